This is an optimization exercise on Yosys and OpenROAD, whose aim is small area and a short achievable clock period, not a production implementation.
At most, simulation tests tie the RTL to the original design; equivalence was not proved.
The runs stand in the order in which they began. Some may have run side by side, so a run need not build on the results above it, and the first need not be the original design.
The series may have gaps, and a smaller design here may also do less where the tests do not look.
The RTL of run 5 was laid out without a check of its function.
Power figures rest on the tool's default switching activity, not on a simulated workload.

[flow/run.sh]
#!/bin/bash
# synth_recipe.tcl (not shown) runs the flow's synth.tcl, then flattens the netlist and writes it again
# the make line also repeats each setting of config.mk as NAME=value (left out here)
make -C /OpenROAD-flow-scripts/flow DESIGN_CONFIG=/design/flow/config.mk WORK_HOME=/design/flow/orfs CLKGATE_MAP_FILE= SYNTH_SCRIPT=/design/flow/synth_recipe.tcl finish
[flow/config.mk]
export PLATFORM = sky130hd
export DESIGN_NAME = CPU
export DESIGN_NICKNAME = CPU
export VERILOG_FILES = /design/flow/design.v
export SDC_FILE = /design/flow/constraint.sdc
export NUM_CORES = 4
export LEC_CHECK = 0
export CAP_MARGIN = 20
export CORE_MARGIN = 2
export CORE_UTILIZATION = 40
export SLEW_MARGIN = 20
[flow/constraint.sdc]
create_clock -name core_clock -period 36.0 [get_ports {clk}]
set_input_delay 7.2000 -clock core_clock [delete_from_list [all_inputs] [get_ports {clk}]]
set_output_delay 7.2000 -clock core_clock [all_outputs]
set_load 0.01 [all_outputs]
[flow/design.v]
module ArithmeticLU(
  input [18:0] r1,
  input [18:0] r2,
  input [4:0] Opcode,
  output reg [18:0] r3
);
  wire sub = Opcode == 5'b00010;
  wire inc = Opcode == 5'b00101;
  wire dec = Opcode == 5'b00110;
  wire [18:0] y = (inc | dec) ? {19{dec}} : (sub ? ~r2 : r2);
  wire [18:0] sum = r1 + y + {18'b0, sub | inc};
  always @(*)
    case (Opcode)
      5'b00001, 5'b00010, 5'b00101, 5'b00110: r3 = sum;
      5'b00011: r3 = r1 * r2;
      5'b00111: r3 = r1 & r2;
      5'b01000: r3 = r1 | r2;
      5'b01001: r3 = r1 ^ r2;
      5'b01010: r3 = ~r1;
      default:  r3 = r1;
    endcase
endmodule
module DivStep #(parameter S = 0) (
  input [18:0] P,
  input a,
  input [18:0] B,
  output [18:0] Po,
  output q
);
  localparam W = S + 1;
  wire [W-1:0] X;
  wire hz;
  generate
    if (S == 0) begin : g0
      assign X = a;
    end else begin : gn
      assign X = {P[S-1:0], a};
    end
    if (S == 18) begin : h18
      assign hz = 1'b1;
    end else begin : hn
      assign hz = ~|B[18:S+1];
    end
  endgenerate
  wire [W:0] diff = {1'b0, X} - {1'b0, B[S:0]};
  assign q = hz & ~diff[W];
  wire [W-1:0] r = q ? diff[W-1:0] : X;
  generate
    if (S == 18) begin : o18
      assign Po = r;
    end else begin : on
      assign Po = {{(18-S){1'b0}}, r};
    end
  endgenerate
endmodule
module DivSteps #(parameter FIRST = 0, parameter LAST = 19) (
  input [18:0] P,
  input [18:0] AQ,
  input [18:0] B,
  output [18:0] Po,
  output [18:0] AQo
);
  wire [18:0] p [FIRST:LAST];
  wire [18:0] aq [FIRST:LAST];
  assign p[FIRST] = P;
  assign aq[FIRST] = AQ;
  genvar s;
  generate
    for (s = FIRST; s < LAST; s = s + 1) begin : st
      wire q;
      DivStep #(.S(s)) step(.P(p[s]), .a(aq[s][18]), .B(B), .Po(p[s+1]), .q(q));
      assign aq[s+1] = {aq[s][17:0], q};
    end
  endgenerate
  assign Po = p[LAST];
  assign AQo = aq[LAST];
endmodule
module ControlUnit(
  input [4:0] Opcode,
  output register_write,
  output is_div,
  output is_load,
  output is_store,
  output sel_res,      
  output branch,
  output jump,         
  output call,
  output ret
);
  assign is_div   = Opcode == 5'b00100;
  assign is_load  = Opcode == 5'b10000;
  assign is_store = Opcode == 5'b10001;
  assign branch   = Opcode == 5'b01011 || Opcode == 5'b01100;
  assign jump     = Opcode == 5'b01101 || Opcode == 5'b01110;
  assign call     = Opcode == 5'b01110;
  assign ret      = Opcode == 5'b01111;
  assign sel_res  = (Opcode >= 5'b00001 && Opcode <= 5'b01101 && !is_div) || is_store;
  assign register_write = (Opcode >= 5'b00001 && Opcode <= 5'b01010) || is_load ||
                          Opcode == 5'b10010 || Opcode == 5'b10011 || Opcode == 5'b10100;
endmodule
module MemoryInterface(
  input clk,
  input reset,
  input [3:0] address,
  input [18:0] write_data,
  input memory_write,
  output [18:0] read_data
);
  reg [18:0] memory [0:15];
  reg [15:0] valid;
  assign read_data = valid[address] ? memory[address] : 19'b0;
  always @(posedge clk)
    if (memory_write)
      memory[address] <= write_data;
  integer i;
  always @(posedge clk or posedge reset)
    if (reset)
      valid <= 16'b0;
    else
      for (i = 0; i < 16; i = i + 1)
        if (memory_write && address == i)
          valid[i] <= 1'b1;
endmodule
module RegisterFile(
  input clk,
  input reset,
  input [2:0] r1, r2, r3,
  input [18:0] write_data,
  input register_write,
  output [18:0] read_data1,
  output [18:0] read_data2
);
  reg [18:0] registers [0:7];
  reg [7:0] valid;
  assign read_data1 = valid[r1] ? registers[r1] : 19'b0;
  assign read_data2 = valid[r2] ? registers[r2] : 19'b0;
  always @(posedge clk)
    if (register_write)
      registers[r3] <= write_data;
  integer i;
  always @(posedge clk or posedge reset)
    if (reset)
      valid <= 8'b0;
    else
      for (i = 0; i < 8; i = i + 1)
        if (register_write && r3 == i)
          valid[i] <= 1'b1;
endmodule
module CPU(
  input clk,
  input reset,
  input [18:0] instruction,
  output reg [18:0] r3,
  output [14:0] Pc
);
  localparam T1 = 8;
  localparam T2 = 14;
  reg [14:0] Pc_register;
  reg [14:0] Link_register;
  assign Pc = Pc_register;
  wire [14:0] Pc_next = Pc_register + 15'd1;
  reg [18:6] If_Id_instruction;
  reg [14:0] If_Id_Pc1;
  always @(posedge clk) begin
    If_Id_instruction <= instruction[18:6];
    If_Id_Pc1 <= Pc_next;
  end
  wire [4:0] id_op = If_Id_instruction[18:14];
  reg [2:0] Memory_Wb_rd;
  reg Memory_Wb_write;
  wire [18:0] A, B;
  RegisterFile register_file(
    .clk(clk),
    .reset(reset),
    .r1(If_Id_instruction[14:12]),
    .r2(If_Id_instruction[11:9]),
    .r3(Memory_Wb_rd),
    .write_data(r3),
    .register_write(Memory_Wb_write),
    .read_data1(A),
    .read_data2(B)
  );
  wire id_register_write, id_div, id_load, id_store, id_sel_res, id_branch, id_jump, id_call, id_ret;
  ControlUnit control(
    .Opcode(id_op),
    .register_write(id_register_write),
    .is_div(id_div),
    .is_load(id_load),
    .is_store(id_store),
    .sel_res(id_sel_res),
    .branch(id_branch),
    .jump(id_jump),
    .call(id_call),
    .ret(id_ret)
  );
  wire [18:0] id_res;
  ArithmeticLU alu(.r1(A), .r2(B), .Opcode(id_op), .r3(id_res));
  wire [18:0] id_P, id_AQ;
  DivSteps #(.FIRST(0), .LAST(T1)) div1(.P(19'b0), .AQ(A), .B(B), .Po(id_P), .AQo(id_AQ));
  reg [18:0] Id_Ex_res, Id_Ex_B, Id_Ex_P, Id_Ex_AQ;
  reg [14:0] Id_Ex_Pc1;
  reg [2:0] Id_Ex_rd;
  reg Id_Ex_register_write, Id_Ex_div, Id_Ex_load, Id_Ex_store, Id_Ex_sel_res;
  reg Id_Ex_take, Id_Ex_call, Id_Ex_ret;
  always @(posedge clk) begin
    Id_Ex_res <= id_res;
    Id_Ex_B <= B;
    Id_Ex_P <= id_P;
    Id_Ex_AQ <= id_AQ;
    Id_Ex_Pc1 <= If_Id_Pc1;
    Id_Ex_rd <= If_Id_instruction[8:6];
    Id_Ex_register_write <= id_register_write;
    Id_Ex_div <= id_div;
    Id_Ex_load <= id_load;
    Id_Ex_store <= id_store;
    Id_Ex_sel_res <= id_sel_res;
    Id_Ex_take <= id_jump | (id_branch && A == B);
    Id_Ex_call <= id_call;
    Id_Ex_ret <= id_ret;
  end
  always @(posedge clk or posedge reset)
    if (reset) begin
      Pc_register <= 15'b0;
      Link_register <= 15'b0;
    end else begin
      if (Id_Ex_ret)
        Pc_register <= Link_register;
      else if (Id_Ex_take)
        Pc_register <= Id_Ex_res[14:0];
      else
        Pc_register <= Pc_next;
      if (Id_Ex_call)
        Link_register <= Id_Ex_Pc1;
    end
  wire [18:0] ex_P, ex_AQ;
  DivSteps #(.FIRST(T1), .LAST(T2)) div2(.P(Id_Ex_P), .AQ(Id_Ex_AQ), .B(Id_Ex_B), .Po(ex_P), .AQo(ex_AQ));
  reg [18:0] Ex_Memory_res, Ex_Memory_B, Ex_Memory_P, Ex_Memory_AQ;
  reg [2:0] Ex_Memory_rd;
  reg Ex_Memory_register_write, Ex_Memory_div, Ex_Memory_load, Ex_Memory_store, Ex_Memory_sel_res;
  always @(posedge clk) begin
    Ex_Memory_res <= Id_Ex_res;
    Ex_Memory_B <= Id_Ex_B;
    Ex_Memory_P <= ex_P;
    Ex_Memory_AQ <= ex_AQ;
    Ex_Memory_rd <= Id_Ex_rd;
    Ex_Memory_register_write <= Id_Ex_register_write;
    Ex_Memory_div <= Id_Ex_div;
    Ex_Memory_load <= Id_Ex_load;
    Ex_Memory_store <= Id_Ex_store;
    Ex_Memory_sel_res <= Id_Ex_sel_res;
  end
  wire [18:0] memory_data;
  MemoryInterface memory_interface(
    .clk(clk),
    .reset(reset),
    .address(Ex_Memory_res[3:0]),
    .write_data(Ex_Memory_B),
    .memory_write(Ex_Memory_store),
    .read_data(memory_data)
  );
  wire [18:0] mem_P, quotient;
  DivSteps #(.FIRST(T2), .LAST(19)) div3(.P(Ex_Memory_P), .AQ(Ex_Memory_AQ), .B(Ex_Memory_B), .Po(mem_P), .AQo(quotient));
  wire sel_div = Ex_Memory_div && Ex_Memory_B != 19'b0;    
  always @(posedge clk) begin
    r3 <= ({19{sel_div}} & quotient) |
          ({19{Ex_Memory_load}} & memory_data) |
          ({19{Ex_Memory_sel_res}} & Ex_Memory_res);
    Memory_Wb_rd <= Ex_Memory_rd;
    Memory_Wb_write <= Ex_Memory_register_write;
  end
endmodule
==> results of run 1 <==
-- per-layer routing --
metal | track usage, % | wire length, um | up-vias
met5 | 0 | 0 | -
met2 | 34.0 | 53800 | 1123
met4 | 7.23 | 3730 | 0
met3 | 2.95 | 9000 | 177
li1 | - | - | 13129
met1 | 31.0 | 52900 | 14539
-- per-stage QoR --
stage	instances	worst slack (ns)	total power, mW	util [%]	hold slack, ns
5_1_grt	5140	17.99	4.74	45.0	0.332
4_1_cts	5140	19.72	4.41	45.0	0.326
3_5_place_dp	4995	19.80	3.58	42.6	0.312
3_3_place_gp	4995	19.78	3.55	42.6	0.310
2_1_floorplan	3610	21.45	2.86	-	0.310
6_report	5141	19.76	4.40	45.0	0.321
-- cell usage after synthesis (19+ instances only) --
master	instances	share of area, %
o21a_1	36	0.63
nor3_1	57	0.66
a31oi_1	19	0.27
ha_1	315	9.1
clkbuf_1	96	0.83
or3_1	25	0.36
nand3_1	31	0.36
dfrtp_1	54	3.1
a22oi_1	20	0.35
o211ai_1	20	0.35
fa_1	142	6.6
buf_1	21	0.18
edfxtp_1	456	32
nand2b_1	48	0.69
mux2_2	125	3.3
mux2i_1	78	1.8
nor2b_1	45	0.65
dfxtp_1	221	10
or2_2	34	0.49
inv_1	326	2.8
mux4_2	169	8.8
xnor2_1	118	2.4
o22ai_1	32	0.46
nor2_1	213	1.8
xor2_1	55	1.1
a21o_1	55	0.96
o21ai_0	127	1.5
a211oi_1	22	0.38
nand2_1	314	2.7
a21oi_1	113	1.3
-- cell families (layout without fill, tap and decap cells) --
| family | Yosys count | after routing | share of synthesized area, % |
|---|---|---|---|
| muxes | 380 | 380 | 14.1 |
| adders and majority gates | 457 | 457 | 15.7 |
| and+or+nand+nor | 836 | 836 | 8.96 |
| DFF | 731 | 731 | 45.0 |
| xor gates and xnor gates | 174 | 174 | 3.56 |
| other | 0 | 1 | 0 |
| buffers and inverters | 470 | 597 | 4.21 |
| AOI/OAI and AO/OA | 562 | 562 | 8.46 |
-- worst reg2reg max path, delay by kind of cell (launching register included) --
family,cells,cell delay (ns)
muxes,3,1.24
buffers and inverters,6,1.29
and+or+nand+nor,8,1.43
DFF,1,0.60
adders and majority gates,6,2.22
AOI/OAI and AO/OA,42,9.35
-- layout make-up --
type,count,area (um^2)
sequential,731,19500
clock inverter,39,404
tap,1403,1760
inverter,335,1260
antenna,1,2.50
multi-input combinational,2409,22100
timing repair buffer,117,998
fill,9645,58800
clock buffer,106,2200
-- worst max path at each step --
stage          startpoint         endpoint  slack (ns)  depth (start not counted)
2_1_floorplan  Id_Ex_B[1]  Ex_Memory_P[11]       21.45                         68
3_3_place_gp   Id_Ex_B[1]   Ex_Memory_P[8]       19.78                         65
3_5_place_dp   Id_Ex_B[1]   Ex_Memory_P[9]       19.80                         65
4_1_cts        Id_Ex_B[1]   Ex_Memory_P[9]       19.72                         65
5_1_grt        Id_Ex_B[1]   Ex_Memory_P[6]       17.99                         65
6_report       Id_Ex_B[1]   Ex_Memory_P[8]       19.76                         65
-- sequential cells by signal (all words and copies together) (netlist names), 16 cells and up --
signal	cells
register_file.registers	152
Ex_Memory_res	19
Ex_Memory_B	19
r3	19
Id_Ex_B	19
memory_interface.memory	304
Id_Ex_res	19
Ex_Memory_AQ	19
memory_interface.valid	16
Id_Ex_AQ	19
-- report_power, final --
part | internal (mW) | leakage, nW | switching [mW]
Clock | 0.459 | 1.26 | 0.350
Combinational | 1.07 | 11.3 | 1.43
Sequential | 0.998 | 6.68 | 0.0900
==> results.ini, run 1 <==
[run_status]
status = timing/DRC/antenna clean

[floorplan]
io_pins = 55
coreArea_mm2 = 0.107
die_w_um = 333
rows = 120
dieArea_mm2 = 0.111
die_h_um = 333
initial_utilization_pct = 40.4

[cells_and_area]
area_delta_synth_final_pct = 11.5
mostFrequentLayoutCell = edfxtp_1
finalInstanceArea_mm2 = 0.0482
drive_above_1_share_pct = 15.4
nNetsFinal = 4151
layout_common_cells = 456 x edfxtp_1, 325 x inv_1, 315 x ha_1

[setup_path]
crit_top_cell = o21ai_0
crit_path_end_kind = flip-flop
path_class = flip-flop to flip-flop
rr_worst_depth = 65
startpoint_type = flip-flop
slowest_stage = o21ai_1
cp_top_family = compound AO/OA/AOI/OAI gates
r2r-end = Ex_Memory_P[8]
critPathMaxFanout = 19
worstPathRequired_ns = 36.53
critPathArrivalTime_ns = 16.76
reg2reg_from = Id_Ex_B[1]
path_buf_inv = 6
reg2reg_slack_ns = 19.76
critical-path-max-stage-delay_ns = 0.71

[synthesis]
synth_cells = 3610
avgSynthCellArea_um2 = 12.0
syn_nets = 4088
synth_enable_flop_cells = 456
seq_area_frac_synth_pct = 45.0
ys_ff_latch = 731
synth_cell_types = 81
async_flop_share_pct = 7.39
yosysWarnings = 7
synth_top_flop_cell = edfxtp_1
syn_area_mm2 = 0.0432

[sta]
rsz0062_at_grt = false
fin_crit_ns = 16.24
hold_violations = 0
clock_skew_ns = 0.0440
fmax_mhz = 61.6
max_slew_margin_pct = 28.1
period_share_pct = 45.1
tns_ns = 0
worst_pin_slew_ns = 1.07
finalSetupViolations = 0
slew_violations = 0

[global_routing]
grt_usage_pct = 21.7
first_global_vias = 28755
gr-total-overflow = 0
grt_antenna_before_repair = 2
grt_pass1_wl_mm = 181
grt_max_degree = 55

[placed_design]
gp_congestion = 0.874
placedInstanceArea_mm2 = 0.0456
portBuffers = 48
place_hpwl_mm = 84.6

[clock_network]
htreeDepth = 3
cts_tree = done
hold_buffers = 0
cts_root_buf = clkbuf_16
cts.sinks = 731
clockBufferDepth = 3
clk_pin_slew_worst_paths_ns = 0.06
clk_latency_ns = 0.65
post-cts-setup-buffers = 0
cts_buffers = 79
cts_resized = 0

[route]
vias = 28968
routed_via_density = 5.63
drt-initial-drc-count = 2643
totalWireLength_mm = 119
drc = 0
post_drt_wl_per_cell_um = 23.2
dr.pass1.iters = 6
ant_nets = 0

[power]
power_density_mw_per_mm2 = 91.4
leakage_nw = 19.2
ir_worst_vdd_uv = 110

[hold_path]
hp-class = flip-flop to flip-flop
holdPathEnd = Ex_Memory_load
hold_start = Id_Ex_load
hold-path-cell-count = 0

[flow_run]
max_cap_viol_count = 0

==> run 2: changes to the inputs <==
--- a/flow/design.v
+++ b/flow/design.v
@@ -20,6 +20,37 @@
       default:  r3 = r1;
     endcase
 endmodule
+module SubGe #(parameter W = 1) (
+  input [W-1:0] Y,
+  input [W-1:0] K,
+  output ge,
+  output [W-1:0] d
+);
+  wire [W-1:0] g [0:5];
+  wire [W-1:0] p [0:5];
+  assign g[0] = ~Y & K;
+  assign p[0] = ~Y | K;
+  genvar l, i;
+  generate
+    for (l = 0; l < 5; l = l + 1) begin : lv
+      for (i = 0; i < W; i = i + 1) begin : b
+        if (i >= (1 << l)) begin : c
+          assign g[l+1][i] = g[l][i] | (p[l][i] & g[l][i - (1 << l)]);
+          assign p[l+1][i] = p[l][i] & p[l][i - (1 << l)];
+        end else begin : n
+          assign g[l+1][i] = g[l][i];
+          assign p[l+1][i] = p[l][i];
+        end
+      end
+    end
+    if (W == 1) begin : w1
+      assign d = K;
+    end else begin : wn
+      assign d = K ^ {g[5][W-2:0], 1'b0};
+    end
+  endgenerate
+  assign ge = ~g[5][W-1];
+endmodule
 module DivStep #(parameter S = 0) (
   input [18:0] P,
   input a,
@@ -42,9 +73,11 @@
       assign hz = ~|B[18:S+1];
     end
   endgenerate
-  wire [W:0] diff = {1'b0, X} - {1'b0, B[S:0]};
-  assign q = hz & ~diff[W];
-  wire [W-1:0] r = q ? diff[W-1:0] : X;
+  wire ge;
+  wire [W-1:0] d;
+  SubGe #(.W(W)) sub(.Y(X), .K(B[S:0]), .ge(ge), .d(d));
+  assign q = hz & ge;
+  wire [W-1:0] r = X ^ ({W{q}} & d);
   generate
     if (S == 18) begin : o18
       assign Po = r;
@@ -53,13 +86,56 @@
     end
   endgenerate
 endmodule
-module DivSteps #(parameter FIRST = 0, parameter LAST = 19) (
+module DivStep2 #(parameter S = 0) (
+  input [18:0] P,
+  input a1,
+  input a2,
+  input [18:0] B,
+  input [20:0] B3,
+  output [18:0] Po,
+  output q1,
+  output q2
+);
+  localparam W = S + 2;
+  wire [W-1:0] Y;
+  generate
+    if (S == 0) begin : g0
+      assign Y = {a1, a2};
+    end else begin : gn
+      assign Y = {P[S-1:0], a1, a2};
+    end
+  endgenerate
+  wire [21:0] K1 = {3'b0, B};
+  wire [21:0] K2 = {2'b0, B, 1'b0};
+  wire [21:0] K3 = {1'b0, B3};
+  wire g1, g2, g3;
+  wire [W-1:0] d1, d2, d3;
+  SubGe #(.W(W)) s1(.Y(Y), .K(K1[W-1:0]), .ge(g1), .d(d1));
+  SubGe #(.W(W)) s2(.Y(Y), .K(K2[W-1:0]), .ge(g2), .d(d2));
+  SubGe #(.W(W)) s3(.Y(Y), .K(K3[W-1:0]), .ge(g3), .d(d3));
+  wire ge1 = ~|K1[21:W] & g1;
+  wire ge2 = ~|K2[21:W] & g2;
+  wire ge3 = ~|K3[21:W] & g3;
+  assign q1 = ge2;
+  assign q2 = ge2 ? ge3 : ge1;
+  wire [W-1:0] r = Y ^ (ge3 ? d3 : ge2 ? d2 : ge1 ? d1 : {W{1'b0}});
+  generate
+    if (W == 19) begin : o19
+      assign Po = r;
+    end else begin : on
+      assign Po = {{(19-W){1'b0}}, r};
+    end
+  endgenerate
+endmodule
+module DivSteps #(parameter FIRST = 0, parameter LAST = 19, parameter R2 = 0) (
   input [18:0] P,
   input [18:0] AQ,
   input [18:0] B,
+  input [20:0] B3,
   output [18:0] Po,
   output [18:0] AQo
 );
+  localparam PS = (FIRST > R2) ? FIRST : R2;    
   wire [18:0] p [FIRST:LAST];
   wire [18:0] aq [FIRST:LAST];
   assign p[FIRST] = P;
@@ -67,9 +143,16 @@
   genvar s;
   generate
     for (s = FIRST; s < LAST; s = s + 1) begin : st
-      wire q;
-      DivStep #(.S(s)) step(.P(p[s]), .a(aq[s][18]), .B(B), .Po(p[s+1]), .q(q));
-      assign aq[s+1] = {aq[s][17:0], q};
+      if (s < PS || ((s - PS) % 2 == 0 && s + 1 == LAST)) begin : one
+        wire q;
+        DivStep #(.S(s)) step(.P(p[s]), .a(aq[s][18]), .B(B), .Po(p[s+1]), .q(q));
+        assign aq[s+1] = {aq[s][17:0], q};
+      end else if ((s - PS) % 2 == 0) begin : two
+        wire q1, q2;
+        DivStep2 #(.S(s)) step(.P(p[s]), .a1(aq[s][18]), .a2(aq[s][17]), .B(B), .B3(B3),
+                               .Po(p[s+2]), .q1(q1), .q2(q2));
+        assign aq[s+2] = {aq[s][16:0], q1, q2};
+      end
     end
   endgenerate
   assign Po = p[LAST];
@@ -124,7 +207,8 @@
 module RegisterFile(
   input clk,
   input reset,
-  input [2:0] r1, r2, r3,
+  input [7:0] r1, r2,
+  input [2:0] r3,
   input [18:0] write_data,
   input register_write,
   output [18:0] read_data1,
@@ -132,12 +216,23 @@
 );
   reg [18:0] registers [0:7];
   reg [7:0] valid;
-  assign read_data1 = valid[r1] ? registers[r1] : 19'b0;
-  assign read_data2 = valid[r2] ? registers[r2] : 19'b0;
+  wire [18:0] d1 [0:8];
+  wire [18:0] d2 [0:8];
+  assign d1[0] = 19'b0;
+  assign d2[0] = 19'b0;
+  genvar g;
+  generate
+    for (g = 0; g < 8; g = g + 1) begin : rd
+      assign d1[g+1] = d1[g] | (registers[g] & {19{r1[g] & valid[g]}});
+      assign d2[g+1] = d2[g] | (registers[g] & {19{r2[g] & valid[g]}});
+    end
+  endgenerate
+  assign read_data1 = d1[8];
+  assign read_data2 = d2[8];
+  integer i;
   always @(posedge clk)
     if (register_write)
       registers[r3] <= write_data;
-  integer i;
   always @(posedge clk or posedge reset)
     if (reset)
       valid <= 8'b0;
@@ -153,27 +248,33 @@
   output reg [18:0] r3,
   output [14:0] Pc
 );
-  localparam T1 = 8;
-  localparam T2 = 14;
+  localparam T1 = 6;
+  localparam T2 = 13;
+  localparam R2 = 4;
   reg [14:0] Pc_register;
   reg [14:0] Link_register;
   assign Pc = Pc_register;
   wire [14:0] Pc_next = Pc_register + 15'd1;
-  reg [18:6] If_Id_instruction;
+  reg [4:0] If_Id_Opcode;
+  reg [7:0] If_Id_rs1, If_Id_rs2;
+  reg [2:0] If_Id_rd;
   reg [14:0] If_Id_Pc1;
   always @(posedge clk) begin
-    If_Id_instruction <= instruction[18:6];
+    If_Id_Opcode <= instruction[18:14];
+    If_Id_rs1 <= 8'b1 << instruction[14:12];
+    If_Id_rs2 <= 8'b1 << instruction[11:9];
+    If_Id_rd <= instruction[8:6];
     If_Id_Pc1 <= Pc_next;
   end
-  wire [4:0] id_op = If_Id_instruction[18:14];
+  wire [4:0] id_op = If_Id_Opcode;
   reg [2:0] Memory_Wb_rd;
   reg Memory_Wb_write;
   wire [18:0] A, B;
   RegisterFile register_file(
     .clk(clk),
     .reset(reset),
-    .r1(If_Id_instruction[14:12]),
-    .r2(If_Id_instruction[11:9]),
+    .r1(If_Id_rs1),
+    .r2(If_Id_rs2),
     .r3(Memory_Wb_rd),
     .write_data(r3),
     .register_write(Memory_Wb_write),
@@ -196,19 +297,20 @@
   wire [18:0] id_res;
   ArithmeticLU alu(.r1(A), .r2(B), .Opcode(id_op), .r3(id_res));
   wire [18:0] id_P, id_AQ;
-  DivSteps #(.FIRST(0), .LAST(T1)) div1(.P(19'b0), .AQ(A), .B(B), .Po(id_P), .AQo(id_AQ));
+  wire [20:0] B3 = {2'b0, B} + {1'b0, B, 1'b0};
+  DivSteps #(.FIRST(0), .LAST(T1), .R2(R2)) div1(.P(19'b0), .AQ(A), .B(B), .B3(B3), .Po(id_P), .AQo(id_AQ));
   reg [18:0] Id_Ex_res, Id_Ex_B, Id_Ex_P, Id_Ex_AQ;
-  reg [14:0] Id_Ex_Pc1;
+  reg [20:0] Id_Ex_B3;
   reg [2:0] Id_Ex_rd;
   reg Id_Ex_register_write, Id_Ex_div, Id_Ex_load, Id_Ex_store, Id_Ex_sel_res;
   reg Id_Ex_take, Id_Ex_call, Id_Ex_ret;
   always @(posedge clk) begin
     Id_Ex_res <= id_res;
     Id_Ex_B <= B;
+    Id_Ex_B3 <= B3;
     Id_Ex_P <= id_P;
     Id_Ex_AQ <= id_AQ;
-    Id_Ex_Pc1 <= If_Id_Pc1;
-    Id_Ex_rd <= If_Id_instruction[8:6];
+    Id_Ex_rd <= If_Id_rd;
     Id_Ex_register_write <= id_register_write;
     Id_Ex_div <= id_div;
     Id_Ex_load <= id_load;
@@ -219,27 +321,37 @@
     Id_Ex_ret <= id_ret;
   end
   always @(posedge clk or posedge reset)
-    if (reset) begin
+    if (reset)
       Pc_register <= 15'b0;
+    else if (Id_Ex_ret)
+      Pc_register <= Link_register;
+    else if (Id_Ex_take)
+      Pc_register <= Id_Ex_res[14:0];
+    else
+      Pc_register <= Pc_next;
+  reg reset_seen;    
+  always @(posedge clk or posedge reset)
+    if (reset)
+      reset_seen <= 1'b1;
+    else
+      reset_seen <= 1'b0;
+  always @(posedge clk or posedge reset)
+    if (reset)
       Link_register <= 15'b0;
-    end else begin
-      if (Id_Ex_ret)
-        Pc_register <= Link_register;
-      else if (Id_Ex_take)
-        Pc_register <= Id_Ex_res[14:0];
-      else
-        Pc_register <= Pc_next;
-      if (Id_Ex_call)
-        Link_register <= Id_Ex_Pc1;
-    end
+    else if (id_call)
+      Link_register <= If_Id_Pc1;
+    else if (reset_seen && Id_Ex_call)
+      Link_register <= 15'd1;
   wire [18:0] ex_P, ex_AQ;
-  DivSteps #(.FIRST(T1), .LAST(T2)) div2(.P(Id_Ex_P), .AQ(Id_Ex_AQ), .B(Id_Ex_B), .Po(ex_P), .AQo(ex_AQ));
+  DivSteps #(.FIRST(T1), .LAST(T2), .R2(R2)) div2(.P(Id_Ex_P), .AQ(Id_Ex_AQ), .B(Id_Ex_B), .B3(Id_Ex_B3), .Po(ex_P), .AQo(ex_AQ));
   reg [18:0] Ex_Memory_res, Ex_Memory_B, Ex_Memory_P, Ex_Memory_AQ;
+  reg [20:0] Ex_Memory_B3;
   reg [2:0] Ex_Memory_rd;
   reg Ex_Memory_register_write, Ex_Memory_div, Ex_Memory_load, Ex_Memory_store, Ex_Memory_sel_res;
   always @(posedge clk) begin
     Ex_Memory_res <= Id_Ex_res;
     Ex_Memory_B <= Id_Ex_B;
+    Ex_Memory_B3 <= Id_Ex_B3;
     Ex_Memory_P <= ex_P;
     Ex_Memory_AQ <= ex_AQ;
     Ex_Memory_rd <= Id_Ex_rd;
@@ -259,7 +371,7 @@
     .read_data(memory_data)
   );
   wire [18:0] mem_P, quotient;
-  DivSteps #(.FIRST(T2), .LAST(19)) div3(.P(Ex_Memory_P), .AQ(Ex_Memory_AQ), .B(Ex_Memory_B), .Po(mem_P), .AQo(quotient));
+  DivSteps #(.FIRST(T2), .LAST(19), .R2(R2)) div3(.P(Ex_Memory_P), .AQ(Ex_Memory_AQ), .B(Ex_Memory_B), .B3(Ex_Memory_B3), .Po(mem_P), .AQo(quotient));
   wire sel_div = Ex_Memory_div && Ex_Memory_B != 19'b0;    
   always @(posedge clk) begin
     r3 <= ({19{sel_div}} & quotient) |
==> run 2 against run 1 <==
Against the previous run:
- non-clock buffer count is 61 higher
- highest routed layer unchanged
- fmax increased by 34%
- global-route usage rose by 2.6 points
- sequential cell count rose by 34
- register-to-register slack improved by 4.1 ns
- sequential power is 7% higher
- cell count up 14%
- count of clock-buffer cells in the layout is 7 lower
- synthesized cell count up 18%
- setup slack better by 4.1 ns
- combinational power shrank 12%
- final area is 6.3% higher
- still clean on timing, DRC and antenna
==> results.ini, run 2 <==
[run_status]
status = timing/DRC/antenna clean  ; unchanged

[clock_network]
hold_buffers = 0  ; unchanged
post-cts-setup-buffers = 0  ; unchanged
cts.sinks = 765  ; was 731
clk_pin_slew_worst_paths_ns = 0.08  ; was 0.06 ns
cts_root_buf = clkbuf_16  ; unchanged
clockBufferDepth = 3  ; unchanged
clk_latency_ns = 0.68  ; was 0.65 ns
htreeDepth = 3  ; unchanged
cts_resized = 0  ; unchanged
cts_tree = done  ; unchanged
cts_buffers = 80  ; was 79

[global_routing]
grt_usage_pct = 24.3  ; was 21.7%
grt_antenna_before_repair = 2  ; unchanged
grt_pass1_wl_mm = 216  ; was 181 mm
grt_max_degree = 56  ; was 55
gr-total-overflow = 0  ; unchanged
first_global_vias = 33961  ; was 28,755

[setup_path]
worstPathRequired_ns = 36.35  ; was 36.53 ns
reg2reg_from = Ex_Memory_B[2]  ; was Id_Ex_B[1]
crit_path_end_kind = flip-flop  ; unchanged
path_class = flip-flop to flip-flop  ; unchanged
critPathArrivalTime_ns = 12.49  ; was 16.76 ns
crit_top_cell = maj3_1  ; was o21ai_0
slowest_stage = dfxtp_1  ; was o21ai_1
critical-path-max-stage-delay_ns = 1.07  ; was 0.71 ns
startpoint_type = flip-flop  ; unchanged
startpoint = Ex_Memory_B[2]  ; was Id_Ex_B[1]
critPathMaxFanout = 26  ; was 19

[sta]
rsz0062_at_grt = false  ; unchanged
clock_skew_ns = 0.0447  ; was 0.0440 ns
fmax_mhz = 82.4  ; was 61.6 MHz
fin_crit_ns = 12.14  ; was 16.24 ns
tns_ns = 0  ; unchanged
finalSetupViolations = 0  ; unchanged
hold_violations = 0  ; unchanged
max_slew_margin_pct = 22.2  ; was 28.1%
slew_violations = 0  ; unchanged
period_share_pct = 33.7  ; was 45.1%
whs_ns = 0.324  ; was 0.321 ns
worst_pin_slew_ns = 1.17  ; was 1.07 ns

[flow_run]
max_cap_viol_count = 0  ; unchanged

[synthesis]
synth_enable_flop_cells = 456  ; unchanged
seq_area_frac_synth_pct = 43.8  ; was 45.0%
syn_nets = 4569  ; was 4,088
yosysTopAreaCell = edfxtp_1  ; unchanged
synth_top_area_share_pct = 29.7  ; was 31.7%
synth_cells = 4267  ; was 3,610
yosysWarnings = 19  ; was 7
synth_cell_types = 114  ; was 81
synth_top_flop_cell = edfxtp_1  ; unchanged
yosysMostFrequentCell = edfxtp_1  ; unchanged
synthTopCellsByCount = 456 x edfxtp_1, 317 x nand2_1, 286 x inv_1  ; was 456 x edfxtp_1, 326 x inv_1, 315 x ha_1
async_flop_share_pct = 7.19  ; was 7.39%
syn_area_mm2 = 0.0460  ; was 0.0432 mm^2
ys_top_cells_by_area = edfxtp_1 30%, dfxtp_1 11%, fa_1 5.5%  ; was edfxtp_1 32%, dfxtp_1 10%, ha_1 9.1%
ys_ff_latch = 765  ; was 731
avgSynthCellArea_um2 = 10.8  ; was 12.0 um^2

[placed_design]
portBuffers = 48  ; unchanged
place_inst = 5695  ; was 4,995
gp_congestion = 0.947  ; was 0.874
place_hpwl_mm = 98.6  ; was 84.6 mm

[cells_and_area]
area_delta_synth_final_pct = 11.3  ; was 11.5%
fill_cells = 10542  ; was 9,645
mostFrequentLayoutCell = edfxtp_1  ; unchanged
instances_no_fill = 5844  ; was 5,141
largest_register = memory_interface.memory  ; unchanged
largest_register_ffs = 304  ; unchanged
final_core_util_pct = 44.9  ; was 45.0%
largestRegisters = memory_interface.memory x304, register_file.registers x152  ; unchanged
layout_common_cells = 456 x edfxtp_1, 317 x nand2_1, 285 x inv_1  ; was 456 x edfxtp_1, 325 x inv_1, 315 x ha_1
nNetsFinal = 4567  ; was 4,151
drive_above_1_share_pct = 11.8  ; was 15.4%

[route]
post_drt_wl_per_cell_um = 24.8  ; was 23.2 um
drc = 0  ; unchanged
routed_via_density = 5.95  ; was 5.63
drt-initial-drc-count = 3376  ; was 2,643
dr.pass1.iters = 6  ; unchanged
vias = 34775  ; was 28,968
totalWireLength_mm = 145  ; was 119 mm
ant_nets = 0  ; unchanged

[power]
seqPwrFrac_pct = 27.6  ; was 24.7%
ir_worst_vdd_uv = 56.0  ; was 110 uV
switchingPower_mw = 1.82  ; was 1.87 mW
leakage_nw = 18.9  ; was 19.2 nW
p_total_mw = 4.24  ; was 4.40 mW
pwr-share-comb_pct = 52.1  ; was 56.9%
p_int_mw = 2.43  ; was 2.53 mW
clkPwrFrac_pct = 20.3  ; was 18.4%
power_density_mw_per_mm2 = 82.8  ; was 91.4 mW/mm^2
p_sw_share_pct = 42.8  ; was 42.5%

[floorplan]
dieArea_mm2 = 0.118  ; was 0.111 mm^2
initial_utilization_pct = 40.3  ; was 40.4%
rows = 124  ; was 120
die_w_um = 343  ; was 333 um
coreArea_mm2 = 0.114  ; was 0.107 mm^2
io_pins = 55  ; unchanged
die_h_um = 343  ; was 333 um

[hold_path]
hold_start = Id_Ex_sel_res  ; was Id_Ex_load
hp-class = flip-flop to flip-flop  ; unchanged

run 2: worst paths after layout:
kind	endpoint	slack, ns	depth (start not counted)
max	r3[0]	23.86	28
min	Ex_Memory_sel_res	0.32	0
max reg2reg	r3[0]	23.86	28
min reg2reg	Ex_Memory_sel_res	0.32	0
max in group asynchronous	memory_interface.valid[9]	28.30	3
min in group asynchronous	Link_register[4]	7.09	3
run 2: area by class of cell:
class	count	area, um^2	area share [%]
Antenna cell	2	5.00	0.00976
Clock buffer	99	2140	4.18
Clock inverter	48	633	1.23
Inverter	305	1140	2.23
Multi-Input combinational cell	2935	23800	46.5
Sequential cell	765	20200	39.3
Tap cell	1512	1890	3.69
Timing Repair Buffer	178	1460	2.84
run 2: per-stage QoR:
stage | worst slack [ns] | instance area, um^2
4_1_cts | 24.06 | 51200
6_report | 23.86 | 51300
3_5_place_dp | 24.08 | 48500
2_1_floorplan | 27.46 | 46000
5_1_grt | 23.57 | 51300
3_3_place_gp | 24.24 | 48500
run 2: logic make-up (layout without fill, tap and decap cells):
| kind of cell | Yosys count | after routing | synth area share (%) |
|---|---|---|---|
| muxes | 133 | 133 | 5.61 |
| buffers and inverters | 567 | 630 | 4.76 |
| other | 1 | 3 | 0.00814 |
| xor gates and xnor gates | 334 | 334 | 6.37 |
| adders and majority gates | 402 | 402 | 12.4 |
| AOI/OAI and AO/OA | 984 | 984 | 15.5 |
| and+or+nand+nor | 1081 | 1081 | 11.6 |
| DFF | 765 | 765 | 43.8 |
run 2: power groups by stage:
stage	combinational [mW]	clock (mW)	sequential, mW
final	2.21	0.861	1.17
after global routing	2.40	0.908	1.18
after CTS	2.18	0.875	1.17
after detailed placement	2.16	0	1.19
after global placement	2.14	0	1.19
after floorplan	1.64	0	1.10
run 2: worst max-delay path, delay by kind of cell (launching register included):
kind | cells | cell delay (ns)
simple gates | 8 | 3.27
fa+ha+maj | 7 | 2.81
compound gates | 10 | 3.46
flops | 1 | 1.07
xor+xnor | 1 | 0.78
buf+inv | 1 | 0.32
mux | 1 | 0.11
run 2: metal layers:
layer | vias to the layer above | part of all wire, % | global-route usage [%]
met2 | 1455 | 46 | 39.0
met4 | 0 | 4.2 | 9.84
met1 | 17416 | 43 | 33.4
met5 | - | 0 | 0
met3 | 274 | 7.3 | 3.05
li1 | 15630 | - | -
==> run 3: changes to the inputs <==
==> flow/flow/run.sh (new file) <==
#!/bin/bash
# Standard ORFS layout (standard.sh, standard synthesis unchanged), with
# two changes to how the layout is made:
#  - port buffers are buf_2 cells instead of the resizer's default delay cells;
#  - timing repair aims for the slack the design can reach at its real speed
#    (a setup margin), so it upsizes the slowest paths.
# The clock period, I/O delays and loads are the design's (constraint.sdc).
set -euo pipefail
export BUFFER_PORTS_ARGS="-buffer_cell sky130_fd_sc_hd__buf_2"
export SETUP_SLACK_MARGIN=27.5
bash standard.sh > standard.log 2>&1
==> flow/standard.sh (new file) <==
#!/bin/bash
# synth_recipe.tcl (not shown) runs the flow's synth.tcl, then flattens the netlist and writes it again
# the make line also repeats each setting of config.mk as NAME=value (left out here)
make -C /OpenROAD-flow-scripts/flow DESIGN_CONFIG=/design/flow/config.mk WORK_HOME=/design/flow/orfs CLKGATE_MAP_FILE= SYNTH_SCRIPT=/design/flow/synth_recipe.tcl "${@:-finish}"
removed: flow/run.sh
==> run 3 against run 2 <==
Against the previous run:
- hold slack got worse by 0.021 ns
- fmax rose by 37%
- critical path depth rose by 4
- highest routed layer unchanged
- register-to-register slack improved by 3.3 ns
- critical endpoint is now Ex_Memory_P[0]
==> results.ini, run 3 <==
[placed_design]
place_inst = 5690  ; was 5,695
portBuffers = 48  ; unchanged
gp_congestion = 0.956  ; was 0.947
place_hpwl_mm = 98.8  ; was 98.6 mm

[power]
power_density_mw_per_mm2 = 85.2  ; was 82.8 mW/mm^2
p_total_mw = 4.70  ; was 4.24 mW
leakage_nw = 20.7  ; was 18.9 nW
ir_worst_vdd_uv = 59.9  ; was 56.0 uV

[floorplan]
die_w_um = 343  ; unchanged
coreArea_mm2 = 0.114  ; unchanged
io_pins = 55  ; unchanged
rows = 124  ; unchanged
dieArea_mm2 = 0.118  ; unchanged
die_h_um = 343  ; unchanged
initial_utilization_pct = 40.3  ; unchanged

[synthesis]
syn_nets = 4569  ; unchanged
synth_top_area_share_pct = 29.7  ; unchanged
avgSynthCellArea_um2 = 10.8  ; unchanged
ys_top_cells_by_area = edfxtp_1 30%, dfxtp_1 11%, fa_1 5.5%  ; unchanged
yosysTopAreaCell = edfxtp_1  ; unchanged
yosysWarnings = 19  ; unchanged
ys_ff_latch = 765  ; unchanged
synthTopCellsByCount = 456 x edfxtp_1, 317 x nand2_1, 286 x inv_1  ; unchanged
synth_enable_flop_cells = 456  ; unchanged
syn_area_mm2 = 0.0460  ; unchanged
yosysMostFrequentCell = edfxtp_1  ; unchanged
seq_area_frac_synth_pct = 43.8  ; unchanged
synth_cells = 4267  ; unchanged
synth_cell_types = 114  ; unchanged
async_flop_share_pct = 7.19  ; unchanged
synth_top_flop_cell = edfxtp_1  ; unchanged

[sta]
clock_skew_ns = 0.0609  ; was 0.0447 ns
fmax_mhz = 113  ; was 82.4 MHz
fin_crit_ns = 8.86  ; was 12.14 ns
rsz0062_at_grt = true  ; was false
slew_violations = 0  ; unchanged
worst_pin_slew_ns = 1.17  ; about the same
max_slew_margin_pct = 21.1  ; was 22.2%
period_share_pct = 24.6  ; was 33.7%
whs_ns = 0.303  ; was 0.324 ns
finalSetupViolations = 0  ; unchanged
tns_ns = 0  ; unchanged
hold_violations = 0  ; unchanged

[global_routing]
first_global_vias = 35402  ; was 33,961
grt_usage_pct = 25.3  ; was 24.3%
grt_antenna_before_repair = 6  ; was 2
grt_max_degree = 56  ; unchanged
grt_pass1_wl_mm = 225  ; was 216 mm
gr-total-overflow = 0  ; unchanged

[setup_path]
slowest_stage = or3_1  ; was dfxtp_1
worstPathRequired_ns = 36.61  ; was 36.35 ns
critPathArrivalTime_ns = 9.46  ; was 12.49 ns
critPathMaxFanout = 8  ; was 26
path_class = flip-flop to flip-flop  ; unchanged
crit_path_end_kind = flip-flop  ; unchanged
rr_worst_depth = 32  ; was 28
reg2reg_from = Id_Ex_B3[0]  ; was Ex_Memory_B[2]
cp_top_family = simple AND/OR/NAND/NOR gates  ; was compound AO/OA/AOI/OAI gates
crit_top_cell = maj3_2  ; was maj3_1
reg2reg_slack_ns = 27.14  ; was 23.86 ns
critical-path-max-stage-delay_ns = 0.44  ; was 1.07 ns
path_buf_inv = 3  ; was 1
startpoint_type = flip-flop  ; unchanged
r2r-end = Ex_Memory_P[0]  ; was r3[0]

[clock_network]
cts.sinks = 765  ; unchanged
hold_buffers = 0  ; unchanged
cts_root_buf = clkbuf_16  ; unchanged
clk_pin_slew_worst_paths_ns = 0.06  ; was 0.08 ns
clockBufferDepth = 3  ; unchanged
clk_latency_ns = 0.70  ; was 0.68 ns
cts_buffers = 81  ; was 80
cts_tree = done  ; unchanged
htreeDepth = 3  ; unchanged

[route]
vias = 36237  ; was 34,775
ant_nets = 0  ; unchanged
drc = 0  ; unchanged
post_drt_wl_per_cell_um = 25.0  ; was 24.8 um
routed_via_density = 5.96  ; was 5.95
dr.pass1.iters = 6  ; unchanged
totalWireLength_mm = 152  ; was 145 mm
drt-initial-drc-count = 3895  ; was 3,376

[cells_and_area]
largest_register = memory_interface.memory  ; unchanged
area_delta_synth_final_pct = 19.9  ; was 11.3%
drive_above_1_share_pct = 24.0  ; was 11.8%
largestRegisters = memory_interface.memory x304, register_file.registers x152  ; unchanged
nNetsFinal = 4804  ; was 4,567
fill_cells = 10311  ; was 10,542
layout_common_cells = 456 x edfxtp_1, 329 x buf_4, 313 x nand2_1  ; was 456 x edfxtp_1, 317 x nand2_1, 285 x inv_1
instances_no_fill = 6083  ; was 5,844
mostFrequentLayoutCell = edfxtp_1  ; unchanged
final_core_util_pct = 48.3  ; was 44.9%
largest_register_ffs = 304  ; unchanged

[hold_path]
hp-class = flip-flop to flip-flop  ; unchanged
hold_start = Ex_Memory_rd[2]  ; was Id_Ex_sel_res
holdPathEnd = Memory_Wb_rd[2]  ; was Ex_Memory_sel_res
hold-path-cell-count = 0  ; unchanged

[flow_run]
max_cap_viol_count = 0  ; unchanged

[run_status]
status = timing/DRC/antenna clean  ; unchanged

==> run 3: layer usage <==
metal  GRT usage (%)  vias to the layer above  wire length [um]
met3            4.61                      365             12500
met5               0                        -                 0
li1                -                    16124                 -
met1            33.9                    18021             63100
met2            40.1                     1727             69100
met4            11.1                        0              7280
==> run 3: final cells by class <==
type	count	area [um^2]	share of cell area, %
flip-flops and latches	765	20300	36.8
repair buffers	409	3330	6.02
inverters	305	1220	2.21
clock buffers	114	2390	4.33
clock inverters	37	434	0.786
well taps	1512	1890	3.43
diodes	1	2.50	0.00453
multi-input cells	2940	25600	46.4
==> run 3: repair_timing <==
| item | 4_1_cts | 5_1_grt |
|---|---|---|
| cloned | 9 | 1 |
| setup endpoints to repair | 56 | 32 |
| pin swaps | 137 | 73 |
| setup buffers | 159 | 72 |
| resized for setup | 374 | 132 |
==> run 3: metrics by stage <==
step	setup WS [ns]	area (um^2)
5_1_grt	26.92	55200
4_1_cts	27.30	54100
3_5_place_dp	24.45	48200
2_1_floorplan	27.52	46100
6_report	27.14	55200
3_3_place_gp	24.45	48200
==> run 3: cell families after synthesis <==
logic type                 count (synthesis)  synth area share, %
and+or+nand+nor                         1081                 11.6
AOI/OAI and AO/OA                        984                 15.5
muxes                                    133                 5.61
xor gates and xnor gates                 334                 6.37
buffers and inverters                    567                 4.76
other                                      1              0.00814
adders and majority gates                402                 12.4
DFF                                      765                 43.8
==> run 3: how the worst max path moves through the flow <==
stage / from / end / slack [ns] / cells after the start
after global placement: Ex_Memory_B[1] / r3[1] / 24.45 / 30
after detailed placement: Ex_Memory_B[1] / r3[1] / 24.45 / 30
after floorplan: Ex_Memory_B[1] / r3[0] / 27.52 / 31
after CTS: Id_Ex_B3[0] / Ex_Memory_P[10] / 27.30 / 35
after global routing: Id_Ex_P[0] / Ex_Memory_P[0] / 26.92 / 34
final: Id_Ex_B3[0] / Ex_Memory_P[0] / 27.14 / 32
==> run 3: where the power goes <==
group | internal (mW) | switching [mW] | leakage (nW) | total (mW)
registers | 1.04 | 0.143 | 7.00 | 1.18
clock network | 0.502 | 0.368 | 1.39 | 0.870
logic | 1.14 | 1.52 | 12.4 | 2.66
total | 2.67 | 2.03 | 20.7 | 4.70
==> run 3: worst reg2reg max path, delay by kind of cell, from the launching register on <==
family	cells	cell delay, ns
simple gates	10	2.96
compound gates	12	2.87
fa+ha+maj	5	1.87
buf+inv	3	0.49
flops	1	0.35
xor+xnor	2	0.28
==> run 4: changes to the inputs <==
--- a/flow/design.v
+++ b/flow/design.v
@@ -20,21 +20,42 @@
       default:  r3 = r1;
     endcase
 endmodule
-module SubGe #(parameter W = 1) (
+module SubGe #(parameter W = 1, parameter FAST = 0) (
   input [W-1:0] Y,
   input [W-1:0] K,
   output ge,
   output [W-1:0] d
 );
-  wire [W-1:0] g [0:5];
-  wire [W-1:0] p [0:5];
+  generate
+    if (FAST) begin : f
+      SubGeBK #(.W(W)) s(.Y(Y), .K(K), .ge(ge), .d(d));
+    end else begin : r
+      wire [W:0] c;    
+      assign c[0] = 1'b0;
+      genvar i;
+      for (i = 0; i < W; i = i + 1) begin : b
+        assign c[i+1] = (~Y[i] & K[i]) | ((~Y[i] | K[i]) & c[i]);
+      end
+      assign ge = ~c[W];
+      assign d = K ^ c[W-1:0];
+    end
+  endgenerate
+endmodule
+module SubGeBK #(parameter W = 1) (
+  input [W-1:0] Y,
+  input [W-1:0] K,
+  output ge,
+  output [W-1:0] d
+);
+  wire [W-1:0] g [0:10];
+  wire [W-1:0] p [0:10];
   assign g[0] = ~Y & K;
   assign p[0] = ~Y | K;
   genvar l, i;
   generate
-    for (l = 0; l < 5; l = l + 1) begin : lv
+    for (l = 0; l < 5; l = l + 1) begin : up
       for (i = 0; i < W; i = i + 1) begin : b
-        if (i >= (1 << l)) begin : c
+        if (((i + 1) % (2 << l)) == 0) begin : c
           assign g[l+1][i] = g[l][i] | (p[l][i] & g[l][i - (1 << l)]);
           assign p[l+1][i] = p[l][i] & p[l][i - (1 << l)];
         end else begin : n
@@ -43,15 +64,26 @@
         end
       end
     end
+    for (l = 0; l < 5; l = l + 1) begin : dn
+      for (i = 0; i < W; i = i + 1) begin : b
+        if (((i + 1) % (1 << (4 - l))) == ((1 << (4 - l)) >> 1) && (i + 1) > (1 << (4 - l)) && l < 4) begin : c
+          assign g[l+6][i] = g[l+5][i] | (p[l+5][i] & g[l+5][i - ((1 << (4 - l)) >> 1)]);
+          assign p[l+6][i] = p[l+5][i] & p[l+5][i - ((1 << (4 - l)) >> 1)];
+        end else begin : n
+          assign g[l+6][i] = g[l+5][i];
+          assign p[l+6][i] = p[l+5][i];
+        end
+      end
+    end
     if (W == 1) begin : w1
       assign d = K;
     end else begin : wn
-      assign d = K ^ {g[5][W-2:0], 1'b0};
+      assign d = K ^ {g[10][W-2:0], 1'b0};
     end
   endgenerate
-  assign ge = ~g[5][W-1];
+  assign ge = ~g[10][W-1];
 endmodule
-module DivStep #(parameter S = 0) (
+module DivStep #(parameter S = 0, parameter RW = 0) (
   input [18:0] P,
   input a,
   input [18:0] B,
@@ -75,7 +107,7 @@
   endgenerate
   wire ge;
   wire [W-1:0] d;
-  SubGe #(.W(W)) sub(.Y(X), .K(B[S:0]), .ge(ge), .d(d));
+  SubGe #(.W(W), .FAST(W > RW)) sub(.Y(X), .K(B[S:0]), .ge(ge), .d(d));
   assign q = hz & ge;
   wire [W-1:0] r = X ^ ({W{q}} & d);
   generate
@@ -86,7 +118,7 @@
     end
   endgenerate
 endmodule
-module DivStep2 #(parameter S = 0) (
+module DivStep2 #(parameter S = 0, parameter RW = 0) (
   input [18:0] P,
   input a1,
   input a2,
@@ -110,9 +142,9 @@
   wire [21:0] K3 = {1'b0, B3};
   wire g1, g2, g3;
   wire [W-1:0] d1, d2, d3;
-  SubGe #(.W(W)) s1(.Y(Y), .K(K1[W-1:0]), .ge(g1), .d(d1));
-  SubGe #(.W(W)) s2(.Y(Y), .K(K2[W-1:0]), .ge(g2), .d(d2));
-  SubGe #(.W(W)) s3(.Y(Y), .K(K3[W-1:0]), .ge(g3), .d(d3));
+  SubGe #(.W(W), .FAST(W > RW)) s1(.Y(Y), .K(K1[W-1:0]), .ge(g1), .d(d1));
+  SubGe #(.W(W), .FAST(W > RW)) s2(.Y(Y), .K(K2[W-1:0]), .ge(g2), .d(d2));
+  SubGe #(.W(W), .FAST(W > RW)) s3(.Y(Y), .K(K3[W-1:0]), .ge(g3), .d(d3));
   wire ge1 = ~|K1[21:W] & g1;
   wire ge2 = ~|K2[21:W] & g2;
   wire ge3 = ~|K3[21:W] & g3;
@@ -127,7 +159,7 @@
     end
   endgenerate
 endmodule
-module DivSteps #(parameter FIRST = 0, parameter LAST = 19, parameter R2 = 0) (
+module DivSteps #(parameter FIRST = 0, parameter LAST = 19, parameter R2 = 0, parameter RW = 0) (
   input [18:0] P,
   input [18:0] AQ,
   input [18:0] B,
@@ -145,11 +177,11 @@
     for (s = FIRST; s < LAST; s = s + 1) begin : st
       if (s < PS || ((s - PS) % 2 == 0 && s + 1 == LAST)) begin : one
         wire q;
-        DivStep #(.S(s)) step(.P(p[s]), .a(aq[s][18]), .B(B), .Po(p[s+1]), .q(q));
+        DivStep #(.S(s), .RW(RW)) step(.P(p[s]), .a(aq[s][18]), .B(B), .Po(p[s+1]), .q(q));
         assign aq[s+1] = {aq[s][17:0], q};
       end else if ((s - PS) % 2 == 0) begin : two
         wire q1, q2;
-        DivStep2 #(.S(s)) step(.P(p[s]), .a1(aq[s][18]), .a2(aq[s][17]), .B(B), .B3(B3),
+        DivStep2 #(.S(s), .RW(RW)) step(.P(p[s]), .a1(aq[s][18]), .a2(aq[s][17]), .B(B), .B3(B3),
                                .Po(p[s+2]), .q1(q1), .q2(q2));
         assign aq[s+2] = {aq[s][16:0], q1, q2};
       end
@@ -248,9 +280,10 @@
   output reg [18:0] r3,
   output [14:0] Pc
 );
-  localparam T1 = 6;
-  localparam T2 = 13;
-  localparam R2 = 4;
+  localparam T1 = 8;
+  localparam T2 = 14;
+  localparam R2 = 19;
+  localparam RW = 12;
   reg [14:0] Pc_register;
   reg [14:0] Link_register;
   assign Pc = Pc_register;
@@ -294,18 +327,18 @@
     .call(id_call),
     .ret(id_ret)
   );
-  wire [18:0] id_res;
-  ArithmeticLU alu(.r1(A), .r2(B), .Opcode(id_op), .r3(id_res));
   wire [18:0] id_P, id_AQ;
   wire [20:0] B3 = {2'b0, B} + {1'b0, B, 1'b0};
-  DivSteps #(.FIRST(0), .LAST(T1), .R2(R2)) div1(.P(19'b0), .AQ(A), .B(B), .B3(B3), .Po(id_P), .AQo(id_AQ));
-  reg [18:0] Id_Ex_res, Id_Ex_B, Id_Ex_P, Id_Ex_AQ;
+  DivSteps #(.FIRST(0), .LAST(T1), .R2(R2), .RW(RW)) div1(.P(19'b0), .AQ(A), .B(B), .B3(B3), .Po(id_P), .AQo(id_AQ));
+  reg [18:0] Id_Ex_A, Id_Ex_B, Id_Ex_P, Id_Ex_AQ;
+  reg [4:0] Id_Ex_Opcode;
   reg [20:0] Id_Ex_B3;
   reg [2:0] Id_Ex_rd;
   reg Id_Ex_register_write, Id_Ex_div, Id_Ex_load, Id_Ex_store, Id_Ex_sel_res;
   reg Id_Ex_take, Id_Ex_call, Id_Ex_ret;
   always @(posedge clk) begin
-    Id_Ex_res <= id_res;
+    Id_Ex_A <= A;
+    Id_Ex_Opcode <= id_op;
     Id_Ex_B <= B;
     Id_Ex_B3 <= B3;
     Id_Ex_P <= id_P;
@@ -326,7 +359,7 @@
     else if (Id_Ex_ret)
       Pc_register <= Link_register;
     else if (Id_Ex_take)
-      Pc_register <= Id_Ex_res[14:0];
+      Pc_register <= Id_Ex_A[14:0];
     else
       Pc_register <= Pc_next;
   reg reset_seen;    
@@ -342,14 +375,16 @@
       Link_register <= If_Id_Pc1;
     else if (reset_seen && Id_Ex_call)
       Link_register <= 15'd1;
+  wire [18:0] ex_res;
+  ArithmeticLU alu(.r1(Id_Ex_A), .r2(Id_Ex_B), .Opcode(Id_Ex_Opcode), .r3(ex_res));
   wire [18:0] ex_P, ex_AQ;
-  DivSteps #(.FIRST(T1), .LAST(T2), .R2(R2)) div2(.P(Id_Ex_P), .AQ(Id_Ex_AQ), .B(Id_Ex_B), .B3(Id_Ex_B3), .Po(ex_P), .AQo(ex_AQ));
+  DivSteps #(.FIRST(T1), .LAST(T2), .R2(R2), .RW(RW)) div2(.P(Id_Ex_P), .AQ(Id_Ex_AQ), .B(Id_Ex_B), .B3(Id_Ex_B3), .Po(ex_P), .AQo(ex_AQ));
   reg [18:0] Ex_Memory_res, Ex_Memory_B, Ex_Memory_P, Ex_Memory_AQ;
   reg [20:0] Ex_Memory_B3;
   reg [2:0] Ex_Memory_rd;
   reg Ex_Memory_register_write, Ex_Memory_div, Ex_Memory_load, Ex_Memory_store, Ex_Memory_sel_res;
   always @(posedge clk) begin
-    Ex_Memory_res <= Id_Ex_res;
+    Ex_Memory_res <= ex_res;
     Ex_Memory_B <= Id_Ex_B;
     Ex_Memory_B3 <= Id_Ex_B3;
     Ex_Memory_P <= ex_P;
@@ -371,7 +406,7 @@
     .read_data(memory_data)
   );
   wire [18:0] mem_P, quotient;
-  DivSteps #(.FIRST(T2), .LAST(19), .R2(R2)) div3(.P(Ex_Memory_P), .AQ(Ex_Memory_AQ), .B(Ex_Memory_B), .B3(Ex_Memory_B3), .Po(mem_P), .AQo(quotient));
+  DivSteps #(.FIRST(T2), .LAST(19), .R2(R2), .RW(RW)) div3(.P(Ex_Memory_P), .AQ(Ex_Memory_AQ), .B(Ex_Memory_B), .B3(Ex_Memory_B3), .Po(mem_P), .AQo(quotient));
   wire sel_div = Ex_Memory_div && Ex_Memory_B != 19'b0;    
   always @(posedge clk) begin
     r3 <= ({19{sel_div}} & quotient) |
--- a/flow/config.mk
+++ b/flow/config.mk
@@ -5,6 +5,7 @@
 export SDC_FILE = /design/flow/constraint.sdc
 export NUM_CORES = 4
 export LEC_CHECK = 0
+export ABC_AREA = 1
 export CAP_MARGIN = 20
 export CORE_MARGIN = 2
 export CORE_UTILIZATION = 40
==> run 4 against run 3 <==
Against the previous run:
- still clean on timing, DRC and antenna
- register-to-register slack gained 0.26 ns
- synthesized cell count up 18%
- hold slack improved by 0.021 ns
- utilization decreased by 0.26 points
- sequential share of layout area increased by 0.84 points
- first-iteration DRC count shrank 16%
- critical path type unchanged
- critical endpoint is now Id_Ex_P[4]
- highest routed layer is now met5
==> results.ini, run 4 <==
[run_status]
status = timing/DRC/antenna clean  ; unchanged

[hold_path]
hp-class = flip-flop to flip-flop  ; unchanged
hold-path-cell-count = 0  ; unchanged

[placed_design]
gp_congestion = 0.917  ; was 0.956
place_hpwl_mm = 88.0  ; was 98.8 mm
portBuffers = 48  ; unchanged
place_inst = 6384  ; was 5,690
placedInstanceArea_mm2 = 0.0449  ; was 0.0482 mm^2

[power]
leakage_nw = 22.7  ; was 20.7 nW
switchingPower_mw = 1.56  ; was 2.03 mW
p_total_mw = 3.64  ; was 4.70 mW
seqPwrFrac_pct = 28.6  ; was 25.0%
p_sw_share_pct = 42.9  ; was 43.2%
clkPwrFrac_pct = 22.2  ; was 18.5%
power_density_mw_per_mm2 = 70.6  ; was 85.2 mW/mm^2
ir_worst_vdd_uv = 42.3  ; was 59.9 uV
p_int_mw = 2.08  ; was 2.67 mW
pwr-share-comb_pct = 49.2  ; was 56.5%

[cells_and_area]
largest_register_ffs = 304  ; unchanged
finalInstanceArea_mm2 = 0.0516  ; was 0.0552 mm^2
instances_no_fill = 6770  ; was 6,083
layout_common_cells = 1,122 x nand2_1, 720 x inv_1, 456 x edfxtp_1  ; was 456 x edfxtp_1, 329 x buf_4, 313 x nand2_1
drive_above_1_share_pct = 18.9  ; was 24.0%
mostFrequentLayoutCell = nand2_1  ; was edfxtp_1
area_delta_synth_final_pct = 19.2  ; was 19.9%
nNetsFinal = 5567  ; was 4,804
largest_register = memory_interface.memory  ; unchanged
largestRegisters = memory_interface.memory x304, register_file.registers x152  ; unchanged

[route]
totalWireLength_mm = 138  ; was 152 mm
post_drt_wl_per_cell_um = 20.3  ; was 25.0 um
ant_nets = 0  ; unchanged
vias = 36872  ; was 36,237
drc = 0  ; unchanged
dr.pass1.iters = 9  ; was 6
routed_via_density = 5.45  ; was 5.96
drt-initial-drc-count = 3254  ; was 3,895

[synthesis]
syn_area_mm2 = 0.0432  ; was 0.0460 mm^2
yosysTopAreaCell = edfxtp_1  ; unchanged
seq_area_frac_synth_pct = 44.6  ; was 43.8%
ys_top_cells_by_area = edfxtp_1 32%, nand2_1 11%, dfxtp_1 9.8%  ; was edfxtp_1 30%, dfxtp_1 11%, fa_1 5.5%
async_flop_share_pct = 7.62  ; was 7.19%
yosysWarnings = 14  ; was 19
synth_top_area_share_pct = 31.7  ; was 29.7%
yosysMostFrequentCell = nand2_1  ; was edfxtp_1
synth_cell_types = 77  ; was 114
synth_enable_flop_cells = 456  ; unchanged
syn_nets = 5303  ; was 4,569
ys_ff_latch = 722  ; was 765
synth_top_flop_cell = edfxtp_1  ; unchanged
synth_cells = 5039  ; was 4,267
avgSynthCellArea_um2 = 8.58  ; was 10.8 um^2
synthTopCellsByCount = 1,218 x nand2_1, 738 x inv_1, 456 x edfxtp_1  ; was 456 x edfxtp_1, 317 x nand2_1, 286 x inv_1

[clock_network]
clockBufferDepth = 3  ; unchanged
clk_pin_slew_worst_paths_ns = 0.06  ; about the same
cts_tree = done  ; unchanged
cts_root_buf = clkbuf_16  ; unchanged
hold_buffers = 0  ; unchanged
cts_buffers = 78  ; was 81
clk_latency_ns = 0.67  ; was 0.70 ns
cts.sinks = 722  ; was 765
htreeDepth = 3  ; unchanged

[sta]
max_slew_margin_pct = 8.32  ; was 21.1%
fmax_mhz = 116  ; was 113 MHz
clock_skew_ns = 0.0557  ; was 0.0609 ns
slew_violations = 0  ; unchanged
hold_violations = 0  ; unchanged
worst_pin_slew_ns = 1.36  ; was 1.17 ns
fin_crit_ns = 8.60  ; was 8.86 ns
tns_ns = 0  ; unchanged
finalSetupViolations = 0  ; unchanged
period_share_pct = 23.9  ; was 24.6%
rsz0062_at_grt = true  ; unchanged

[setup_path]
critical-path-max-stage-delay_ns = 0.43  ; was 0.44 ns
critPathArrivalTime_ns = 9.14  ; was 9.46 ns
crit_top_cell = nand2_2  ; was maj3_2
path_class = flip-flop to flip-flop  ; unchanged
startpoint_type = flip-flop  ; unchanged
rr_worst_depth = 83  ; was 32
worstPathRequired_ns = 36.54  ; was 36.61 ns
slowest_stage = dfrtp_2  ; was or3_1
crit_path_end_kind = flip-flop  ; unchanged
critPathMaxFanout = 9  ; was 8

[global_routing]
grt_pass1_wl_mm = 202  ; was 225 mm
grt_max_degree = 92  ; was 56
grt_usage_pct = 23.8  ; was 25.3%
gr-total-overflow = 0  ; unchanged
grt_antenna_before_repair = 5  ; was 6
first_global_vias = 34233  ; was 35,402

[floorplan]
coreArea_mm2 = 0.107  ; was 0.114 mm^2
dieArea_mm2 = 0.111  ; was 0.118 mm^2
rows = 120  ; was 124
die_w_um = 333  ; was 343 um
initial_utilization_pct = 40.3  ; about the same
die_h_um = 333  ; was 343 um
io_pins = 55  ; unchanged

[flow_run]
max_cap_viol_count = 0  ; unchanged

[run 4: per-layer routing]
metal | track usage, % | part of all wire [%] | vias to the layer above
met5 | 0 | 0.0073 | -
met1 | 31.5 | 41 | 17703
li1 | - | - | 17255
met4 | 10.1 | 4.8 | 2
met2 | 38.5 | 46 | 1586
met3 | 3.78 | 8.1 | 326
[run 4: worst paths after layout]
check | slack [ns] | startpoint | end
setup / recovery | 27.40 | register_file.valid[2] | Id_Ex_P[4]
hold / removal | 0.32 | Id_Ex_AQ[4] | Ex_Memory_AQ[10]
setup reg to reg | 27.40 | register_file.valid[2] | Id_Ex_P[4]
hold reg to reg | 0.32 | Id_Ex_AQ[4] | Ex_Memory_AQ[10]
max in group asynchronous | 28.55 | reset | register_file.valid[7]
min in group asynchronous | 6.81 | reset | register_file.valid[5]
[run 4: critical path: cells and delay by family (launching register included)]
| family | cells | cell delay, ns |
|---|---|---|
| AOI/OAI and AO/OA | 4 | 0.67 |
| and+or+nand+nor | 71 | 6.62 |
| DFF | 1 | 0.43 |
| buffers and inverters | 8 | 0.70 |
[run 4: cell families (layout without fill, tap and decap cells)]
family	Yosys count	after routing	share of synthesized area, %
compound gates	641	641	9.56
fa+ha+maj	245	245	9.25
xor+xnor	172	172	3.48
flops	722	722	44.6
buf+inv	992	1308	9.51
other cells	1	2	0.00867
simple gates	2266	2277	23.6
[run 4: layout make-up]
cell class	instances	area (um^2)
Fill cell	10036	55600
Multi-Input combinational cell	3336	21700
Sequential cell	722	19400
Inverter	796	3120
Timing Repair Buffer	366	2940
Clock buffer	110	2190
Tap cell	1403	1760
Clock inverter	33	405
Timing Repair inverter	3	22.5
Antenna cell	1	2.50
[run 4: per-stage QoR]
step | setup slack (ns) | hold WS [ns] | util [%]
after floorplan | 28.24 | 0.310 | -
after global placement | 24.99 | 0.311 | 41.9
after detailed placement | 24.83 | 0.312 | 41.9
after CTS | 27.38 | 0.325 | 46.1
after global routing | 26.80 | 0.333 | 48.1
final | 27.40 | 0.324 | 48.1
[run 4: what timing repair did]
item / CTS / global route
endpoints found under the setup margin: 46 / 30
gates resized for setup: 222 / 279
cloned: 12 / 7
pin swaps: 83 / 160
setup buffers: 119 / 104
[run 4: power groups by stage]
stage,clock [mW],combinational [mW],sequential (mW)
CTS,0.816,1.62,1.04
global placement,0,1.45,1.05
global route,0.853,1.99,1.05
finish,0.808,1.79,1.04
detailed placement,0,1.47,1.05
floorplan,0,1.14,1.03
==> run 5: changes to the inputs <==
--- a/flow/design.v
+++ b/flow/design.v
@@ -330,14 +330,15 @@
   wire [18:0] id_P, id_AQ;
   wire [20:0] B3 = {2'b0, B} + {1'b0, B, 1'b0};
   DivSteps #(.FIRST(0), .LAST(T1), .R2(R2), .RW(RW)) div1(.P(19'b0), .AQ(A), .B(B), .B3(B3), .Po(id_P), .AQo(id_AQ));
-  reg [18:0] Id_Ex_A, Id_Ex_B, Id_Ex_P, Id_Ex_AQ;
+  reg [18:0] Id_Ex_B, Id_Ex_P, Id_Ex_AQ;
+  reg [18:19-T1] Id_Ex_A_high;    
   reg [4:0] Id_Ex_Opcode;
   reg [20:0] Id_Ex_B3;
   reg [2:0] Id_Ex_rd;
   reg Id_Ex_register_write, Id_Ex_div, Id_Ex_load, Id_Ex_store, Id_Ex_sel_res;
   reg Id_Ex_take, Id_Ex_call, Id_Ex_ret;
   always @(posedge clk) begin
-    Id_Ex_A <= A;
+    Id_Ex_A_high <= A[18:19-T1];
     Id_Ex_Opcode <= id_op;
     Id_Ex_B <= B;
     Id_Ex_B3 <= B3;
@@ -353,6 +354,7 @@
     Id_Ex_call <= id_call;
     Id_Ex_ret <= id_ret;
   end
+  wire [18:0] Id_Ex_A = {Id_Ex_A_high, Id_Ex_AQ[18:T1]};
   always @(posedge clk or posedge reset)
     if (reset)
       Pc_register <= 15'b0;
--- a/flow/config.mk
+++ b/flow/config.mk
@@ -8,5 +8,6 @@
 export ABC_AREA = 1
 export CAP_MARGIN = 20
 export CORE_MARGIN = 2
-export CORE_UTILIZATION = 40
+export CORE_UTILIZATION = 55
+export PLACE_DENSITY = 0.7
 export SLEW_MARGIN = 20
==> run 5 against run 4 <==
Against the previous run:
- global-route usage is 7.2 points higher
- utilization is 17 points higher
- clock power is essentially flat
- count of clock-buffer cells in the layout down 17
- fmax down 1.3%
- die area fell by 27%
- wire length down 3.2%
- critical endpoint is now r3[0]
- largest cell class unchanged
==> results.ini, run 5 <==
[placed_design]
portBuffers = 48  ; unchanged
place_hpwl_mm = 83.5  ; was 88.0 mm
gp_congestion = 0.958  ; was 0.917
place_inst = 6006  ; was 6,384

[setup_path]
slowest_stage = dfxtp_4  ; was dfrtp_2
worstPathRequired_ns = 36.50  ; was 36.54 ns
path_class = flip-flop to flip-flop  ; unchanged
cp-endpoint = r3[0]  ; was Id_Ex_P[4]
critPathArrivalTime_ns = 9.22  ; was 9.14 ns
crit_path_end_kind = flip-flop  ; unchanged
reg2reg_from = Ex_Memory_B[2]  ; was register_file.valid[2]
rr_worst_depth = 62  ; was 83
reg2reg_slack_ns = 27.28  ; was 27.40 ns
startpoint_type = flip-flop  ; unchanged
r2r-end = r3[0]  ; was Id_Ex_P[4]
startpoint = Ex_Memory_B[2]  ; was register_file.valid[2]
critPathMaxFanout = 15  ; was 9
crit_top_cell = nand2_1  ; was nand2_2
critical-path-max-stage-delay_ns = 0.51  ; was 0.43 ns

[route]
ant_nets = 0  ; unchanged
totalWireLength_mm = 133  ; was 138 mm
routed_via_density = 5.87  ; was 5.45
dr.pass1.iters = 6  ; was 9
vias = 37406  ; was 36,872
drc = 0  ; unchanged
drt-initial-drc-count = 3729  ; was 3,254
post_drt_wl_per_cell_um = 20.9  ; was 20.3 um

[floorplan]
initial_utilization_pct = 55.8  ; was 40.3%
dieArea_mm2 = 0.0811  ; was 0.111 mm^2
coreArea_mm2 = 0.0777  ; was 0.107 mm^2
die_h_um = 285  ; was 333 um
rows = 102  ; was 120
io_pins = 55  ; unchanged
die_w_um = 285  ; was 333 um

[cells_and_area]
layout_common_cells = 1,078 x nand2_1, 728 x inv_1, 456 x edfxtp_1  ; was 1,122 x nand2_1, 720 x inv_1, 456 x edfxtp_1
largest_register_ffs = 304  ; unchanged
fill_cells = 6104  ; was 10,036
area_delta_synth_final_pct = 17.2  ; was 19.2%
instances_no_fill = 6376  ; was 6,770
mostFrequentLayoutCell = nand2_1  ; unchanged
nNetsFinal = 5533  ; was 5,567
drive_above_1_share_pct = 19.8  ; was 18.9%
regArea_mm2 = 0.0194  ; about the same
final_core_util_pct = 65.4  ; was 48.1%
largest_register = memory_interface.memory  ; unchanged
multi_input_comb_area_mm2 = 0.0216  ; was 0.0217 mm^2
largestRegisters = memory_interface.memory x304, register_file.registers x152  ; unchanged

[power]
leakage_nw = 22.5  ; was 22.7 nW
clkPwrFrac_pct = 21.9  ; was 22.2%
p_total_mw = 3.67  ; was 3.64 mW
power_density_mw_per_mm2 = 72.2  ; was 70.6 mW/mm^2
p_sw_share_pct = 43.4  ; was 42.9%
pwr-share-comb_pct = 49.8  ; was 49.2%
seqPwrFrac_pct = 28.3  ; was 28.6%
ir_worst_vdd_uv = 50.4  ; was 42.3 uV
p_int_mw = 2.07  ; was 2.08 mW
switchingPower_mw = 1.59  ; was 1.56 mW

[sta]
fmax_mhz = 115  ; was 116 MHz
worst_pin_slew_ns = 1.37  ; was 1.36 ns
hold_violations = 0  ; unchanged
finalSetupViolations = 0  ; unchanged
tns_ns = 0  ; unchanged
max_slew_margin_pct = 7.16  ; was 8.32%
rsz0062_at_grt = true  ; unchanged
fin_crit_ns = 8.72  ; was 8.60 ns
whs_ns = 0.308  ; was 0.324 ns
slew_violations = 0  ; unchanged
period_share_pct = 24.2  ; was 23.9%
clock_skew_ns = 0.0379  ; was 0.0557 ns

[synthesis]
yosysWarnings = 14  ; unchanged
yosysTopAreaCell = edfxtp_1  ; unchanged
ys_top_cells_by_area = edfxtp_1 32%, nand2_1 10%, dfxtp_1 9.7%  ; was edfxtp_1 32%, nand2_1 11%, dfxtp_1 9.8%
synth_top_area_share_pct = 31.6  ; was 31.7%
syn_nets = 5295  ; was 5,303
yosysMostFrequentCell = nand2_1  ; unchanged
avgSynthCellArea_um2 = 8.61  ; was 8.58 um^2
seq_area_frac_synth_pct = 44.5  ; was 44.6%
synth_enable_flop_cells = 456  ; unchanged
synth_top_flop_cell = edfxtp_1  ; unchanged
async_flop_share_pct = 7.62  ; unchanged
syn_area_mm2 = 0.0433  ; was 0.0432 mm^2
synth_cell_types = 82  ; was 77
synthTopCellsByCount = 1,188 x nand2_1, 755 x inv_1, 456 x edfxtp_1  ; was 1,218 x nand2_1, 738 x inv_1, 456 x edfxtp_1
synth_cells = 5031  ; was 5,039
ys_ff_latch = 722  ; unchanged

[clock_network]
cts.sinks = 722  ; unchanged
clk_pin_slew_worst_paths_ns = 0.06  ; about the same
cts_tree = done  ; unchanged
cts_root_buf = clkbuf_16  ; unchanged
cts_buffers = 76  ; was 78
clk_latency_ns = 0.65  ; was 0.67 ns
clockBufferDepth = 3  ; unchanged
htreeDepth = 3  ; unchanged

[hold_path]
hold_start = Id_Ex_AQ[6]  ; was Id_Ex_AQ[4]
hp-class = flip-flop to flip-flop  ; unchanged

[global_routing]
grt_usage_pct = 31.0  ; was 23.8%
first_global_vias = 34194  ; was 34,233
gr-total-overflow = 0  ; unchanged
grt_pass1_wl_mm = 194  ; was 202 mm
grt_max_degree = 91  ; was 92
grt_antenna_before_repair = 7  ; was 5

[run_status]
status = timing/DRC/antenna clean  ; unchanged

[flow_run]
max_cap_viol_count = 0  ; unchanged

## run 5: changes by cell type after synthesis, moves of 17 or more
cell,previous run,this run
nand2_1,1218,1188
buf_6,33,16
o21ai_1,35,16
inv_1,738,755
nand2_2,54,76
## run 5: area by class of cell
type | count | area share (%)
clock inverter | 48 | 1.07
inverter | 795 | 6.14
timing repair inverter | 3 | 0.0394
sequential | 722 | 38.1
clock buffer | 93 | 3.97
timing repair buffer | 350 | 5.50
antenna | 4 | 0.0197
tap | 1040 | 2.56
multi-input combinational | 3321 | 42.6
## run 5: worst min path at each step
| stage | cells after the start | slack, ns | to |
|---|---|---|---|
| 2_1_floorplan | 0 | 0.31 | Ex_Memory_AQ[10] |
| 3_3_place_gp | 0 | 0.31 | Ex_Memory_AQ[6] |
| 3_5_place_dp | 0 | 0.31 | Ex_Memory_AQ[10] |
| 4_1_cts | 0 | 0.30 | Ex_Memory_AQ[12] |
| 5_1_grt | 0 | 0.31 | Ex_Memory_AQ[12] |
| 6_report | 0 | 0.31 | Ex_Memory_AQ[12] |
## run 5: stage by stage
stage,area [um^2],setup WS (ns)
after floorplan,43300,28.24
after global placement,44500,25.63
after detailed placement,44500,25.39
after CTS,48500,27.35
after global routing,50800,26.87
final,50800,27.28
## run 5: power by group through the flow
stage / clock [mW] / sequential [mW] / combinational (mW)
finish: 0.805 / 1.04 / 1.83
global route: 0.839 / 1.05 / 2.01
CTS: 0.809 / 1.03 / 1.59
detailed placement: 0 / 1.05 / 1.48
global placement: 0 / 1.05 / 1.44
floorplan: 0 / 1.02 / 1.15
## run 5: metal layers
metal / GRT usage (%) / share of wire (%)
met3: 5.32 / 9.4
met5: 0 / 0.0090
met2: 49.7 / 46
met1: 40.7 / 39
met4: 15.5 / 6.0
## run 5: kinds of logic (layout without fill, tap and decap cells)
kind of cell               count (synthesis)  in the layout  synth area share, %
AOI/OAI and AO/OA                        658            658                 9.89
other                                      1              5              0.00865
and+or+nand+nor                         2235           2245                 23.2
adders and majority gates                245            245                 9.23
DFF                                      722            722                 44.5
xor gates and xnor gates                 172            172                 3.49
buffers and inverters                    998           1289                 9.66
## run 5: worst max-delay path: cells and delay by family (launching register included)
kind,cells,cell delay (ns)
AO/OA/AOI/OAI,12,1.86
XOR/XNOR,2,0.62
adder cells (fa/ha/maj),2,0.51
AND/OR/NAND/NOR,39,4.10
flip-flops,1,0.51
buffers and inverters,7,0.89
## run 5: repair_timing
action	4_1_cts	5_1_grt
setup endpoints to repair	45	27
pin swaps	49	167
cloned	7	9
hold buffers	0	0
gates resized for setup	168	340
hold endpoints to repair	0	0
setup buffers	85	124
==> run 6: changes to the inputs <==
--- a/flow/design.v
+++ b/flow/design.v
@@ -118,56 +118,13 @@
     end
   endgenerate
 endmodule
-module DivStep2 #(parameter S = 0, parameter RW = 0) (
-  input [18:0] P,
-  input a1,
-  input a2,
-  input [18:0] B,
-  input [20:0] B3,
-  output [18:0] Po,
-  output q1,
-  output q2
-);
-  localparam W = S + 2;
-  wire [W-1:0] Y;
-  generate
-    if (S == 0) begin : g0
-      assign Y = {a1, a2};
-    end else begin : gn
-      assign Y = {P[S-1:0], a1, a2};
-    end
-  endgenerate
-  wire [21:0] K1 = {3'b0, B};
-  wire [21:0] K2 = {2'b0, B, 1'b0};
-  wire [21:0] K3 = {1'b0, B3};
-  wire g1, g2, g3;
-  wire [W-1:0] d1, d2, d3;
-  SubGe #(.W(W), .FAST(W > RW)) s1(.Y(Y), .K(K1[W-1:0]), .ge(g1), .d(d1));
-  SubGe #(.W(W), .FAST(W > RW)) s2(.Y(Y), .K(K2[W-1:0]), .ge(g2), .d(d2));
-  SubGe #(.W(W), .FAST(W > RW)) s3(.Y(Y), .K(K3[W-1:0]), .ge(g3), .d(d3));
-  wire ge1 = ~|K1[21:W] & g1;
-  wire ge2 = ~|K2[21:W] & g2;
-  wire ge3 = ~|K3[21:W] & g3;
-  assign q1 = ge2;
-  assign q2 = ge2 ? ge3 : ge1;
-  wire [W-1:0] r = Y ^ (ge3 ? d3 : ge2 ? d2 : ge1 ? d1 : {W{1'b0}});
-  generate
-    if (W == 19) begin : o19
-      assign Po = r;
-    end else begin : on
-      assign Po = {{(19-W){1'b0}}, r};
-    end
-  endgenerate
-endmodule
-module DivSteps #(parameter FIRST = 0, parameter LAST = 19, parameter R2 = 0, parameter RW = 0) (
+module DivSteps #(parameter FIRST = 0, parameter LAST = 19, parameter RW = 0) (
   input [18:0] P,
   input [18:0] AQ,
   input [18:0] B,
-  input [20:0] B3,
   output [18:0] Po,
   output [18:0] AQo
 );
-  localparam PS = (FIRST > R2) ? FIRST : R2;    
   wire [18:0] p [FIRST:LAST];
   wire [18:0] aq [FIRST:LAST];
   assign p[FIRST] = P;
@@ -175,16 +132,9 @@
   genvar s;
   generate
     for (s = FIRST; s < LAST; s = s + 1) begin : st
-      if (s < PS || ((s - PS) % 2 == 0 && s + 1 == LAST)) begin : one
-        wire q;
-        DivStep #(.S(s), .RW(RW)) step(.P(p[s]), .a(aq[s][18]), .B(B), .Po(p[s+1]), .q(q));
-        assign aq[s+1] = {aq[s][17:0], q};
-      end else if ((s - PS) % 2 == 0) begin : two
-        wire q1, q2;
-        DivStep2 #(.S(s), .RW(RW)) step(.P(p[s]), .a1(aq[s][18]), .a2(aq[s][17]), .B(B), .B3(B3),
-                               .Po(p[s+2]), .q1(q1), .q2(q2));
-        assign aq[s+2] = {aq[s][16:0], q1, q2};
-      end
+      wire q;
+      DivStep #(.S(s), .RW(RW)) step(.P(p[s]), .a(aq[s][18]), .B(B), .Po(p[s+1]), .q(q));
+      assign aq[s+1] = {aq[s][17:0], q};
     end
   endgenerate
   assign Po = p[LAST];
@@ -282,7 +232,6 @@
 );
   localparam T1 = 8;
   localparam T2 = 14;
-  localparam R2 = 19;
   localparam RW = 12;
   reg [14:0] Pc_register;
   reg [14:0] Link_register;
@@ -328,12 +277,10 @@
     .ret(id_ret)
   );
   wire [18:0] id_P, id_AQ;
-  wire [20:0] B3 = {2'b0, B} + {1'b0, B, 1'b0};
-  DivSteps #(.FIRST(0), .LAST(T1), .R2(R2), .RW(RW)) div1(.P(19'b0), .AQ(A), .B(B), .B3(B3), .Po(id_P), .AQo(id_AQ));
+  DivSteps #(.FIRST(0), .LAST(T1), .RW(RW)) div1(.P(19'b0), .AQ(A), .B(B), .Po(id_P), .AQo(id_AQ));
   reg [18:0] Id_Ex_B, Id_Ex_P, Id_Ex_AQ;
   reg [18:19-T1] Id_Ex_A_high;    
   reg [4:0] Id_Ex_Opcode;
-  reg [20:0] Id_Ex_B3;
   reg [2:0] Id_Ex_rd;
   reg Id_Ex_register_write, Id_Ex_div, Id_Ex_load, Id_Ex_store, Id_Ex_sel_res;
   reg Id_Ex_take, Id_Ex_call, Id_Ex_ret;
@@ -341,7 +288,6 @@
     Id_Ex_A_high <= A[18:19-T1];
     Id_Ex_Opcode <= id_op;
     Id_Ex_B <= B;
-    Id_Ex_B3 <= B3;
     Id_Ex_P <= id_P;
     Id_Ex_AQ <= id_AQ;
     Id_Ex_rd <= If_Id_rd;
@@ -380,15 +326,13 @@
   wire [18:0] ex_res;
   ArithmeticLU alu(.r1(Id_Ex_A), .r2(Id_Ex_B), .Opcode(Id_Ex_Opcode), .r3(ex_res));
   wire [18:0] ex_P, ex_AQ;
-  DivSteps #(.FIRST(T1), .LAST(T2), .R2(R2), .RW(RW)) div2(.P(Id_Ex_P), .AQ(Id_Ex_AQ), .B(Id_Ex_B), .B3(Id_Ex_B3), .Po(ex_P), .AQo(ex_AQ));
+  DivSteps #(.FIRST(T1), .LAST(T2), .RW(RW)) div2(.P(Id_Ex_P), .AQ(Id_Ex_AQ), .B(Id_Ex_B), .Po(ex_P), .AQo(ex_AQ));
   reg [18:0] Ex_Memory_res, Ex_Memory_B, Ex_Memory_P, Ex_Memory_AQ;
-  reg [20:0] Ex_Memory_B3;
   reg [2:0] Ex_Memory_rd;
   reg Ex_Memory_register_write, Ex_Memory_div, Ex_Memory_load, Ex_Memory_store, Ex_Memory_sel_res;
   always @(posedge clk) begin
     Ex_Memory_res <= ex_res;
     Ex_Memory_B <= Id_Ex_B;
-    Ex_Memory_B3 <= Id_Ex_B3;
     Ex_Memory_P <= ex_P;
     Ex_Memory_AQ <= ex_AQ;
     Ex_Memory_rd <= Id_Ex_rd;
@@ -408,7 +352,7 @@
     .read_data(memory_data)
   );
   wire [18:0] mem_P, quotient;
-  DivSteps #(.FIRST(T2), .LAST(19), .R2(R2), .RW(RW)) div3(.P(Ex_Memory_P), .AQ(Ex_Memory_AQ), .B(Ex_Memory_B), .B3(Ex_Memory_B3), .Po(mem_P), .AQo(quotient));
+  DivSteps #(.FIRST(T2), .LAST(19), .RW(RW)) div3(.P(Ex_Memory_P), .AQ(Ex_Memory_AQ), .B(Ex_Memory_B), .Po(mem_P), .AQo(quotient));
   wire sel_div = Ex_Memory_div && Ex_Memory_B != 19'b0;    
   always @(posedge clk) begin
     r3 <= ({19{sel_div}} & quotient) |
--- a/flow/config.mk
+++ b/flow/config.mk
@@ -9,5 +9,6 @@
 export CAP_MARGIN = 20
 export CORE_MARGIN = 2
 export CORE_UTILIZATION = 55
+export CTS_BUF_LIST = sky130_fd_sc_hd__clkbuf_4 sky130_fd_sc_hd__clkbuf_8
 export PLACE_DENSITY = 0.7
 export SLEW_MARGIN = 20
==> run 6 against run 5 <==
Against the previous run:
- still clean
- power up 1.3%
- cell count up 2.3%
- global-route usage up 0.54 points
- clock power down 7.7%
- combinational power up 6%
- critical path type unchanged
- largest cell class unchanged
- largest power group unchanged
==> results.ini, run 6 <==
[sta]
timing.final.ws_setup_ns = 27.29  ; was 27.28 ns
finalSetupViolations = 0  ; unchanged
max_slew_margin_pct = 21.4  ; was 7.16%
fmax_mhz = 115  ; about the same
hold_violations = 0  ; unchanged
period_share_pct = 24.2  ; about the same
whs_ns = 0.311  ; was 0.308 ns
fin_crit_ns = 8.71  ; was 8.72 ns
clock_skew_ns = 0.0777  ; was 0.0379 ns
worst_pin_slew_ns = 1.16  ; was 1.37 ns
rsz0062_at_grt = true  ; unchanged
tns_ns = 0  ; unchanged
slew_violations = 0  ; unchanged

[route]
routed_via_density = 5.83  ; was 5.87
vias = 38040  ; was 37,406
dr.pass1.iters = 8  ; was 6
drt-initial-drc-count = 3848  ; was 3,729
ant_nets = 0  ; unchanged
post_drt_wl_per_cell_um = 20.7  ; was 20.9 um
totalWireLength_mm = 135  ; was 133 mm
drc = 0  ; unchanged

[cells_and_area]
largest_register_ffs = 304  ; unchanged
finalInstanceArea_mm2 = 0.0516  ; was 0.0508 mm^2
instances_no_fill = 6525  ; was 6,376
mostFrequentLayoutCell = nand2_1  ; unchanged
largestRegisters = memory_interface.memory x304, register_file.registers x152  ; unchanged
largest_register = memory_interface.memory  ; unchanged
drive_above_1_share_pct = 22.7  ; was 19.8%
multi_input_comb_area_mm2 = 0.0218  ; was 0.0216 mm^2
regArea_mm2 = 0.0194  ; about the same
nNetsFinal = 5650  ; was 5,533
area_delta_synth_final_pct = 20.0  ; was 17.2%
layout_common_cells = 1,062 x nand2_1, 717 x inv_1, 456 x edfxtp_1  ; was 1,078 x nand2_1, 728 x inv_1, 456 x edfxtp_1
fill_cells = 5986  ; was 6,104
final_core_util_pct = 66.6  ; was 65.4%

[placed_design]
place_hpwl_mm = 84.2  ; was 83.5 mm
placedInstanceArea_mm2 = 0.0444  ; was 0.0445 mm^2
gp_congestion = 0.948  ; was 0.958
dp_slack_ns = 25.12  ; was 25.39 ns
place_inst = 6010  ; was 6,006
portBuffers = 48  ; unchanged

[power]
leakage_nw = 23.1  ; was 22.5 nW
p_total_mw = 3.71  ; was 3.67 mW
ir_worst_vdd_uv = 46.1  ; was 50.4 uV
power_density_mw_per_mm2 = 72.0  ; was 72.2 mW/mm^2

[synthesis]
synth_top_area_share_pct = 31.9  ; was 31.6%
synth_enable_flop_cells = 456  ; unchanged
yosysMostFrequentCell = nand2_1  ; unchanged
async_flop_share_pct = 7.62  ; unchanged
synth_cell_types = 77  ; was 82
avgSynthCellArea_um2 = 8.54  ; was 8.61 um^2
synth_cells = 5032  ; was 5,031
syn_area_mm2 = 0.0430  ; was 0.0433 mm^2
yosysWarnings = 14  ; unchanged
synth_top_flop_cell = edfxtp_1  ; unchanged
synthTopCellsByCount = 1,206 x nand2_1, 741 x inv_1, 456 x edfxtp_1  ; was 1,188 x nand2_1, 755 x inv_1, 456 x edfxtp_1
seq_area_frac_synth_pct = 44.9  ; was 44.5%
yosysTopAreaCell = edfxtp_1  ; unchanged
ys_top_cells_by_area = edfxtp_1 32%, nand2_1 11%, dfxtp_1 9.8%  ; was edfxtp_1 32%, nand2_1 10%, dfxtp_1 9.7%
ys_ff_latch = 722  ; unchanged
syn_nets = 5296  ; was 5,295

[global_routing]
gr-total-overflow = 0  ; unchanged
grt_antenna_before_repair = 9  ; was 7
first_global_vias = 34581  ; was 34,194
grt_max_degree = 70  ; was 91
grt_usage_pct = 31.5  ; was 31.0%
grt_pass1_wl_mm = 197  ; was 194 mm

[clock_network]
clk_latency_ns = 0.78  ; was 0.65 ns
cts.sinks = 722  ; unchanged
clockBufferDepth = 3  ; unchanged
clk_pin_slew_worst_paths_ns = 0.08  ; was 0.06 ns
cts_tree = done  ; unchanged
cts_buffers = 109  ; was 76
htreeDepth = 3  ; unchanged
cts_root_buf = clkbuf_8  ; was clkbuf_16

[floorplan]
coreArea_mm2 = 0.0775  ; was 0.0777 mm^2
rows = 102  ; unchanged
io_pins = 55  ; unchanged
die_h_um = 284  ; was 285 um
dieArea_mm2 = 0.0804  ; was 0.0811 mm^2
initial_utilization_pct = 55.5  ; was 55.8%
die_w_um = 284  ; was 285 um

[setup_path]
critPathArrivalTime_ns = 9.30  ; was 9.22 ns
reg2reg_from = register_file.valid[4]  ; was Ex_Memory_B[2]
startpoint = register_file.valid[4]  ; was Ex_Memory_B[2]
path_class = flip-flop to flip-flop  ; unchanged
critPathMaxFanout = 20  ; was 15
critical-path-max-stage-delay_ns = 0.42  ; was 0.51 ns
crit_top_cell = nand2_2  ; was nand2_1
startpoint_type = flip-flop  ; unchanged
crit_path_end_kind = flip-flop  ; unchanged
slowest_stage = inv_1  ; was dfxtp_4
worstPathRequired_ns = 36.59  ; was 36.50 ns

[run_status]
status = timing/DRC/antenna clean  ; unchanged

[hold_path]
hp-class = flip-flop to flip-flop  ; unchanged
hold_start = Ex_Memory_register_write  ; was Id_Ex_AQ[6]

[flow_run]
max_cap_viol_count = 0  ; unchanged

## run 6: what timing repair did
item,4_1_cts,5_1_grt
hold buffers,0,0
resized for setup,185,413
buffers inserted,112,174
endpoints found under the setup margin,60,42
cloned,12,7
pin swaps,36,222
## run 6: logic make-up after synthesis
logic type,share of synthesized area [%]
AND/OR/NAND/NOR,23.3
flip-flops,44.9
buffers and inverters,9.14
XOR/XNOR,3.52
AO/OA/AOI/OAI,9.88
other,0.00872
adder cells (fa/ha/maj),9.31
## run 6: layout make-up
cell class	instances	area share (%)
Inverter	796	6.03
Multi-Input combinational cell	3323	42.3
Tap cell	1040	2.52
Clock inverter	35	0.689
Timing Repair inverter	3	0.0340
Antenna cell	2	0.00970
Timing Repair Buffer	431	6.71
Clock buffer	173	4.09
Sequential cell	722	37.6
## run 6: worst paths after layout
check,to,slack (ns),cells past startpoint
worst max register to register,Id_Ex_P[0],27.29,70
worst min register to register,Memory_Wb_write,0.31,0
worst min-delay path,Memory_Wb_write,0.31,0
min in group asynchronous,register_file.valid[4],6.71,3
max in group asynchronous,memory_interface.valid[4],28.62,3
worst max-delay path,Id_Ex_P[0],27.29,70
## run 6: routing by layer
| layer | GRT usage [%] | wire length, um |
|---|---|---|
| met5 | 0 | 41 |
| met4 | 14.7 | 7340 |
| met3 | 6.05 | 13200 |
| met2 | 51.6 | 63000 |
| met1 | 40.6 | 51400 |
## run 6: worst max-delay path: cells and delay by family, from the launching register on
kind	cells	cell delay, ns
simple gates	51	5.07
flops	1	0.41
buf+inv	15	2.22
compound gates	2	0.35
xor+xnor	2	0.41
## run 6: report_power, final
group | internal (mW) | switching [mW]
Sequential | 0.964 | 0.0619
Clock | 0.407 | 0.335
Combinational | 0.721 | 1.22
Total | 2.09 | 1.62
==> run 7: changes to the inputs <==
--- a/flow/flow/run.sh
+++ b/flow/flow/run.sh
@@ -7,5 +7,5 @@
 # The clock period, I/O delays and loads are the design's (constraint.sdc).
 set -euo pipefail
 export BUFFER_PORTS_ARGS="-buffer_cell sky130_fd_sc_hd__buf_2"
-export SETUP_SLACK_MARGIN=27.5
+export SETUP_SLACK_MARGIN=27.0
 bash standard.sh > standard.log 2>&1
==> run 7 against run 6 <==
Against the previous run:
- highest routed layer unchanged
- area after synthesis is the same
- fmax shrank 3.0%
- still clean on timing, DRC and antenna
- final area shrank 5.0%
==> results.ini, run 7 <==
[run_status]
status = timing/DRC/antenna clean  ; unchanged

[global_routing]
use_met2_pct = 49.7  ; was 51.6%
gr-total-overflow = 0  ; unchanged
busiest_layer = met2  ; unchanged
grt_usage_pct = 30.5  ; was 31.5%
grt_max_degree = 86  ; was 70
met3_usage_pct = 4.90  ; was 6.05%
grt_antenna_before_repair = 5  ; was 9
grt_util_met1_pct = 41.0  ; was 40.6%
first_global_vias = 33710  ; was 34,581
grt_pass1_wl_mm = 191  ; was 197 mm

[sta]
max_slew_margin_pct = 17.7  ; was 21.4%
fmax_mhz = 111  ; was 115 MHz
period_share_pct = 25.0  ; was 24.2%
whs_ns = 0.305  ; was 0.311 ns
clock_skew_ns = 0.0581  ; was 0.0777 ns
tns_ns = 0  ; unchanged
finalSetupViolations = 0  ; unchanged
hold_violations = 0  ; unchanged
rsz0062_at_grt = true  ; unchanged
worst_pin_slew_ns = 1.22  ; was 1.16 ns
slew_violations = 0  ; unchanged
fin_crit_ns = 8.98  ; was 8.71 ns

[power]
leakage_nw = 21.9  ; was 23.1 nW
power_density_mw_per_mm2 = 70.1  ; was 72.0 mW/mm^2
ir_worst_vdd_uv = 47.9  ; was 46.1 uV

[synthesis]
synth_top_flop_cell = edfxtp_1  ; unchanged
synth_cells = 5032  ; unchanged
ys_top_cells_by_area = edfxtp_1 32%, nand2_1 11%, dfxtp_1 9.8%  ; unchanged
ys_ff_latch = 722  ; unchanged
yosysWarnings = 14  ; unchanged
syn_nets = 5296  ; unchanged
synth_enable_flop_cells = 456  ; unchanged
yosysTopAreaCell = edfxtp_1  ; unchanged
syn_area_mm2 = 0.0430  ; unchanged
seq_area_frac_synth_pct = 44.9  ; unchanged
async_flop_share_pct = 7.62  ; unchanged
synth_top_area_share_pct = 31.9  ; unchanged
synthTopCellsByCount = 1,206 x nand2_1, 741 x inv_1, 456 x edfxtp_1  ; unchanged
avgSynthCellArea_um2 = 8.54  ; unchanged
synth_cell_types = 77  ; unchanged
yosysMostFrequentCell = nand2_1  ; unchanged

[setup_path]
critPathMaxFanout = 8  ; was 20
path_class = flip-flop to flip-flop  ; unchanged
rr_worst_depth = 79  ; was 70
startpoint_type = flip-flop  ; unchanged
reg2reg_from = register_file.valid[2]  ; was register_file.valid[4]
reg2reg_slack_ns = 27.02  ; was 27.29 ns
critPathArrivalTime_ns = 9.61  ; was 9.30 ns
slowest_stage = dfrtp_2  ; was inv_1
crit_path_end_kind = flip-flop  ; unchanged
crit_top_cell = nand2_2  ; unchanged
worstPathRequired_ns = 36.63  ; was 36.59 ns
r2r-end = Id_Ex_P[0]  ; unchanged
critical-path-max-stage-delay_ns = 0.47  ; was 0.42 ns

[floorplan]
coreArea_mm2 = 0.0775  ; unchanged
die_w_um = 284  ; unchanged
rows = 102  ; unchanged
dieArea_mm2 = 0.0804  ; unchanged
die_h_um = 284  ; unchanged
initial_utilization_pct = 55.5  ; unchanged
io_pins = 55  ; unchanged

[cells_and_area]
mostFrequentLayoutCell = nand2_1  ; unchanged
largest_register_ffs = 304  ; unchanged
nNetsFinal = 5475  ; was 5,650
area_delta_synth_final_pct = 14.0  ; was 20.0%
drive_above_1_share_pct = 16.4  ; was 22.7%
largest_register = memory_interface.memory  ; unchanged
largestRegisters = memory_interface.memory x304, register_file.registers x152  ; unchanged
layout_common_cells = 1,148 x nand2_1, 727 x inv_1, 456 x edfxtp_1  ; was 1,062 x nand2_1, 717 x inv_1, 456 x edfxtp_1

[clock_network]
clockBufferDepth = 3  ; unchanged
clk_pin_slew_worst_paths_ns = 0.07  ; was 0.08 ns
cts_tree = done  ; unchanged
cts_buffers = 108  ; was 109
htreeDepth = 3  ; unchanged
clk_latency_ns = 0.76  ; was 0.78 ns
hold_buffers = 0  ; unchanged
cts.sinks = 722  ; unchanged
cts_root_buf = clkbuf_8  ; unchanged

[placed_design]
gp_congestion = 0.961  ; was 0.948
place_hpwl_mm = 83.5  ; was 84.2 mm
portBuffers = 48  ; unchanged

[route]
drt-initial-drc-count = 3591  ; was 3,848
totalWireLength_mm = 128  ; was 135 mm
routed_via_density = 5.76  ; was 5.83
vias = 36587  ; was 38,040
dr.pass1.iters = 6  ; was 8
ant_nets = 0  ; unchanged
drc = 0  ; unchanged
post_drt_wl_per_cell_um = 20.2  ; was 20.7 um

[hold_path]
holdPathEnd = Ex_Memory_AQ[10]  ; was Memory_Wb_write
hold_start = Id_Ex_AQ[4]  ; was Ex_Memory_register_write
hold-path-cell-count = 0  ; unchanged
hp-class = flip-flop to flip-flop  ; unchanged

[flow_run]
max_cap_viol_count = 0  ; unchanged

run 7: layout make-up:
type / count / area, um^2
antenna: 2 / 5.00
clock buffer: 171 / 2040
clock inverter: 33 / 357
fill: 6402 / 28500
inverter: 796 / 3080
multi-input combinational: 3319 / 20900
sequential: 722 / 19300
tap: 1040 / 1300
timing repair buffer: 264 / 2020
run 7: what timing repair did:
action,in CTS,in global routing
gates cloned,0,11
pin swaps,1,110
gates resized for setup,34,254
endpoints found under the hold margin,0,0
buffers inserted,11,110
setup endpoints to repair,24,26
run 7: kinds of logic (layout without fill, tap and decap cells):
family                   after synthesis  after routing  share of synthesized area (%)
XOR/XNOR                             172            172                           3.52
AO/OA/AOI/OAI                        657            657                           9.88
AND/OR/NAND/NOR                     2236           2244                           23.3
flip-flops                           722            722                           44.9
adder cells (fa/ha/maj)              245            245                           9.31
buffers and inverters                999           1264                           9.14
other                                  1              3                        0.00872
run 7: critical path, delay by kind of cell, from the launching register on:
kind / cells / cell delay, ns
AND/OR/NAND/NOR: 69 / 6.67
AO/OA/AOI/OAI: 4 / 0.88
buffers and inverters: 5 / 0.57
flip-flops: 1 / 0.47
XOR/XNOR: 1 / 0.22
run 7: how the worst max path moves through the flow:
stage	startpoint	to	slack, ns	cells after the start
floorplan	reset	Link_register[0]	27.46	1
global placement	Ex_Memory_B[0]	r3[0]	25.20	72
detailed placement	Ex_Memory_B[0]	r3[0]	24.98	72
CTS	Ex_Memory_B[0]	r3[0]	26.96	74
global route	register_file.valid[2]	Id_Ex_P[0]	26.58	77
finish	register_file.valid[2]	Id_Ex_P[0]	27.02	79
run 7: routing by layer:
metal | part of all wire [%] | routed length, um | vias to the layer above
li1 | - | - | 17100
met1 | 39 | 50500 | 17286
met2 | 46 | 59100 | 1839
met3 | 9.8 | 12500 | 360
met4 | 4.6 | 5870 | 2
met5 | 0.010 | 13 | -
run 7: per-stage QoR:
stage                     std cells  total power, mW  utilization, %  worst slack, ns  area, um^2
final                          6347             3.44            63.3            27.02       49000
after global routing           6346             3.69            63.3            26.58       49000
after CTS                      6224             3.25            60.7            26.96       47000
after detailed placement       6009             2.52            57.3            24.98       44400
after global placement         6009             2.48            57.3            25.20       44400
after floorplan                5032             2.16               -            27.46       43000
run 7: report_power, final:
group	internal (mW)	switching [mW]
clock network	0.395	0.328
logic	0.591	1.10
registers	0.963	0.0619
==> run 8: changes to the inputs <==
--- a/flow/design.v
+++ b/flow/design.v
@@ -232,7 +232,7 @@
 );
   localparam T1 = 8;
   localparam T2 = 14;
-  localparam RW = 12;
+  localparam RW = 10;
   reg [14:0] Pc_register;
   reg [14:0] Link_register;
   assign Pc = Pc_register;
--- a/flow/flow/run.sh
+++ b/flow/flow/run.sh
@@ -7,5 +7,5 @@
 # The clock period, I/O delays and loads are the design's (constraint.sdc).
 set -euo pipefail
 export BUFFER_PORTS_ARGS="-buffer_cell sky130_fd_sc_hd__buf_2"
-export SETUP_SLACK_MARGIN=27.0
+export SETUP_SLACK_MARGIN=27.5
 bash standard.sh > standard.log 2>&1
--- a/flow/config.mk
+++ b/flow/config.mk
@@ -12,3 +12,4 @@
 export CTS_BUF_LIST = sky130_fd_sc_hd__clkbuf_4 sky130_fd_sc_hd__clkbuf_8
 export PLACE_DENSITY = 0.7
 export SLEW_MARGIN = 20
+export TNS_END_PERCENT = 10
==> run 8 against run 7 <==
Against the previous run:
- global-route usage down 0.11 points
- utilization is 1.1 points lower
- via count grew 3.3%
- power decreased by 0.52%
- fmax is 5.5% higher
- combinational power is essentially flat
- still clean on timing, DRC and antenna
- sequential power about the same
- register-to-register slack better by 1.0 ns
- critical path depth decreased by 78
==> results.ini, run 8 <==
[run_status]
status = timing/DRC/antenna clean  ; unchanged

[power]
leakage_nw = 22.3  ; was 21.9 nW
ir_worst_vdd_uv = 52.4  ; was 47.9 uV
clkPwrFrac_pct = 20.7  ; was 21.0%
p_sw_share_pct = 44.0  ; was 43.3%
switchingPower_mw = 1.51  ; was 1.49 mW
power_density_mw_per_mm2 = 69.4  ; was 70.1 mW/mm^2
p_total_mw = 3.42  ; was 3.44 mW
p_int_mw = 1.91  ; was 1.95 mW
seqPwrFrac_pct = 29.9  ; was 29.8%
pwr-share-comb_pct = 49.4  ; was 49.2%

[synthesis]
seq_area_frac_synth_pct = 43.6  ; was 44.9%
yosysWarnings = 16  ; was 14
syn_area_mm2 = 0.0442  ; was 0.0430 mm^2
synth_cell_types = 80  ; was 77
synthTopCellsByCount = 1,340 x nand2_1, 753 x inv_1, 555 x nand3_1  ; was 1,206 x nand2_1, 741 x inv_1, 456 x edfxtp_1
async_flop_share_pct = 7.62  ; unchanged
ys_ff_latch = 722  ; unchanged
synth_top_flop_cell = edfxtp_1  ; unchanged
syn_nets = 5561  ; was 5,296
synth_cells = 5297  ; was 5,032
yosysTopAreaCell = edfxtp_1  ; unchanged
ys_top_cells_by_area = edfxtp_1 31%, nand2_1 11%, dfxtp_1 9.6%  ; was edfxtp_1 32%, nand2_1 11%, dfxtp_1 9.8%
avgSynthCellArea_um2 = 8.35  ; was 8.54 um^2
synth_enable_flop_cells = 456  ; unchanged
synth_top_area_share_pct = 31.0  ; was 31.9%
yosysMostFrequentCell = nand2_1  ; unchanged

[cells_and_area]
drive_above_1_share_pct = 14.2  ; was 16.4%
instances_no_fill = 6580  ; was 6,347
area_delta_synth_final_pct = 11.5  ; was 14.0%
largestRegisters = memory_interface.memory x304, register_file.registers x152  ; unchanged
largest_register_ffs = 304  ; unchanged
fill_cells = 6716  ; was 6,402
nNetsFinal = 5698  ; was 5,475
mostFrequentLayoutCell = nand2_1  ; unchanged
finalInstanceArea_mm2 = 0.0493  ; was 0.0490 mm^2
final_core_util_pct = 62.2  ; was 63.3%
layout_common_cells = 1,312 x nand2_1, 739 x inv_1, 549 x nand3_1  ; was 1,148 x nand2_1, 727 x inv_1, 456 x edfxtp_1
largest_register = memory_interface.memory  ; unchanged

[placed_design]
place_hpwl_mm = 86.3  ; was 83.5 mm
gp_congestion = 0.929  ; was 0.961
place_inst = 6279  ; was 6,009
dp_slack_ns = 26.39  ; was 24.98 ns
portBuffers = 48  ; unchanged
placedInstanceArea_mm2 = 0.0454  ; was 0.0444 mm^2

[floorplan]
die_h_um = 287  ; was 284 um
die_w_um = 287  ; was 284 um
dieArea_mm2 = 0.0827  ; was 0.0804 mm^2
coreArea_mm2 = 0.0793  ; was 0.0775 mm^2
rows = 103  ; was 102
initial_utilization_pct = 55.8  ; was 55.5%
io_pins = 55  ; unchanged

[clock_network]
htreeDepth = 3  ; unchanged
cts.sinks = 722  ; unchanged
cts_buffers = 109  ; was 108
cts_tree = done  ; unchanged
clk_pin_slew_worst_paths_ns = 0.06  ; was 0.07 ns
clk_latency_ns = 0.75  ; was 0.76 ns
cts_root_buf = clkbuf_8  ; unchanged
clockBufferDepth = 3  ; unchanged

[setup_path]
critPathMaxFanout = 9  ; was 8
slowest_stage = dfxtp_4  ; was dfrtp_2
path_class = flip-flop to output pin  ; was flip-flop to flip-flop
critical-path-max-stage-delay_ns = 0.42  ; was 0.47 ns
critPathArrivalTime_ns = 1.32  ; was 9.61 ns
cp_top_family = flip-flops  ; was simple AND/OR/NAND/NOR gates
crit_path_end_kind = output pin  ; was flip-flop
startpoint_type = flip-flop  ; unchanged
path_buf_inv = 1  ; was 5
worstPathRequired_ns = 28.80  ; was 36.63 ns
crit_chain = buf_4

[route]
vias = 37799  ; was 36,587
post_drt_wl_per_cell_um = 19.7  ; was 20.2 um
routed_via_density = 5.74  ; was 5.76
drt-initial-drc-count = 3823  ; was 3,591
ant_nets = 0  ; unchanged
totalWireLength_mm = 130  ; was 128 mm
dr.pass1.iters = 6  ; unchanged
drc = 0  ; unchanged

[sta]
finalSetupViolations = 0  ; unchanged
worst_pin_slew_ns = 1.01  ; was 1.22 ns
slew_violations = 0  ; unchanged
hold_violations = 0  ; unchanged
rsz0062_at_grt = true  ; unchanged
period_share_pct = 23.7  ; was 25.0%
timing.final.ws_setup_ns = 27.48  ; was 27.02 ns
max_slew_margin_pct = 31.6  ; was 17.7%
tns_ns = 0  ; unchanged
fmax_mhz = 117  ; was 111 MHz
fin_crit_ns = 8.52  ; was 8.98 ns
whs_ns = 0.286  ; was 0.305 ns
clock_skew_ns = 0.0626  ; was 0.0581 ns

[global_routing]
first_global_vias = 34892  ; was 33,710
grt_antenna_before_repair = 12  ; was 5
grt_max_degree = 85  ; was 86
gr-total-overflow = 0  ; unchanged
grt_usage_pct = 30.4  ; was 30.5%
grt_pass1_wl_mm = 195  ; was 191 mm

[hold_path]
hp-class = flip-flop to flip-flop  ; unchanged

[flow_run]
max_cap_viol_count = 0  ; unchanged

run 8: path summary, 6_finish.rpt:
kind	from	to	slack (ns)	cells past startpoint
worst max-delay path	r3[5]	r3[5]	27.48	1
worst min-delay path	Id_Ex_AQ[1]	Ex_Memory_AQ[7]	0.29	0
worst max register to register	Id_Ex_B[5]	Ex_Memory_P[11]	28.03	53
worst min register to register	Id_Ex_AQ[1]	Ex_Memory_AQ[7]	0.29	0
max in group asynchronous	reset	memory_interface.valid[6]	28.69	3
min in group asynchronous	reset	register_file.valid[4]	6.73	3
run 8: cell type report:
type	count	area [um^2]	share of cell area [%]
multi-input combinational	3567	21400	43.5
sequential	722	19400	39.4
antenna	4	10.0	0.0203
clock inverter	40	355	0.721
timing repair buffer	225	1690	3.42
inverter	809	3100	6.30
tap	1050	1310	2.67
clock buffer	163	1960	3.98
run 8: logic make-up after synthesis:
kind of cell	Yosys count	share of synthesized area, %
compound gates	626	9.02
buf+inv	1015	9.51
xor+xnor	155	3.14
flops	722	43.6
simple gates	2533	25.6
other cells	1	0.00848
fa+ha+maj	245	9.05
run 8: power groups by stage:
| stage | combinational, mW | clock (mW) | sequential [mW] |
|---|---|---|---|
| after global routing | 1.90 | 0.747 | 1.03 |
| after global placement | 1.53 | 0 | 1.04 |
| final | 1.69 | 0.708 | 1.02 |
| after detailed placement | 1.56 | 0 | 1.04 |
| after floorplan | 1.22 | 0 | 1.03 |
| after CTS | 1.59 | 0.712 | 1.02 |
run 8: metal layers:
| metal | vias up | global-route usage, % | part of all wire, % |
|---|---|---|---|
| met1 | 17900 | 40.7 | 40 |
| met2 | 1690 | 49.4 | 46 |
| met3 | 341 | 4.67 | 8.8 |
| met5 | - | 0 | 0.029 |
| met4 | 6 | 12.8 | 4.5 |
| li1 | 17862 | - | - |
run 8: what timing repair did:
action                                  CTS  global route
gates cloned                              1             7
resized for setup                        54           154
setup buffers                            11            75
endpoints found under the setup margin   49            58
pin swaps                                 3            38
hold buffers                              0             0
==> run 9: changes to the inputs <==
--- a/flow/design.v
+++ b/flow/design.v
@@ -232,7 +232,7 @@
 );
   localparam T1 = 8;
   localparam T2 = 14;
-  localparam RW = 10;
+  localparam RW = 12;
   reg [14:0] Pc_register;
   reg [14:0] Link_register;
   assign Pc = Pc_register;
==> run 9 against run 8 <==
Against the previous run:
- first-iteration DRC count is 1.3% lower
- utilization up 2.9 points
- still clean on timing, DRC and antenna
- clock power grew 4.8%
- die area decreased by 2.7%
- critical path type is now flip-flop to flip-flop
- global-route usage up 0.87 points
==> results.ini, run 9 <==
[cells_and_area]
final_core_util_pct = 65.0  ; was 62.2%
layout_common_cells = 1,115 x nand2_1, 723 x inv_1, 456 x edfxtp_1  ; was 1,312 x nand2_1, 739 x inv_1, 549 x nand3_1
drive_above_1_share_pct = 19.8  ; was 14.2%
largestRegisters = memory_interface.memory x304, register_file.registers x152  ; unchanged
regArea_mm2 = 0.0194  ; about the same
largest_register_ffs = 304  ; unchanged
mostFrequentLayoutCell = nand2_1  ; unchanged
instances_no_fill = 6452  ; was 6,580
largest_register = memory_interface.memory  ; unchanged
nNetsFinal = 5578  ; was 5,698
fill_cells = 6142  ; was 6,716
multi_input_comb_area_mm2 = 0.0213  ; was 0.0214 mm^2
area_delta_synth_final_pct = 17.2  ; was 11.5%

[setup_path]
cp_top_family = simple AND/OR/NAND/NOR gates  ; was flip-flops
critPathMaxFanout = 8  ; was 9
startpoint_type = flip-flop  ; unchanged
path_buf_inv = 6  ; was 1
reg2reg_slack_ns = 27.30  ; was 28.03 ns
reg2reg_from = register_file.valid[4]  ; was Id_Ex_B[5]
critical-path-max-stage-delay_ns = 0.42  ; about the same
critPathArrivalTime_ns = 9.30  ; was 1.32 ns
path_class = flip-flop to flip-flop  ; was flip-flop to output pin
rr_worst_depth = 78  ; was 53
slowest_stage = nor4_4  ; was dfxtp_4
crit_top_cell = nand2_2
r2r-end = Id_Ex_P[0]  ; was Ex_Memory_P[11]
crit_path_end_kind = flip-flop  ; was output pin
worstPathRequired_ns = 36.59  ; was 28.80 ns

[sta]
slew_violations = 0  ; unchanged
hold_violations = 0  ; unchanged
fmax_mhz = 115  ; was 117 MHz
fin_crit_ns = 8.70  ; was 8.52 ns
period_share_pct = 24.2  ; was 23.7%
whs_ns = 0.308  ; was 0.286 ns
finalSetupViolations = 0  ; unchanged
tns_ns = 0  ; unchanged
max_slew_margin_pct = 20.7  ; was 31.6%
timing.final.ws_setup_ns = 27.30  ; was 27.48 ns
clock_skew_ns = 0.0721  ; was 0.0626 ns
rsz0062_at_grt = true  ; unchanged
worst_pin_slew_ns = 1.18  ; was 1.01 ns

[flow_run]
max_cap_viol_count = 0  ; unchanged

[global_routing]
busiest_layer = met2  ; unchanged
gr-total-overflow = 0  ; unchanged
use_met2_pct = 51.4  ; was 49.4%
grt_antenna_before_repair = 6  ; was 12
grt_max_degree = 70  ; was 85
first_global_vias = 34240  ; was 34,892
met3_usage_pct = 6.02  ; was 4.67%
grt_pass1_wl_mm = 195  ; about the same
grt_util_met1_pct = 40.4  ; was 40.7%
grt_usage_pct = 31.3  ; was 30.4%

[power]
p_sw_share_pct = 43.5  ; was 44.0%
p_int_mw = 2.01  ; was 1.91 mW
ir_worst_vdd_uv = 45.1  ; was 52.4 uV
seqPwrFrac_pct = 28.9  ; was 29.9%
clkPwrFrac_pct = 20.8  ; was 20.7%
switchingPower_mw = 1.55  ; was 1.51 mW
leakage_nw = 22.6  ; was 22.3 nW
pwr-share-comb_pct = 50.3  ; was 49.4%
power_density_mw_per_mm2 = 70.7  ; was 69.4 mW/mm^2

[floorplan]
io_pins = 55  ; unchanged
initial_utilization_pct = 55.5  ; was 55.8%
dieArea_mm2 = 0.0804  ; was 0.0827 mm^2
rows = 102  ; was 103
die_w_um = 284  ; was 287 um
coreArea_mm2 = 0.0775  ; was 0.0793 mm^2
die_h_um = 284  ; was 287 um

[clock_network]
clk_pin_slew_worst_paths_ns = 0.08  ; was 0.06 ns
cts_tree = done  ; unchanged
cts_buffers = 109  ; unchanged
cts.sinks = 722  ; unchanged
clockBufferDepth = 3  ; unchanged
clk_latency_ns = 0.78  ; was 0.75 ns
cts_root_buf = clkbuf_8  ; unchanged
hold_buffers = 0  ; unchanged
htreeDepth = 3  ; unchanged

[synthesis]
synth_top_area_share_pct = 31.9  ; was 31.0%
ys_top_cells_by_area = edfxtp_1 32%, nand2_1 11%, dfxtp_1 9.8%  ; was edfxtp_1 31%, nand2_1 11%, dfxtp_1 9.6%
synth_enable_flop_cells = 456  ; unchanged
syn_nets = 5296  ; was 5,561
yosysTopAreaCell = edfxtp_1  ; unchanged
synth_cells = 5032  ; was 5,297
avgSynthCellArea_um2 = 8.54  ; was 8.35 um^2
synth_cell_types = 77  ; was 80
syn_area_mm2 = 0.0430  ; was 0.0442 mm^2
ys_ff_latch = 722  ; unchanged
yosysMostFrequentCell = nand2_1  ; unchanged
synthTopCellsByCount = 1,206 x nand2_1, 741 x inv_1, 456 x edfxtp_1  ; was 1,340 x nand2_1, 753 x inv_1, 555 x nand3_1
synth_top_flop_cell = edfxtp_1  ; unchanged
seq_area_frac_synth_pct = 44.9  ; was 43.6%
yosysWarnings = 14  ; was 16
async_flop_share_pct = 7.62  ; unchanged

[placed_design]
portBuffers = 48  ; unchanged
place_inst = 6010  ; was 6,279
place_hpwl_mm = 84.2  ; was 86.3 mm
gp_congestion = 0.948  ; was 0.929
dp_slack_ns = 25.12  ; was 26.39 ns

[route]
totalWireLength_mm = 133  ; was 130 mm
drc = 0  ; unchanged
routed_via_density = 5.81  ; was 5.74
dr.pass1.iters = 7  ; was 6
drt-initial-drc-count = 3774  ; was 3,823
vias = 37477  ; was 37,799
post_drt_wl_per_cell_um = 20.6  ; was 19.7 um
ant_nets = 0  ; unchanged

[hold_path]
holdPathEnd = Memory_Wb_write  ; was Ex_Memory_AQ[7]
hp-class = flip-flop to flip-flop  ; unchanged
hold_start = Ex_Memory_register_write  ; was Id_Ex_AQ[1]
hold-path-cell-count = 0  ; unchanged

[run_status]
status = timing/DRC/antenna clean  ; unchanged

[run 9: worst max path at each step]
stage                           start               end  depth (start not counted)
2_1_floorplan                   reset  Link_register[0]                          1
3_3_place_gp           Ex_Memory_B[0]             r3[0]                         72
3_5_place_dp           Ex_Memory_B[0]             r3[0]                         72
4_1_cts                        r3[14]            r3[14]                          1
5_1_grt        register_file.valid[4]        Id_Ex_P[0]                         75
6_report       register_file.valid[4]        Id_Ex_P[0]                         78
[run 9: logic make-up after synthesis]
| group | after synthesis | synth area share (%) |
|---|---|---|
| and+or+nand+nor | 2236 | 23.3 |
| xor gates and xnor gates | 172 | 3.52 |
| AOI/OAI and AO/OA | 657 | 9.88 |
| buffers and inverters | 999 | 9.14 |
| DFF | 722 | 44.9 |
| other | 1 | 0.00872 |
| adders and majority gates | 245 | 9.31 |
[run 9: stage by stage]
| step | area [um^2] | power (mW) |
|---|---|---|
| 3_3_place_gp | 44400 | 2.48 |
| 2_1_floorplan | 43000 | 2.16 |
| 6_report | 50400 | 3.56 |
| 4_1_cts | 48300 | 3.36 |
| 3_5_place_dp | 44400 | 2.51 |
| 5_1_grt | 50400 | 3.80 |
[run 9: per-layer routing]
metal | share of wire [%] | up-vias | routed length, um
met1 | 39 | 17825 | 51300
met3 | 9.5 | 421 | 12600
met5 | 0.019 | - | 25
li1 | - | 17285 | -
met2 | 47 | 1942 | 61800
met4 | 5.2 | 4 | 6870
[run 9: layout make-up]
class | instances | share of cell area, %
multi-input combinational | 3323 | 42.3
sequential | 722 | 38.5
inverter | 796 | 6.14
timing repair buffer | 360 | 5.59
clock buffer | 173 | 4.19
tap | 1040 | 2.58
clock inverter | 35 | 0.705
timing repair inverter | 2 | 0.0174
antenna | 1 | 0.00497
[run 9: power by group through the flow]
stage / combinational [mW] / clock, mW / sequential, mW
after global placement: 1.43 / 0 / 1.05
final: 1.79 / 0.742 / 1.03
after detailed placement: 1.46 / 0 / 1.05
after CTS: 1.58 / 0.747 / 1.03
after global routing: 1.98 / 0.781 / 1.04
after floorplan: 1.14 / 0 / 1.02
[run 9: repair_timing]
item                                    4_1_cts  5_1_grt
resized for setup                           163      263
buffers inserted                             82      133
endpoints found under the setup margin       60       59
gates cloned                                 11        7
pin swaps                                    29      151
==> run 10: changes to the inputs <==
--- a/flow/design.v
+++ b/flow/design.v
@@ -9,10 +9,12 @@
   wire dec = Opcode == 5'b00110;
   wire [18:0] y = (inc | dec) ? {19{dec}} : (sub ? ~r2 : r2);
   wire [18:0] sum = r1 + y + {18'b0, sub | inc};
+  wire [18:0] product;
+  Mul19 mul(.A(r1), .B(r2), .P(product));
   always @(*)
     case (Opcode)
       5'b00001, 5'b00010, 5'b00101, 5'b00110: r3 = sum;
-      5'b00011: r3 = r1 * r2;
+      5'b00011: r3 = product;
       5'b00111: r3 = r1 & r2;
       5'b01000: r3 = r1 | r2;
       5'b01001: r3 = r1 ^ r2;
@@ -140,6 +142,342 @@
   assign Po = p[LAST];
   assign AQo = aq[LAST];
 endmodule
+module Mul19(input [18:0] A, input [18:0] B, output [18:0] P);
+  wire [18:0] pp [0:18];
+  genvar i;
+  generate for (i = 0; i < 19; i = i + 1) begin : g
+    assign pp[i] = A & {19{B[i]}};
+  end endgenerate
+  wire w1, w2, w3, w4, w5, w6, w7, w8, w9, w10, w11, w12, w13, w14, w15, w16, w17, w18, w19, w20, w21, w22, w23, w24, w25, w26, w27, w28, w29, w30, w31, w32, w33, w34, w35, w36, w37, w38, w39, w40, w41, w42, w43, w44, w45, w46, w47, w48, w49, w50, w51, w52, w53, w54, w55, w56, w57, w58, w59, w60, w61, w62, w63, w64, w65, w66, w67, w68, w69, w70, w71, w72, w73, w74, w75, w76, w77, w78, w79, w80, w81, w82, w83, w84, w85, w86, w87, w88, w89, w90, w91, w92, w93, w94, w95, w96, w97, w98, w99, w100, w101, w102, w103, w104, w105, w106, w107, w108, w109, w110, w111, w112, w113, w114, w115, w116, w117, w118, w119, w120, w121, w122, w123, w124, w125, w126, w127, w128, w129, w130, w131, w132, w133, w134, w135, w136, w137, w138, w139, w140, w141, w142, w143, w144, w145, w146, w147, w148, w149, w150, w151, w152, w153, w154, w155, w156, w157, w158, w159, w160, w161, w162, w163, w164, w165, w166, w167, w168, w169, w170, w171, w172, w173, w174, w175, w176, w177, w178, w179, w180, w181, w182, w183, w184, w185, w186, w187, w188, w189, w190, w191, w192, w193, w194, w195, w196, w197, w198, w199, w200, w201, w202, w203, w204, w205, w206, w207, w208, w209, w210, w211, w212, w213, w214, w215, w216, w217, w218, w219, w220, w221, w222, w223, w224, w225, w226, w227, w228, w229, w230, w231, w232, w233, w234, w235, w236, w237, w238, w239, w240, w241, w242, w243, w244, w245, w246, w247, w248, w249, w250, w251, w252, w253, w254, w255, w256, w257, w258, w259, w260, w261, w262, w263, w264, w265, w266, w267, w268, w269, w270, w271, w272, w273, w274, w275, w276, w277, w278, w279, w280, w281, w282, w283, w284, w285, w286, w287, w288, w289;
+  assign w1 = pp[0][13] ^ pp[1][12];
+  assign w2 = pp[0][13] & pp[1][12];
+  assign w3 = pp[0][14] ^ pp[1][13] ^ pp[2][12];
+  assign w4 = (pp[0][14] & pp[1][13]) | (pp[0][14] & pp[2][12]) | (pp[1][13] & pp[2][12]);
+  assign w5 = pp[3][11] ^ pp[4][10];
+  assign w6 = pp[3][11] & pp[4][10];
+  assign w7 = pp[0][15] ^ pp[1][14] ^ pp[2][13];
+  assign w8 = (pp[0][15] & pp[1][14]) | (pp[0][15] & pp[2][13]) | (pp[1][14] & pp[2][13]);
+  assign w9 = pp[3][12] ^ pp[4][11] ^ pp[5][10];
+  assign w10 = (pp[3][12] & pp[4][11]) | (pp[3][12] & pp[5][10]) | (pp[4][11] & pp[5][10]);
+  assign w11 = pp[6][9] ^ pp[7][8];
+  assign w12 = pp[6][9] & pp[7][8];
+  assign w13 = pp[0][16] ^ pp[1][15] ^ pp[2][14];
+  assign w14 = (pp[0][16] & pp[1][15]) | (pp[0][16] & pp[2][14]) | (pp[1][15] & pp[2][14]);
+  assign w15 = pp[3][13] ^ pp[4][12] ^ pp[5][11];
+  assign w16 = (pp[3][13] & pp[4][12]) | (pp[3][13] & pp[5][11]) | (pp[4][12] & pp[5][11]);
+  assign w17 = pp[6][10] ^ pp[7][9] ^ pp[8][8];
+  assign w18 = (pp[6][10] & pp[7][9]) | (pp[6][10] & pp[8][8]) | (pp[7][9] & pp[8][8]);
+  assign w19 = pp[9][7] ^ pp[10][6];
+  assign w20 = pp[9][7] & pp[10][6];
+  assign w21 = pp[0][17] ^ pp[1][16] ^ pp[2][15];
+  assign w22 = (pp[0][17] & pp[1][16]) | (pp[0][17] & pp[2][15]) | (pp[1][16] & pp[2][15]);
+  assign w23 = pp[3][14] ^ pp[4][13] ^ pp[5][12];
+  assign w24 = (pp[3][14] & pp[4][13]) | (pp[3][14] & pp[5][12]) | (pp[4][13] & pp[5][12]);
+  assign w25 = pp[6][11] ^ pp[7][10] ^ pp[8][9];
+  assign w26 = (pp[6][11] & pp[7][10]) | (pp[6][11] & pp[8][9]) | (pp[7][10] & pp[8][9]);
+  assign w27 = pp[9][8] ^ pp[10][7] ^ pp[11][6];
+  assign w28 = (pp[9][8] & pp[10][7]) | (pp[9][8] & pp[11][6]) | (pp[10][7] & pp[11][6]);
+  assign w29 = pp[12][5] ^ pp[13][4];
+  assign w30 = pp[12][5] & pp[13][4];
+  assign w31 = pp[0][18] ^ pp[1][17] ^ pp[2][16];
+  assign w32 = pp[3][15] ^ pp[4][14] ^ pp[5][13];
+  assign w33 = pp[6][12] ^ pp[7][11] ^ pp[8][10];
+  assign w34 = pp[9][9] ^ pp[10][8] ^ pp[11][7];
+  assign w35 = pp[12][6] ^ pp[13][5] ^ pp[14][4];
+  assign w36 = pp[15][3] ^ pp[16][2];
+  assign w37 = pp[0][9] ^ pp[1][8];
+  assign w38 = pp[0][9] & pp[1][8];
+  assign w39 = pp[0][10] ^ pp[1][9] ^ pp[2][8];
+  assign w40 = (pp[0][10] & pp[1][9]) | (pp[0][10] & pp[2][8]) | (pp[1][9] & pp[2][8]);
+  assign w41 = pp[3][7] ^ pp[4][6];
+  assign w42 = pp[3][7] & pp[4][6];
+  assign w43 = pp[0][11] ^ pp[1][10] ^ pp[2][9];
+  assign w44 = (pp[0][11] & pp[1][10]) | (pp[0][11] & pp[2][9]) | (pp[1][10] & pp[2][9]);
+  assign w45 = pp[3][8] ^ pp[4][7] ^ pp[5][6];
+  assign w46 = (pp[3][8] & pp[4][7]) | (pp[3][8] & pp[5][6]) | (pp[4][7] & pp[5][6]);
+  assign w47 = pp[6][5] ^ pp[7][4];
+  assign w48 = pp[6][5] & pp[7][4];
+  assign w49 = pp[0][12] ^ pp[1][11] ^ pp[2][10];
+  assign w50 = (pp[0][12] & pp[1][11]) | (pp[0][12] & pp[2][10]) | (pp[1][11] & pp[2][10]);
+  assign w51 = pp[3][9] ^ pp[4][8] ^ pp[5][7];
+  assign w52 = (pp[3][9] & pp[4][8]) | (pp[3][9] & pp[5][7]) | (pp[4][8] & pp[5][7]);
+  assign w53 = pp[6][6] ^ pp[7][5] ^ pp[8][4];
+  assign w54 = (pp[6][6] & pp[7][5]) | (pp[6][6] & pp[8][4]) | (pp[7][5] & pp[8][4]);
+  assign w55 = pp[9][3] ^ pp[10][2];
+  assign w56 = pp[9][3] & pp[10][2];
+  assign w57 = pp[2][11] ^ pp[3][10] ^ pp[4][9];
+  assign w58 = (pp[2][11] & pp[3][10]) | (pp[2][11] & pp[4][9]) | (pp[3][10] & pp[4][9]);
+  assign w59 = pp[5][8] ^ pp[6][7] ^ pp[7][6];
+  assign w60 = (pp[5][8] & pp[6][7]) | (pp[5][8] & pp[7][6]) | (pp[6][7] & pp[7][6]);
+  assign w61 = pp[8][5] ^ pp[9][4] ^ pp[10][3];
+  assign w62 = (pp[8][5] & pp[9][4]) | (pp[8][5] & pp[10][3]) | (pp[9][4] & pp[10][3]);
+  assign w63 = pp[11][2] ^ pp[12][1] ^ pp[13][0];
+  assign w64 = (pp[11][2] & pp[12][1]) | (pp[11][2] & pp[13][0]) | (pp[12][1] & pp[13][0]);
+  assign w65 = pp[5][9] ^ pp[6][8] ^ pp[7][7];
+  assign w66 = (pp[5][9] & pp[6][8]) | (pp[5][9] & pp[7][7]) | (pp[6][8] & pp[7][7]);
+  assign w67 = pp[8][6] ^ pp[9][5] ^ pp[10][4];
+  assign w68 = (pp[8][6] & pp[9][5]) | (pp[8][6] & pp[10][4]) | (pp[9][5] & pp[10][4]);
+  assign w69 = pp[11][3] ^ pp[12][2] ^ pp[13][1];
+  assign w70 = (pp[11][3] & pp[12][2]) | (pp[11][3] & pp[13][1]) | (pp[12][2] & pp[13][1]);
+  assign w71 = pp[14][0] ^ w3 ^ w5;
+  assign w72 = (pp[14][0] & w3) | (pp[14][0] & w5) | (w3 & w5);
+  assign w73 = pp[8][7] ^ pp[9][6] ^ pp[10][5];
+  assign w74 = (pp[8][7] & pp[9][6]) | (pp[8][7] & pp[10][5]) | (pp[9][6] & pp[10][5]);
+  assign w75 = pp[11][4] ^ pp[12][3] ^ pp[13][2];
+  assign w76 = (pp[11][4] & pp[12][3]) | (pp[11][4] & pp[13][2]) | (pp[12][3] & pp[13][2]);
+  assign w77 = pp[14][1] ^ pp[15][0] ^ w7;
+  assign w78 = (pp[14][1] & pp[15][0]) | (pp[14][1] & w7) | (pp[15][0] & w7);
+  assign w79 = w9 ^ w11 ^ w4;
+  assign w80 = (w9 & w11) | (w9 & w4) | (w11 & w4);
+  assign w81 = pp[11][5] ^ pp[12][4] ^ pp[13][3];
+  assign w82 = (pp[11][5] & pp[12][4]) | (pp[11][5] & pp[13][3]) | (pp[12][4] & pp[13][3]);
+  assign w83 = pp[14][2] ^ pp[15][1] ^ pp[16][0];
+  assign w84 = (pp[14][2] & pp[15][1]) | (pp[14][2] & pp[16][0]) | (pp[15][1] & pp[16][0]);
+  assign w85 = w13 ^ w15 ^ w17;
+  assign w86 = (w13 & w15) | (w13 & w17) | (w15 & w17);
+  assign w87 = w19 ^ w8 ^ w10;
+  assign w88 = (w19 & w8) | (w19 & w10) | (w8 & w10);
+  assign w89 = pp[14][3] ^ pp[15][2] ^ pp[16][1];
+  assign w90 = (pp[14][3] & pp[15][2]) | (pp[14][3] & pp[16][1]) | (pp[15][2] & pp[16][1]);
+  assign w91 = pp[17][0] ^ w21 ^ w23;
+  assign w92 = (pp[17][0] & w21) | (pp[17][0] & w23) | (w21 & w23);
+  assign w93 = w25 ^ w27 ^ w29;
+  assign w94 = (w25 & w27) | (w25 & w29) | (w27 & w29);
+  assign w95 = w14 ^ w16 ^ w18;
+  assign w96 = (w14 & w16) | (w14 & w18) | (w16 & w18);
+  assign w97 = pp[17][1] ^ pp[18][0] ^ w31;
+  assign w98 = w32 ^ w33 ^ w34;
+  assign w99 = w35 ^ w36 ^ w22;
+  assign w100 = w24 ^ w26 ^ w28;
+  assign w101 = pp[0][6] ^ pp[1][5];
+  assign w102 = pp[0][6] & pp[1][5];
+  assign w103 = pp[0][7] ^ pp[1][6] ^ pp[2][5];
+  assign w104 = (pp[0][7] & pp[1][6]) | (pp[0][7] & pp[2][5]) | (pp[1][6] & pp[2][5]);
+  assign w105 = pp[3][4] ^ pp[4][3];
+  assign w106 = pp[3][4] & pp[4][3];
+  assign w107 = pp[0][8] ^ pp[1][7] ^ pp[2][6];
+  assign w108 = (pp[0][8] & pp[1][7]) | (pp[0][8] & pp[2][6]) | (pp[1][7] & pp[2][6]);
+  assign w109 = pp[3][5] ^ pp[4][4] ^ pp[5][3];
+  assign w110 = (pp[3][5] & pp[4][4]) | (pp[3][5] & pp[5][3]) | (pp[4][4] & pp[5][3]);
+  assign w111 = pp[6][2] ^ pp[7][1];
+  assign w112 = pp[6][2] & pp[7][1];
+  assign w113 = pp[2][7] ^ pp[3][6] ^ pp[4][5];
+  assign w114 = (pp[2][7] & pp[3][6]) | (pp[2][7] & pp[4][5]) | (pp[3][6] & pp[4][5]);
+  assign w115 = pp[5][4] ^ pp[6][3] ^ pp[7][2];
+  assign w116 = (pp[5][4] & pp[6][3]) | (pp[5][4] & pp[7][2]) | (pp[6][3] & pp[7][2]);
+  assign w117 = pp[8][1] ^ pp[9][0] ^ w37;
+  assign w118 = (pp[8][1] & pp[9][0]) | (pp[8][1] & w37) | (pp[9][0] & w37);
+  assign w119 = pp[5][5] ^ pp[6][4] ^ pp[7][3];
+  assign w120 = (pp[5][5] & pp[6][4]) | (pp[5][5] & pp[7][3]) | (pp[6][4] & pp[7][3]);
+  assign w121 = pp[8][2] ^ pp[9][1] ^ pp[10][0];
+  assign w122 = (pp[8][2] & pp[9][1]) | (pp[8][2] & pp[10][0]) | (pp[9][1] & pp[10][0]);
+  assign w123 = w39 ^ w41 ^ w38;
+  assign w124 = (w39 & w41) | (w39 & w38) | (w41 & w38);
+  assign w125 = pp[8][3] ^ pp[9][2] ^ pp[10][1];
+  assign w126 = (pp[8][3] & pp[9][2]) | (pp[8][3] & pp[10][1]) | (pp[9][2] & pp[10][1]);
+  assign w127 = pp[11][0] ^ w43 ^ w45;
+  assign w128 = (pp[11][0] & w43) | (pp[11][0] & w45) | (w43 & w45);
+  assign w129 = w47 ^ w40 ^ w42;
+  assign w130 = (w47 & w40) | (w47 & w42) | (w40 & w42);
+  assign w131 = pp[11][1] ^ pp[12][0] ^ w49;
+  assign w132 = (pp[11][1] & pp[12][0]) | (pp[11][1] & w49) | (pp[12][0] & w49);
+  assign w133 = w51 ^ w53 ^ w55;
+  assign w134 = (w51 & w53) | (w51 & w55) | (w53 & w55);
+  assign w135 = w44 ^ w46 ^ w48;
+  assign w136 = (w44 & w46) | (w44 & w48) | (w46 & w48);
+  assign w137 = w1 ^ w57 ^ w59;
+  assign w138 = (w1 & w57) | (w1 & w59) | (w57 & w59);
+  assign w139 = w61 ^ w63 ^ w50;
+  assign w140 = (w61 & w63) | (w61 & w50) | (w63 & w50);
+  assign w141 = w52 ^ w54 ^ w56;
+  assign w142 = (w52 & w54) | (w52 & w56) | (w54 & w56);
+  assign w143 = w2 ^ w65 ^ w67;
+  assign w144 = (w2 & w65) | (w2 & w67) | (w65 & w67);
+  assign w145 = w69 ^ w71 ^ w58;
+  assign w146 = (w69 & w71) | (w69 & w58) | (w71 & w58);
+  assign w147 = w60 ^ w62 ^ w64;
+  assign w148 = (w60 & w62) | (w60 & w64) | (w62 & w64);
+  assign w149 = w6 ^ w73 ^ w75;
+  assign w150 = (w6 & w73) | (w6 & w75) | (w73 & w75);
+  assign w151 = w77 ^ w79 ^ w66;
+  assign w152 = (w77 & w79) | (w77 & w66) | (w79 & w66);
+  assign w153 = w68 ^ w70 ^ w72;
+  assign w154 = (w68 & w70) | (w68 & w72) | (w70 & w72);
+  assign w155 = w12 ^ w81 ^ w83;
+  assign w156 = (w12 & w81) | (w12 & w83) | (w81 & w83);
+  assign w157 = w85 ^ w87 ^ w74;
+  assign w158 = (w85 & w87) | (w85 & w74) | (w87 & w74);
+  assign w159 = w76 ^ w78 ^ w80;
+  assign w160 = (w76 & w78) | (w76 & w80) | (w78 & w80);
+  assign w161 = w20 ^ w89 ^ w91;
+  assign w162 = (w20 & w89) | (w20 & w91) | (w89 & w91);
+  assign w163 = w93 ^ w95 ^ w82;
+  assign w164 = (w93 & w95) | (w93 & w82) | (w95 & w82);
+  assign w165 = w84 ^ w86 ^ w88;
+  assign w166 = (w84 & w86) | (w84 & w88) | (w86 & w88);
+  assign w167 = w30 ^ w97 ^ w98;
+  assign w168 = w99 ^ w100 ^ w90;
+  assign w169 = w92 ^ w94 ^ w96;
+  assign w170 = pp[0][4] ^ pp[1][3];
+  assign w171 = pp[0][4] & pp[1][3];
+  assign w172 = pp[0][5] ^ pp[1][4] ^ pp[2][3];
+  assign w173 = (pp[0][5] & pp[1][4]) | (pp[0][5] & pp[2][3]) | (pp[1][4] & pp[2][3]);
+  assign w174 = pp[3][2] ^ pp[4][1];
+  assign w175 = pp[3][2] & pp[4][1];
+  assign w176 = pp[2][4] ^ pp[3][3] ^ pp[4][2];
+  assign w177 = (pp[2][4] & pp[3][3]) | (pp[2][4] & pp[4][2]) | (pp[3][3] & pp[4][2]);
+  assign w178 = pp[5][1] ^ pp[6][0] ^ w101;
+  assign w179 = (pp[5][1] & pp[6][0]) | (pp[5][1] & w101) | (pp[6][0] & w101);
+  assign w180 = pp[5][2] ^ pp[6][1] ^ pp[7][0];
+  assign w181 = (pp[5][2] & pp[6][1]) | (pp[5][2] & pp[7][0]) | (pp[6][1] & pp[7][0]);
+  assign w182 = w103 ^ w105 ^ w102;
+  assign w183 = (w103 & w105) | (w103 & w102) | (w105 & w102);
+  assign w184 = pp[8][0] ^ w107 ^ w109;
+  assign w185 = (pp[8][0] & w107) | (pp[8][0] & w109) | (w107 & w109);
+  assign w186 = w111 ^ w104 ^ w106;
+  assign w187 = (w111 & w104) | (w111 & w106) | (w104 & w106);
+  assign w188 = w113 ^ w115 ^ w117;
+  assign w189 = (w113 & w115) | (w113 & w117) | (w115 & w117);
+  assign w190 = w108 ^ w110 ^ w112;
+  assign w191 = (w108 & w110) | (w108 & w112) | (w110 & w112);
+  assign w192 = w119 ^ w121 ^ w123;
+  assign w193 = (w119 & w121) | (w119 & w123) | (w121 & w123);
+  assign w194 = w114 ^ w116 ^ w118;
+  assign w195 = (w114 & w116) | (w114 & w118) | (w116 & w118);
+  assign w196 = w125 ^ w127 ^ w129;
+  assign w197 = (w125 & w127) | (w125 & w129) | (w127 & w129);
+  assign w198 = w120 ^ w122 ^ w124;
+  assign w199 = (w120 & w122) | (w120 & w124) | (w122 & w124);
+  assign w200 = w131 ^ w133 ^ w135;
+  assign w201 = (w131 & w133) | (w131 & w135) | (w133 & w135);
+  assign w202 = w126 ^ w128 ^ w130;
+  assign w203 = (w126 & w128) | (w126 & w130) | (w128 & w130);
+  assign w204 = w137 ^ w139 ^ w141;
+  assign w205 = (w137 & w139) | (w137 & w141) | (w139 & w141);
+  assign w206 = w132 ^ w134 ^ w136;
+  assign w207 = (w132 & w134) | (w132 & w136) | (w134 & w136);
+  assign w208 = w143 ^ w145 ^ w147;
+  assign w209 = (w143 & w145) | (w143 & w147) | (w145 & w147);
+  assign w210 = w138 ^ w140 ^ w142;
+  assign w211 = (w138 & w140) | (w138 & w142) | (w140 & w142);
+  assign w212 = w149 ^ w151 ^ w153;
+  assign w213 = (w149 & w151) | (w149 & w153) | (w151 & w153);
+  assign w214 = w144 ^ w146 ^ w148;
+  assign w215 = (w144 & w146) | (w144 & w148) | (w146 & w148);
+  assign w216 = w155 ^ w157 ^ w159;
+  assign w217 = (w155 & w157) | (w155 & w159) | (w157 & w159);
+  assign w218 = w150 ^ w152 ^ w154;
+  assign w219 = (w150 & w152) | (w150 & w154) | (w152 & w154);
+  assign w220 = w161 ^ w163 ^ w165;
+  assign w221 = (w161 & w163) | (w161 & w165) | (w163 & w165);
+  assign w222 = w156 ^ w158 ^ w160;
+  assign w223 = (w156 & w158) | (w156 & w160) | (w158 & w160);
+  assign w224 = w167 ^ w168 ^ w169;
+  assign w225 = w162 ^ w164 ^ w166;
+  assign w226 = pp[0][3] ^ pp[1][2];
+  assign w227 = pp[0][3] & pp[1][2];
+  assign w228 = pp[2][2] ^ pp[3][1] ^ pp[4][0];
+  assign w229 = (pp[2][2] & pp[3][1]) | (pp[2][2] & pp[4][0]) | (pp[3][1] & pp[4][0]);
+  assign w230 = pp[5][0] ^ w172 ^ w174;
+  assign w231 = (pp[5][0] & w172) | (pp[5][0] & w174) | (w172 & w174);
+  assign w232 = w176 ^ w178 ^ w173;
+  assign w233 = (w176 & w178) | (w176 & w173) | (w178 & w173);
+  assign w234 = w180 ^ w182 ^ w177;
+  assign w235 = (w180 & w182) | (w180 & w177) | (w182 & w177);
+  assign w236 = w184 ^ w186 ^ w181;
+  assign w237 = (w184 & w186) | (w184 & w181) | (w186 & w181);
+  assign w238 = w188 ^ w190 ^ w185;
+  assign w239 = (w188 & w190) | (w188 & w185) | (w190 & w185);
+  assign w240 = w192 ^ w194 ^ w189;
+  assign w241 = (w192 & w194) | (w192 & w189) | (w194 & w189);
+  assign w242 = w196 ^ w198 ^ w193;
+  assign w243 = (w196 & w198) | (w196 & w193) | (w198 & w193);
+  assign w244 = w200 ^ w202 ^ w197;
+  assign w245 = (w200 & w202) | (w200 & w197) | (w202 & w197);
+  assign w246 = w204 ^ w206 ^ w201;
+  assign w247 = (w204 & w206) | (w204 & w201) | (w206 & w201);
+  assign w248 = w208 ^ w210 ^ w205;
+  assign w249 = (w208 & w210) | (w208 & w205) | (w210 & w205);
+  assign w250 = w212 ^ w214 ^ w209;
+  assign w251 = (w212 & w214) | (w212 & w209) | (w214 & w209);
+  assign w252 = w216 ^ w218 ^ w213;
+  assign w253 = (w216 & w218) | (w216 & w213) | (w218 & w213);
+  assign w254 = w220 ^ w222 ^ w217;
+  assign w255 = (w220 & w222) | (w220 & w217) | (w222 & w217);
+  assign w256 = w224 ^ w225 ^ w221;
+  assign w257 = pp[0][2] ^ pp[1][1];
+  assign w258 = pp[0][2] & pp[1][1];
+  assign w259 = pp[2][1] ^ pp[3][0] ^ w226;
+  assign w260 = (pp[2][1] & pp[3][0]) | (pp[2][1] & w226) | (pp[3][0] & w226);
+  assign w261 = w170 ^ w228 ^ w227;
+  assign w262 = (w170 & w228) | (w170 & w227) | (w228 & w227);
+  assign w263 = w171 ^ w230 ^ w229;
+  assign w264 = (w171 & w230) | (w171 & w229) | (w230 & w229);
+  assign w265 = w175 ^ w232 ^ w231;
+  assign w266 = (w175 & w232) | (w175 & w231) | (w232 & w231);
+  assign w267 = w179 ^ w234 ^ w233;
+  assign w268 = (w179 & w234) | (w179 & w233) | (w234 & w233);
+  assign w269 = w183 ^ w236 ^ w235;
+  assign w270 = (w183 & w236) | (w183 & w235) | (w236 & w235);
+  assign w271 = w187 ^ w238 ^ w237;
+  assign w272 = (w187 & w238) | (w187 & w237) | (w238 & w237);
+  assign w273 = w191 ^ w240 ^ w239;
+  assign w274 = (w191 & w240) | (w191 & w239) | (w240 & w239);
+  assign w275 = w195 ^ w242 ^ w241;
+  assign w276 = (w195 & w242) | (w195 & w241) | (w242 & w241);
+  assign w277 = w199 ^ w244 ^ w243;
+  assign w278 = (w199 & w244) | (w199 & w243) | (w244 & w243);
+  assign w279 = w203 ^ w246 ^ w245;
+  assign w280 = (w203 & w246) | (w203 & w245) | (w246 & w245);
+  assign w281 = w207 ^ w248 ^ w247;
+  assign w282 = (w207 & w248) | (w207 & w247) | (w248 & w247);
+  assign w283 = w211 ^ w250 ^ w249;
+  assign w284 = (w211 & w250) | (w211 & w249) | (w250 & w249);
+  assign w285 = w215 ^ w252 ^ w251;
+  assign w286 = (w215 & w252) | (w215 & w251) | (w252 & w251);
+  assign w287 = w219 ^ w254 ^ w253;
+  assign w288 = (w219 & w254) | (w219 & w253) | (w254 & w253);
+  assign w289 = w223 ^ w256 ^ w255;
+  wire [18:0] r0 = {w289, w287, w285, w283, w281, w279, w277, w275, w273, w271, w269, w267, w265, w263, w261, w259, pp[2][0], pp[0][1], pp[0][0]};
+  wire [18:0] r1 = {w288, w286, w284, w282, w280, w278, w276, w274, w272, w270, w268, w266, w264, w262, w260, w258, w257, pp[1][0], 1'b0};
+  AddBK #(.W(19)) add(.X(r0), .Y(r1), .S(P));
+endmodule
+module AddBK #(parameter W = 19) (
+  input [W-1:0] X,
+  input [W-1:0] Y,
+  output [W-1:0] S
+);
+  wire [W-1:0] g [0:10];
+  wire [W-1:0] p [0:10];
+  assign g[0] = X & Y;
+  assign p[0] = X | Y;
+  genvar l, i;
+  generate
+    for (l = 0; l < 5; l = l + 1) begin : up
+      for (i = 0; i < W; i = i + 1) begin : b
+        if (((i + 1) % (2 << l)) == 0) begin : c
+          assign g[l+1][i] = g[l][i] | (p[l][i] & g[l][i - (1 << l)]);
+          assign p[l+1][i] = p[l][i] & p[l][i - (1 << l)];
+        end else begin : n
+          assign g[l+1][i] = g[l][i];
+          assign p[l+1][i] = p[l][i];
+        end
+      end
+    end
+    for (l = 0; l < 5; l = l + 1) begin : dn
+      for (i = 0; i < W; i = i + 1) begin : b
+        if (((i + 1) % (1 << (4 - l))) == ((1 << (4 - l)) >> 1) && (i + 1) > (1 << (4 - l)) && l < 4) begin : c
+          assign g[l+6][i] = g[l+5][i] | (p[l+5][i] & g[l+5][i - ((1 << (4 - l)) >> 1)]);
+          assign p[l+6][i] = p[l+5][i] & p[l+5][i - ((1 << (4 - l)) >> 1)];
+        end else begin : n
+          assign g[l+6][i] = g[l+5][i];
+          assign p[l+6][i] = p[l+5][i];
+        end
+      end
+    end
+  endgenerate
+  assign S = X ^ Y ^ {g[10][W-2:0], 1'b0};
+endmodule
 module ControlUnit(
   input [4:0] Opcode,
   output register_write,
@@ -232,7 +570,7 @@
 );
   localparam T1 = 8;
   localparam T2 = 14;
-  localparam RW = 12;
+  localparam RW = 10;
   reg [14:0] Pc_register;
   reg [14:0] Link_register;
   assign Pc = Pc_register;
==> run 10 against run 9 <==
Against the previous run:
- hold slack gained 0.018 ns
- highest routed layer unchanged
- clock power grew 1%
- sequential cell count is the same
- critical endpoint is now Pc[5]
- wire length grew 1.1%
- final area shrank 2.2%
- sequential share of layout area grew 0.87 points
- clock skew grew 0.026 ns
==> results.ini, run 10 <==
[run_status]
status = timing/DRC/antenna clean  ; unchanged

[synthesis]
yosysTopAreaCell = edfxtp_1  ; unchanged
synth_enable_flop_cells = 456  ; unchanged
yosysWarnings = 18  ; was 14
ys_ff_latch = 722  ; unchanged
syn_area_mm2 = 0.0436  ; was 0.0430 mm^2
synth_cells = 5220  ; was 5,032
async_flop_share_pct = 7.62  ; unchanged
synth_top_flop_cell = edfxtp_1  ; unchanged
ys_top_cells_by_area = edfxtp_1 31%, nand2_1 11%, dfxtp_1 9.7%  ; was edfxtp_1 32%, nand2_1 11%, dfxtp_1 9.8%
synth_cell_types = 72  ; was 77
seq_area_frac_synth_pct = 44.3  ; was 44.9%
synth_top_area_share_pct = 31.4  ; was 31.9%
yosysMostFrequentCell = nand2_1  ; unchanged
syn_nets = 5476  ; was 5,296
synthTopCellsByCount = 1,319 x nand2_1, 768 x inv_1, 540 x nand3_1  ; was 1,206 x nand2_1, 741 x inv_1, 456 x edfxtp_1
avgSynthCellArea_um2 = 8.35  ; was 8.54 um^2

[power]
ir_worst_vdd_uv = 54.2  ; was 45.1 uV
power_density_mw_per_mm2 = 71.7  ; was 70.7 mW/mm^2
p_sw_share_pct = 44.3  ; was 43.5%
switchingPower_mw = 1.57  ; was 1.55 mW
seqPwrFrac_pct = 29.1  ; was 28.9%
pwr-share-comb_pct = 49.6  ; was 50.3%
leakage_nw = 22.3  ; was 22.6 nW
p_int_mw = 1.97  ; was 2.01 mW
clkPwrFrac_pct = 21.3  ; was 20.8%

[setup_path]
path_class = flip-flop to output pin  ; was flip-flop to flip-flop
rr_worst_depth = 64  ; was 78
slowest_stage = dfrtp_2  ; was nor4_4
reg2reg_from = register_file.valid[1]  ; was register_file.valid[4]
startpoint_type = flip-flop  ; unchanged
critPathArrivalTime_ns = 1.32  ; was 9.30 ns
crit_cells = 1  ; was 78
path_buf_inv = 1  ; was 6
worstPathRequired_ns = 28.80  ; was 36.59 ns
crit_path_end_kind = output pin  ; was flip-flop
r2r-end = Id_Ex_P[6]  ; was Id_Ex_P[0]
reg2reg_slack_ns = 28.04  ; was 27.30 ns
critPathMaxFanout = 5  ; was 8
crit_chain = buf_6
critical-path-max-stage-delay_ns = 0.46  ; was 0.42 ns
cp_top_family = flip-flops  ; was simple AND/OR/NAND/NOR gates

[route]
wl_met3_mm = 13.5  ; was 12.6 mm
vias = 37962  ; was 37,477
routed.top_layer = met5  ; unchanged
drt-initial-drc-count = 4408  ; was 3,774
routed_via_density = 5.81  ; about the same
drc = 0  ; unchanged
ant_nets = 0  ; unchanged
post_drt_wl_per_cell_um = 20.5  ; was 20.6 um
dr_wl_met2_mm = 60.1  ; was 61.8 mm
met1_length_mm = 53.3  ; was 51.3 mm
totalWireLength_mm = 134  ; was 133 mm
dr.pass1.iters = 6  ; was 7

[sta]
fmax_mhz = 117  ; was 115 MHz
max_slew_margin_pct = 13.5  ; was 20.7%
fin_crit_ns = 8.52  ; was 8.70 ns
tns_ns = 0  ; unchanged
hold_violations = 0  ; unchanged
clock_skew_ns = 0.0977  ; was 0.0721 ns
worst_pin_slew_ns = 1.28  ; was 1.18 ns
period_share_pct = 23.7  ; was 24.2%
slew_violations = 0  ; unchanged
rsz0062_at_grt = true  ; unchanged
finalSetupViolations = 0  ; unchanged

[cells_and_area]
largestRegisters = memory_interface.memory x304, register_file.registers x152  ; unchanged
regArea_mm2 = 0.0194  ; about the same
largest_register_ffs = 304  ; unchanged
instances_no_fill = 6538  ; was 6,452
largest_register = memory_interface.memory  ; unchanged
nNetsFinal = 5644  ; was 5,578
area_delta_synth_final_pct = 13.0  ; was 17.2%
drive_above_1_share_pct = 14.3  ; was 19.8%
layout_common_cells = 1,284 x nand2_1, 756 x inv_1, 533 x nand3_1  ; was 1,115 x nand2_1, 723 x inv_1, 456 x edfxtp_1
multi_input_comb_area_mm2 = 0.0210  ; was 0.0213 mm^2
mostFrequentLayoutCell = nand2_1  ; unchanged
fill_cells = 6579  ; was 6,142

[floorplan]
dieArea_mm2 = 0.0815  ; was 0.0804 mm^2
initial_utilization_pct = 55.4  ; was 55.5%
io_pins = 55  ; unchanged
die_w_um = 286  ; was 284 um
die_h_um = 286  ; was 284 um
rows = 103  ; was 102
coreArea_mm2 = 0.0787  ; was 0.0775 mm^2

[clock_network]
clk_pin_slew_worst_paths_ns = 0.07  ; was 0.08 ns
cts_root_buf = clkbuf_8  ; unchanged
clk_latency_ns = 0.78  ; about the same
cts_tree = done  ; unchanged
htreeDepth = 3  ; unchanged
cts.sinks = 722  ; unchanged
cts_buffers = 112  ; was 109
clockBufferDepth = 3  ; unchanged
hold_buffers = 0  ; unchanged

[flow_run]
max_cap_viol_count = 0  ; unchanged

[global_routing]
grt_usage_pct = 31.7  ; was 31.3%
grt_antenna_before_repair = 8  ; was 6
grt_pass1_wl_mm = 199  ; was 195 mm
grt_max_degree = 80  ; was 70
first_global_vias = 35077  ; was 34,240
gr-total-overflow = 0  ; unchanged

[hold_path]
holdPathEnd = Ex_Memory_rd[0]  ; was Memory_Wb_write
hold_start = Id_Ex_rd[0]  ; was Ex_Memory_register_write
hp-class = flip-flop to flip-flop  ; unchanged
hold-path-cell-count = 0  ; unchanged

[placed_design]
place_inst = 6211  ; was 6,010
place_hpwl_mm = 88.3  ; was 84.2 mm
portBuffers = 48  ; unchanged
gp_congestion = 0.937  ; was 0.948

## run 10: cell types whose count changed after synthesis, moves of 10 or more
cell / delta
nand2_2: -24
buf_4: +13
o31ai_1: -11
nand4_1: +17
xor2_1: -10
nand2_1: +113
inv_2: -11
a221oi_1: -11
clkbuf_1: -15
inv_1: +27
nand3_1: +104
o21ai_1: -18
ha_1: -13
## run 10: power groups by stage
| stage | clock, mW | combinational, mW | sequential [mW] |
|---|---|---|---|
| final | 0.753 | 1.75 | 1.03 |
| after CTS | 0.760 | 1.62 | 1.02 |
| after global routing | 0.795 | 1.96 | 1.03 |
| after global placement | 0 | 1.56 | 1.04 |
| after detailed placement | 0 | 1.59 | 1.04 |
| after floorplan | 0 | 1.22 | 1.02 |
## run 10: final cells by class
class | count | area share, %
Sequential cell | 722 | 39.4
Inverter | 816 | 6.37
Timing Repair inverter | 1 | 0.0102
Timing Repair Buffer | 247 | 3.88
Clock inverter | 40 | 0.774
Multi-Input combinational cell | 3488 | 42.5
Clock buffer | 173 | 4.37
Tap cell | 1050 | 2.67
Antenna cell | 1 | 0.00508
## run 10: repair_timing
action	4_1_cts	5_1_grt
resized for setup	66	166
gates cloned	1	11
setup endpoints to repair	51	47
setup buffers	13	88
pin swaps	1	46
## run 10: per-layer routing
layer	vias to the layer above	GRT usage, %
met2	2032	49.8
met4	4	16.2
met3	392	4.94
met1	17908	42.7
met5	-	0
li1	17626	-
## run 10: how the worst max path moves through the flow
stage | from | endpoint | slack (ns)
2_1_floorplan | reset | Link_register[0] | 28.24
3_3_place_gp | Ex_Memory_B[2] | r3[0] | 26.00
3_5_place_dp | Ex_Memory_B[2] | r3[0] | 25.91
4_1_cts | r3[16] | r3[16] | 27.44
5_1_grt | register_file.valid[2] | Id_Ex_P[6] | 27.32
6_report | Pc_register[5] | Pc[5] | 27.48
## run 10: through the flow
stage          worst slack, ns  instance area, um^2  total power [mW]  util (%)  hold slack (ns)
3_3_place_gp             26.00                45000              2.60      57.2            0.310
4_1_cts                  27.44                47800              3.40      60.8            0.328
6_report                 27.48                49300              3.53      62.6            0.327
3_5_place_dp             25.91                45000              2.63      57.2            0.313
5_1_grt                  27.32                49300              3.78      62.6            0.334
2_1_floorplan            28.24                43600              2.24         -            0.310
## run 10: kinds of logic (layout without fill, tap and decap cells)
logic type	count (synthesis)	in the layout	synth area share, %
AND/OR/NAND/NOR	2458	2465	24.9
buffers and inverters	1019	1277	9.28
flip-flops	722	722	44.3
AO/OA/AOI/OAI	621	623	9.19
adder cells (fa/ha/maj)	237	237	9.03
XOR/XNOR	162	162	3.29
other	1	2	0.00860
==> run 11: changes to the inputs <==
==> flow/design.v: back to that of run 8 <==
--- a/flow/config.mk
+++ b/flow/config.mk
@@ -12,4 +12,4 @@
 export CTS_BUF_LIST = sky130_fd_sc_hd__clkbuf_4 sky130_fd_sc_hd__clkbuf_8
 export PLACE_DENSITY = 0.7
 export SLEW_MARGIN = 20
-export TNS_END_PERCENT = 10
+export TNS_END_PERCENT = 1
==> run 11 against run 10 <==
Against the previous run:
- first-iteration DRC count decreased by 14%
- combinational power shrank 3%
- clock skew decreased by 0.024 ns
- synthesized cell count increased by 1.5%
- non-clock buffer count fell by 25
- clock power decreased by 5.8%
- die area up 1.4%
- critical endpoint is now Pc[4]
==> results.ini, run 11 <==
[run_status]
status = timing/DRC/antenna clean  ; unchanged

[setup_path]
path_buf_inv = 1  ; unchanged
rr_worst_depth = 57  ; was 64
critical-path-max-stage-delay_ns = 0.43  ; was 0.46 ns
crit_path_end_kind = output pin  ; unchanged
slowest_stage = dfrtp_1  ; was dfrtp_2
crit_cells = 1  ; unchanged
path_class = flip-flop to output pin  ; unchanged
crit_chain = buf_2  ; was buf_6
worstPathRequired_ns = 28.80  ; about the same
cp_top_family = flip-flops  ; unchanged
critPathMaxFanout = 4  ; was 5
critPathArrivalTime_ns = 1.32  ; about the same
startpoint_type = flip-flop  ; unchanged

[sta]
whs_ns = 0.282  ; was 0.327 ns
tns_ns = 0  ; unchanged
slew_violations = 0  ; unchanged
max_slew_margin_pct = 31.2  ; was 13.5%
clock_skew_ns = 0.0742  ; was 0.0977 ns
rsz0062_at_grt = true  ; unchanged
fmax_mhz = 117  ; about the same
finalSetupViolations = 0  ; unchanged
fin_crit_ns = 8.52  ; about the same
worst_pin_slew_ns = 1.02  ; was 1.28 ns
period_share_pct = 23.7  ; about the same
hold_violations = 0  ; unchanged

[synthesis]
synth_cells = 5297  ; was 5,220
ys_ff_latch = 722  ; unchanged
syn_nets = 5561  ; was 5,476
synthTopCellsByCount = 1,340 x nand2_1, 753 x inv_1, 555 x nand3_1  ; was 1,319 x nand2_1, 768 x inv_1, 540 x nand3_1
synth_cell_types = 80  ; was 72
synth_enable_flop_cells = 456  ; unchanged
avgSynthCellArea_um2 = 8.35  ; about the same
ys_top_cells_by_area = edfxtp_1 31%, nand2_1 11%, dfxtp_1 9.6%  ; was edfxtp_1 31%, nand2_1 11%, dfxtp_1 9.7%
synth_top_area_share_pct = 31.0  ; was 31.4%
synth_top_flop_cell = edfxtp_1  ; unchanged
yosysTopAreaCell = edfxtp_1  ; unchanged
seq_area_frac_synth_pct = 43.6  ; was 44.3%
async_flop_share_pct = 7.62  ; unchanged
yosysMostFrequentCell = nand2_1  ; unchanged
syn_area_mm2 = 0.0442  ; was 0.0436 mm^2
yosysWarnings = 16  ; was 18

[floorplan]
io_pins = 55  ; unchanged
die_h_um = 287  ; was 286 um
rows = 103  ; unchanged
initial_utilization_pct = 55.8  ; was 55.4%
die_w_um = 287  ; was 286 um
dieArea_mm2 = 0.0827  ; was 0.0815 mm^2
coreArea_mm2 = 0.0793  ; was 0.0787 mm^2

[route]
ant_nets = 0  ; unchanged
vias = 37691  ; was 37,962
post_drt_wl_per_cell_um = 19.7  ; was 20.5 um
drc = 0  ; unchanged
dr.pass1.iters = 6  ; unchanged
totalWireLength_mm = 129  ; was 134 mm
drt-initial-drc-count = 3802  ; was 4,408
routed_via_density = 5.73  ; was 5.81

[power]
pwr-share-comb_pct = 49.4  ; was 49.6%
clkPwrFrac_pct = 20.7  ; was 21.3%
p_total_mw = 3.42  ; was 3.53 mW
p_sw_share_pct = 44.0  ; was 44.3%
switchingPower_mw = 1.51  ; was 1.57 mW
leakage_nw = 22.3  ; about the same
ir_worst_vdd_uv = 52.2  ; was 54.2 uV
p_int_mw = 1.91  ; was 1.97 mW
power_density_mw_per_mm2 = 69.5  ; was 71.7 mW/mm^2
seqPwrFrac_pct = 29.9  ; was 29.1%

[cells_and_area]
mostFrequentLayoutCell = nand2_1  ; unchanged
largest_register = memory_interface.memory  ; unchanged
final_core_util_pct = 62.1  ; was 62.6%
area_delta_synth_final_pct = 11.4  ; was 13.0%
largest_register_ffs = 304  ; unchanged
nNetsFinal = 5694  ; was 5,644
largestRegisters = memory_interface.memory x304, register_file.registers x152  ; unchanged
layout_common_cells = 1,313 x nand2_1, 740 x inv_1, 549 x nand3_1  ; was 1,284 x nand2_1, 756 x inv_1, 533 x nand3_1
fill_cells = 6721  ; was 6,579
drive_above_1_share_pct = 14.0  ; was 14.3%

[flow_run]
max_cap_viol_count = 0  ; unchanged

[clock_network]
htreeDepth = 3  ; unchanged
clk_latency_ns = 0.76  ; was 0.78 ns
cts_tree = done  ; unchanged
cts.sinks = 722  ; unchanged
cts_buffers = 109  ; was 112
clk_pin_slew_worst_paths_ns = 0.08  ; was 0.07 ns
cts_root_buf = clkbuf_8  ; unchanged
clockBufferDepth = 3  ; unchanged
hold_buffers = 0  ; unchanged

[placed_design]
gp_congestion = 0.929  ; was 0.937
portBuffers = 48  ; unchanged
place_hpwl_mm = 86.3  ; was 88.3 mm

[global_routing]
grt_antenna_before_repair = 12  ; was 8
grt_max_degree = 85  ; was 80
gr-total-overflow = 0  ; unchanged
grt_usage_pct = 30.4  ; was 31.7%
first_global_vias = 34880  ; was 35,077
grt_pass1_wl_mm = 195  ; was 199 mm

[hold_path]
hp-class = flip-flop to flip-flop  ; unchanged
hold-path-cell-count = 0  ; unchanged

[run 11: cell types whose count changed after synthesis, moves of 13 or more]
cell,before,now
a221oi_1,29,11
nand3_1,540,555
buf_2,30,16
inv_1,768,753
o21ai_0,144,166
ha_1,105,118
nand4_1,110,126
buf_6,11,25
nand2_1,1319,1340
[run 11: routing by layer]
layer | track usage, % | wire length [um] | up-vias
met2 | 49.4 | 59500 | 1670
met3 | 4.67 | 11300 | 355
met5 | 0 | 62 | -
met4 | 12.8 | 5890 | 10
li1 | - | - | 17849
met1 | 40.7 | 52600 | 17807
[run 11: worst paths after layout]
kind                                     start                         to  slack, ns
worst min register to register     Id_Ex_AQ[1]            Ex_Memory_AQ[7]       0.28
worst min-delay path               Id_Ex_AQ[1]            Ex_Memory_AQ[7]       0.28
worst max-delay path            Pc_register[4]                      Pc[4]      27.48
max in group asynchronous                reset  memory_interface.valid[6]      28.70
min in group asynchronous                reset     register_file.valid[4]       6.72
worst max register to register      Id_Ex_B[5]            Ex_Memory_P[11]      28.03
[run 11: power groups by stage]
stage	logic [mW]	registers (mW)	clock network [mW]
finish	1.69	1.02	0.709
global route	1.90	1.03	0.747
CTS	1.59	1.02	0.712
detailed placement	1.56	1.04	0
global placement	1.53	1.04	0
floorplan	1.22	1.03	0
[run 11: area by class of cell]
| cell class | instances | area [um^2] | share of cell area (%) |
|---|---|---|---|
| tap | 1050 | 1310 | 2.67 |
| antenna | 3 | 7.51 | 0.0153 |
| sequential | 722 | 19400 | 39.4 |
| inverter | 809 | 3100 | 6.31 |
| multi-input combinational | 3566 | 21400 | 43.5 |
| timing repair buffer | 222 | 1660 | 3.38 |
| clock inverter | 40 | 355 | 0.722 |
| clock buffer | 163 | 1960 | 3.99 |
[run 11: through the flow]
| step | instance area, um^2 | setup slack (ns) | instances |
|---|---|---|---|
| finish | 49200 | 27.48 | 6575 |
| global route | 49200 | 27.36 | 6573 |
| CTS | 48000 | 27.46 | 6494 |
| detailed placement | 45400 | 26.39 | 6279 |
| global placement | 45400 | 26.50 | 6279 |
| floorplan | 44200 | 28.24 | 5297 |
[run 11: repair_timing]
action                                  CTS  global route
cloned                                    1             6
setup buffers                            11            72
resized for setup                        53           150
endpoints found under the setup margin   49            58
pin swaps                                 3            36
[run 11: cell families (layout without fill, tap and decap cells)]
| logic type | count (synthesis) | after routing | share of synthesized area, % |
|---|---|---|---|
| adder cells (fa/ha/maj) | 245 | 245 | 9.05 |
| flip-flops | 722 | 722 | 43.6 |
| other | 1 | 4 | 0.00848 |
| XOR/XNOR | 155 | 155 | 3.14 |
| buffers and inverters | 1015 | 1234 | 9.51 |
| AO/OA/AOI/OAI | 626 | 628 | 9.02 |
| AND/OR/NAND/NOR | 2533 | 2537 | 25.6 |
==> run 12: changes to the inputs <==
--- a/flow/design.v
+++ b/flow/design.v
@@ -9,10 +9,12 @@
   wire dec = Opcode == 5'b00110;
   wire [18:0] y = (inc | dec) ? {19{dec}} : (sub ? ~r2 : r2);
   wire [18:0] sum = r1 + y + {18'b0, sub | inc};
+  wire [18:0] product;
+  Mul19 mul(.A(r1), .B(r2), .P(product));
   always @(*)
     case (Opcode)
       5'b00001, 5'b00010, 5'b00101, 5'b00110: r3 = sum;
-      5'b00011: r3 = r1 * r2;
+      5'b00011: r3 = product;
       5'b00111: r3 = r1 & r2;
       5'b01000: r3 = r1 | r2;
       5'b01001: r3 = r1 ^ r2;
@@ -140,6 +142,237 @@
   assign Po = p[LAST];
   assign AQo = aq[LAST];
 endmodule
+module Mul19(input [18:0] A, input [18:0] B, output [18:0] P);
+  wire [20:0] b = {2'b0, B};
+  wire [9:0] one, two, neg;
+  wire [18:0] pp0, pp1, pp2, pp3, pp4, pp5, pp6, pp7, pp8, pp9;
+  genvar i;
+  generate for (i = 0; i < 10; i = i + 1) begin : enc
+    wire b2 = b[2*i+1];
+    wire b1 = b[2*i];
+    if (i == 0) begin : z
+      assign one[i] = b1;
+      assign two[i] = b2 & ~b1;
+    end else begin : nz
+      wire b0 = b[2*i-1];
+      assign one[i] = b1 ^ b0;
+      assign two[i] = (b2 & ~b1 & ~b0) | (~b2 & b1 & b0);
+    end
+    assign neg[i] = b2;
+  end endgenerate
+  assign pp0[18:0] = (({19{one[0]}} & A[18:0]) | ({19{two[0]}} & {A[17:0], 1'b0})) ^ {19{neg[0]}};
+  assign pp1[16:0] = (({17{one[1]}} & A[16:0]) | ({17{two[1]}} & {A[15:0], 1'b0})) ^ {17{neg[1]}};
+  assign pp1[18:17] = 2'b0;
+  assign pp2[14:0] = (({15{one[2]}} & A[14:0]) | ({15{two[2]}} & {A[13:0], 1'b0})) ^ {15{neg[2]}};
+  assign pp2[18:15] = 4'b0;
+  assign pp3[12:0] = (({13{one[3]}} & A[12:0]) | ({13{two[3]}} & {A[11:0], 1'b0})) ^ {13{neg[3]}};
+  assign pp3[18:13] = 6'b0;
+  assign pp4[10:0] = (({11{one[4]}} & A[10:0]) | ({11{two[4]}} & {A[9:0], 1'b0})) ^ {11{neg[4]}};
+  assign pp4[18:11] = 8'b0;
+  assign pp5[8:0] = (({9{one[5]}} & A[8:0]) | ({9{two[5]}} & {A[7:0], 1'b0})) ^ {9{neg[5]}};
+  assign pp5[18:9] = 10'b0;
+  assign pp6[6:0] = (({7{one[6]}} & A[6:0]) | ({7{two[6]}} & {A[5:0], 1'b0})) ^ {7{neg[6]}};
+  assign pp6[18:7] = 12'b0;
+  assign pp7[4:0] = (({5{one[7]}} & A[4:0]) | ({5{two[7]}} & {A[3:0], 1'b0})) ^ {5{neg[7]}};
+  assign pp7[18:5] = 14'b0;
+  assign pp8[2:0] = (({3{one[8]}} & A[2:0]) | ({3{two[8]}} & {A[1:0], 1'b0})) ^ {3{neg[8]}};
+  assign pp8[18:3] = 16'b0;
+  assign pp9[0] = (one[9] & A[0]) ^ neg[9];
+  assign pp9[18:1] = 18'b0;
+  wire w1, w2, w3, w4, w5, w6, w7, w8, w9, w10, w11, w12, w13, w14, w15, w16, w17, w18, w19, w20, w21, w22, w23, w24, w25, w26, w27, w28, w29, w30, w31, w32, w33, w34, w35, w36, w37, w38, w39, w40, w41, w42, w43, w44, w45, w46, w47, w48, w49, w50, w51, w52, w53, w54, w55, w56, w57, w58, w59, w60, w61, w62, w63, w64, w65, w66, w67, w68, w69, w70, w71, w72, w73, w74, w75, w76, w77, w78, w79, w80, w81, w82, w83, w84, w85, w86, w87, w88, w89, w90, w91, w92, w93, w94, w95, w96, w97, w98, w99, w100, w101, w102, w103, w104, w105, w106, w107, w108, w109, w110, w111, w112, w113, w114, w115, w116, w117, w118, w119, w120, w121, w122, w123, w124, w125, w126, w127, w128, w129, w130, w131, w132, w133, w134, w135, w136, w137, w138, w139, w140, w141, w142, w143, w144, w145, w146, w147, w148, w149, w150, w151, w152, w153;
+  assign w1 = pp0[16] ^ pp1[14];
+  assign w2 = pp0[16] & pp1[14];
+  assign w3 = pp0[17] ^ pp1[15];
+  assign w4 = pp0[17] & pp1[15];
+  assign w5 = pp0[18] ^ pp1[16] ^ pp2[14];
+  assign w6 = pp3[12] ^ pp4[10];
+  assign w7 = pp0[10] ^ pp1[8];
+  assign w8 = pp0[10] & pp1[8];
+  assign w9 = pp0[11] ^ pp1[9];
+  assign w10 = pp0[11] & pp1[9];
+  assign w11 = pp0[12] ^ pp1[10] ^ pp2[8];
+  assign w12 = (pp0[12] & pp1[10]) | (pp0[12] & pp2[8]) | (pp1[10] & pp2[8]);
+  assign w13 = pp3[6] ^ pp4[4];
+  assign w14 = pp3[6] & pp4[4];
+  assign w15 = pp0[13] ^ pp1[11] ^ pp2[9];
+  assign w16 = (pp0[13] & pp1[11]) | (pp0[13] & pp2[9]) | (pp1[11] & pp2[9]);
+  assign w17 = pp3[7] ^ pp4[5];
+  assign w18 = pp3[7] & pp4[5];
+  assign w19 = pp0[14] ^ pp1[12] ^ pp2[10];
+  assign w20 = (pp0[14] & pp1[12]) | (pp0[14] & pp2[10]) | (pp1[12] & pp2[10]);
+  assign w21 = pp3[8] ^ pp4[6] ^ pp5[4];
+  assign w22 = (pp3[8] & pp4[6]) | (pp3[8] & pp5[4]) | (pp4[6] & pp5[4]);
+  assign w23 = pp6[2] ^ pp7[0];
+  assign w24 = pp6[2] & pp7[0];
+  assign w25 = pp0[15] ^ pp1[13] ^ pp2[11];
+  assign w26 = (pp0[15] & pp1[13]) | (pp0[15] & pp2[11]) | (pp1[13] & pp2[11]);
+  assign w27 = pp3[9] ^ pp4[7] ^ pp5[5];
+  assign w28 = (pp3[9] & pp4[7]) | (pp3[9] & pp5[5]) | (pp4[7] & pp5[5]);
+  assign w29 = pp6[3] ^ pp7[1];
+  assign w30 = pp6[3] & pp7[1];
+  assign w31 = pp2[12] ^ pp3[10] ^ pp4[8];
+  assign w32 = (pp2[12] & pp3[10]) | (pp2[12] & pp4[8]) | (pp3[10] & pp4[8]);
+  assign w33 = pp5[6] ^ pp6[4] ^ pp7[2];
+  assign w34 = (pp5[6] & pp6[4]) | (pp5[6] & pp7[2]) | (pp6[4] & pp7[2]);
+  assign w35 = pp8[0] ^ neg[8] ^ w1;
+  assign w36 = (pp8[0] & neg[8]) | (pp8[0] & w1) | (neg[8] & w1);
+  assign w37 = pp2[13] ^ pp3[11] ^ pp4[9];
+  assign w38 = (pp2[13] & pp3[11]) | (pp2[13] & pp4[9]) | (pp3[11] & pp4[9]);
+  assign w39 = pp5[7] ^ pp6[5] ^ pp7[3];
+  assign w40 = (pp5[7] & pp6[5]) | (pp5[7] & pp7[3]) | (pp6[5] & pp7[3]);
+  assign w41 = pp8[1] ^ w3 ^ w2;
+  assign w42 = (pp8[1] & w3) | (pp8[1] & w2) | (w3 & w2);
+  assign w43 = pp5[8] ^ pp6[6] ^ pp7[4];
+  assign w44 = pp8[2] ^ pp9[0] ^ neg[9];
+  assign w45 = w5 ^ w6 ^ w4;
+  assign w46 = pp0[6] ^ pp1[4];
+  assign w47 = pp0[6] & pp1[4];
+  assign w48 = pp0[7] ^ pp1[5];
+  assign w49 = pp0[7] & pp1[5];
+  assign w50 = pp0[8] ^ pp1[6] ^ pp2[4];
+  assign w51 = (pp0[8] & pp1[6]) | (pp0[8] & pp2[4]) | (pp1[6] & pp2[4]);
+  assign w52 = pp3[2] ^ pp4[0];
+  assign w53 = pp3[2] & pp4[0];
+  assign w54 = pp0[9] ^ pp1[7] ^ pp2[5];
+  assign w55 = (pp0[9] & pp1[7]) | (pp0[9] & pp2[5]) | (pp1[7] & pp2[5]);
+  assign w56 = pp3[3] ^ pp4[1];
+  assign w57 = pp3[3] & pp4[1];
+  assign w58 = pp2[6] ^ pp3[4] ^ pp4[2];
+  assign w59 = (pp2[6] & pp3[4]) | (pp2[6] & pp4[2]) | (pp3[4] & pp4[2]);
+  assign w60 = pp5[0] ^ neg[5] ^ w7;
+  assign w61 = (pp5[0] & neg[5]) | (pp5[0] & w7) | (neg[5] & w7);
+  assign w62 = pp2[7] ^ pp3[5] ^ pp4[3];
+  assign w63 = (pp2[7] & pp3[5]) | (pp2[7] & pp4[3]) | (pp3[5] & pp4[3]);
+  assign w64 = pp5[1] ^ w9 ^ w8;
+  assign w65 = (pp5[1] & w9) | (pp5[1] & w8) | (w9 & w8);
+  assign w66 = pp5[2] ^ pp6[0] ^ neg[6];
+  assign w67 = (pp5[2] & pp6[0]) | (pp5[2] & neg[6]) | (pp6[0] & neg[6]);
+  assign w68 = w11 ^ w13 ^ w10;
+  assign w69 = (w11 & w13) | (w11 & w10) | (w13 & w10);
+  assign w70 = pp5[3] ^ pp6[1] ^ w15;
+  assign w71 = (pp5[3] & pp6[1]) | (pp5[3] & w15) | (pp6[1] & w15);
+  assign w72 = w17 ^ w12 ^ w14;
+  assign w73 = (w17 & w12) | (w17 & w14) | (w12 & w14);
+  assign w74 = neg[7] ^ w19 ^ w21;
+  assign w75 = (neg[7] & w19) | (neg[7] & w21) | (w19 & w21);
+  assign w76 = w23 ^ w16 ^ w18;
+  assign w77 = (w23 & w16) | (w23 & w18) | (w16 & w18);
+  assign w78 = w25 ^ w27 ^ w29;
+  assign w79 = (w25 & w27) | (w25 & w29) | (w27 & w29);
+  assign w80 = w20 ^ w22 ^ w24;
+  assign w81 = (w20 & w22) | (w20 & w24) | (w22 & w24);
+  assign w82 = w31 ^ w33 ^ w35;
+  assign w83 = (w31 & w33) | (w31 & w35) | (w33 & w35);
+  assign w84 = w26 ^ w28 ^ w30;
+  assign w85 = (w26 & w28) | (w26 & w30) | (w28 & w30);
+  assign w86 = w37 ^ w39 ^ w41;
+  assign w87 = (w37 & w39) | (w37 & w41) | (w39 & w41);
+  assign w88 = w32 ^ w34 ^ w36;
+  assign w89 = (w32 & w34) | (w32 & w36) | (w34 & w36);
+  assign w90 = w43 ^ w44 ^ w45;
+  assign w91 = w38 ^ w40 ^ w42;
+  assign w92 = pp0[4] ^ pp1[2];
+  assign w93 = pp0[4] & pp1[2];
+  assign w94 = pp0[5] ^ pp1[3];
+  assign w95 = pp0[5] & pp1[3];
+  assign w96 = pp2[2] ^ pp3[0] ^ neg[3];
+  assign w97 = (pp2[2] & pp3[0]) | (pp2[2] & neg[3]) | (pp3[0] & neg[3]);
+  assign w98 = pp2[3] ^ pp3[1] ^ w48;
+  assign w99 = (pp2[3] & pp3[1]) | (pp2[3] & w48) | (pp3[1] & w48);
+  assign w100 = neg[4] ^ w50 ^ w52;
+  assign w101 = (neg[4] & w50) | (neg[4] & w52) | (w50 & w52);
+  assign w102 = w54 ^ w56 ^ w51;
+  assign w103 = (w54 & w56) | (w54 & w51) | (w56 & w51);
+  assign w104 = w58 ^ w60 ^ w55;
+  assign w105 = (w58 & w60) | (w58 & w55) | (w60 & w55);
+  assign w106 = w62 ^ w64 ^ w59;
+  assign w107 = (w62 & w64) | (w62 & w59) | (w64 & w59);
+  assign w108 = w66 ^ w68 ^ w63;
+  assign w109 = (w66 & w68) | (w66 & w63) | (w68 & w63);
+  assign w110 = w70 ^ w72 ^ w67;
+  assign w111 = (w70 & w72) | (w70 & w67) | (w72 & w67);
+  assign w112 = w74 ^ w76 ^ w71;
+  assign w113 = (w74 & w76) | (w74 & w71) | (w76 & w71);
+  assign w114 = w78 ^ w80 ^ w75;
+  assign w115 = (w78 & w80) | (w78 & w75) | (w80 & w75);
+  assign w116 = w82 ^ w84 ^ w79;
+  assign w117 = (w82 & w84) | (w82 & w79) | (w84 & w79);
+  assign w118 = w86 ^ w88 ^ w83;
+  assign w119 = (w86 & w88) | (w86 & w83) | (w88 & w83);
+  assign w120 = w90 ^ w91 ^ w87;
+  assign w121 = pp0[2] ^ pp1[0];
+  assign w122 = pp0[2] & pp1[0];
+  assign w123 = pp0[3] ^ pp1[1];
+  assign w124 = pp0[3] & pp1[1];
+  assign w125 = pp2[0] ^ neg[2] ^ w92;
+  assign w126 = (pp2[0] & neg[2]) | (pp2[0] & w92) | (neg[2] & w92);
+  assign w127 = pp2[1] ^ w94 ^ w93;
+  assign w128 = (pp2[1] & w94) | (pp2[1] & w93) | (w94 & w93);
+  assign w129 = w46 ^ w96 ^ w95;
+  assign w130 = (w46 & w96) | (w46 & w95) | (w96 & w95);
+  assign w131 = w47 ^ w98 ^ w97;
+  assign w132 = (w47 & w98) | (w47 & w97) | (w98 & w97);
+  assign w133 = w49 ^ w100 ^ w99;
+  assign w134 = (w49 & w100) | (w49 & w99) | (w100 & w99);
+  assign w135 = w53 ^ w102 ^ w101;
+  assign w136 = (w53 & w102) | (w53 & w101) | (w102 & w101);
+  assign w137 = w57 ^ w104 ^ w103;
+  assign w138 = (w57 & w104) | (w57 & w103) | (w104 & w103);
+  assign w139 = w61 ^ w106 ^ w105;
+  assign w140 = (w61 & w106) | (w61 & w105) | (w106 & w105);
+  assign w141 = w65 ^ w108 ^ w107;
+  assign w142 = (w65 & w108) | (w65 & w107) | (w108 & w107);
+  assign w143 = w69 ^ w110 ^ w109;
+  assign w144 = (w69 & w110) | (w69 & w109) | (w110 & w109);
+  assign w145 = w73 ^ w112 ^ w111;
+  assign w146 = (w73 & w112) | (w73 & w111) | (w112 & w111);
+  assign w147 = w77 ^ w114 ^ w113;
+  assign w148 = (w77 & w114) | (w77 & w113) | (w114 & w113);
+  assign w149 = w81 ^ w116 ^ w115;
+  assign w150 = (w81 & w116) | (w81 & w115) | (w116 & w115);
+  assign w151 = w85 ^ w118 ^ w117;
+  assign w152 = (w85 & w118) | (w85 & w117) | (w118 & w117);
+  assign w153 = w89 ^ w120 ^ w119;
+  wire [18:0] r0 = {w153, w151, w149, w147, w145, w143, w141, w139, w137, w135, w133, w131, w129, w127, w125, w123, neg[1], pp0[1], pp0[0]};
+  wire [18:0] r1 = {w152, w150, w148, w146, w144, w142, w140, w138, w136, w134, w132, w130, w128, w126, w124, w122, w121, 1'b0, neg[0]};
+  AddBK #(.W(19)) add(.X(r0), .Y(r1), .S(P));
+endmodule
+module AddBK #(parameter W = 19) (
+  input [W-1:0] X,
+  input [W-1:0] Y,
+  output [W-1:0] S
+);
+  wire [W-1:0] g [0:10];
+  wire [W-1:0] p [0:10];
+  assign g[0] = X & Y;
+  assign p[0] = X | Y;
+  genvar l, i;
+  generate
+    for (l = 0; l < 5; l = l + 1) begin : up
+      for (i = 0; i < W; i = i + 1) begin : b
+        if (((i + 1) % (2 << l)) == 0) begin : c
+          assign g[l+1][i] = g[l][i] | (p[l][i] & g[l][i - (1 << l)]);
+          assign p[l+1][i] = p[l][i] & p[l][i - (1 << l)];
+        end else begin : n
+          assign g[l+1][i] = g[l][i];
+          assign p[l+1][i] = p[l][i];
+        end
+      end
+    end
+    for (l = 0; l < 5; l = l + 1) begin : dn
+      for (i = 0; i < W; i = i + 1) begin : b
+        if (((i + 1) % (1 << (4 - l))) == ((1 << (4 - l)) >> 1) && (i + 1) > (1 << (4 - l)) && l < 4) begin : c
+          assign g[l+6][i] = g[l+5][i] | (p[l+5][i] & g[l+5][i - ((1 << (4 - l)) >> 1)]);
+          assign p[l+6][i] = p[l+5][i] & p[l+5][i - ((1 << (4 - l)) >> 1)];
+        end else begin : n
+          assign g[l+6][i] = g[l+5][i];
+          assign p[l+6][i] = p[l+5][i];
+        end
+      end
+    end
+  endgenerate
+  assign S = X ^ Y ^ {g[10][W-2:0], 1'b0};
+endmodule
 module ControlUnit(
   input [4:0] Opcode,
   output register_write,
--- a/flow/config.mk
+++ b/flow/config.mk
@@ -12,4 +12,4 @@
 export CTS_BUF_LIST = sky130_fd_sc_hd__clkbuf_4 sky130_fd_sc_hd__clkbuf_8
 export PLACE_DENSITY = 0.7
 export SLEW_MARGIN = 20
-export TNS_END_PERCENT = 1
+export TNS_END_PERCENT = 10
==> run 12 against run 11 <==
Against the previous run:
- clock skew fell by 0.0016 ns
- first-iteration DRC count rose by 1.3%
- fmax fell by 0.36%
- clock power rose by 2%
- register-to-register slack got worse by 0.09 ns
- largest power group unchanged
==> results.ini, run 12 <==
[setup_path]
slowest_stage = dfxtp_4  ; was dfrtp_1
critical-path-max-stage-delay_ns = 0.42  ; was 0.43 ns
path_buf_inv = 1  ; unchanged
crit_cells = 1  ; unchanged
worstPathRequired_ns = 28.80  ; about the same
critPathMaxFanout = 9  ; was 4
critPathArrivalTime_ns = 1.35  ; was 1.32 ns
crit_chain = buf_2  ; unchanged
rr_worst_depth = 61  ; was 57
cp_top_family = flip-flops  ; unchanged
path_class = flip-flop to output pin  ; unchanged
startpoint_type = flip-flop  ; unchanged
crit_path_end_kind = output pin  ; unchanged

[hold_path]
hold-path-cell-count = 0  ; unchanged
hp-class = flip-flop to flip-flop  ; unchanged

[floorplan]
die_h_um = 284  ; was 287 um
initial_utilization_pct = 55.5  ; was 55.8%
die_w_um = 284  ; was 287 um
io_pins = 55  ; unchanged
rows = 102  ; was 103
dieArea_mm2 = 0.0805  ; was 0.0827 mm^2
coreArea_mm2 = 0.0775  ; was 0.0793 mm^2

[flow_run]
max_cap_viol_count = 0  ; unchanged

[cells_and_area]
nNetsFinal = 5359  ; was 5,694
fill_cells = 6623  ; was 6,721
largest_register = memory_interface.memory  ; unchanged
area_delta_synth_final_pct = 11.5  ; was 11.4%
multi_input_comb_area_mm2 = 0.0207  ; was 0.0214 mm^2
finalInstanceArea_mm2 = 0.0479  ; was 0.0492 mm^2
largest_register_ffs = 304  ; unchanged
layout_common_cells = 1,193 x nand2_1, 557 x inv_1, 456 x edfxtp_1  ; was 1,313 x nand2_1, 740 x inv_1, 549 x nand3_1
drive_above_1_share_pct = 14.7  ; was 14.0%
largestRegisters = memory_interface.memory x304, register_file.registers x152  ; unchanged
regArea_mm2 = 0.0194  ; about the same
final_core_util_pct = 61.9  ; was 62.1%
mostFrequentLayoutCell = nand2_1  ; unchanged

[sta]
finalSetupViolations = 0  ; unchanged
period_share_pct = 23.7  ; about the same
tns_ns = 0  ; unchanged
rsz0062_at_grt = true  ; unchanged
clock_skew_ns = 0.0725  ; was 0.0742 ns
hold_violations = 0  ; unchanged
timing.final.ws_setup_ns = 27.45  ; was 27.48 ns
fmax_mhz = 117  ; about the same
max_slew_margin_pct = 21.7  ; was 31.2%
slew_violations = 0  ; unchanged
worst_pin_slew_ns = 1.16  ; was 1.02 ns
fin_crit_ns = 8.55  ; was 8.52 ns

[route]
totalWireLength_mm = 130  ; was 129 mm
routed_via_density = 5.85  ; was 5.73
post_drt_wl_per_cell_um = 20.6  ; was 19.7 um
vias = 36914  ; was 37,691
drc = 0  ; unchanged
drt-initial-drc-count = 3852  ; was 3,802
dr.pass1.iters = 6  ; unchanged
ant_nets = 0  ; unchanged

[placed_design]
gp_congestion = 0.942  ; was 0.929
placedInstanceArea_mm2 = 0.0441  ; was 0.0454 mm^2
portBuffers = 48  ; unchanged
place_hpwl_mm = 85.4  ; was 86.3 mm
dp_slack_ns = 26.38  ; was 26.39 ns

[synthesis]
avgSynthCellArea_um2 = 8.56  ; was 8.35 um^2
synth_enable_flop_cells = 456  ; unchanged
synth_top_area_share_pct = 31.8  ; was 31.0%
syn_area_mm2 = 0.0430  ; was 0.0442 mm^2
async_flop_share_pct = 7.62  ; unchanged
yosysWarnings = 17  ; was 16
seq_area_frac_synth_pct = 44.9  ; was 43.6%
yosysTopAreaCell = edfxtp_1  ; unchanged
synthTopCellsByCount = 1,211 x nand2_1, 570 x inv_1, 456 x edfxtp_1  ; was 1,340 x nand2_1, 753 x inv_1, 555 x nand3_1
synth_cell_types = 80  ; unchanged
synth_top_flop_cell = edfxtp_1  ; unchanged
ys_ff_latch = 722  ; unchanged
ys_top_cells_by_area = edfxtp_1 32%, nand2_1 11%, dfxtp_1 9.8%  ; was edfxtp_1 31%, nand2_1 11%, dfxtp_1 9.6%
synth_cells = 5026  ; was 5,297
yosysMostFrequentCell = nand2_1  ; unchanged
syn_nets = 5219  ; was 5,561

[global_routing]
gr-total-overflow = 0  ; unchanged
first_global_vias = 34070  ; was 34,880
grt_antenna_before_repair = 5  ; was 12
grt_pass1_wl_mm = 195  ; about the same
grt_max_degree = 77  ; was 85
grt_usage_pct = 31.1  ; was 30.4%

[power]
ir_worst_vdd_uv = 177  ; was 52.2 uV
leakage_nw = 20.8  ; was 22.3 nW
power_density_mw_per_mm2 = 89.8  ; was 69.5 mW/mm^2

[clock_network]
htreeDepth = 3  ; unchanged
clockBufferDepth = 3  ; unchanged
cts.sinks = 722  ; unchanged
cts_buffers = 112  ; was 109
clk_latency_ns = 0.77  ; was 0.76 ns
clk_pin_slew_worst_paths_ns = 0.06  ; was 0.08 ns
cts_tree = done  ; unchanged
cts_root_buf = clkbuf_8  ; unchanged
hold_buffers = 0  ; unchanged

[run_status]
status = timing/DRC/antenna clean  ; unchanged

[run 12: changes by cell type after synthesis, sizes merged, moves of 26 or more]
| cell | previous run | this run |
|---|---|---|
| a221oi | 11 | 37 |
| o22ai | 61 | 138 |
| xor2 | 130 | 211 |
| o21ai | 196 | 231 |
| nand2 | 1402 | 1279 |
| inv | 788 | 599 |
| fa | 125 | 61 |
| nand3 | 587 | 496 |
[run 12: final timing paths]
path | from | to | slack (ns)
worst max register to register | Id_Ex_B[6] | Ex_Memory_P[11] | 27.94
min in group asynchronous | reset | register_file.valid[7] | 6.72
max in group asynchronous | reset | Pc_register[2] | 28.62
worst min-delay path | Id_Ex_register_write | Ex_Memory_register_write | 0.27
worst min register to register | Id_Ex_register_write | Ex_Memory_register_write | 0.27
worst max-delay path | r3[8] | r3[8] | 27.45
[run 12: per-layer routing]
metal / vias up / wire, um / track usage [%]
li1: 17383 / - / -
met1: 17396 / 52400 / 41.5
met2: 1759 / 59600 / 49.9
met3: 376 / 12000 / 4.67
met4: 0 / 6160 / 14.4
met5: - / 0 / 0
[run 12: per-stage QoR]
stage,power [mW],std cells,hold slack [ns]
3_5_place_dp,3.44,6000,0.312
5_1_grt,4.60,6307,0.284
2_1_floorplan,2.78,5026,0.310
6_report,4.31,6308,0.270
4_1_cts,4.18,6226,0.266
3_3_place_gp,3.38,6000,0.311
[run 12: cell type report]
cell class,count,share of cell area (%)
tap,1040,2.71
clock buffer,170,4.37
sequential,722,40.5
antenna,4,0.0209
timing repair inverter,2,0.0209
multi-input combinational,3481,43.2
clock inverter,42,0.652
inverter,630,5.15
timing repair buffer,217,3.40
[run 12: where the power goes]
group / total (mW) / internal [mW] / switching (mW)
clock network: 0.722 / 0.385 / 0.336
logic: 2.55 / 0.891 / 1.66
registers: 1.04 / 0.968 / 0.0692
[run 12: kinds of logic after synthesis]
kind of cell	count (synthesis)	synth area share, %
AOI/OAI and AO/OA	749	11.2
xor gates and xnor gates	235	4.85
adders and majority gates	174	6.12
buffers and inverters	829	8.36
DFF	722	44.9
muxes	1	0.0262
other	1	0.00872
and+or+nand+nor	2315	24.6
[run 12: what timing repair did]
action                     4_1_cts  5_1_grt
setup endpoints to repair       51       60
pin swaps                        2       18
buffers inserted                12       70
gates cloned                     2        8
resized for setup               51      140
==> run 13: changes to the inputs <==
--- a/flow/design.v
+++ b/flow/design.v
@@ -465,7 +465,7 @@
 );
   localparam T1 = 8;
   localparam T2 = 14;
-  localparam RW = 10;
+  localparam RW = 11;
   reg [14:0] Pc_register;
   reg [14:0] Link_register;
   assign Pc = Pc_register;
==> run 13 against run 12 <==
Against the previous run:
- sequential share of layout area shrank 0.21 points
- clock power is essentially flat
- area after synthesis shrank 1.7%
- setup slack gained 0.034 ns
- clock skew shrank 0.014 ns
- first-iteration DRC count grew 8.9%
- largest power group unchanged
- combinational power grew 3%
- critical path type unchanged
==> results.ini, run 13 <==
[hold_path]
hp-class = flip-flop to flip-flop  ; unchanged
holdPathEnd = Ex_Memory_AQ[10]  ; was Ex_Memory_register_write
hold_start = Id_Ex_AQ[4]  ; was Id_Ex_register_write
hold-path-cell-count = 0  ; unchanged

[synthesis]
seq_area_frac_synth_pct = 45.6  ; was 44.9%
synth_top_flop_cell = edfxtp_1  ; unchanged
yosysMostFrequentCell = nand2_1  ; unchanged
synthTopCellsByCount = 1,153 x nand2_1, 580 x inv_1, 456 x edfxtp_1  ; was 1,211 x nand2_1, 570 x inv_1, 456 x edfxtp_1
synth_cells = 4933  ; was 5,026
synth_top_area_share_pct = 32.4  ; was 31.8%
synth_cell_types = 78  ; was 80
async_flop_share_pct = 7.62  ; unchanged
ys_ff_latch = 722  ; unchanged
synth_enable_flop_cells = 456  ; unchanged
syn_nets = 5126  ; was 5,219
yosysWarnings = 16  ; was 17
ys_top_cells_by_area = edfxtp_1 32%, nand2_1 10%, dfxtp_1 10%  ; was edfxtp_1 32%, nand2_1 11%, dfxtp_1 9.8%
yosysTopAreaCell = edfxtp_1  ; unchanged
avgSynthCellArea_um2 = 8.57  ; was 8.56 um^2
syn_area_mm2 = 0.0423  ; was 0.0430 mm^2

[setup_path]
worstPathRequired_ns = 28.80  ; about the same
critPathMaxFanout = 9  ; unchanged
slowest_stage = dfxtp_2  ; was dfxtp_4
reg2reg_slack_ns = 27.83  ; was 27.94 ns
startpoint_type = flip-flop  ; unchanged
path_class = flip-flop to output pin  ; unchanged
rr_worst_depth = 67  ; was 61
cp_top_family = flip-flops  ; unchanged
crit_path_end_kind = output pin  ; unchanged
r2r-end = Id_Ex_P[3]  ; was Ex_Memory_P[11]
crit_chain = buf_2  ; unchanged
critPathArrivalTime_ns = 1.31  ; was 1.35 ns
critical-path-max-stage-delay_ns = 0.42  ; about the same
path_buf_inv = 1  ; unchanged
reg2reg_from = register_file.valid[1]  ; was Id_Ex_B[6]

[power]
p_int_mw = 2.33  ; was 2.25 mW
seqPwrFrac_pct = 23.7  ; was 24.1%
clkPwrFrac_pct = 16.4  ; was 16.8%
power_density_mw_per_mm2 = 91.0  ; was 89.8 mW/mm^2
switchingPower_mw = 2.06  ; about the same
leakage_nw = 20.8  ; about the same
p_sw_share_pct = 46.9  ; was 47.9%
pwr-share-comb_pct = 59.8  ; was 59.1%
p_total_mw = 4.39  ; was 4.31 mW
ir_worst_vdd_uv = 127  ; was 177 uV

[route]
ant_nets = 0  ; unchanged
drt-initial-drc-count = 4195  ; was 3,852
post_drt_wl_per_cell_um = 20.9  ; was 20.6 um
dr.pass1.iters = 7  ; was 6
drc = 0  ; unchanged
totalWireLength_mm = 131  ; was 130 mm
routed_via_density = 5.90  ; was 5.85
vias = 36914  ; unchanged

[floorplan]
rows = 101  ; was 102
die_w_um = 281  ; was 284 um
dieArea_mm2 = 0.0791  ; was 0.0805 mm^2
io_pins = 55  ; unchanged
die_h_um = 281  ; was 284 um
initial_utilization_pct = 55.6  ; was 55.5%
coreArea_mm2 = 0.0761  ; was 0.0775 mm^2

[sta]
period_share_pct = 23.7  ; about the same
worst_pin_slew_ns = 1.22  ; was 1.16 ns
fmax_mhz = 117  ; about the same
rsz0062_at_grt = true  ; unchanged
finalSetupViolations = 0  ; unchanged
tns_ns = 0  ; unchanged
fin_crit_ns = 8.51  ; was 8.55 ns
clock_skew_ns = 0.0589  ; was 0.0725 ns
slew_violations = 0  ; unchanged
hold_violations = 0  ; unchanged
max_slew_margin_pct = 17.9  ; was 21.7%

[global_routing]
grt_usage_pct = 32.0  ; was 31.1%
first_global_vias = 33768  ; was 34,070
grt_antenna_before_repair = 5  ; unchanged
gr-total-overflow = 0  ; unchanged
grt_max_degree = 78  ; was 77
grt_pass1_wl_mm = 193  ; was 195 mm

[cells_and_area]
drive_above_1_share_pct = 16.2  ; was 14.7%
area_delta_synth_final_pct = 13.9  ; was 11.5%
instances_no_fill = 6257  ; was 6,308
largest_register_ffs = 304  ; unchanged
largest_register = memory_interface.memory  ; unchanged
largestRegisters = memory_interface.memory x304, register_file.registers x152  ; unchanged
layout_common_cells = 1,099 x nand2_1, 564 x inv_1, 456 x edfxtp_1  ; was 1,193 x nand2_1, 557 x inv_1, 456 x edfxtp_1
nNetsFinal = 5320  ; was 5,359
mostFrequentLayoutCell = nand2_1  ; unchanged

[clock_network]
cts_root_buf = clkbuf_8  ; unchanged
clk_latency_ns = 0.75  ; was 0.77 ns
clk_pin_slew_worst_paths_ns = 0.06  ; about the same
cts_tree = done  ; unchanged
cts_buffers = 111  ; was 112
clockBufferDepth = 3  ; unchanged
cts.sinks = 722  ; unchanged
htreeDepth = 3  ; unchanged

[run_status]
status = timing/DRC/antenna clean  ; unchanged

[placed_design]
portBuffers = 48  ; unchanged
gp_congestion = 0.936  ; was 0.942
place_inst = 5911  ; was 6,000
place_hpwl_mm = 85.1  ; was 85.4 mm

[flow_run]
max_cap_viol_count = 0  ; unchanged

-- run 13: changes by cell type after synthesis, moves of 14 or more --
cell      delta
nand2_1     -58
nand3_1     -14
nand4_1     -29
o21ai_0     +40
clkinv_1    -14
clkbuf_8    -17
-- run 13: worst max-delay path by stage --
stage / cells past startpoint / slack [ns] / from / endpoint
final: 1 / 27.49 / r3[9] / r3[9]
after global routing: 70 / 27.24 / register_file.valid[7] / Id_Ex_P[1]
after CTS: 1 / 27.43 / Pc_register[10] / Pc[10]
after detailed placement: 60 / 25.78 / Id_Ex_B[6] / Ex_Memory_P[6]
after global placement: 58 / 25.89 / Id_Ex_B[6] / Ex_Memory_P[6]
after floorplan: 1 / 28.24 / reset / Link_register[0]
-- run 13: final cells by class --
cell class	instances	area, um^2
Fill cell	6399	27900
Clock buffer	169	2080
Clock inverter	42	335
Timing Repair Buffer	268	2160
Inverter	625	2490
Multi-Input combinational cell	3397	20400
Antenna cell	2	5.00
Timing Repair inverter	2	17.5
Tap cell	1030	1290
Sequential cell	722	19400
-- run 13: power by group through the flow --
stage               Sequential (mW)  Clock, mW  Combinational [mW]
finish                         1.04      0.721                2.62
global placement               1.05          0                2.33
CTS                            1.04      0.729                2.41
global route                   1.05      0.762                2.86
detailed placement             1.05          0                2.37
floorplan                      1.03          0                1.76
-- run 13: timing repair --
item,4_1_cts,5_1_grt
setup endpoints to repair,61,57
hold buffers,0,0
gates resized for setup,71,214
pin swaps,5,83
buffers inserted,19,103
cloned,0,11
-- run 13: logic make-up (layout without fill, tap and decap cells) --
kind of cell | after synthesis | in the layout | synth area share [%]
xor gates and xnor gates | 246 | 246 | 5.26
muxes | 1 | 1 | 0.0266
DFF | 722 | 722 | 45.6
AOI/OAI and AO/OA | 780 | 780 | 11.7
adders and majority gates | 174 | 174 | 6.23
other | 1 | 3 | 0.00887
and+or+nand+nor | 2190 | 2195 | 23.2
buffers and inverters | 819 | 1106 | 8.00
-- run 13: through the flow --
stage,utilization [%],hold WS [ns],cell area (um^2),setup WS [ns]
after CTS,61.0,0.305,46400,27.43
after floorplan,-,0.310,42300,28.24
after detailed placement,57.3,0.312,43600,25.78
after global placement,57.3,0.311,43600,25.89
after global routing,63.3,0.332,48200,27.24
final,63.3,0.303,48200,27.49
-- run 13: routing by layer --
layer / GRT usage, % / up-vias / wire (um)
met4: 14.2 / 4 / 6530
li1: - / 17124 / -
met5: 0 / - / 47
met1: 42.2 / 17376 / 51200
met3: 6.10 / 419 / 13800
met2: 51.4 / 1991 / 59200
==> run 14: changes to the inputs <==
--- a/flow/design.v
+++ b/flow/design.v
@@ -465,7 +465,7 @@
 );
   localparam T1 = 8;
   localparam T2 = 14;
-  localparam RW = 11;
+  localparam RW = 10;
   reg [14:0] Pc_register;
   reg [14:0] Link_register;
   assign Pc = Pc_register;
--- a/flow/config.mk
+++ b/flow/config.mk
@@ -8,8 +8,8 @@
 export ABC_AREA = 1
 export CAP_MARGIN = 20
 export CORE_MARGIN = 2
-export CORE_UTILIZATION = 55
+export CORE_UTILIZATION = 65
 export CTS_BUF_LIST = sky130_fd_sc_hd__clkbuf_4 sky130_fd_sc_hd__clkbuf_8
-export PLACE_DENSITY = 0.7
+export PLACE_DENSITY = 0.8
 export SLEW_MARGIN = 20
 export TNS_END_PERCENT = 10
==> run 14 against run 13 <==
Against the previous run:
- clock power down 3.1%
- hold slack got worse by 0.011 ns
- die area fell by 14%
- wire length fell by 1.8%
- critical path depth unchanged
- fmax shrank 0.59%
- highest routed layer unchanged
- sequential power barely moved
- register-to-register slack better by 0.12 ns
- utilization up 8.9 points
- synthesized cell count up 1.9%
==> results.ini, run 14 <==
[setup_path]
rr_worst_depth = 66  ; was 67
crit_path_end_kind = output pin  ; unchanged
worstPathRequired_ns = 28.80  ; about the same
crit_chain = buf_2  ; unchanged
reg2reg_slack_ns = 27.95  ; was 27.83 ns
path_class = flip-flop to output pin  ; unchanged
critPathArrivalTime_ns = 1.36  ; was 1.31 ns
critPathMaxFanout = 9  ; unchanged
startpoint = r3[3]  ; was r3[9]
path_buf_inv = 1  ; unchanged
critical-path-max-stage-delay_ns = 0.43  ; was 0.42 ns
reg2reg_from = Ex_Memory_B[1]  ; was register_file.valid[1]
cp_top_family = flip-flops  ; unchanged
startpoint_type = flip-flop  ; unchanged
cp-endpoint = r3[3]  ; was r3[9]
r2r-end = r3[0]  ; was Id_Ex_P[3]
crit_cells = 1  ; unchanged
slowest_stage = dfxtp_2  ; unchanged

[power]
p_total_mw = 4.28  ; was 4.39 mW
ir_worst_vdd_uv = 165  ; was 127 uV
p_sw_share_pct = 47.9  ; was 46.9%
seqPwrFrac_pct = 24.4  ; was 23.7%
power_density_mw_per_mm2 = 90.3  ; was 91.0 mW/mm^2
pwr-share-comb_pct = 59.3  ; was 59.8%
p_int_mw = 2.23  ; was 2.33 mW
leakage_nw = 20.7  ; was 20.8 nW
clkPwrFrac_pct = 16.3  ; was 16.4%
switchingPower_mw = 2.05  ; was 2.06 mW

[synthesis]
yosysTopAreaCell = edfxtp_1  ; unchanged
avgSynthCellArea_um2 = 8.56  ; was 8.57 um^2
ys_top_cells_by_area = edfxtp_1 32%, nand2_1 11%, dfxtp_1 9.8%  ; was edfxtp_1 32%, nand2_1 10%, dfxtp_1 10%
synth_top_area_share_pct = 31.8  ; was 32.4%
synth_top_flop_cell = edfxtp_1  ; unchanged
yosysMostFrequentCell = nand2_1  ; unchanged
syn_area_mm2 = 0.0430  ; was 0.0423 mm^2
async_flop_share_pct = 7.62  ; unchanged
synth_cells = 5026  ; was 4,933
yosysWarnings = 17  ; was 16
synthTopCellsByCount = 1,211 x nand2_1, 570 x inv_1, 456 x edfxtp_1  ; was 1,153 x nand2_1, 580 x inv_1, 456 x edfxtp_1
ys_ff_latch = 722  ; unchanged
syn_nets = 5219  ; was 5,126
synth_cell_types = 80  ; was 78
seq_area_frac_synth_pct = 44.9  ; was 45.6%
synth_enable_flop_cells = 456  ; unchanged

[placed_design]
gp_congestion = 0.954  ; was 0.936
portBuffers = 48  ; unchanged
place_hpwl_mm = 84.2  ; was 85.1 mm
place_inst = 5823  ; was 5,911

[cells_and_area]
instances_no_fill = 6095  ; was 6,257
nNetsFinal = 5338  ; was 5,320
layout_common_cells = 1,196 x nand2_1, 558 x inv_1, 456 x edfxtp_1  ; was 1,099 x nand2_1, 564 x inv_1, 456 x edfxtp_1
area_delta_synth_final_pct = 10.2  ; was 13.9%
largest_register = memory_interface.memory  ; unchanged
drive_above_1_share_pct = 14.3  ; was 16.2%
mostFrequentLayoutCell = nand2_1  ; unchanged
largestRegisters = memory_interface.memory x304, register_file.registers x152  ; unchanged
largest_register_ffs = 304  ; unchanged

[clock_network]
htreeDepth = 3  ; unchanged
clk_pin_slew_worst_paths_ns = 0.06  ; about the same
cts.sinks = 722  ; unchanged
clk_latency_ns = 0.75  ; about the same
cts_root_buf = clkbuf_8  ; unchanged
cts_buffers = 108  ; was 111
clockBufferDepth = 3  ; unchanged
cts_tree = done  ; unchanged

[global_routing]
grt_util_met1_pct = 46.7  ; was 42.2%
use_met2_pct = 57.6  ; was 51.4%
busiest_layer = met2  ; unchanged
gr-total-overflow = 0  ; unchanged
grt_max_degree = 68  ; was 78
grt_pass1_wl_mm = 190  ; was 193 mm
first_global_vias = 34610  ; was 33,768
met3_usage_pct = 7.83  ; was 6.10%
grt_antenna_before_repair = 2  ; was 5
grt_usage_pct = 36.2  ; was 32.0%

[floorplan]
dieArea_mm2 = 0.0682  ; was 0.0791 mm^2
coreArea_mm2 = 0.0656  ; was 0.0761 mm^2
initial_utilization_pct = 65.5  ; was 55.6%
rows = 94  ; was 101
io_pins = 55  ; unchanged
die_w_um = 261  ; was 281 um
die_h_um = 261  ; was 281 um

[sta]
clock_skew_ns = 0.0797  ; was 0.0589 ns
finalSetupViolations = 0  ; unchanged
slew_violations = 0  ; unchanged
tns_ns = 0  ; unchanged
hold_violations = 0  ; unchanged
rsz0062_at_grt = true  ; unchanged
worst_pin_slew_ns = 1.26  ; was 1.22 ns
period_share_pct = 23.8  ; was 23.7%
max_slew_margin_pct = 15.0  ; was 17.9%
fmax_mhz = 117  ; about the same
whs_ns = 0.293  ; was 0.303 ns
fin_crit_ns = 8.56  ; was 8.51 ns

[route]
ant_nets = 0  ; unchanged
drc = 0  ; unchanged
vias = 37817  ; was 36,914
routed_via_density = 6.20  ; was 5.90
totalWireLength_mm = 128  ; was 131 mm
dr.pass1.iters = 6  ; was 7
drt-initial-drc-count = 4765  ; was 4,195
post_drt_wl_per_cell_um = 21.1  ; was 20.9 um

[flow_run]
max_cap_viol_count = 0  ; unchanged

[hold_path]
hp-class = flip-flop to flip-flop  ; unchanged

[run_status]
status = timing/DRC/antenna clean  ; unchanged

==> run 14: cell count changes after synthesis, moves of 14 or more <==
cell,before,now
nand3_1,437,451
clkbuf_8,1,18
o21ai_0,239,199
nand4_1,95,124
clkinv_1,17,31
nand2_1,1153,1211
==> run 14: worst min-delay path by stage <==
stage / slack [ns] / start / cells past startpoint / end
2_1_floorplan: 0.31 / Id_Ex_AQ[4] / 0 / Ex_Memory_AQ[10]
3_3_place_gp: 0.31 / Id_Ex_sel_res / 0 / Ex_Memory_sel_res
3_5_place_dp: 0.31 / Ex_Memory_register_write / 0 / Memory_Wb_write
4_1_cts: 0.30 / Ex_Memory_rd[0] / 0 / Memory_Wb_rd[0]
5_1_grt: 0.30 / Ex_Memory_rd[0] / 0 / Memory_Wb_rd[0]
6_report: 0.29 / Ex_Memory_rd[0] / 0 / Memory_Wb_rd[0]
==> run 14: cells by family after synthesis <==
group | synth area share (%)
other | 0.00872
muxes | 0.0262
and+or+nand+nor | 24.6
DFF | 44.9
adders and majority gates | 6.12
buffers and inverters | 8.36
AOI/OAI and AO/OA | 11.2
xor gates and xnor gates | 4.85
==> run 14: what timing repair did <==
action                                  CTS  global route
setup buffers                             5            59
cloned                                    2             9
pin swaps                                 2            15
endpoints found under the setup margin   50            58
resized for setup                        35           134
hold buffers                              0             0
==> run 14: stage by stage <==
step	cell area (um^2)	utilization [%]	setup WS, ns
final	47400	72.2	27.44
after global placement	43900	66.8	26.51
after global routing	47400	72.2	27.40
after CTS	46300	70.5	27.40
after detailed placement	43900	66.8	26.25
after floorplan	43000	-	28.24
==> run 14: per-layer routing <==
| metal | wire, um | part of all wire (%) | up-vias |
|---|---|---|---|
| met5 | 13 | 0.010 | - |
| met4 | 7160 | 5.6 | 2 |
| met3 | 15300 | 12 | 524 |
| met2 | 58700 | 46 | 2448 |
| met1 | 47200 | 37 | 17504 |
| li1 | - | - | 17339 |
==> run 14: final cells by class <==
cell class,instances,area [um^2]
Timing Repair inverter,2,10.0
Antenna cell,2,5.00
Clock buffer,163,1980
Multi-Input combinational cell,3483,20700
Timing Repair Buffer,198,1470
Fill cell,4790,18200
Sequential cell,722,19300
Inverter,630,2480
Tap cell,864,1080
Clock inverter,31,302
==> run 14: power groups by stage <==
stage | Combinational [mW] | Sequential [mW] | Clock (mW)
2_1_floorplan | 1.75 | 1.03 | 0
3_3_place_gp | 2.28 | 1.05 | 0
3_5_place_dp | 2.36 | 1.06 | 0
4_1_cts | 2.38 | 1.04 | 0.700
5_1_grt | 2.77 | 1.05 | 0.734
6_report | 2.54 | 1.04 | 0.699
==> run 15: changes to the inputs <==
--- a/flow/config.mk
+++ b/flow/config.mk
@@ -10,6 +10,8 @@
 export CORE_MARGIN = 2
 export CORE_UTILIZATION = 65
 export CTS_BUF_LIST = sky130_fd_sc_hd__clkbuf_4 sky130_fd_sc_hd__clkbuf_8
+export CTS_CLUSTER_DIAMETER = 80
+export CTS_CLUSTER_SIZE = 12
 export PLACE_DENSITY = 0.8
 export SLEW_MARGIN = 20
 export TNS_END_PERCENT = 10
==> run 15 against run 14 <==
Against the previous run:
- via count shrank 0.76%
- largest cell class unchanged
- clock power decreased by 24%
- still clean
- power is 4.1% lower
- clock skew shrank 0.031 ns
==> results.ini, run 15 <==
[route]
routed.top_layer = met5  ; unchanged
dr_wl_met2_mm = 57.6  ; was 58.7 mm
drc = 0  ; unchanged
wl_met3_mm = 15.0  ; was 15.3 mm
dr.pass1.iters = 12  ; was 6
totalWireLength_mm = 127  ; was 128 mm
met1_length_mm = 47.0  ; was 47.2 mm
vias = 37529  ; was 37,817
ant_nets = 0  ; unchanged
drt-initial-drc-count = 4629  ; was 4,765
routed_via_density = 6.24  ; was 6.20
post_drt_wl_per_cell_um = 21.1  ; about the same

[synthesis]
synth_top_flop_cell = edfxtp_1  ; unchanged
yosysTopAreaCell = edfxtp_1  ; unchanged
syn_nets = 5219  ; unchanged
seq_area_frac_synth_pct = 44.9  ; unchanged
ys_ff_latch = 722  ; unchanged
synthTopCellsByCount = 1,211 x nand2_1, 570 x inv_1, 456 x edfxtp_1  ; unchanged
yosysWarnings = 17  ; unchanged
synth_cell_types = 80  ; unchanged
ys_top_cells_by_area = edfxtp_1 32%, nand2_1 11%, dfxtp_1 9.8%  ; unchanged
synth_cells = 5026  ; unchanged
async_flop_share_pct = 7.62  ; unchanged
syn_area_mm2 = 0.0430  ; unchanged
synth_enable_flop_cells = 456  ; unchanged
synth_top_area_share_pct = 31.8  ; unchanged
avgSynthCellArea_um2 = 8.56  ; unchanged
yosysMostFrequentCell = nand2_1  ; unchanged

[power]
power_density_mw_per_mm2 = 88.6  ; was 90.3 mW/mm^2
ir_worst_vdd_uv = 168  ; was 165 uV
leakage_nw = 20.2  ; was 20.7 nW

[sta]
hold_violations = 0  ; unchanged
worst_pin_slew_ns = 1.21  ; was 1.26 ns
clock_skew_ns = 0.0483  ; was 0.0797 ns
slew_violations = 0  ; unchanged
whs_ns = 0.323  ; was 0.293 ns
rsz0062_at_grt = true  ; unchanged
finalSetupViolations = 0  ; unchanged
fin_crit_ns = 8.58  ; was 8.56 ns
fmax_mhz = 117  ; about the same
max_slew_margin_pct = 18.5  ; was 15.0%
period_share_pct = 23.8  ; about the same
tns_ns = 0  ; unchanged

[floorplan]
dieArea_mm2 = 0.0682  ; unchanged
io_pins = 55  ; unchanged
coreArea_mm2 = 0.0656  ; unchanged
die_w_um = 261  ; unchanged
die_h_um = 261  ; unchanged
rows = 94  ; unchanged
initial_utilization_pct = 65.5  ; unchanged

[flow_run]
max_cap_viol_count = 0  ; unchanged

[hold_path]
hp-class = flip-flop to flip-flop  ; unchanged

[cells_and_area]
final_core_util_pct = 70.6  ; was 72.2%
largest_register_ffs = 304  ; unchanged
largest_register = memory_interface.memory  ; unchanged
instances_no_fill = 6014  ; was 6,095
area_delta_synth_final_pct = 7.66  ; was 10.2%
drive_above_1_share_pct = 12.7  ; was 14.3%
nNetsFinal = 5286  ; was 5,338
mostFrequentLayoutCell = nand2_1  ; unchanged
largestRegisters = memory_interface.memory x304, register_file.registers x152  ; unchanged
layout_common_cells = 1,200 x nand2_1, 559 x inv_1, 456 x edfxtp_1  ; was 1,196 x nand2_1, 558 x inv_1, 456 x edfxtp_1

[global_routing]
gr-total-overflow = 0  ; unchanged
grt_max_degree = 68  ; unchanged
grt_usage_pct = 36.0  ; was 36.2%
grt_antenna_before_repair = 4  ; was 2
first_global_vias = 33960  ; was 34,610
grt_pass1_wl_mm = 188  ; was 190 mm

[clock_network]
cts_root_buf = clkbuf_8  ; unchanged
cts.sinks = 722  ; unchanged
clockBufferDepth = 3  ; unchanged
clk_pin_slew_worst_paths_ns = 0.08  ; was 0.06 ns
clk_latency_ns = 0.70  ; was 0.75 ns
hold_buffers = 0  ; unchanged
cts_tree = done  ; unchanged
cts_buffers = 71  ; was 108
htreeDepth = 3  ; unchanged

[placed_design]
portBuffers = 48  ; unchanged
place_inst = 5823  ; unchanged
gp_congestion = 0.954  ; unchanged
place_hpwl_mm = 84.2  ; unchanged

[setup_path]
worstPathRequired_ns = 28.80  ; about the same
crit_path_end_kind = output pin  ; unchanged
critical-path-max-stage-delay_ns = 0.51  ; was 0.43 ns
crit_chain = buf_2  ; unchanged
path_buf_inv = 1  ; unchanged
path_class = flip-flop to output pin  ; unchanged
critPathMaxFanout = 9  ; unchanged
cp_top_family = flip-flops  ; unchanged
slowest_stage = dfxtp_1  ; was dfxtp_2
startpoint_type = flip-flop  ; unchanged
critPathArrivalTime_ns = 1.38  ; was 1.36 ns

[run_status]
status = timing/DRC/antenna clean  ; unchanged

[run 15: cell counts after synthesis]
No cell type changed its count.
[run 15: area by class of cell]
| class | instances | area, um^2 |
|---|---|---|
| Timing Repair Buffer | 185 | 1350 |
| Antenna cell | 1 | 2.50 |
| Timing Repair inverter | 2 | 10.0 |
| Fill cell | 4955 | 19300 |
| Tap cell | 864 | 1080 |
| Clock buffer | 122 | 1380 |
| Inverter | 630 | 2470 |
| Clock inverter | 7 | 95.1 |
| Sequential cell | 722 | 19300 |
| Multi-Input combinational cell | 3481 | 20600 |
[run 15: path summary, 6_finish.rpt]
kind,cells after the start,slack (ns),startpoint,end
worst max register to register,63,27.95,Id_Ex_B[2],Ex_Memory_P[11]
worst max-delay path,1,27.42,r3[12],r3[12]
min in group asynchronous,3,6.77,reset,register_file.valid[1]
worst min-delay path,0,0.32,Id_Ex_AQ[6],Ex_Memory_AQ[12]
worst min register to register,0,0.32,Id_Ex_AQ[6],Ex_Memory_AQ[12]
max in group asynchronous,3,28.60,reset,memory_interface.valid[0]
[run 15: cell families after synthesis]
| family | Yosys count | share of synthesized area (%) |
|---|---|---|
| compound gates | 749 | 11.2 |
| buf+inv | 829 | 8.36 |
| simple gates | 2315 | 24.6 |
| other cells | 1 | 0.00872 |
| xor+xnor | 235 | 4.85 |
| flops | 722 | 44.9 |
| fa+ha+maj | 174 | 6.12 |
| mux | 1 | 0.0262 |
[run 15: worst register-to-register path: cells and delay by family (launching register included)]
kind,cells,cell delay [ns]
simple gates,55,5.87
flops,1,0.32
compound gates,3,0.84
buf+inv,5,0.91
[run 15: through the flow]
step	area [um^2]	setup slack, ns	power (mW)
floorplan	43000	28.24	2.78
global placement	43900	26.51	3.34
detailed placement	43900	26.25	3.42
CTS	45500	27.39	3.96
global route	46300	27.34	4.39
finish	46300	27.42	4.10
[run 15: layer usage]
| metal | GRT usage [%] | up-vias |
|---|---|---|
| met2 | 57.1 | 2432 |
| li1 | - | 17185 |
| met1 | 47.3 | 17399 |
| met5 | 0 | - |
| met3 | 7.08 | 509 |
| met4 | 18.5 | 4 |
[run 15: power by group]
group / leakage (nW) / internal [mW] / switching, mW
logic: 12.8 / 0.877 / 1.65
clock network: 0.800 / 0.251 / 0.280
registers: 6.54 / 0.965 / 0.0773
[run 15: repair_timing]
item,CTS,global route
gates resized for setup,31,105
setup buffers,5,47
cloned,2,7
pin swaps,2,11
endpoints found under the setup margin,48,55
==> run 16: changes to the inputs <==
--- a/flow/design.v
+++ b/flow/design.v
@@ -560,14 +560,13 @@
   ArithmeticLU alu(.r1(Id_Ex_A), .r2(Id_Ex_B), .Opcode(Id_Ex_Opcode), .r3(ex_res));
   wire [18:0] ex_P, ex_AQ;
   DivSteps #(.FIRST(T1), .LAST(T2), .RW(RW)) div2(.P(Id_Ex_P), .AQ(Id_Ex_AQ), .B(Id_Ex_B), .Po(ex_P), .AQo(ex_AQ));
-  reg [18:0] Ex_Memory_res, Ex_Memory_B, Ex_Memory_P, Ex_Memory_AQ;
+  reg [18:0] Ex_Memory_B, Ex_Memory_P, Ex_Memory_AQ;
   reg [2:0] Ex_Memory_rd;
   reg Ex_Memory_register_write, Ex_Memory_div, Ex_Memory_load, Ex_Memory_store, Ex_Memory_sel_res;
   always @(posedge clk) begin
-    Ex_Memory_res <= ex_res;
     Ex_Memory_B <= Id_Ex_B;
     Ex_Memory_P <= ex_P;
-    Ex_Memory_AQ <= ex_AQ;
+    Ex_Memory_AQ <= Id_Ex_div ? ex_AQ : ex_res;
     Ex_Memory_rd <= Id_Ex_rd;
     Ex_Memory_register_write <= Id_Ex_register_write;
     Ex_Memory_div <= Id_Ex_div;
@@ -575,6 +574,7 @@
     Ex_Memory_store <= Id_Ex_store;
     Ex_Memory_sel_res <= Id_Ex_sel_res;
   end
+  wire [18:0] Ex_Memory_res = Ex_Memory_AQ;
   wire [18:0] memory_data;
   MemoryInterface memory_interface(
     .clk(clk),
--- a/flow/config.mk
+++ b/flow/config.mk
@@ -10,8 +10,6 @@
 export CORE_MARGIN = 2
 export CORE_UTILIZATION = 65
 export CTS_BUF_LIST = sky130_fd_sc_hd__clkbuf_4 sky130_fd_sc_hd__clkbuf_8
-export CTS_CLUSTER_DIAMETER = 80
-export CTS_CLUSTER_SIZE = 12
 export PLACE_DENSITY = 0.8
 export SLEW_MARGIN = 20
 export TNS_END_PERCENT = 10
==> run 16 against run 15 <==
Against the previous run:
- still clean on timing, DRC and antenna
- setup slack improved by 0.049 ns
- count of clock-buffer cells in the layout increased by 41
- hold slack got worse by 0.0020 ns
- via count increased by 1.4%
- sequential share of layout area decreased by 1.4 points
- area after synthesis decreased by 0.86%
- clock power increased by about 30%
- wire length increased by 1.9%
- cell count increased by 1.8%
- first-iteration DRC count increased by 7.9%
- combinational power increased by 3%
- utilization increased by 2.2 points
- critical path type unchanged
- critical endpoint is now r3[16]
- largest power group unchanged
==> results.ini, run 16 <==
[synthesis]
async_flop_share_pct = 7.82  ; was 7.62%
synth_top_area_share_pct = 32.1  ; was 31.8%
seq_area_frac_synth_pct = 44.4  ; was 44.9%
avgSynthCellArea_um2 = 8.39  ; was 8.56 um^2
yosysMostFrequentCell = nand2_1  ; unchanged
syn_area_mm2 = 0.0426  ; was 0.0430 mm^2
synth_cells = 5082  ; was 5,026
ys_ff_latch = 703  ; was 722
synthTopCellsByCount = 1,176 x nand2_1, 573 x inv_1, 559 x nand3_1  ; was 1,211 x nand2_1, 570 x inv_1, 456 x edfxtp_1
yosysTopAreaCell = edfxtp_1  ; unchanged
ys_top_cells_by_area = edfxtp_1 32%, nand2_1 10%, dfxtp_1 9.0%  ; was edfxtp_1 32%, nand2_1 11%, dfxtp_1 9.8%
synth_enable_flop_cells = 456  ; unchanged
synth_cell_types = 80  ; unchanged
synth_top_flop_cell = edfxtp_1  ; unchanged
syn_nets = 5275  ; was 5,219
yosysWarnings = 17  ; unchanged

[setup_path]
startpoint_type = flip-flop  ; unchanged
critical-path-max-stage-delay_ns = 0.41  ; was 0.51 ns
critPathMaxFanout = 7  ; was 9
cp_top_family = flip-flops  ; unchanged
path_class = flip-flop to output pin  ; unchanged
slowest_stage = dfxtp_4  ; was dfxtp_1
worstPathRequired_ns = 28.80  ; about the same
crit_chain = buf_2  ; unchanged
path_buf_inv = 1  ; unchanged
startpoint = r3[16]  ; was r3[12]
crit_path_end_kind = output pin  ; unchanged
reg2reg_from = Id_Ex_B[1]  ; was Id_Ex_B[2]
critPathArrivalTime_ns = 1.33  ; was 1.38 ns

[floorplan]
rows = 93  ; was 94
initial_utilization_pct = 65.9  ; was 65.5%
io_pins = 55  ; unchanged
dieArea_mm2 = 0.0677  ; was 0.0682 mm^2
die_w_um = 260  ; was 261 um
die_h_um = 260  ; was 261 um
coreArea_mm2 = 0.0647  ; was 0.0656 mm^2

[route]
vias = 38054  ; was 37,529
drc = 0  ; unchanged
ant_nets = 0  ; unchanged
drt-initial-drc-count = 4995  ; was 4,629
routed_via_density = 6.21  ; was 6.24
totalWireLength_mm = 129  ; was 127 mm
post_drt_wl_per_cell_um = 21.1  ; about the same
dr.pass1.iters = 7  ; was 12

[power]
leakage_nw = 20.5  ; was 20.2 nW
pwr-share-comb_pct = 60.0  ; was 61.7%
switchingPower_mw = 2.07  ; was 2.01 mW
p_int_mw = 2.26  ; was 2.09 mW
seqPwrFrac_pct = 24.0  ; was 25.4%
clkPwrFrac_pct = 16.0  ; was 12.9%
power_density_mw_per_mm2 = 91.9  ; was 88.6 mW/mm^2
p_total_mw = 4.33  ; was 4.10 mW
p_sw_share_pct = 47.8  ; was 49.0%
ir_worst_vdd_uv = 176  ; was 168 uV

[placed_design]
gp_congestion = 0.991  ; was 0.954
portBuffers = 48  ; unchanged
place_hpwl_mm = 86.6  ; was 84.2 mm
place_inst = 5859  ; was 5,823

[clock_network]
clk_latency_ns = 0.76  ; was 0.70 ns
cts_buffers = 106  ; was 71
cts_root_buf = clkbuf_8  ; unchanged
cts.sinks = 703  ; was 722
htreeDepth = 3  ; unchanged
cts_tree = done  ; unchanged
hold_buffers = 0  ; unchanged
clockBufferDepth = 3  ; unchanged
clk_pin_slew_worst_paths_ns = 0.06  ; was 0.08 ns

[cells_and_area]
area_delta_synth_final_pct = 10.4  ; was 7.66%
instances_no_fill = 6124  ; was 6,014
largest_register_ffs = 304  ; unchanged
final_core_util_pct = 72.8  ; was 70.6%
largest_register = memory_interface.memory  ; unchanged
layout_common_cells = 1,160 x nand2_1, 563 x inv_1, 555 x nand3_1  ; was 1,200 x nand2_1, 559 x inv_1, 456 x edfxtp_1
drive_above_1_share_pct = 13.6  ; was 12.7%
multi_input_comb_area_mm2 = 0.0208  ; was 0.0206 mm^2
mostFrequentLayoutCell = nand2_1  ; unchanged
fill_cells = 4762  ; was 4,955
largestRegisters = memory_interface.memory x304, register_file.registers x152  ; unchanged
nNetsFinal = 5367  ; was 5,286
regArea_mm2 = 0.0190  ; was 0.0193 mm^2

[global_routing]
first_global_vias = 34495  ; was 33,960
grt_max_degree = 79  ; was 68
grt_pass1_wl_mm = 194  ; was 188 mm
grt_antenna_before_repair = 3  ; was 4
grt_usage_pct = 37.1  ; was 36.0%
gr-total-overflow = 0  ; unchanged

[run_status]
status = timing/DRC/antenna clean  ; unchanged

[sta]
fin_crit_ns = 8.53  ; was 8.58 ns
rsz0062_at_grt = true  ; unchanged
max_slew_margin_pct = 18.9  ; was 18.5%
whs_ns = 0.321  ; was 0.323 ns
slew_violations = 0  ; unchanged
finalSetupViolations = 0  ; unchanged
hold_violations = 0  ; unchanged
fmax_mhz = 117  ; about the same
tns_ns = 0  ; unchanged
clock_skew_ns = 0.0489  ; was 0.0483 ns
worst_pin_slew_ns = 1.21  ; about the same
period_share_pct = 23.7  ; was 23.8%

[hold_path]
hp-class = flip-flop to flip-flop  ; unchanged
hold_start = If_Id_rd[1]  ; was Id_Ex_AQ[6]

[flow_run]
max_cap_viol_count = 0  ; unchanged

-- run 16: cell count changes after synthesis, sizes merged, moves of 5 or more --
cell / previous run / this run
nand3: 496 / 602
nand2: 1279 / 1249
dfxtp: 211 / 192
a221oi: 37 / 28
a21oi: 87 / 95
clkbuf: 132 / 140
inv: 599 / 607
o2111ai: 14 / 6
a22oi: 77 / 83
nand4: 134 / 128
o22ai: 138 / 132
a211oi: 5 / 10
or2: 27 / 32
-- run 16: cell families (layout without fill, tap and decap cells) --
logic type                 after synthesis  count (layout)  synth area share (%)
DFF                                    703             703                  44.4
and+or+nand+nor                       2387            2391                  25.6
xor gates and xnor gates               229             229                  4.76
adders and majority gates              174             174                  6.17
AOI/OAI and AO/OA                      745             746                  11.1
muxes                                    1               1                0.0264
other                                    1               3               0.00879
buffers and inverters                  842            1022                  7.98
-- run 16: through the flow --
step           setup slack [ns]  area (um^2)
5_1_grt                   27.35        47100
4_1_cts                   27.42        46000
2_1_floorplan             28.24        42600
3_3_place_gp              26.97        43700
3_5_place_dp              26.81        43700
6_report                  27.47        47100
-- run 16: area by class of cell --
type,instances,area share [%]
Multi-Input combinational cell,3542,44.2
Sequential cell,703,40.4
Inverter,634,5.26
Clock buffer,163,4.19
Timing Repair Buffer,187,3.03
Tap cell,855,2.27
Clock inverter,38,0.643
Antenna cell,2,0.0106
-- run 16: layer usage --
metal	routed length, um	GRT usage (%)
met5	10	0
met4	8090	20.3
met3	14700	6.25
met2	57800	58.1
met1	48800	49.5
-- run 16: final timing paths --
path                                     endpoint  slack (ns)  cells after the start
min in group asynchronous  register_file.valid[0]        6.71                      3
max in group asynchronous          Pc_register[0]       28.69                      3
hold reg to reg                       Id_Ex_rd[1]        0.32                      0
setup / recovery                           r3[16]       27.47                      1
setup reg to reg                   Ex_Memory_P[3]       27.92                     63
hold / removal                        Id_Ex_rd[1]        0.32                      0
-- run 16: repair_timing --
item / in CTS / in global routing
pin swaps: 0 / 19
resized for setup: 33 / 136
setup buffers: 0 / 55
hold endpoints to repair: 0 / 0
setup endpoints to repair: 47 / 58
gates cloned: 0 / 7
-- run 16: power groups by stage --
stage | combinational, mW | clock [mW] | sequential [mW]
final | 2.60 | 0.692 | 1.04
after CTS | 2.43 | 0.689 | 1.03
after detailed placement | 2.42 | 0 | 1.05
after global placement | 2.36 | 0 | 1.04
after floorplan | 1.83 | 0 | 1.01
after global routing | 2.89 | 0.724 | 1.04
==> run 17: changes to the inputs <==
--- a/flow/config.mk
+++ b/flow/config.mk
@@ -10,6 +10,8 @@
 export CORE_MARGIN = 2
 export CORE_UTILIZATION = 65
 export CTS_BUF_LIST = sky130_fd_sc_hd__clkbuf_4 sky130_fd_sc_hd__clkbuf_8
+export CTS_CLUSTER_DIAMETER = 80
+export CTS_CLUSTER_SIZE = 12
 export PLACE_DENSITY = 0.8
 export SLEW_MARGIN = 20
 export TNS_END_PERCENT = 10
==> run 17 against run 16 <==
Against the previous run:
- sequential share of layout area increased by 0.95 points
- via count decreased by 1.5%
- die area unchanged
- register-to-register slack improved by 0.04 ns
- critical path depth unchanged
- synthesized cell count unchanged
- sequential power about the same
- count of clock-buffer cells in the layout decreased by 50
- power decreased by 5.7%
- highest routed layer unchanged
- combinational power decreased by 2%
- critical endpoint unchanged
- fmax decreased by 0.61%
==> results.ini, run 17 <==
[run_status]
status = timing/DRC/antenna clean  ; unchanged

[placed_design]
gp_congestion = 0.991  ; unchanged
place_hpwl_mm = 86.6  ; unchanged
place_inst = 5859  ; unchanged
portBuffers = 48  ; unchanged
placedInstanceArea_mm2 = 0.0437  ; unchanged

[setup_path]
crit_chain = buf_2  ; unchanged
reg2reg_slack_ns = 27.96  ; was 27.92 ns
cp_top_family = flip-flops  ; unchanged
startpoint = r3[16]  ; unchanged
critPathMaxFanout = 9  ; was 7
slowest_stage = dfxtp_2  ; was dfxtp_4
path_class = flip-flop to output pin  ; unchanged
rr_worst_depth = 53  ; was 63
worstPathRequired_ns = 28.80  ; about the same
startpoint_type = flip-flop  ; unchanged
critical-path-max-stage-delay_ns = 0.47  ; was 0.41 ns
path_buf_inv = 1  ; unchanged
reg2reg_from = Id_Ex_B[16]  ; was Id_Ex_B[1]
crit_cells = 1  ; unchanged
r2r-end = Ex_Memory_P[3]  ; unchanged
critPathArrivalTime_ns = 1.38  ; was 1.33 ns
crit_path_end_kind = output pin  ; unchanged

[power]
p_total_mw = 4.08  ; was 4.33 mW
pwr-share-comb_pct = 62.1  ; was 60.0%
p_int_mw = 2.09  ; was 2.26 mW
clkPwrFrac_pct = 12.4  ; was 16.0%
power_density_mw_per_mm2 = 88.9  ; was 91.9 mW/mm^2
p_sw_share_pct = 48.7  ; was 47.8%
switchingPower_mw = 1.99  ; was 2.07 mW
leakage_nw = 19.9  ; was 20.5 nW
ir_worst_vdd_uv = 173  ; was 176 uV
seqPwrFrac_pct = 25.4  ; was 24.0%

[hold_path]
hp-class = flip-flop to flip-flop  ; unchanged
holdPathEnd = Ex_Memory_store  ; was Id_Ex_rd[1]
hold-path-cell-count = 0  ; unchanged
hold_start = Id_Ex_store  ; was If_Id_rd[1]

[route]
dr.pass1.iters = 7  ; unchanged
vias = 37501  ; was 38,054
routed_via_density = 6.23  ; was 6.21
drt-initial-drc-count = 5088  ; was 4,995
drc = 0  ; unchanged
post_drt_wl_per_cell_um = 21.1  ; about the same
totalWireLength_mm = 127  ; was 129 mm
ant_nets = 0  ; unchanged

[floorplan]
die_h_um = 260  ; unchanged
coreArea_mm2 = 0.0647  ; unchanged
dieArea_mm2 = 0.0677  ; unchanged
io_pins = 55  ; unchanged
die_w_um = 260  ; unchanged
initial_utilization_pct = 65.9  ; unchanged
rows = 93  ; unchanged

[sta]
rsz0062_at_grt = true  ; unchanged
slew_violations = 0  ; unchanged
tns_ns = 0  ; unchanged
max_slew_margin_pct = 13.2  ; was 18.9%
hold_violations = 0  ; unchanged
period_share_pct = 23.8  ; was 23.7%
fmax_mhz = 117  ; about the same
fin_crit_ns = 8.58  ; was 8.53 ns
finalSetupViolations = 0  ; unchanged
clock_skew_ns = 0.0432  ; was 0.0489 ns
worst_pin_slew_ns = 1.28  ; was 1.21 ns

[clock_network]
hold_buffers = 0  ; unchanged
clockBufferDepth = 3  ; unchanged
cts_buffers = 70  ; was 106
htreeDepth = 3  ; unchanged
cts.sinks = 703  ; unchanged
clk_latency_ns = 0.70  ; was 0.76 ns
clk_pin_slew_worst_paths_ns = 0.09  ; was 0.06 ns
cts_root_buf = clkbuf_8  ; unchanged
cts_tree = done  ; unchanged

[synthesis]
yosysWarnings = 17  ; unchanged
synth_cells = 5082  ; unchanged
avgSynthCellArea_um2 = 8.39  ; unchanged
synth_top_flop_cell = edfxtp_1  ; unchanged
synthTopCellsByCount = 1,176 x nand2_1, 573 x inv_1, 559 x nand3_1  ; unchanged
syn_area_mm2 = 0.0426  ; unchanged
synth_cell_types = 80  ; unchanged
synth_enable_flop_cells = 456  ; unchanged
seq_area_frac_synth_pct = 44.4  ; unchanged
ys_top_cells_by_area = edfxtp_1 32%, nand2_1 10%, dfxtp_1 9.0%  ; unchanged
syn_nets = 5275  ; unchanged
yosysTopAreaCell = edfxtp_1  ; unchanged
yosysMostFrequentCell = nand2_1  ; unchanged
ys_ff_latch = 703  ; unchanged
async_flop_share_pct = 7.82  ; unchanged
synth_top_area_share_pct = 32.1  ; unchanged

[cells_and_area]
fill_cells = 4974  ; was 4,762
drive_above_1_share_pct = 12.1  ; was 13.6%
final_core_util_pct = 71.0  ; was 72.8%
instances_no_fill = 6021  ; was 6,124
area_delta_synth_final_pct = 7.67  ; was 10.4%
mostFrequentLayoutCell = nand2_1  ; unchanged
layout_common_cells = 1,161 x nand2_1, 565 x inv_1, 557 x nand3_1  ; was 1,160 x nand2_1, 563 x inv_1, 555 x nand3_1
largestRegisters = memory_interface.memory x304, register_file.registers x152  ; unchanged
nNetsFinal = 5310  ; was 5,367
largest_register_ffs = 304  ; unchanged
finalInstanceArea_mm2 = 0.0459  ; was 0.0471 mm^2
largest_register = memory_interface.memory  ; unchanged

[global_routing]
grt_antenna_before_repair = 3  ; unchanged
gr-total-overflow = 0  ; unchanged
grt_max_degree = 79  ; unchanged
grt_usage_pct = 36.7  ; was 37.1%
first_global_vias = 33932  ; was 34,495
grt_pass1_wl_mm = 191  ; was 194 mm

[flow_run]
max_cap_viol_count = 0  ; unchanged

==> run 17: kinds of logic (layout without fill, tap and decap cells) <==
| group | Yosys count | count (layout) | share of synthesized area (%) |
|---|---|---|---|
| and+or+nand+nor | 2387 | 2389 | 25.6 |
| buffers and inverters | 842 | 922 | 7.98 |
| AOI/OAI and AO/OA | 745 | 746 | 11.1 |
| DFF | 703 | 703 | 44.4 |
| xor gates and xnor gates | 229 | 229 | 4.76 |
| adders and majority gates | 174 | 174 | 6.17 |
| other | 1 | 2 | 0.00879 |
| muxes | 1 | 1 | 0.0264 |
==> run 17: worst reg2reg max path, delay by kind of cell (launching register included) <==
family	cells	cell delay, ns
buf+inv	6	0.73
compound gates	5	1.11
simple gates	39	4.72
xor+xnor	2	0.47
flops	1	0.65
fa+ha+maj	1	0.27
==> run 17: what timing repair did <==
action / in CTS / in global routing
gates cloned: 0 / 5
gates resized for setup: 27 / 108
pin swaps: 0 / 16
buffers inserted: 0 / 36
endpoints found under the setup margin: 40 / 49
hold endpoints to repair: 0 / 0
==> run 17: final cells by class <==
type	instances	area [um^2]	share of cell area, %
tap	855	1070	2.33
timing repair buffer	168	1260	2.75
clock buffer	113	1310	2.86
clock inverter	7	78.8	0.172
antenna	1	2.50	0.00545
multi-input combinational	3540	20800	45.2
inverter	634	2470	5.37
sequential	703	19000	41.3
==> run 17: power by group through the flow <==
stage	Sequential, mW	Combinational (mW)	Clock, mW
after detailed placement	1.05	2.42	0
final	1.04	2.54	0.508
after global routing	1.04	2.84	0.538
after floorplan	1.01	1.83	0
after CTS	1.03	2.43	0.509
after global placement	1.04	2.36	0
==> run 17: worst max-delay path by stage <==
| stage | to | slack, ns |
|---|---|---|
| finish | r3[16] | 27.42 |
| global route | Id_Ex_P[6] | 27.39 |
| CTS | r3[16] | 27.43 |
| detailed placement | Ex_Memory_P[1] | 26.81 |
| global placement | Ex_Memory_P[11] | 26.97 |
| floorplan | Link_register[0] | 28.24 |
==> run 17: metal layers <==
layer / vias up / wire length [um] / part of all wire, % / global-route usage [%]
li1: 17349 / - / - / -
met1: 17384 / 48500 / 38 / 49.4
met2: 2315 / 56800 / 45 / 57.7
met3: 451 / 14000 / 11 / 5.90
met4: 2 / 7620 / 6.0 / 18.9
met5: - / 10 / 0.0079 / 0
==> run 17: through the flow <==
step                hold WS (ns)  worst slack [ns]
detailed placement         0.312             26.81
floorplan                  0.310             28.24
global placement           0.310             26.97
CTS                        0.318             27.43
finish                     0.329             27.42
global route               0.330             27.39
==> run 18: changes to the inputs <==
--- a/flow/config.mk
+++ b/flow/config.mk
@@ -9,9 +9,9 @@
 export CAP_MARGIN = 20
 export CORE_MARGIN = 2
 export CORE_UTILIZATION = 65
-export CTS_BUF_LIST = sky130_fd_sc_hd__clkbuf_4 sky130_fd_sc_hd__clkbuf_8
+export CTS_BUF_LIST = sky130_fd_sc_hd__clkbuf_16
 export CTS_CLUSTER_DIAMETER = 80
-export CTS_CLUSTER_SIZE = 12
+export CTS_CLUSTER_SIZE = 20
 export PLACE_DENSITY = 0.8
 export SLEW_MARGIN = 20
 export TNS_END_PERCENT = 10
==> run 18 against run 17 <==
Against the previous run:
- first-iteration DRC count increased by 5.1%
- cell count fell by 0.55%
- critical path depth unchanged
- fmax down 0.59%
- sequential cell count unchanged
- sequential share of layout area is essentially flat
- combinational power about the same
- wire length up 0.19%
==> results.ini, run 18 <==
[synthesis]
yosysMostFrequentCell = nand2_1  ; unchanged
ys_ff_latch = 703  ; unchanged
synth_enable_flop_cells = 456  ; unchanged
ys_top_cells_by_area = edfxtp_1 32%, nand2_1 10%, dfxtp_1 9.0%  ; unchanged
syn_area_mm2 = 0.0426  ; unchanged
synth_cells = 5082  ; unchanged
avgSynthCellArea_um2 = 8.39  ; unchanged
synth_top_area_share_pct = 32.1  ; unchanged
yosysTopAreaCell = edfxtp_1  ; unchanged
syn_nets = 5275  ; unchanged
synth_cell_types = 80  ; unchanged
seq_area_frac_synth_pct = 44.4  ; unchanged
synthTopCellsByCount = 1,176 x nand2_1, 573 x inv_1, 559 x nand3_1  ; unchanged
synth_top_flop_cell = edfxtp_1  ; unchanged
yosysWarnings = 17  ; unchanged
async_flop_share_pct = 7.82  ; unchanged

[global_routing]
met3_usage_pct = 5.70  ; was 5.90%
gr-total-overflow = 0  ; unchanged
first_global_vias = 33847  ; was 33,932
grt_max_degree = 79  ; unchanged
grt_util_met1_pct = 49.4  ; about the same
use_met2_pct = 58.0  ; was 57.7%
busiest_layer = met2  ; unchanged
grt_pass1_wl_mm = 191  ; about the same
grt_antenna_before_repair = 4  ; was 3
grt_usage_pct = 36.6  ; was 36.7%

[route]
drt-initial-drc-count = 5349  ; was 5,088
ant_nets = 0  ; unchanged
routed_via_density = 6.27  ; was 6.23
totalWireLength_mm = 127  ; about the same
vias = 37528  ; was 37,501
drc = 0  ; unchanged
post_drt_wl_per_cell_um = 21.2  ; was 21.1 um
dr.pass1.iters = 8  ; was 7

[power]
p_total_mw = 4.09  ; was 4.08 mW
ir_worst_vdd_uv = 174  ; was 173 uV
power_density_mw_per_mm2 = 89.0  ; was 88.9 mW/mm^2
leakage_nw = 19.9  ; about the same

[cells_and_area]
instances_no_fill = 5988  ; was 6,021
area_delta_synth_final_pct = 7.63  ; was 7.67%
layout_common_cells = 1,163 x nand2_1, 591 x inv_1, 557 x nand3_1  ; was 1,161 x nand2_1, 565 x inv_1, 557 x nand3_1
largest_register = memory_interface.memory  ; unchanged
nNetsFinal = 5291  ; was 5,310
largest_register_ffs = 304  ; unchanged
mostFrequentLayoutCell = nand2_1  ; unchanged
final_core_util_pct = 70.9  ; was 71.0%
drive_above_1_share_pct = 10.6  ; was 12.1%
largestRegisters = memory_interface.memory x304, register_file.registers x152  ; unchanged

[sta]
finalSetupViolations = 0  ; unchanged
rsz0062_at_grt = true  ; unchanged
tns_ns = 0  ; unchanged
slew_violations = 0  ; unchanged
hold_violations = 0  ; unchanged
timing.final.ws_setup_ns = 27.37  ; was 27.42 ns
max_slew_margin_pct = 12.9  ; was 13.2%
fin_crit_ns = 8.63  ; was 8.58 ns
fmax_mhz = 116  ; was 117 MHz
worst_pin_slew_ns = 1.29  ; was 1.28 ns
period_share_pct = 24.0  ; was 23.8%
clock_skew_ns = 0.0387  ; was 0.0432 ns

[floorplan]
rows = 93  ; unchanged
die_w_um = 260  ; unchanged
die_h_um = 260  ; unchanged
coreArea_mm2 = 0.0647  ; unchanged
initial_utilization_pct = 65.9  ; unchanged
dieArea_mm2 = 0.0677  ; unchanged
io_pins = 55  ; unchanged

[hold_path]
hp-class = flip-flop to flip-flop  ; unchanged

[placed_design]
dp_slack_ns = 26.81  ; unchanged
portBuffers = 48  ; unchanged
place_hpwl_mm = 86.6  ; unchanged
gp_congestion = 0.991  ; unchanged
place_inst = 5859  ; unchanged

[setup_path]
startpoint_type = flip-flop  ; unchanged
slowest_stage = dfxtp_1  ; was dfxtp_2
worstPathRequired_ns = 28.80  ; about the same
crit_chain = buf_2  ; unchanged
critPathArrivalTime_ns = 1.43  ; was 1.38 ns
crit_path_end_kind = output pin  ; unchanged
critical-path-max-stage-delay_ns = 0.57  ; was 0.47 ns
cp_top_family = flip-flops  ; unchanged
critPathMaxFanout = 9  ; unchanged
path_class = flip-flop to output pin  ; unchanged
path_buf_inv = 1  ; unchanged

[run_status]
status = timing/DRC/antenna clean  ; unchanged

[clock_network]
cts.sinks = 703  ; unchanged
cts_buffers = 43  ; was 70
cts_tree = done  ; unchanged
clk_latency_ns = 0.62  ; was 0.70 ns
cts_root_buf = clkbuf_16  ; was clkbuf_8
htreeDepth = 2  ; was 3
hold_buffers = 0  ; unchanged
clk_pin_slew_worst_paths_ns = 0.08  ; was 0.09 ns
clockBufferDepth = 3  ; unchanged

[flow_run]
max_cap_viol_count = 0  ; unchanged

==> run 18: cell count changes in the layout (fill, tap and decap cells not counted), sizes merged <==
cell      change
inv          +26
nand2         +1
clkbuf       -69
clkinvlp      +1
buf           +7
bufinv        +1
==> run 18: what timing repair did <==
action,CTS,global route
buffers inserted,0,42
gates resized for setup,10,106
pin swaps,0,17
cloned,0,6
setup endpoints to repair,34,45
==> run 18: report_power, final <==
part	total (mW)	switching (mW)	internal [mW]
Clock	0.509	0.273	0.235
Sequential	1.04	0.0931	0.942
Combinational	2.54	1.63	0.914
==> run 18: through the flow <==
| stage | area [um^2] | hold slack, ns |
|---|---|---|
| 2_1_floorplan | 42600 | 0.310 |
| 3_3_place_gp | 43700 | 0.310 |
| 3_5_place_dp | 43700 | 0.312 |
| 4_1_cts | 45000 | 0.325 |
| 5_1_grt | 45900 | 0.336 |
| 6_report | 45900 | 0.321 |
==> run 18: kinds of logic (layout without fill, tap and decap cells) <==
family          Yosys count  in the layout  share of synthesized area [%]
other cells               1              2                        0.00879
simple gates           2387           2390                           25.6
compound gates          745            746                           11.1
flops                   703            703                           44.4
buf+inv                 842            888                           7.98
xor+xnor                229            229                           4.76
mux                       1              1                         0.0264
fa+ha+maj               174            174                           6.17
==> run 18: final cells by class <==
| class | instances | area (um^2) |
|---|---|---|
| multi-input cells | 3541 | 20800 |
| fillers | 4949 | 18800 |
| inverters | 634 | 2470 |
| clock inverters | 35 | 243 |
| diodes | 1 | 2.50 |
| flip-flops and latches | 703 | 18900 |
| clock buffers | 44 | 1100 |
| repair buffers | 175 | 1310 |
| well taps | 855 | 1070 |
==> run 18: layer usage <==
layer | vias up | share of wire [%]
met3 | 455 | 11
met5 | - | 0.0087
li1 | 17312 | -
met1 | 17443 | 38
met2 | 2316 | 45
met4 | 2 | 6.0
==> run 18: worst paths after layout <==
| check | from | slack, ns | end | cells after the start |
|---|---|---|---|---|
| min in group asynchronous | reset | 6.84 | register_file.valid[5] | 3 |
| worst min register to register | Id_Ex_store | 0.32 | Ex_Memory_store | 0 |
| worst max-delay path | r3[14] | 27.37 | r3[14] | 1 |
| max in group asynchronous | reset | 28.62 | memory_interface.valid[3] | 3 |
| worst min-delay path | Id_Ex_store | 0.32 | Ex_Memory_store | 0 |
| worst max register to register | Id_Ex_B[17] | 28.01 | Ex_Memory_P[5] | 57 |
==> run 19: changes to the inputs <==
--- a/flow/config.mk
+++ b/flow/config.mk
@@ -9,9 +9,9 @@
 export CAP_MARGIN = 20
 export CORE_MARGIN = 2
 export CORE_UTILIZATION = 65
-export CTS_BUF_LIST = sky130_fd_sc_hd__clkbuf_16
-export CTS_CLUSTER_DIAMETER = 80
-export CTS_CLUSTER_SIZE = 20
+export CTS_BUF_LIST = sky130_fd_sc_hd__clkbuf_4 sky130_fd_sc_hd__clkbuf_8
+export CTS_CLUSTER_DIAMETER = 100
+export CTS_CLUSTER_SIZE = 14
 export PLACE_DENSITY = 0.8
 export SLEW_MARGIN = 20
 export TNS_END_PERCENT = 10
==> run 19 against run 18 <==
Against the previous run:
- still clean
- utilization shrank 0.12 points
- via count grew 0.11%
- sequential power about the same
- die area unchanged
- first-iteration DRC count decreased by 7.4%
- fmax up 1.2%
- setup slack better by 0.11 ns
- hold slack better by 0.011 ns
- synthesized cell count did not move
- sequential cell count unchanged
- area after synthesis is the same
- critical path type unchanged
- largest power group unchanged
==> results.ini, run 19 <==
[run_status]
status = timing/DRC/antenna clean  ; unchanged

[global_routing]
grt_antenna_before_repair = 6  ; was 4
grt_pass1_wl_mm = 191  ; about the same
gr-total-overflow = 0  ; unchanged
first_global_vias = 33938  ; was 33,847
grt_usage_pct = 36.6  ; about the same
grt_max_degree = 79  ; unchanged

[floorplan]
rows = 93  ; unchanged
io_pins = 55  ; unchanged
dieArea_mm2 = 0.0677  ; unchanged
die_h_um = 260  ; unchanged
die_w_um = 260  ; unchanged
initial_utilization_pct = 65.9  ; unchanged
coreArea_mm2 = 0.0647  ; unchanged

[sta]
tns_ns = 0  ; unchanged
whs_ns = 0.332  ; was 0.321 ns
worst_pin_slew_ns = 1.36  ; was 1.29 ns
fin_crit_ns = 8.52  ; was 8.63 ns
slew_violations = 0  ; unchanged
hold_violations = 0  ; unchanged
max_slew_margin_pct = 8.19  ; was 12.9%
fmax_mhz = 117  ; was 116 MHz
rsz0062_at_grt = true  ; unchanged
finalSetupViolations = 0  ; unchanged
clock_skew_ns = 0.0682  ; was 0.0387 ns
timing.final.ws_setup_ns = 27.48  ; was 27.37 ns
period_share_pct = 23.7  ; was 24.0%

[hold_path]
holdPathEnd = Id_Ex_rd[1]  ; was Ex_Memory_store
hp-class = flip-flop to flip-flop  ; unchanged
hold_start = If_Id_rd[1]  ; was Id_Ex_store
hold-path-cell-count = 0  ; unchanged

[route]
routed_via_density = 6.24  ; was 6.27
vias = 37568  ; was 37,528
drc = 0  ; unchanged
ant_nets = 0  ; unchanged
dr.pass1.iters = 8  ; unchanged
totalWireLength_mm = 127  ; about the same
post_drt_wl_per_cell_um = 21.1  ; was 21.2 um
drt-initial-drc-count = 4951  ; was 5,349

[placed_design]
place_hpwl_mm = 86.6  ; unchanged
dp_slack_ns = 26.81  ; unchanged
place_inst = 5859  ; unchanged
portBuffers = 48  ; unchanged
gp_congestion = 0.991  ; unchanged

[cells_and_area]
drive_above_1_share_pct = 12.1  ; was 10.6%
largest_register_ffs = 304  ; unchanged
instances_no_fill = 6019  ; was 5,988
nNetsFinal = 5308  ; was 5,291
largest_register = memory_interface.memory  ; unchanged
largestRegisters = memory_interface.memory x304, register_file.registers x152  ; unchanged
mostFrequentLayoutCell = nand2_1  ; unchanged
area_delta_synth_final_pct = 7.44  ; was 7.63%
layout_common_cells = 1,161 x nand2_1, 563 x inv_1, 556 x nand3_1  ; was 1,163 x nand2_1, 591 x inv_1, 557 x nand3_1

[synthesis]
syn_nets = 5275  ; unchanged
synth_cells = 5082  ; unchanged
synth_top_flop_cell = edfxtp_1  ; unchanged
synth_top_area_share_pct = 32.1  ; unchanged
synth_enable_flop_cells = 456  ; unchanged
syn_area_mm2 = 0.0426  ; unchanged
synth_cell_types = 80  ; unchanged
avgSynthCellArea_um2 = 8.39  ; unchanged
synthTopCellsByCount = 1,176 x nand2_1, 573 x inv_1, 559 x nand3_1  ; unchanged
yosysTopAreaCell = edfxtp_1  ; unchanged
async_flop_share_pct = 7.82  ; unchanged
ys_ff_latch = 703  ; unchanged
ys_top_cells_by_area = edfxtp_1 32%, nand2_1 10%, dfxtp_1 9.0%  ; unchanged
yosysMostFrequentCell = nand2_1  ; unchanged
seq_area_frac_synth_pct = 44.4  ; unchanged
yosysWarnings = 17  ; unchanged

[clock_network]
cts_buffers = 57  ; was 43
htreeDepth = 2  ; unchanged
clk_latency_ns = 0.72  ; was 0.62 ns
clockBufferDepth = 3  ; unchanged
cts_tree = done  ; unchanged
clk_pin_slew_worst_paths_ns = 0.09  ; was 0.08 ns
cts.sinks = 703  ; unchanged
cts_root_buf = clkbuf_8  ; was clkbuf_16

[setup_path]
rr_worst_depth = 56  ; was 57
crit_path_end_kind = output pin  ; unchanged
path_buf_inv = 1  ; unchanged
critPathMaxFanout = 9  ; unchanged
startpoint_type = flip-flop  ; unchanged
startpoint = r3[17]  ; was r3[14]
worstPathRequired_ns = 28.80  ; about the same
path_class = flip-flop to output pin  ; unchanged
r2r-end = Ex_Memory_P[3]  ; was Ex_Memory_P[5]
cp_top_family = flip-flops  ; unchanged
slowest_stage = dfxtp_4  ; was dfxtp_1
reg2reg_slack_ns = 27.96  ; was 28.01 ns
crit_chain = buf_2  ; unchanged
critical-path-max-stage-delay_ns = 0.44  ; was 0.57 ns
reg2reg_from = Id_Ex_B[17]  ; unchanged
critPathArrivalTime_ns = 1.32  ; was 1.43 ns

[power]
leakage_nw = 19.9  ; about the same
ir_worst_vdd_uv = 173  ; was 174 uV
power_density_mw_per_mm2 = 88.2  ; was 89.0 mW/mm^2

[flow_run]
max_cap_viol_count = 0  ; unchanged

run 19: cell families after synthesis:
group | synth area share (%)
multiplexers | 0.0264
buffers and inverters | 7.98
AND/OR/NAND/NOR | 25.6
adder cells (fa/ha/maj) | 6.17
other | 0.00879
flip-flops | 44.4
XOR/XNOR | 4.76
AO/OA/AOI/OAI | 11.1
run 19: worst max path at each step:
stage	endpoint	slack, ns	cells after the start
global placement	Ex_Memory_P[11]	26.97	48
floorplan	Link_register[0]	28.24	1
detailed placement	Ex_Memory_P[1]	26.81	48
CTS	r3[17]	27.39	1
finish	r3[17]	27.48	1
global route	Id_Ex_P[3]	27.38	65
run 19: cell type report:
class                   count  area, um^2
diodes                      3        7.51
inverters                 634        2470
clock inverters             5        60.1
flip-flops and latches    703       19000
well taps                 855        1070
fillers                  4992       18900
clock buffers             100        1110
repair buffers            178        1310
multi-input cells        3541       20800
run 19: power by group:
part	leakage [nW]	switching, mW	internal [mW]	total [mW]
clock	0.640	0.263	0.196	0.459
combinational	12.8	1.63	0.920	2.55
sequential	6.43	0.0930	0.944	1.04
total	19.9	1.98	2.06	4.04
run 19: stage by stage:
step / power, mW / utilization, % / instance area (um^2)
final: 4.04 / 70.8 / 45800
after global routing: 4.37 / 70.8 / 45800
after CTS: 3.92 / 69.4 / 44900
after detailed placement: 3.46 / 67.5 / 43700
after global placement: 3.41 / 67.5 / 43700
after floorplan: 2.84 / - / 42600
run 19: per-layer routing:
metal / vias to the layer above / global-route usage, % / routed length, um
met1: 17484 / 49.2 / 48700
met3: 429 / 5.78 / 14100
met4: 2 / 18.4 / 7200
met2: 2327 / 58.0 / 57300
li1: 17326 / - / -
met5: - / 0 / 13
run 19: what timing repair did:
| action | 4_1_cts | 5_1_grt |
|---|---|---|
| setup endpoints to repair | 44 | 53 |
| hold buffers | 0 | 0 |
| resized for setup | 27 | 132 |
| cloned | 0 | 5 |
| buffers inserted | 0 | 47 |
| pin swaps | 0 | 17 |
==> run 20: changes to the inputs <==
--- a/flow/config.mk
+++ b/flow/config.mk
@@ -8,10 +8,10 @@
 export ABC_AREA = 1
 export CAP_MARGIN = 20
 export CORE_MARGIN = 2
-export CORE_UTILIZATION = 65
+export CORE_UTILIZATION = 70
 export CTS_BUF_LIST = sky130_fd_sc_hd__clkbuf_4 sky130_fd_sc_hd__clkbuf_8
-export CTS_CLUSTER_DIAMETER = 100
-export CTS_CLUSTER_SIZE = 14
-export PLACE_DENSITY = 0.8
+export CTS_CLUSTER_DIAMETER = 80
+export CTS_CLUSTER_SIZE = 12
+export PLACE_DENSITY = 0.85
 export SLEW_MARGIN = 20
 export TNS_END_PERCENT = 10
==> run 20 against run 19 <==
Against the previous run:
- still clean on timing, DRC and antenna
- hold slack worse by 0.012 ns
- final area is 0.72% higher
- sequential cell count stayed put
- global-route usage is 2.8 points higher
- fmax is 0.33% lower
- wire length is 1.8% higher
- via count is 2.3% higher
- non-clock buffer count is 13 higher
- utilization is 5.8 points higher
- combinational power is 6% higher
- setup slack worse by 0.028 ns
- critical endpoint is now r3[13]
- largest cell class unchanged
- largest power group unchanged
==> results.ini, run 20 <==
[synthesis]
seq_area_frac_synth_pct = 44.4  ; unchanged
syn_area_mm2 = 0.0426  ; unchanged
synth_enable_flop_cells = 456  ; unchanged
syn_nets = 5275  ; unchanged
ys_top_cells_by_area = edfxtp_1 32%, nand2_1 10%, dfxtp_1 9.0%  ; unchanged
synth_top_flop_cell = edfxtp_1  ; unchanged
yosysTopAreaCell = edfxtp_1  ; unchanged
synthTopCellsByCount = 1,176 x nand2_1, 573 x inv_1, 559 x nand3_1  ; unchanged
async_flop_share_pct = 7.82  ; unchanged
synth_cells = 5082  ; unchanged
ys_ff_latch = 703  ; unchanged
avgSynthCellArea_um2 = 8.39  ; unchanged
synth_cell_types = 80  ; unchanged
yosysMostFrequentCell = nand2_1  ; unchanged
synth_top_area_share_pct = 32.1  ; unchanged
yosysWarnings = 17  ; unchanged

[placed_design]
placedInstanceArea_mm2 = 0.0436  ; was 0.0437 mm^2
gp_congestion = 0.976  ; was 0.991
portBuffers = 48  ; unchanged
place_hpwl_mm = 85.0  ; was 86.6 mm

[clock_network]
clockBufferDepth = 3  ; unchanged
cts.sinks = 703  ; unchanged
cts_root_buf = clkbuf_8  ; unchanged
cts_tree = done  ; unchanged
htreeDepth = 3  ; was 2
clk_latency_ns = 0.68  ; was 0.72 ns
hold_buffers = 0  ; unchanged
cts_buffers = 70  ; was 57
clk_pin_slew_worst_paths_ns = 0.08  ; was 0.09 ns

[route]
drc = 0  ; unchanged
routed_via_density = 6.43  ; was 6.24
post_drt_wl_per_cell_um = 21.7  ; was 21.1 um
totalWireLength_mm = 130  ; was 127 mm
ant_nets = 0  ; unchanged
dr.pass1.iters = 9  ; was 8
drt-initial-drc-count = 5096  ; was 4,951
vias = 38440  ; was 37,568

[setup_path]
rr_worst_depth = 63  ; was 56
critical-path-max-stage-delay_ns = 0.49  ; was 0.44 ns
critPathArrivalTime_ns = 1.35  ; was 1.32 ns
r2r-end = r3[0]  ; was Ex_Memory_P[3]
crit_cells = 1  ; unchanged
critPathMaxFanout = 9  ; unchanged
crit_path_end_kind = output pin  ; unchanged
startpoint_type = flip-flop  ; unchanged
worstPathRequired_ns = 28.80  ; about the same
reg2reg_slack_ns = 27.94  ; was 27.96 ns
reg2reg_from = Ex_Memory_B[1]  ; was Id_Ex_B[17]
crit_chain = buf_2  ; unchanged
path_buf_inv = 1  ; unchanged
path_class = flip-flop to output pin  ; unchanged
slowest_stage = dfxtp_2  ; was dfxtp_4
cp_top_family = flip-flops  ; unchanged

[hold_path]
hp-class = flip-flop to flip-flop  ; unchanged
hold_start = If_Id_rd[0]  ; was If_Id_rd[1]
holdPathEnd = Id_Ex_rd[0]  ; was Id_Ex_rd[1]
hold-path-cell-count = 0  ; unchanged

[cells_and_area]
mostFrequentLayoutCell = nand2_1  ; unchanged
drive_above_1_share_pct = 12.8  ; was 12.1%
largest_register_ffs = 304  ; unchanged
layout_common_cells = 1,159 x nand2_1, 566 x inv_1, 552 x nand3_1  ; was 1,161 x nand2_1, 563 x inv_1, 556 x nand3_1
finalInstanceArea_mm2 = 0.0461  ; was 0.0458 mm^2
nNetsFinal = 5340  ; was 5,308
largestRegisters = memory_interface.memory x304, register_file.registers x152  ; unchanged
area_delta_synth_final_pct = 8.21  ; was 7.44%
largest_register = memory_interface.memory  ; unchanged

[floorplan]
die_h_um = 251  ; was 260 um
coreArea_mm2 = 0.0602  ; was 0.0647 mm^2
die_w_um = 251  ; was 260 um
rows = 90  ; was 93
io_pins = 55  ; unchanged
initial_utilization_pct = 70.8  ; was 65.9%
dieArea_mm2 = 0.0629  ; was 0.0677 mm^2

[sta]
worst_pin_slew_ns = 1.16  ; was 1.36 ns
tns_ns = 0  ; unchanged
fmax_mhz = 117  ; about the same
clock_skew_ns = 0.0401  ; was 0.0682 ns
hold_violations = 0  ; unchanged
finalSetupViolations = 0  ; unchanged
rsz0062_at_grt = true  ; unchanged
max_slew_margin_pct = 22.0  ; was 8.19%
period_share_pct = 23.8  ; was 23.7%
fin_crit_ns = 8.55  ; was 8.52 ns
slew_violations = 0  ; unchanged

[global_routing]
gr-total-overflow = 0  ; unchanged
grt_max_degree = 86  ; was 79
first_global_vias = 35276  ; was 33,938
grt_pass1_wl_mm = 193  ; was 191 mm
grt_antenna_before_repair = 6  ; unchanged
grt_usage_pct = 39.4  ; was 36.6%

[flow_run]
max_cap_viol_count = 0  ; unchanged

[power]
ir_worst_vdd_uv = 199  ; was 173 uV
leakage_nw = 20.0  ; was 19.9 nW
power_density_mw_per_mm2 = 91.7  ; was 88.2 mW/mm^2

[run_status]
status = timing/DRC/antenna clean  ; unchanged

[run 20: cell count changes in the layout (fill, tap and decap cells not counted), moves of 5 or more]
cell	before	now
dfxtp_2	9	26
clkbuf_8	58	72
nor2_1	262	257
dfxtp_4	22	6
nand3_2	40	45
buf_4	121	130
clkbuf_4	42	35
[run 20: metrics by stage]
stage	setup WS (ns)	std cells	total power [mW]	hold WS [ns]	utilization, %
after floorplan	28.24	5082	2.84	0.310	-
after global placement	26.59	5788	3.45	0.312	72.3
after detailed placement	26.39	5788	3.52	0.312	72.3
after CTS	27.38	5905	4.02	0.319	74.7
after global routing	27.27	5973	4.51	0.326	76.6
final	27.45	5976	4.23	0.320	76.6
[run 20: worst max path at each step]
stage | start | endpoint | slack [ns]
finish | r3[13] | r3[13] | 27.45
global route | Ex_Memory_B[1] | r3[0] | 27.27
CTS | r3[15] | r3[15] | 27.38
detailed placement | Id_Ex_B[4] | Ex_Memory_P[4] | 26.39
global placement | Id_Ex_B[4] | Ex_Memory_P[4] | 26.59
floorplan | reset | Link_register[0] | 28.24
[run 20: routing by layer]
metal	routed length, um	vias to the layer above	track usage (%)	share of wire (%)
met3	16500	566	8.44	13
met4	7950	6	21.4	6.1
met1	46900	17741	51.5	36
met5	53	-	0	0.041
met2	58200	2719	61.9	45
li1	-	17408	-	-
[run 20: final cells by class]
class	count	area (um^2)
well taps	782	978
inverters	634	2460
fillers	4137	14100
clock buffers	106	1240
multi-input cells	3543	20900
diodes	5	12.5
clock inverters	8	88.8
repair buffers	191	1460
flip-flops and latches	703	19000
repair inverters	4	30.0
[run 20: logic make-up after synthesis]
family,synth area share [%]
buf+inv,7.98
flops,44.4
xor+xnor,4.76
compound gates,11.1
other cells,0.00879
mux,0.0264
fa+ha+maj,6.17
simple gates,25.6
[run 20: what timing repair did]
item / 4_1_cts / 5_1_grt
setup endpoints to repair: 40 / 52
buffers inserted: 3 / 55
gates cloned: 0 / 11
resized for setup: 30 / 133
pin swaps: 0 / 25
hold endpoints to repair: 0 / 0
[run 20: report_power, final]
group	leakage (nW)	total (mW)	switching (mW)	internal, mW
clock network	0.711	0.494	0.272	0.223
registers	6.43	1.03	0.0834	0.943
logic	12.9	2.71	1.75	0.962

-- separate check: timing with driven ports --
No port has a modelled driver above. Below, the same layouts with a new extraction and two added sets of constraints.
Step 1 (the two cells are an assumption about what drives the block):
set clk [get_ports {clk}]
set_driving_cell -lib_cell sky130_fd_sc_hd__clkbuf_16 $clk
set_driving_cell -lib_cell sky130_fd_sc_hd__buf_2 [delete_from_list [all_inputs] $clk]
Step 2 times the ports against the registers' clock, not the clock port: input delays grow and output delays shrink by t, the midpoint of the rising clock arrivals with the driver on.
a / b / c = ideal ports / drivers / drivers and shift; a / b = the first two.
| run | t, ns | setup WS [ns] | hold slack, ns | worst setup path after step 2 | clock arrival spread, ns |
|---|---|---|---|---|---|
| run 1 | 0.702 | 19.764 / 19.764 / 19.764 | 0.321 / 0.321 / 0.321 | register to register | 0.045 / 0.045 |
| run 2 | 0.726 | 23.863 / 23.863 / 23.863 | 0.324 / 0.324 / 0.324 | register to register | 0.045 / 0.045 |
| run 3 | 0.736 | 27.143 / 27.143 / 27.143 | 0.303 / 0.303 / 0.303 | register to register | 0.062 / 0.061 |
| run 4 | 0.720 | 27.402 / 27.402 / 27.402 | 0.324 / 0.324 / 0.324 | register to register | 0.057 / 0.057 |
| run 5 | 0.705 | 27.285 / 27.285 / 27.285 | 0.308 / 0.308 / 0.308 | register to register | 0.039 / 0.038 |
| run 6 | 0.800 | 27.289 / 27.289 / 27.289 | 0.311 / 0.311 / 0.311 | register to register | 0.078 / 0.078 |
| run 7 | 0.800 | 27.016 / 27.016 / 27.016 | 0.305 / 0.305 / 0.305 | register to register | 0.058 / 0.059 |
| run 8 | 0.780 | 27.482 / 27.419 / 27.959 | 0.286 / 0.286 / 0.286 | input, reset recovery | 0.063 / 0.063 |
| run 9 | 0.804 | 27.299 / 27.299 / 27.299 | 0.308 / 0.308 / 0.308 | register to register | 0.072 / 0.073 |
| run 10 | 0.797 | 27.476 / 27.406 / 27.887 | 0.327 / 0.327 / 0.327 | input, reset recovery | 0.107 / 0.106 |
| run 11 | 0.783 | 27.482 / 27.418 / 27.964 | 0.282 / 0.282 / 0.282 | input, reset recovery | 0.074 / 0.074 |
| run 12 | 0.796 | 27.452 / 27.387 / 27.866 | 0.270 / 0.270 / 0.270 | input, reset recovery | 0.075 / 0.075 |
| run 13 | 0.787 | 27.486 / 27.418 / 27.833 | 0.303 / 0.303 / 0.303 | register to register | 0.059 / 0.059 |
| run 14 | 0.777 | 27.435 / 27.372 / 27.855 | 0.293 / 0.293 / 0.293 | input, reset recovery | 0.080 / 0.080 |
| run 15 | 0.744 | 27.423 / 27.359 / 27.898 | 0.323 / 0.323 / 0.323 | input, reset recovery | 0.049 / 0.049 |
| run 16 | 0.803 | 27.473 / 27.406 / 27.919 | 0.321 / 0.321 / 0.321 | register to register | 0.053 / 0.054 |
| run 17 | 0.746 | 27.420 / 27.356 / 27.963 | 0.329 / 0.329 / 0.329 | register to register | 0.044 / 0.044 |
| run 18 | 0.674 | 27.370 / 27.300 / 27.974 | 0.321 / 0.321 / 0.321 | register to output | 0.046 / 0.046 |
| run 19 | 0.757 | 27.475 / 27.407 / 27.958 | 0.332 / 0.332 / 0.332 | register to register | 0.070 / 0.070 |
| run 20 | 0.732 | 27.447 / 27.384 / 27.939 | 0.320 / 0.320 / 0.320 | register to register | 0.051 / 0.051 |
After both steps every run listed still meets setup and hold. The worst setup slack also covers recovery checks on asynchronous resets.
